From an optimization exercise on the open Yosys and OpenROAD flow, aimed at small area, a short achievable clock period and few clock cycles per item; shortcuts taken in it are not production practice.
Where RTL was checked, it was by simulation tests only, not by an equivalence proof against the original.
Order is by start time. A run may have started before the one above it ended, and the first run may already hold edits.
Not every run is shown, and edits may drop behaviour that the tests do not exercise.
Function not checked in runs 3 to 6, 11, 12 and 14: the RTL went through the layout flow alone.

`flow/constraint.sdc`:
```
create_clock -name core_clock -period 6.0 [get_ports {clk_i}]
set_input_delay 1.2000 -clock core_clock [delete_from_list [all_inputs] [get_ports {clk_i}]]
set_output_delay 1.2000 -clock core_clock [all_outputs]
set_load 0.01 [all_outputs]
```
`flow/config.mk`:
```
export PLATFORM = sky130hd
export DESIGN_NAME = gcd
export DESIGN_NICKNAME = gcd
export VERILOG_FILES = /design/flow/design.v
export SDC_FILE = /design/flow/constraint.sdc
export NUM_CORES = 4
export LEC_CHECK = 0
export CAP_MARGIN = 20
export CORE_MARGIN = 2
export CORE_UTILIZATION = 40
export PLACE_DENSITY = 0.6
export SLEW_MARGIN = 20
```
`flow/run.sh`:
```
#!/bin/bash
# synth_recipe.tcl (not shown) runs the flow's synth.tcl, then flattens the netlist and writes it again
# the make line also repeats each setting of config.mk as NAME=value (left out here)
make -C /OpenROAD-flow-scripts/flow DESIGN_CONFIG=/design/flow/config.mk WORK_HOME=/design/flow/orfs CLKGATE_MAP_FILE= SYNTH_SCRIPT=/design/flow/synth_recipe.tcl finish
```
`flow/design.v`:
```
module gcd (
    input  logic        clk_i,
    input  logic        rst_i,
    input  logic        start_i,
    input  logic [31:0] a_i,
    input  logic [31:0] b_i,
    output logic        busy_o,
    output logic        valid_o,
    output logic [31:0] result_o
);
    logic [31:0] a, a_nxt;
    logic [31:0] b, b_nxt;
    logic [5:0]  k, k_nxt;           
    logic [31:0] result, result_nxt;
    typedef enum logic [3:0] {
        IDLE       = 4'b0000,
        LOAD       = 4'b0001,
        CHK_ZERO   = 4'b0010,
        FACTOR2    = 4'b0011,
        STRIP_A    = 4'b0100,
        STRIP_B    = 4'b0101,
        CMP        = 4'b0110,
        SUB        = 4'b0111,
        DONE       = 4'b1000
    } state_t;
    state_t state, state_nxt;
    logic a_is_zero, b_is_zero;
    logic both_even, a_even, b_even;
    logic a_gt_b;
    logic b_will_be_zero;           
    assign a_is_zero = (a == 0);
    assign b_is_zero = (b == 0);
    assign both_even = (a[0] == 0) && (b[0] == 0);
    assign a_even    = (a[0] == 0);
    assign b_even    = (b[0] == 0);
    assign a_gt_b    = (a > b);
    logic load_inputs, inc_k, shift_a, shift_b, swap, set_res;
    always_comb begin
        state_nxt   = state;
        load_inputs = 1'b0;
        inc_k       = 1'b0;
        shift_a     = 1'b0;
        shift_b     = 1'b0;
        swap        = 1'b0;
        set_res     = 1'b0;
        a_nxt      = a;
        b_nxt      = b;
        k_nxt      = k;
        result_nxt = result;
        b_will_be_zero = 1'b0;
        case (state)
            IDLE: begin
                if (start_i) begin
                    load_inputs = 1'b1;           
                    state_nxt   = LOAD;
                end
            end
            LOAD: begin
                a_nxt = a_i;                      
                b_nxt = b_i;
                k_nxt = 6'd0;                     
                state_nxt = CHK_ZERO;
            end
            CHK_ZERO: begin
                if (a_is_zero && b_is_zero) begin
                    set_res     = 1'b1;
                    result_nxt  = 32'd0;
                    state_nxt   = DONE;
                end else if (a_is_zero) begin
                    set_res     = 1'b1;
                    result_nxt  = b;
                    state_nxt   = DONE;
                end else if (b_is_zero) begin
                    set_res     = 1'b1;
                    result_nxt  = a;
                    state_nxt   = DONE;
                end else begin
                    state_nxt = FACTOR2;
                end
            end
            FACTOR2: begin
                if (both_even) begin
                    shift_a = 1'b1;
                    shift_b = 1'b1;
                    inc_k   = 1'b1;
                    a_nxt = a >> 1;
                    b_nxt = b >> 1;
                    k_nxt = k + 1'b1;
                    state_nxt = FACTOR2;           
                end else begin
                    state_nxt = STRIP_A;
                end
            end
            STRIP_A: begin
                if (a_even) begin
                    shift_a = 1'b1;
                    a_nxt   = a >> 1;
                    state_nxt = STRIP_A;
                end else begin
                    state_nxt = STRIP_B;
                end
            end
            STRIP_B: begin
                if (b_even) begin
                    shift_b = 1'b1;
                    b_nxt   = b >> 1;
                    state_nxt = STRIP_B;
                end else begin
                    state_nxt = CMP;
                end
            end
            CMP: begin
                if (a_gt_b) begin
                    swap  = 1'b1;
                    a_nxt = b;
                    b_nxt = a;
                end
                state_nxt = SUB;
            end
            SUB: begin
                b_nxt = b - a;                      
                b_will_be_zero = (b_nxt == 0);
                if (b_will_be_zero) begin
                    set_res     = 1'b1;
                    result_nxt  = a << k;         
                    state_nxt   = DONE;
                end else begin
                    state_nxt = STRIP_B;
                end
            end
            DONE: begin
                state_nxt = IDLE;                  
            end
            default: state_nxt = IDLE;            
        endcase
    end
    always_ff @(posedge clk_i or posedge rst_i) begin
        if (rst_i) begin
            a      <= 32'd0;
            b      <= 32'd0;
            k      <= 6'd0;
            result <= 32'd0;
        end else begin
            a      <= a_nxt;
            b      <= b_nxt;
            k      <= k_nxt;
            result <= result_nxt;
        end
    end
    always_ff @(posedge clk_i or posedge rst_i) begin
        if (rst_i)
            state <= IDLE;
        else
            state <= state_nxt;
    end
    always_ff @(posedge clk_i or posedge rst_i) begin
        if (rst_i) begin
            busy_o   <= 1'b0;
            valid_o  <= 1'b0;
            result_o <= 32'd0;
        end else begin
            busy_o   <= (state != IDLE) && (state != DONE);
            valid_o  <= set_res;                
            result_o <= result_nxt;
        end
    end
endmodule
```
==> summary.txt, run 1 <==
Setup path
  – Crit Path Category: reg -> reg
  – Category of the worst setup path capture point: flip-flop
  – Crit path arrival time: 5.17 ns
  – Worst Reg2Reg Path Length in Cells: 15
  – Worst flop-to-flop path startpoint: b[0]
  – Capturing element of the worst setup path: result[27]
  – Critical R2R Capture: result[27]
  – Worst setup SP type: flip-flop
  – Worst setup slack for register-to-register paths: 1.09 ns
  – Worst endpoint required time: 6.25 ns
  – Launch point of the critical path: b[0]
  – Worst Path Max Fanout: 34

Synth
  – Most common flop cell mapped by yosys: sky130_fd_sc_hd__dfrtp_1
  – Synthesis-stage register bit count: 108
  – Most instantiated library cell after synthesis: sky130_fd_sc_hd__nand2_1
  – Xor/xnor share of the synthesized area: 2.83%
  – Synthesized cell area: 9560 um^2
  – Yosys Warn Count: 1
  – Number of flops mapped to enable cells by yosys: 0
  – Synth top area cells: sky130_fd_sc_hd__dfrtp_1 28%, sky130_fd_sc_hd__o21ai_0 6.4%, sky130_fd_sc_hd__nand2_1 6.1%, sky130_fd_sc_hd__a21oi_1 5.5%, sky130_fd_sc_hd__ha_1 4.6%
  – Synth Area in Adders: 4.79%
  – Unique cell type count in the Yosys netlist: 75
  – Share of the synthesized area in compound gates (AO/OA/AOI/OAI): 27.9%
  – Leading cell types by count after synthesis: 156 x sky130_fd_sc_hd__nand2_1, 123 x sky130_fd_sc_hd__o21ai_0, 108 x sky130_fd_sc_hd__dfrtp_1
  – Async set or reset register ratio after synthesis: 100%
  – Register area share after synthesis: 28.3%
  – Combinational family with the most area after synthesis: compound AO/OA/AOI/OAI gates
  – Area share of the largest cell type after synthesis: 28.3%
  – Post-Syn Instances: 1181
  – Synthesized net count: 1284
  – Multiplexer share of the synthesized area: 12.7%
  – Average cell area after synthesis: 8.09 um^2
  – Simple-gate share of the synthesized area: 15.9%
  – Largest area contributor in the netlist: sky130_fd_sc_hd__dfrtp_1

Floorplanning
  – Area of the die: 25100 um^2
  – X dimension of the die: 159 um
  – Placeable core region: 23500 um^2
  – Standard-cell row count: 56
  – Die extent in y: 159 um
  – Initial Util: 40.7%
  – Top Ports: 101

STA
  – Number of slew-limit violations in the final report: 0
  – Actual transition at the worst max-transition pin: 1.07 ns
  – Unrepaired setup endpoints after global routing: no
  – Final-report setup violation count: 0
  – Max Freq: 0.204 GHz
  – Final setup skew: 0.00735 ns
  – Normalized max-slew margin: 29.0%
  – Aggregate negative setup slack: 0 ns
  – Min Tclk post-route: 4.91 ns
  – Final clock period utilization by the worst path: 81.9%
  – Final hold violation count: 0

Layout
  – Fraction of final layout cells with drive strength greater than 1: 9.61%
  – Number of filler cells placed in the layout: 2346
  – Net total in the final layout: 1305
  – Count of inserted antenna diode cells: 0
  – Area delta synth->final: 14.3%

Global routing
  – Initial antenna violation count: 0
  – GR Util All Layers: 27.4%
  – Global route overflow: 0
  – Met3 Resource Use GR: 2.56%
  – Maximum number of pins on one net before global-route repair: 65
  – Met2 track demand over resource: 41.8%
  – Vias in the first global route: 8935
  – Most Crowded Layer GR: met2
  – M1 GR Usage: 40.2%
  – Global-route wire length before repair: 52600 um

Route
  – Detailed-route via count: 9341
  – Post-DR wirelength/cell: 22.2 um
  – Via count normalized by instance count: 6.12
  – Number of iterations in the first detailed-routing pass: 5
  – Routed wire length: 33900 um
  – Number of DRC violations after detailed routing: 0
  – Residual antenna-violating net count after detailed routing: 0
  – Detailed router's first-iteration violation count: 977

Clocking
  – CTS clk-pin slew, worst paths: 0.08 ns
  – Insertion delay of the later-clocked pin in the worst-skew pair: 0.37 ns
  – Buffer count from post-CTS setup fixing: 0
  – Clock tree from TritonCTS: yes
  – Number of hold buffers added after cts: 0
  – Cts bufs inserted: 9
  – CTS sink cnt: 108
  – Clock tree root buffer cell: sky130_fd_sc_hd__clkbuf_16
  – Max Buffers Root-to-Sink: 2
  – CTS H-tree depth: 3
  – Post-cts resize count: 0

Outcome
  – Outcome: no timing/DRC/antenna violations

Placement
  – Half-perimeter wire length after detailed placement: 25200 um
  – Quantity of I/O buffers inserted on ports: 100
  – Gpl congestion: 0.969

Min path
  – Path category of the worst min-delay check: reg -> reg

Run
  – Max-cap violations: 0
## per-stage QoR
step,worst slack (ns),area (um^2),std cells,utilization [%],hold WS (ns)
after global routing,0.787,10900,1526,46.5,0.531
after floorplan,1.83,9560,1181,-,0.534
after CTS,1.11,10900,1526,46.5,0.517
after global placement,1.14,10600,1510,45.2,0.498
final,1.09,10900,1526,46.5,0.511
after detailed placement,1.14,10600,1510,45.2,0.496
## area by class of cell
class | instances | area (um^2) | area share, %
clock inverters | 3 | 46.3 | 0.424
clock buffers | 13 | 260 | 2.38
repair buffers | 121 | 1160 | 10.6
flip-flops and latches | 108 | 2700 | 24.8
inverters | 47 | 179 | 1.64
well taps | 319 | 399 | 3.65
multi-input cells | 915 | 6170 | 56.5
## kinds of logic after synthesis
group           after synthesis
buf+inv                     158
xor+xnor                     30
fa+ha+maj                    36
simple gates                343
flops                       108
mux                          85
compound gates              421
## critical path, stage by stage, from the launching register on
cell and delay, ns:
sky130_fd_sc_hd__dfrtp_1 0.46, sky130_fd_sc_hd__inv_1 0.14, sky130_fd_sc_hd__ha_1 0.16, sky130_fd_sc_hd__inv_1 0.05
sky130_fd_sc_hd__fa_1 0.40, sky130_fd_sc_hd__a211oi_1 0.40, sky130_fd_sc_hd__o21ai_1 0.20, sky130_fd_sc_hd__a21oi_1 0.30
sky130_fd_sc_hd__xor2_1 0.25, sky130_fd_sc_hd__o21ai_0 0.12, sky130_fd_sc_hd__or4_1 0.40, sky130_fd_sc_hd__nor4b_1 0.27
sky130_fd_sc_hd__nand4_1 0.15, sky130_fd_sc_hd__or4_4 0.48, sky130_fd_sc_hd__o32a_2 0.57, sky130_fd_sc_hd__mux2_4 0.43
## registers in the layout, summed over array words and instances, names as in the netlist
name,count
valid_o,1
a,32
b,32
k,6
result,32
state,4
busy_o,1
## how the worst min path moves through the flow
stage	cells after the start	to	from	slack, ns
2_1_floorplan	2	b[27]	b[27]	0.53
3_5_place_dp	1	result[15]	result[15]	0.50
6_report	1	result[1]	result[1]	0.51
5_1_grt	1	result[5]	result[5]	0.53
4_1_cts	1	result[24]	result[24]	0.52
3_3_place_gp	1	result[17]	result[17]	0.50
## per-layer routing
metal | wire, um | vias up | share of wire, %
met5 | 0 | - | 0
li1 | - | 4407 | -
met4 | 998 | 0 | 2.9
met1 | 15800 | 4471 | 47
met2 | 14800 | 409 | 44
met3 | 2220 | 54 | 6.6
## placed cells by master, fill, tap and decap left out, drive strengths merged, types with 9 or more instances in the layout
cell,instances
nand2,156
o21ai,126
dfrtp,108
a21oi,106
clkdlybuf4s50,100
nor2,90
inv,47
mux2,41
ha,35
a31oi,33
a22oi,33
mux2i,27
a221oi,21
buf,21
nor4,18
xor2,17
mux4,17
nor3,15
nand4,14
nand3,13
xnor2,13
clkbuf,13
o31ai,10
a221o,10
o22ai,10
o211ai,9
a211oi,9
Testbench counts, summed over its fixed seeds: cycles 237,910, items 2,400.
Power of run 1 is not shown: the default activity estimate is doubtful for this run.
==> run 2: changes to the inputs <==
==> flow/design.v (replaced) <==
module gcd #(
    parameter int M = 4
) (
    input  logic        clk_i,
    input  logic        rst_i,
    input  logic        start_i,
    input  logic [31:0] a_i,
    input  logic [31:0] b_i,
    output logic        busy_o,
    output logic        valid_o,
    output logic [31:0] result_o
);
    logic [31:0] a, b;
    logic [4:0]  k;
    logic        run;
    logic a_zero, k_zero;
    assign a_zero = (a == 32'd0);
    assign k_zero = (k == 5'd0);
    logic [32:0] t;
    logic        a_ge_b;
    logic [31:0] absd;
    assign t      = {1'b0, a} + {1'b0, ~b};
    assign a_ge_b = t[32];                  
    assign absd   = a_ge_b ? (t[31:0] + 32'd1) : ~t[31:0];
    logic [31:0] x;
    logic        both_even;
    assign both_even = ~a[0] & ~b[0];
    always_comb begin
        if (~a[0])      x = a;             
        else if (~b[0]) x = b;             
        else            x = absd;          
    end
    logic [31:0] xs;
    logic [M:0]  lowz;                     
    always_comb begin
        lowz[0] = 1'b1;
        for (int s = 1; s <= M; s++) lowz[s] = lowz[s-1] & ~x[s-1];
        xs = x >> 1;
        if (!both_even)
            for (int s = 2; s <= M; s++)
                if (lowz[s]) xs = x >> s;
    end
    always_ff @(posedge clk_i or posedge rst_i) begin
        if (rst_i) run <= 1'b0;
        else if (!run) run <= start_i;
        else if (a_zero && k_zero) run <= 1'b0;
    end
    always_ff @(posedge clk_i) begin
        if (!run) begin
            a <= a_i;
            b <= b_i;
            k <= 5'd0;
        end else if (a_zero) begin
            b <= b << 1;
            k <= k - 5'd1;
        end else begin
            a <= xs;
            if (both_even) begin
                b <= b >> 1;
                k <= k + 5'd1;
            end else if (a[0]) begin
                if (!b[0] || !a_ge_b) b <= a;    
            end
        end
    end
    assign busy_o   = run;
    assign valid_o  = run & a_zero & k_zero;
    assign result_o = b;
endmodule
==> run 2 against run 1 <==
Still clean on timing, DRC and antenna. Synthesized area shrank 12%. Routed wire length shrank 8.9%. First-iteration DRC count grew 5.0%. Via count shrank 4.5%. Final area shrank 8.5%. Clock-buffer cell count shrank 3. Register-to-register slack lost 0.49 ns. Core utilization grew 1.3 points. Die area shrank 11%. Final cell count shrank 8.3%. Sequential share of layout area shrank 4.3 points. Critical path type unchanged. Highest routed layer unchanged.
==> summary.txt, run 2 <==
STA
  – Normalized max-slew margin: 27.7% (-1.3 points)
  – Unrepaired setup endpoints after global routing: no
  – Final-report setup violation count: 0 (unchanged)
  – Number of slew-limit violations in the final report: 0 (unchanged)
  – Aggregate negative setup slack: 0 ns (unchanged)
  – Final clock period utilization by the worst path: 90.0% (+8.2 points)
  – Min Tclk post-route: 5.40 ns (+0.491 ns)
  – Max Freq: 0.185 GHz (-9.1%)
  – Final setup skew: 0.00949 ns (+0.00214 ns)
  – Final hold violation count: 0 (unchanged)
  – Actual transition at the worst max-transition pin: 1.08 ns (+0.0177 ns)

Synth
  – Average cell area after synthesis: 8.01 um^2 (-1.0%)
  – Yosys Warn Count: 1 (unchanged)
  – Most common flop cell mapped by yosys: sky130_fd_sc_hd__edfxtp_1
  – Synth top area cells: sky130_fd_sc_hd__edfxtp_1 23%, sky130_fd_sc_hd__ha_1 5.6%, sky130_fd_sc_hd__mux2i_1 5.0%, sky130_fd_sc_hd__nand2_1 4.8%, sky130_fd_sc_hd__o21ai_0 4.7%
  – Unique cell type count in the Yosys netlist: 95 (+27%)
  – Number of flops mapped to enable cells by yosys: 64 (+64)
  – Largest area contributor in the netlist: sky130_fd_sc_hd__edfxtp_1
  – Async set or reset register ratio after synthesis: 1.43% (-99 points)
  – Synthesized net count: 1160 (-9.7%)
  – Synthesis-stage register bit count: 70 (-35%)
  – Register area share after synthesis: 24.3% (-4.0 points)
  – Area share of the largest cell type after synthesis: 22.8% (-5.5 points)
  – Leading cell types by count after synthesis: 108 x sky130_fd_sc_hd__nand2_1, 94 x sky130_fd_sc_hd__nor2_1, 79 x sky130_fd_sc_hd__o21ai_0
  – Synthesized cell area: 8430 um^2 (-12%)
  – Post-Syn Instances: 1053 (-11%)
  – Most instantiated library cell after synthesis: sky130_fd_sc_hd__nand2_1

Clocking
  – Insertion delay of the later-clocked pin in the worst-skew pair: 0.36 ns (about the same)
  – Number of hold buffers added after cts: 0 (unchanged)
  – Cts bufs inserted: 9 (unchanged)
  – CTS sink cnt: 70 (-35%)
  – CTS H-tree depth: 3 (unchanged)
  – Buffer count from post-CTS setup fixing: 0 (unchanged)
  – Post-cts resize count: 0 (unchanged)
  – Clock tree root buffer cell: sky130_fd_sc_hd__clkbuf_16
  – CTS clk-pin slew, worst paths: 0.06 ns (-0.02 ns)
  – Max Buffers Root-to-Sink: 2 (unchanged)
  – Clock tree from TritonCTS: yes

Route
  – Detailed router's first-iteration violation count: 1026 (+5.0%)
  – Number of iterations in the first detailed-routing pass: 7 (+2)
  – Number of DRC violations after detailed routing: 0 (unchanged)
  – Residual antenna-violating net count after detailed routing: 0 (unchanged)
  – Post-DR wirelength/cell: 22.0 um (-0.67%)
  – Via count normalized by instance count: 6.37 (+4.1%)
  – Detailed-route via count: 8919 (-4.5%)
  – Routed wire length: 30800 um (-8.9%)

Layout
  – Post-route design area: 10000 um^2 (-8.5%)
  – Final core utilization: 47.9% (+1.3 points)
  – Number of filler cells placed in the layout: 2094 (-11%)
  – Count of inserted antenna diode cells: 0 (unchanged)
  – Most frequent cells in the layout: 108 x sky130_fd_sc_hd__nand2_1, 100 x sky130_fd_sc_hd__clkdlybuf4s50_1, 93 x sky130_fd_sc_hd__nor2_1
  – Fraction of final layout cells with drive strength greater than 1: 10.2% (+0.61 points)
  – Biggest regs: a x32, b x32, k x5
  – Net total in the final layout: 1227 (-6.0%)
  – Commonest non-fill, non-tap cell in the layout: sky130_fd_sc_hd__nand2_1
  – Area delta synth->final: 18.5%

Global routing
  – Maximum number of pins on one net before global-route repair: 75 (+15%)
  – Initial antenna violation count: 0 (unchanged)
  – Global route overflow: 0 (unchanged)
  – Global-route wire length before repair: 47900 um (-8.9%)
  – Vias in the first global route: 8350 (-6.5%)
  – GR Util All Layers: 27.7% (+0.29 points)

Setup path
  – Crit path buffers/inverters: 0 (-2)
  – Worst setup SP type: flip-flop
  – Cell family contributing the most delay on the critical path: compound AO/OA/AOI/OAI gates
  – List of cells traversed by the critical path: ha_1 > a21oi_4 > a21boi_2 > nor4_4 > a31oi_2 > a2111oi_0 > nor4bb_1 > a41oi_1 > xnor2_1 > a221oi_1 > o32a_1 > nor2_1 > a311o_1
  – Crit Path Category: reg -> reg
  – Largest stage delay on the critical path: 0.85 ns (+0.28 ns)
  – Worst Path Max Fanout: 10 (-71%)
  – CP max-delay cell: sky130_fd_sc_hd__a221oi_1
  – Category of the worst setup path capture point: flip-flop
  – Worst endpoint required time: 6.11 ns (-0.14 ns)
  – Crit path arrival time: 5.51 ns (+0.34 ns)

Floorplanning
  – Die extent in y: 149 um (-5.9%)
  – Top Ports: 101 (unchanged)
  – Standard-cell row count: 53 (-5.4%)
  – Initial Util: 40.4% (-0.33 points)
  – X dimension of the die: 149 um (-5.9%)
  – Area of the die: 22300 um^2 (-11%)
  – Placeable core region: 20900 um^2 (-11%)

Placement
  – Gpl congestion: 0.945 (-2.4%)
  – Cell area after placement: 9670 um^2 (-8.9%)
  – Quantity of I/O buffers inserted on ports: 100 (unchanged)
  – Half-perimeter wire length after detailed placement: 22800 um (-9.3%)

Min path
  – Path category of the worst min-delay check: reg -> reg

Outcome
  – Outcome: no timing/DRC/antenna violations

Run
  – Max-cap violations: 0 (unchanged)
[run 2: cell count changes after synthesis, moves of 15 or more]
cell | before | now
sky130_fd_sc_hd__o21ai_0 | 123 | 79
sky130_fd_sc_hd__a31oi_1 | 33 | 9
sky130_fd_sc_hd__mux2i_1 | 27 | 42
sky130_fd_sc_hd__mux2_4 | 27 | 0
sky130_fd_sc_hd__mux2_2 | 14 | 34
sky130_fd_sc_hd__nand3_1 | 13 | 30
sky130_fd_sc_hd__edfxtp_1 | 0 | 64
sky130_fd_sc_hd__a22oi_1 | 33 | 5
sky130_fd_sc_hd__dfrtp_1 | 108 | 1
sky130_fd_sc_hd__a21oi_1 | 105 | 75
sky130_fd_sc_hd__mux4_2 | 17 | 0
sky130_fd_sc_hd__clkbuf_1 | 89 | 45
sky130_fd_sc_hd__nand2_1 | 156 | 108
[run 2: worst paths after layout]
check,start,to,slack [ns],depth (start not counted)
setup / recovery,a[11],a[22],0.60,13
hold / removal,k[3],k[3],0.48,2
setup reg to reg,a[11],a[22],0.60,13
hold reg to reg,k[3],k[3],0.48,2
max in group asynchronous,rst_i,run,4.93,2
min in group asynchronous,rst_i,run,0.97,2
[run 2: through the flow]
stage | setup WS [ns] | cells | hold slack [ns]
2_1_floorplan | 1.15 | 1053 | 0.444
3_3_place_gp | 0.853 | 1384 | 0.465
3_5_place_dp | 0.812 | 1384 | 0.464
4_1_cts | 0.721 | 1400 | 0.477
5_1_grt | 0.337 | 1400 | 0.501
6_report | 0.597 | 1400 | 0.480
[run 2: logic make-up after synthesis]
logic type | after synthesis | share of synthesized area [%]
xor gates and xnor gates | 37 | 3.84
adders and majority gates | 40 | 6.11
AOI/OAI and AO/OA | 347 | 29.0
muxes | 76 | 9.52
DFF | 70 | 24.3
buffers and inverters | 114 | 5.53
and+or+nand+nor | 369 | 21.7
[run 2: tightest hold or removal path, stage by stage (launching register included)]
cell	delay, ns
sky130_fd_sc_hd__dfxtp_1	0.33
sky130_fd_sc_hd__nand2_1	0.06
sky130_fd_sc_hd__a21oi_1	0.05
[run 2: layer usage]
metal | routed length [um] | GRT usage, % | vias up
met3 | 2780 | 3.91 | 45
met4 | 652 | 8.52 | 0
met5 | 0 | 0 | -
met1 | 13600 | 39.6 | 4243
li1 | - | - | 4166
met2 | 13800 | 43.1 | 465
[run 2: layout make-up]
type | count | area [um^2] | area share [%]
clock buffer | 10 | 229 | 2.29
clock inverter | 6 | 95.1 | 0.951
inverter | 50 | 188 | 1.88
multi-input combinational | 869 | 5940 | 59.4
sequential | 70 | 2050 | 20.5
tap | 275 | 344 | 3.44
timing repair buffer | 120 | 1150 | 11.5
Testbench counts for the RTL of run 2, summed over its fixed seeds: cycles 59,861, items 2,400.
Power of run 2 is not shown: default switching activity piles up to over one toggle a cycle in this logic, so the estimate is an artifact.
==> run 3: changes to the inputs <==
==> flow/design.v (replaced) <==
module gcd (
    input  logic        clk_i,
    input  logic        rst_i,
    input  logic        start_i,
    input  logic [31:0] a_i,
    input  logic [31:0] b_i,
    output logic        busy_o,
    output logic        valid_o,
    output logic [31:0] result_o
);
    logic [31:0] a, b;
    logic [4:0]  k;
    logic        run;
    logic a_zero, k_zero;
    assign a_zero = ~|a;
    assign k_zero = ~|k;
    localparam int W = 31;
    logic [W-1:0] a1, b1, hp, hg, gg, pp, d;
    logic         cout;
    assign a1 = a[31:1];
    assign b1 = b[31:1];
    assign hg = a1 & ~b1;
    assign hp = ~(a1 ^ b1);             
    always_comb begin
        gg = hg;
        pp = hp;
        for (int l = 0; l < 5; l++)
            for (int i = 0; i < W; i++)
                if ((i >> l) & 1) begin
                    gg[i] = gg[i] | (pp[i] & gg[((i >> l) << l) - 1]);
                    pp[i] = pp[i] & pp[((i >> l) << l) - 1];
                end
    end
    assign cout = gg[W-1];              
    always_comb begin
        d[0] = ~hp[0];
        for (int i = 1; i < W; i++)
            d[i] = hp[i] ^ ~cout ^ (gg[i-1] | (cout & pp[i-1]));
    end
    logic both_odd, swap;
    assign both_odd = a[0] & b[0];
    assign swap     = a[0] & ~b[0];
    logic [31:0] y;
    logic [3:0]  ylow;                  
    always_comb begin
        if (both_odd) begin
            y    = {1'b0, d};
            ylow = a1[3:0] ^ b1[3:0];   
        end else if (swap) begin
            y    = b >> 1;
            ylow = b[4:1];
        end else begin
            y    = a >> 1;
            ylow = a[4:1];
        end
    end
    logic [1:0] s;
    always_comb begin
        if (~a[0] & ~b[0]) s = 2'd0;    
        else if (ylow[0])  s = 2'd0;
        else if (ylow[1])  s = 2'd1;
        else if (ylow[2])  s = 2'd2;
        else               s = 2'd3;
    end
    logic [31:0] ys;
    always_comb begin
        case (s)
            2'd0: ys = y;
            2'd1: ys = y >> 1;
            2'd2: ys = y >> 2;
            default: ys = y >> 3;
        endcase
    end
    always_ff @(posedge clk_i or posedge rst_i) begin
        if (rst_i) run <= 1'b0;
        else if (!run) run <= start_i;
        else if (a_zero && k_zero) run <= 1'b0;
    end
    always_ff @(posedge clk_i) begin
        if (!run) begin
            a <= a_i;
            b <= b_i;
            k <= 5'd0;
        end else if (a_zero) begin
            a <= ys;
            b <= b << 1;
            k <= k - 5'd1;
        end else begin
            a <= ys;
            if (~a[0] & ~b[0]) begin
                b <= b >> 1;
                k <= k + 5'd1;
            end else if (swap || (both_odd && !cout)) begin
                b <= a;
            end
        end
    end
    assign busy_o   = run;
    assign valid_o  = run & a_zero & k_zero;
    assign result_o = b;
endmodule
--- a/flow/config.mk
+++ b/flow/config.mk
@@ -9,4 +9,5 @@
 export CORE_MARGIN = 2
 export CORE_UTILIZATION = 40
 export PLACE_DENSITY = 0.6
+export SETUP_SLACK_MARGIN = 3.0
 export SLEW_MARGIN = 20
==> run 3 against run 2 <==
Still clean on timing, DRC and antenna. Routed wire length grew 4.7%. Clock-buffer cell count is the same. Worst setup slack better by 1.9 ns. Highest routed layer unchanged.
==> summary.txt, run 3 <==
Global routing
  – GR Util All Layers: 32.5% (+4.9 points)
  – Initial antenna violation count: 0 (unchanged)
  – Vias in the first global route: 7701 (-7.8%)
  – Global-route wire length before repair: 46000 um (-3.9%)
  – Global route overflow: 0 (unchanged)
  – Maximum number of pins on one net before global-route repair: 78 (+4.0%)

Placement
  – Pre-CTS setup slack: 1.84 ns (+1.03 ns)
  – Total instance count after detailed placement: 1213 (-12%)
  – Half-perimeter wire length after detailed placement: 20400 um (-11%)
  – Quantity of I/O buffers inserted on ports: 100 (unchanged)
  – Gpl congestion: 0.949 (+0.35%)

Synth
  – Average cell area after synthesis: 7.69 um^2 (-4.0%)
  – Synthesized net count: 1033 (-11%)
  – Register area share after synthesis: 24.1% (-0.14 points)
  – Most instantiated library cell after synthesis: sky130_fd_sc_hd__nand2_1
  – Yosys Warn Count: 1 (unchanged)
  – Synthesis-stage register bit count: 70 (unchanged)
  – Synthesized cell area: 7160 um^2 (-15%)
  – Unique cell type count in the Yosys netlist: 77 (-19%)
  – Synth top area cells: sky130_fd_sc_hd__edfxtp_1 13%, sky130_fd_sc_hd__dfxtp_1 10%, sky130_fd_sc_hd__o21ai_0 6.3%, sky130_fd_sc_hd__ha_1 5.9%, sky130_fd_sc_hd__mux2i_1 5.7%
  – Number of flops mapped to enable cells by yosys: 32 (-50%)
  – Area share of the largest cell type after synthesis: 13.4% (-9.4 points)
  – Most common flop cell mapped by yosys: sky130_fd_sc_hd__dfxtp_1
  – Async set or reset register ratio after synthesis: 1.43% (unchanged)
  – Post-Syn Instances: 931 (-12%)
  – Leading cell types by count after synthesis: 104 x sky130_fd_sc_hd__nand2_1, 90 x sky130_fd_sc_hd__o21ai_0, 73 x sky130_fd_sc_hd__nor2_1
  – Largest area contributor in the netlist: sky130_fd_sc_hd__edfxtp_1

Clocking
  – Cts bufs inserted: 9 (unchanged)
  – CTS clk-pin slew, worst paths: 0.06 ns (about the same)
  – CTS H-tree depth: 3 (unchanged)
  – Insertion delay of the later-clocked pin in the worst-skew pair: 0.36 ns (about the same)
  – Clock tree from TritonCTS: yes
  – Max Buffers Root-to-Sink: 2 (unchanged)
  – CTS sink cnt: 70 (unchanged)
  – Clock tree root buffer cell: sky130_fd_sc_hd__clkbuf_16

Floorplanning
  – Top Ports: 101 (unchanged)
  – Placeable core region: 17400 um^2 (-17%)
  – Standard-cell row count: 48 (-9.4%)
  – Initial Util: 41.1% (+0.71 points)
  – Area of the die: 19000 um^2 (-15%)
  – Die extent in y: 138 um (-7.7%)
  – X dimension of the die: 138 um (-7.7%)

Route
  – Post-DR wirelength/cell: 23.9 um (+8.3%)
  – Number of iterations in the first detailed-routing pass: 5 (-2)
  – Via count normalized by instance count: 6.35 (-0.30%)
  – Detailed-route via count: 8594 (-3.6%)
  – Number of DRC violations after detailed routing: 0 (unchanged)
  – Detailed router's first-iteration violation count: 1113 (+8.5%)
  – Residual antenna-violating net count after detailed routing: 0 (unchanged)
  – Routed wire length: 32300 um (+4.7%)

Layout
  – Net total in the final layout: 1225 (-0.16%)
  – Post-route non-filler standard cell count: 1353 (-3.4%)
  – Number of filler cells placed in the layout: 1499 (-28%)
  – Area used by multi-input combinational logic: 6260 um^2 (+5.4%)
  – Most frequent cells in the layout: 108 x sky130_fd_sc_hd__buf_4, 103 x sky130_fd_sc_hd__nand2_1, 99 x sky130_fd_sc_hd__clkdlybuf4s50_1
  – Count of inserted antenna diode cells: 0 (unchanged)
  – Commonest non-fill, non-tap cell in the layout: sky130_fd_sc_hd__buf_4
  – Area delta synth->final: 54.7%
  – Fraction of final layout cells with drive strength greater than 1: 33.4% (+23 points)
  – Footprint of the flip-flops and latches: 1750 um^2 (-15%)
  – Biggest regs: a x32, b x32, k x5

Setup path
  – Crit Path Category: reg -> reg
  – Worst Reg2Reg Path Length in Cells: 12 (-1)
  – Critical R2R Capture: a[21]
  – Crit path arrival time: 3.78 ns (-1.73 ns)
  – CP max-delay cell: sky130_fd_sc_hd__dfxtp_1
  – Worst endpoint required time: 6.24 ns (+0.13 ns)
  – Largest stage delay on the critical path: 0.49 ns (-0.36 ns)
  – Worst flop-to-flop path startpoint: a[30]
  – CP dominant cell by count: sky130_fd_sc_hd__a221o_1
  – Worst setup slack for register-to-register paths: 2.46 ns (+1.87 ns)
  – List of cells traversed by the critical path: ha_4 > a21o_1 > a221o_1 > or2_4 > nor4_4 > nor2_4 > buf_12 > o2111a_1 > a221o_1 > a21o_1 > a221o_1 > a32o_1
  – Worst Path Max Fanout: 5 (-5)
  – Worst setup SP type: flip-flop
  – Category of the worst setup path capture point: flip-flop

STA
  – Actual transition at the worst max-transition pin: 1.01 ns (-0.0742 ns)
  – Aggregate negative setup slack: 0 ns (unchanged)
  – PnR worst setup slack: 2.46 ns (+1.87 ns)
  – Normalized max-slew margin: 32.7% (+5.0 points)
  – Number of slew-limit violations in the final report: 0 (unchanged)
  – Final setup skew: 0.0102 ns (+0.000682 ns)
  – Final clock period utilization by the worst path: 58.9% (-31 points)
  – Unrepaired setup endpoints after global routing: yes
  – Final hold violation count: 0 (unchanged)
  – Min Tclk post-route: 3.54 ns (-1.87 ns)
  – Final-report setup violation count: 0 (unchanged)
  – Max Freq: 0.283 GHz (+53%)

Min path
  – Hold path cells: 2 (unchanged)
  – Start point of the worst hold path: k[1]
  – Path category of the worst min-delay check: reg -> reg
  – Capture endpoint of the worst hold path: k[1]

Run
  – Max-cap violations: 0 (unchanged)

Outcome
  – Outcome: no timing/DRC/antenna violations
-- run 3: how the worst max path moves through the flow --
stage,from,to,slack [ns],depth (start not counted)
6_report,a[30],a[21],2.46,12
5_1_grt,b[30],a[21],2.42,13
4_1_cts,b[31],a[21],2.54,13
3_5_place_dp,b[14],b[1],1.84,10
3_3_place_gp,b[14],b[1],1.85,10
2_1_floorplan,b[30],b[0],2.62,10
-- run 3: final cells by class --
| cell class | instances | share of cell area (%) |
|---|---|---|
| multi-input combinational | 760 | 56.6 |
| timing repair buffer | 239 | 20.9 |
| sequential | 70 | 15.8 |
| tap | 225 | 2.54 |
| clock buffer | 10 | 2.26 |
| inverter | 43 | 1.48 |
| clock inverter | 6 | 0.396 |
-- run 3: metal layers --
layer / share of wire [%] / up-vias / global-route usage (%) / wire, um
met3: 12 / 74 / 10.6 / 3810
met1: 43 / 4077 / 47.3 / 14000
li1: - / 3910 / - / -
met2: 42 / 533 / 44.7 / 13400
met5: 0 / - / 0 / 0
met4: 3.2 / 0 / 11.1 / 1030
-- run 3: per-stage QoR --
stage	cell area (um^2)	util [%]	hold WS, ns
floorplan	7350	-	0.479
global placement	8510	48.9	0.501
detailed placement	8510	48.9	0.519
finish	11100	63.6	0.537
CTS	9990	57.3	0.542
global route	11100	63.6	0.562
-- run 3: logic make-up after synthesis --
family                   after synthesis  synth area share (%)
XOR/XNOR                              26                  3.18
adder cells (fa/ha/maj)               35                  6.22
flip-flops                            70                  24.1
AO/OA/AOI/OAI                        338                  31.1
multiplexers                          74                  11.0
buffers and inverters                101                  5.63
AND/OR/NAND/NOR                      287                  18.8
-- run 3: critical path, delay by kind of cell, from the launching register on --
family / cells / cell delay (ns)
simple gates: 3 / 0.78
compound gates: 7 / 1.73
flops: 1 / 0.49
fa+ha+maj: 1 / 0.28
buf+inv: 1 / 0.15
-- run 3: timing repair --
action,in CTS,in global routing
hold buffers,0,0
setup buffers,59,61
hold endpoints to repair,0,0
cloned,4,0
resized for setup,138,120
endpoints found under the setup margin,67,66
pin swaps,68,77
Power of run 3 is left out for the same reason.
==> run 4: changes to the inputs <==
--- a/flow/config.mk
+++ b/flow/config.mk
@@ -9,5 +9,5 @@
 export CORE_MARGIN = 2
 export CORE_UTILIZATION = 40
 export PLACE_DENSITY = 0.6
-export SETUP_SLACK_MARGIN = 3.0
+export SETUP_SLACK_MARGIN = 3.8
 export SLEW_MARGIN = 20
==> run 4 against run 3 <==
Synthesized cell count did not move. Global-route usage grew 4.9 points. Worst setup slack worse by 0.033 ns. Highest routed layer unchanged.
==> summary.txt, run 4 <==
Route
  – Via count normalized by instance count: 6.65 (+4.7%)
  – Number of iterations in the first detailed-routing pass: 8 (+3)
  – Detailed router's first-iteration violation count: 1415 (+27%)
  – Residual antenna-violating net count after detailed routing: 0 (unchanged)
  – Detailed-route via count: 9461 (+10%)
  – Number of DRC violations after detailed routing: 0 (unchanged)
  – Post-DR wirelength/cell: 25.9 um (+8.7%)
  – Routed wire length: 36900 um (+14%)

Clocking
  – CTS sink cnt: 70 (unchanged)
  – Number of hold buffers added after cts: 0 (unchanged)
  – Cts bufs inserted: 9 (unchanged)
  – Insertion delay of the later-clocked pin in the worst-skew pair: 0.35 ns (about the same)
  – CTS clk-pin slew, worst paths: 0.06 ns (about the same)
  – CTS H-tree depth: 3 (unchanged)
  – Clock tree from TritonCTS: yes
  – Clock tree root buffer cell: sky130_fd_sc_hd__clkbuf_16
  – Max Buffers Root-to-Sink: 2 (unchanged)

Layout
  – Fraction of final layout cells with drive strength greater than 1: 40.5% (+7.1 points)
  – Number of filler cells placed in the layout: 1321 (-12%)
  – Area delta synth->final: 67.4%
  – Commonest non-fill, non-tap cell in the layout: sky130_fd_sc_hd__buf_4
  – Most frequent cells in the layout: 118 x sky130_fd_sc_hd__buf_4, 101 x sky130_fd_sc_hd__nand2_1, 93 x sky130_fd_sc_hd__buf_6
  – Post-route non-filler standard cell count: 1423 (+5.2%)
  – Count of inserted antenna diode cells: 0 (unchanged)
  – Biggest regs: a x32, b x32, k x5
  – Post-route design area: 12000 um^2 (+8.2%)
  – Net total in the final layout: 1295 (+5.7%)

Floorplanning
  – Area of the die: 19000 um^2 (unchanged)
  – Initial Util: 41.1% (unchanged)
  – Standard-cell row count: 48 (unchanged)
  – X dimension of the die: 138 um (unchanged)
  – Die extent in y: 138 um (unchanged)
  – Placeable core region: 17400 um^2 (unchanged)
  – Top Ports: 101 (unchanged)

Synth
  – Simple-gate share of the synthesized area: 18.8% (unchanged)
  – Area share of the largest cell type after synthesis: 13.4% (unchanged)
  – Average cell area after synthesis: 7.69 um^2 (unchanged)
  – Synthesis-stage register bit count: 70 (unchanged)
  – Yosys Warn Count: 1 (unchanged)
  – Post-Syn Instances: 931 (unchanged)
  – Unique cell type count in the Yosys netlist: 77 (unchanged)
  – Synth top area cells: sky130_fd_sc_hd__edfxtp_1 13%, sky130_fd_sc_hd__dfxtp_1 10%, sky130_fd_sc_hd__o21ai_0 6.3%, sky130_fd_sc_hd__ha_1 5.9%, sky130_fd_sc_hd__mux2i_1 5.7%
  – Async set or reset register ratio after synthesis: 1.43% (unchanged)
  – Synth Area in Adders: 6.22% (unchanged)
  – Leading cell types by count after synthesis: 104 x sky130_fd_sc_hd__nand2_1, 90 x sky130_fd_sc_hd__o21ai_0, 73 x sky130_fd_sc_hd__nor2_1
  – Number of flops mapped to enable cells by yosys: 32 (unchanged)
  – Synthesized net count: 1033 (unchanged)
  – Most common flop cell mapped by yosys: sky130_fd_sc_hd__dfxtp_1
  – Largest area contributor in the netlist: sky130_fd_sc_hd__edfxtp_1
  – Register area share after synthesis: 24.1% (unchanged)
  – Share of the synthesized area in compound gates (AO/OA/AOI/OAI): 31.1% (unchanged)
  – Multiplexer share of the synthesized area: 11.0% (unchanged)
  – Xor/xnor share of the synthesized area: 3.18% (unchanged)
  – Combinational family with the most area after synthesis: compound AO/OA/AOI/OAI gates
  – Most instantiated library cell after synthesis: sky130_fd_sc_hd__nand2_1
  – Synthesized cell area: 7160 um^2 (unchanged)

Global routing
  – Vias in the first global route: 8507 (+10%)
  – GR Util All Layers: 37.4% (+4.9 points)
  – Maximum number of pins on one net before global-route repair: 40 (-49%)
  – Initial antenna violation count: 0 (unchanged)
  – Global-route wire length before repair: 52100 um (+13%)
  – Global route overflow: 0 (unchanged)

Placement
  – Total instance count after detailed placement: 1216 (+0.25%)
  – Pre-CTS setup slack: 1.94 ns (+0.101 ns)
  – Cell area after placement: 8570 um^2 (+0.69%)
  – Half-perimeter wire length after detailed placement: 20700 um (+1.8%)
  – Quantity of I/O buffers inserted on ports: 100 (unchanged)
  – Gpl congestion: 0.930 (-1.9%)

STA
  – Final setup skew: 0.00694 ns (-0.00323 ns)
  – Final-report setup violation count: 0 (unchanged)
  – Final clock period utilization by the worst path: 59.5% (+0.55 points)
  – Max Freq: 0.280 GHz (-0.92%)
  – Final hold violation count: 0 (unchanged)
  – Unrepaired setup endpoints after global routing: yes
  – Min Tclk post-route: 3.57 ns (+0.0327 ns)
  – Actual transition at the worst max-transition pin: 1.15 ns (+0.145 ns)
  – Normalized max-slew margin: 22.8% (-9.9 points)
  – Number of slew-limit violations in the final report: 0 (unchanged)
  – PnR worst setup slack: 2.43 ns (-0.0327 ns)
  – Aggregate negative setup slack: 0 ns (unchanged)

Setup path
  – List of cells traversed by the critical path: inv_2 > ha_4 > a21o_1 > a221o_1 > or2_4 > nor4_4 > nor2_4 > buf_12 > o2111a_1 > a221o_1 > a21o_1 > a221o_1 > a32o_1
  – Crit path buffers/inverters: 2 (+1)
  – Largest stage delay on the critical path: 0.45 ns (-0.04 ns)
  – Crit path arrival time: 3.81 ns (+0.03 ns)
  – Launch point of the critical path: b[30]
  – Worst setup SP type: flip-flop
  – Worst endpoint required time: 6.24 ns (about the same)
  – Worst Path Max Fanout: 5 (unchanged)
  – CP dominant cell by count: sky130_fd_sc_hd__a221o_1
  – Cell family contributing the most delay on the critical path: compound AO/OA/AOI/OAI gates
  – Worst flop-to-flop path startpoint: b[30]
  – Category of the worst setup path capture point: flip-flop
  – Crit Path Category: reg -> reg
  – CP max-delay cell: sky130_fd_sc_hd__edfxtp_1

Run
  – Max-cap violations: 0 (unchanged)

Min path
  – Start point of the worst hold path: k[1]
  – Path category of the worst min-delay check: reg -> reg

Outcome
  – Outcome: no timing/DRC/antenna violations
[run 4: cell counts after synthesis]
No cell type changed its count.
[run 4: worst reg2reg max path: cells and delay by family, from the launching register on]
| kind | cells | cell delay [ns] |
|---|---|---|
| flip-flops | 1 | 0.45 |
| AND/OR/NAND/NOR | 3 | 0.75 |
| AO/OA/AOI/OAI | 7 | 1.77 |
| buffers and inverters | 2 | 0.28 |
| adder cells (fa/ha/maj) | 1 | 0.21 |
[run 4: what timing repair did]
| item | CTS | global route |
|---|---|---|
| pin swaps | 65 | 43 |
| gates cloned | 11 | 1 |
| setup buffers | 143 | 36 |
| setup endpoints to repair | 133 | 132 |
| gates resized for setup | 374 | 110 |
[run 4: final timing paths]
check	end	slack [ns]	depth (start not counted)
setup / recovery	a[21]	2.43	13
hold / removal	k[1]	0.55	2
setup reg to reg	a[21]	2.43	13
hold reg to reg	k[1]	0.55	2
max in group asynchronous	run	4.91	2
min in group asynchronous	run	0.99	2
[run 4: cell families (layout without fill, tap and decap cells)]
kind of cell               Yosys count  in the layout
AOI/OAI and AO/OA                  338            338
xor gates and xnor gates            26             26
adders and majority gates           35             35
buffers and inverters              101            368
DFF                                 70             70
muxes                               74             74
and+or+nand+nor                    287            287
[run 4: final cells by class]
cell class,count,area (um^2),share of cell area (%)
clock buffer,11,264,2.20
clock inverter,5,31.3,0.261
inverter,43,164,1.37
multi-input combinational,760,6220,51.9
sequential,70,1750,14.6
tap,225,282,2.35
timing repair buffer,309,3270,27.3
[run 4: stage by stage]
| step | hold WS (ns) | utilization, % |
|---|---|---|
| 4_1_cts | 0.539 | 64.3 |
| 2_1_floorplan | 0.484 | - |
| 5_1_grt | 0.563 | 68.8 |
| 3_5_place_dp | 0.529 | 49.2 |
| 6_report | 0.547 | 68.8 |
| 3_3_place_gp | 0.525 | 49.2 |
[run 4: routing by layer]
layer	track usage [%]	part of all wire (%)	wire length [um]	vias to the layer above
li1	-	-	-	4047
met1	51.6	38	14200	4425
met2	53.2	42	15400	825
met3	11.3	14	5340	164
met4	17.2	5.3	1970	0
met5	0	0	0	-
Power of run 4 is left out for the same reason.
==> run 5: changes to the inputs <==
==> flow/design.v (replaced) <==
module gcd (
    input  logic        clk_i,
    input  logic        rst_i,
    input  logic        start_i,
    input  logic [31:0] a_i,
    input  logic [31:0] b_i,
    output logic        busy_o,
    output logic        valid_o,
    output logic [31:0] result_o
);
    logic [31:0] a, b;
    logic [4:0]  k;
    logic        run;
    logic both_odd, both_even, swap;
    assign both_odd  = a[0] & b[0];
    assign both_even = ~a[0] & ~b[0];
    assign swap      = a[0] & ~b[0];
    localparam int W = 31;
    logic [W-1:0] x1, x2, hp, hg, gg, pp, d;
    logic         cout;
    assign x1 = a[31:1] & {W{~swap}};
    assign x2 = b[31:1] & {W{a[0]}};
    assign hg = x1 & ~x2;
    assign hp = ~(x1 ^ x2);             
    always_comb begin
        gg = hg;
        pp = hp;
        for (int l = 0; l < 5; l++)
            for (int i = 0; i < W; i++)
                if ((i >> l) & 1) begin
                    gg[i] = gg[i] | (pp[i] & gg[((i >> l) << l) - 1]);
                    pp[i] = pp[i] & pp[((i >> l) << l) - 1];
                end
    end
    assign cout = gg[W-1];              
    always_comb begin
        d[0] = ~hp[0];
        for (int i = 1; i < W; i++)
            d[i] = hp[i] ^ ~cout ^ (gg[i-1] | (cout & pp[i-1]));
    end
    logic eq, a_zero, k_zero, fin;
    assign eq     = both_odd & (&hp);
    assign a_zero = ~|a;
    assign k_zero = ~|k;
    assign fin    = a_zero | eq;
    logic [3:0] dlow;
    assign dlow = ~hp[3:0];
    logic [1:0] s;
    always_comb begin
        if (both_even)    s = 2'd0;
        else if (dlow[0]) s = 2'd0;
        else if (dlow[1]) s = 2'd1;
        else if (dlow[2]) s = 2'd2;
        else              s = 2'd3;
    end
    logic [31:0] ds;
    always_comb begin
        case (s)
            2'd0: ds = {1'b0, d};
            2'd1: ds = {2'b0, d[W-1:1]};
            2'd2: ds = {3'b0, d[W-1:2]};
            default: ds = {4'b0, d[W-1:3]};
        endcase
    end
    always_ff @(posedge clk_i or posedge rst_i) begin
        if (rst_i) run <= 1'b0;
        else if (!run) run <= start_i;
        else if (fin && k_zero) run <= 1'b0;
    end
    always_ff @(posedge clk_i) begin
        if (!run) begin
            a <= a_i;
            b <= b_i;
            k <= 5'd0;
        end else begin
            a <= ds;
            if (fin) begin
                b <= b << 1;
                k <= k - 5'd1;
            end else if (both_even) begin
                b <= b >> 1;
                k <= k + 5'd1;
            end else if (swap || (both_odd && !cout)) begin
                b <= a;
            end
        end
    end
    assign busy_o   = run;
    assign valid_o  = run & fin & k_zero;
    assign result_o = b;
endmodule
--- a/flow/config.mk
+++ b/flow/config.mk
@@ -9,5 +9,5 @@
 export CORE_MARGIN = 2
 export CORE_UTILIZATION = 40
 export PLACE_DENSITY = 0.6
-export SETUP_SLACK_MARGIN = 3.8
+export SETUP_SLACK_MARGIN = 3.5
 export SLEW_MARGIN = 20
==> run 5 against run 4 <==
Still clean on timing, DRC and antenna. Final area decreased by 8.7%. Synthesized area decreased by 5.8%. Synthesized cell count decreased by 4.0%. Hold slack got worse by 0.014 ns. Routed wire length decreased by 16%. Critical path depth decreased by 4. Core utilization decreased by 2.6 points. Worst setup slack got worse by 0.53 ns. Critical path type is now reg -> out. Largest cell class unchanged.
==> summary.txt, run 5 <==
Outcome
  – Outcome: no timing/DRC/antenna violations

Setup path
  – Crit path buffers/inverters: 1 (-1)
  – Worst flop-to-flop path startpoint: b[0]
  – Crit path arrival time: 2.90 ns (-0.91 ns)
  – Worst setup slack for register-to-register paths: 2.00 ns (-0.43 ns)
  – Crit Path Category: reg -> out
  – CP max-delay cell: sky130_fd_sc_hd__edfxtp_1
  – Category of the worst setup path capture point: output pin
  – Worst endpoint required time: 4.80 ns (-1.44 ns)
  – Largest stage delay on the critical path: 0.53 ns (+0.08 ns)
  – Critical R2R Capture: k[4]
  – Worst Reg2Reg Path Length in Cells: 16 (+3)
  – List of cells traversed by the critical path: nand2b_4 > and2_4 > ha_4 > nand4_1 > or2_4 > nor3_4 > a41oi_4 > nor4_4 > buf_2
  – Worst Path Max Fanout: 8 (+3)
  – Cell family contributing the most delay on the critical path: simple AND/OR/NAND/NOR gates
  – Worst setup SP type: flip-flop

Global routing
  – Met3 Resource Use GR: 5.71% (-5.6 points)
  – Global route overflow: 0 (unchanged)
  – M1 GR Usage: 38.7% (-13 points)
  – Met2 track demand over resource: 51.9% (-1.4 points)
  – Initial antenna violation count: 0 (unchanged)
  – Global-route wire length before repair: 43500 um (-17%)
  – Vias in the first global route: 7584 (-11%)
  – Most Crowded Layer GR: met2
  – Maximum number of pins on one net before global-route repair: 66 (+65%)
  – GR Util All Layers: 31.3% (-6.1 points)

Synth
  – Largest area contributor in the netlist: sky130_fd_sc_hd__edfxtp_1
  – Synthesis-stage register bit count: 70 (unchanged)
  – Post-Syn Instances: 894 (-4.0%)
  – Register area share after synthesis: 25.6% (+1.5 points)
  – Area share of the largest cell type after synthesis: 14.2% (+0.82 points)
  – Leading cell types by count after synthesis: 125 x sky130_fd_sc_hd__nand2_1, 74 x sky130_fd_sc_hd__a21oi_1, 60 x sky130_fd_sc_hd__o21ai_0
  – Unique cell type count in the Yosys netlist: 74 (-3.9%)
  – Number of flops mapped to enable cells by yosys: 32 (unchanged)
  – Yosys Warn Count: 1 (unchanged)
  – Synthesized cell area: 6750 um^2 (-5.8%)
  – Synth top area cells: sky130_fd_sc_hd__edfxtp_1 14%, sky130_fd_sc_hd__dfxtp_1 11%, sky130_fd_sc_hd__nand2_1 7.0%, sky130_fd_sc_hd__ha_1 6.3%, sky130_fd_sc_hd__a21oi_1 5.5%
  – Most instantiated library cell after synthesis: sky130_fd_sc_hd__nand2_1
  – Async set or reset register ratio after synthesis: 1.43% (unchanged)
  – Synthesized net count: 996 (-3.6%)
  – Average cell area after synthesis: 7.54 um^2 (-1.9%)
  – Most common flop cell mapped by yosys: sky130_fd_sc_hd__dfxtp_1

Clocking
  – Max Buffers Root-to-Sink: 2 (unchanged)
  – Number of hold buffers added after cts: 0 (unchanged)
  – Clock tree root buffer cell: sky130_fd_sc_hd__clkbuf_16
  – Cts bufs inserted: 9 (unchanged)
  – CTS clk-pin slew, worst paths: 0.06 ns (about the same)
  – Clock tree from TritonCTS: yes
  – Insertion delay of the later-clocked pin in the worst-skew pair: 0.36 ns (about the same)
  – CTS H-tree depth: 3 (unchanged)
  – CTS sink cnt: 70 (unchanged)

Layout
  – Fraction of final layout cells with drive strength greater than 1: 32.1% (-8.4 points)
  – Most frequent cells in the layout: 120 x sky130_fd_sc_hd__nand2_1, 113 x sky130_fd_sc_hd__buf_4, 66 x sky130_fd_sc_hd__clkdlybuf4s50_1
  – Area delta synth->final: 62.1%
  – Net total in the final layout: 1206 (-6.9%)
  – Count of inserted antenna diode cells: 0 (unchanged)
  – Biggest regs: a x32, b x32, k x5
  – Final core utilization: 66.2% (-2.6 points)
  – Number of filler cells placed in the layout: 1328 (+0.53%)
  – Commonest non-fill, non-tap cell in the layout: sky130_fd_sc_hd__nand2_1
  – Post-route non-filler standard cell count: 1329 (-6.6%)

Route
  – Number of iterations in the first detailed-routing pass: 8 (unchanged)
  – Number of DRC violations after detailed routing: 0 (unchanged)
  – Post-DR wirelength/cell: 23.3 um (-10%)
  – Detailed-route via count: 8513 (-10%)
  – Via count normalized by instance count: 6.41 (-3.7%)
  – Residual antenna-violating net count after detailed routing: 0 (unchanged)
  – Routed wire length: 31000 um (-16%)
  – Detailed router's first-iteration violation count: 1025 (-28%)

Floorplanning
  – X dimension of the die: 134 um (-2.8%)
  – Standard-cell row count: 47 (-2.1%)
  – Area of the die: 17900 um^2 (-5.6%)
  – Initial Util: 40.8% (-0.27 points)
  – Placeable core region: 16500 um^2 (-5.1%)
  – Top Ports: 101 (unchanged)
  – Die extent in y: 134 um (-2.8%)

STA
  – Normalized max-slew margin: 23.4% (+0.66 points)
  – Aggregate negative setup slack: 0 ns (unchanged)
  – Number of slew-limit violations in the final report: 0 (unchanged)
  – Final-report setup violation count: 0 (unchanged)
  – Final setup skew: 0.00987 ns (+0.00293 ns)
  – Actual transition at the worst max-transition pin: 1.14 ns (-0.00984 ns)
  – Final hold violation count: 0 (unchanged)
  – Min Tclk post-route: 4.10 ns (+0.529 ns)
  – Final clock period utilization by the worst path: 68.3% (+8.8 points)
  – PnR worst setup slack: 1.90 ns (-0.529 ns)
  – Max Freq: 0.244 GHz (-13%)
  – Unrepaired setup endpoints after global routing: yes

Min path
  – Capture endpoint of the worst hold path: k[3]
  – Start point of the worst hold path: k[3]
  – Hold path cells: 2 (unchanged)
  – Path category of the worst min-delay check: reg -> reg

Placement
  – Total instance count after detailed placement: 1160 (-4.6%)
  – Pre-CTS setup slack: 1.30 ns (-0.641 ns)
  – Quantity of I/O buffers inserted on ports: 100 (unchanged)
  – Gpl congestion: 0.923 (-0.80%)
  – Half-perimeter wire length after detailed placement: 18000 um (-13%)

Run
  – Max-cap violations: 0 (unchanged)
-- run 5: how the worst max path moves through the flow --
stage | startpoint | to | slack, ns | cells past startpoint
after CTS | b[0] | valid_o | 2.00 | 9
after global routing | b[0] | valid_o | 1.85 | 9
final | b[0] | valid_o | 1.90 | 9
after global placement | a[0] | valid_o | 1.38 | 10
after floorplan | b[0] | b[0] | 1.84 | 15
after detailed placement | a[0] | valid_o | 1.30 | 10
-- run 5: worst register-to-register path: stages, from the launching register on --
cell and delay [ns]:
sky130_fd_sc_hd__edfxtp_1 0.53, sky130_fd_sc_hd__nand2b_4 0.29, sky130_fd_sc_hd__and2_4 0.21, sky130_fd_sc_hd__ha_4 0.24, sky130_fd_sc_hd__nand4_1 0.17, sky130_fd_sc_hd__or2_4 0.18
sky130_fd_sc_hd__nor3_4 0.05, sky130_fd_sc_hd__a41oi_4 0.26, sky130_fd_sc_hd__buf_4 0.58, sky130_fd_sc_hd__inv_2 0.21, sky130_fd_sc_hd__ha_1 0.37, sky130_fd_sc_hd__nor2b_1 0.15
sky130_fd_sc_hd__o21a_1 0.18, sky130_fd_sc_hd__o211ai_1 0.16, sky130_fd_sc_hd__o31ai_1 0.11, sky130_fd_sc_hd__xnor2_1 0.16, sky130_fd_sc_hd__nor2_1 0.05
-- run 5: layer usage --
metal / vias to the layer above / wire, um
li1: 3770 / -
met1: 4040 / 11700
met2: 549 / 14500
met3: 154 / 2700
met4: 0 / 2150
met5: - / 0
-- run 5: cells by family (layout without fill, tap and decap cells) --
family / after synthesis / in the layout / synth area share (%)
buffers and inverters: 108 / 320 / 6.57
AO/OA/AOI/OAI: 332 / 332 / 33.3
flip-flops: 70 / 70 / 25.6
multiplexers: 18 / 18 / 2.73
adder cells (fa/ha/maj): 35 / 35 / 6.60
XOR/XNOR: 30 / 30 / 4.12
AND/OR/NAND/NOR: 301 / 304 / 21.1
-- run 5: area by class of cell --
| type | instances | area, um^2 | share of cell area (%) |
|---|---|---|---|
| multi-input cells | 719 | 5830 | 53.3 |
| repair buffers | 265 | 2660 | 24.3 |
| flip-flops and latches | 70 | 1730 | 15.8 |
| well taps | 220 | 275 | 2.52 |
| clock buffers | 9 | 225 | 2.06 |
| inverters | 39 | 146 | 1.34 |
| clock inverters | 7 | 72.6 | 0.664 |
-- run 5: stage by stage --
step / instance area (um^2) / hold slack, ns
detailed placement: 7990 / 0.526
global route: 10900 / 0.594
finish: 10900 / 0.533
global placement: 7990 / 0.522
floorplan: 6950 / 0.481
CTS: 9780 / 0.536
-- run 5: repair_timing --
item / CTS / global route
pin swaps: 40 / 73
setup endpoints to repair: 135 / 104
cloned: 9 / 2
resized for setup: 167 / 122
setup buffers: 83 / 59
Power of run 5 is left out for the same reason.
==> run 6: changes to the inputs <==
==> flow/flow/run.sh (new file) <==
#!/bin/bash
# Standard layout, with the smallest buffer on each port.
export BUFFER_PORTS_ARGS="-buffer_cell sky130_fd_sc_hd__buf_1"
bash standard.sh > standard.log 2>&1
==> flow/standard.sh (new file) <==
#!/bin/bash
# synth_recipe.tcl (not shown) runs the flow's synth.tcl, then flattens the netlist and writes it again
# the make line also repeats each setting of config.mk as NAME=value (left out here)
make -C /OpenROAD-flow-scripts/flow DESIGN_CONFIG=/design/flow/config.mk WORK_HOME=/design/flow/orfs CLKGATE_MAP_FILE= SYNTH_SCRIPT=/design/flow/synth_recipe.tcl "${@:-finish}"
removed: flow/run.sh
==> run 6 against run 5 <==
Still clean. Non-clock buffer count down 58. Core utilization is 9.0 points lower. Routed wire length is 11% lower. Synthesized cell count stayed put. Via count down 4.5%. Hold slack improved by 0.021 ns. Highest routed layer unchanged. Fmax decreased by 0.76%. Clock skew grew 0.0030 ns.
==> summary.txt, run 6 <==
Outcome
  – Outcome: no timing/DRC/antenna violations

Clocking
  – Clock tree from TritonCTS: yes
  – Cts bufs inserted: 9 (unchanged)
  – Max Buffers Root-to-Sink: 2 (unchanged)
  – Insertion delay of the later-clocked pin in the worst-skew pair: 0.36 ns (about the same)
  – CTS H-tree depth: 3 (unchanged)
  – CTS sink cnt: 70 (unchanged)
  – Clock tree root buffer cell: sky130_fd_sc_hd__clkbuf_16
  – CTS clk-pin slew, worst paths: 0.06 ns (about the same)

Layout
  – Area delta synth->final: 40.0%
  – Count of inserted antenna diode cells: 0 (unchanged)
  – Fraction of final layout cells with drive strength greater than 1: 22.7% (-9.4 points)
  – Most frequent cells in the layout: 121 x sky130_fd_sc_hd__nand2_1, 99 x sky130_fd_sc_hd__buf_1, 70 x sky130_fd_sc_hd__buf_4
  – Post-route non-filler standard cell count: 1272 (-4.3%)
  – Net total in the final layout: 1149 (-4.7%)
  – Commonest non-fill, non-tap cell in the layout: sky130_fd_sc_hd__nand2_1
  – Biggest regs: a x32, b x32, k x5

Synth
  – Synth top area cells: sky130_fd_sc_hd__edfxtp_1 14%, sky130_fd_sc_hd__dfxtp_1 11%, sky130_fd_sc_hd__nand2_1 7.0%, sky130_fd_sc_hd__ha_1 6.3%, sky130_fd_sc_hd__a21oi_1 5.5%
  – Synthesized cell area: 6750 um^2 (unchanged)
  – Area share of the largest cell type after synthesis: 14.2% (unchanged)
  – Largest area contributor in the netlist: sky130_fd_sc_hd__edfxtp_1
  – Async set or reset register ratio after synthesis: 1.43% (unchanged)
  – Unique cell type count in the Yosys netlist: 74 (unchanged)
  – Post-Syn Instances: 894 (unchanged)
  – Synthesized net count: 996 (unchanged)
  – Leading cell types by count after synthesis: 125 x sky130_fd_sc_hd__nand2_1, 74 x sky130_fd_sc_hd__a21oi_1, 60 x sky130_fd_sc_hd__o21ai_0
  – Most common flop cell mapped by yosys: sky130_fd_sc_hd__dfxtp_1
  – Most instantiated library cell after synthesis: sky130_fd_sc_hd__nand2_1
  – Synthesis-stage register bit count: 70 (unchanged)
  – Number of flops mapped to enable cells by yosys: 32 (unchanged)
  – Register area share after synthesis: 25.6% (unchanged)
  – Average cell area after synthesis: 7.54 um^2 (unchanged)
  – Yosys Warn Count: 1 (unchanged)

Placement
  – Gpl congestion: 0.918 (-0.56%)
  – Half-perimeter wire length after detailed placement: 17000 um (-5.4%)
  – Quantity of I/O buffers inserted on ports: 100 (unchanged)
  – Total instance count after detailed placement: 1159 (-0.086%)

Min path
  – Start point of the worst hold path: k[3]
  – Hold path cells: 2 (unchanged)
  – Path category of the worst min-delay check: reg -> reg
  – Capture endpoint of the worst hold path: k[3]

Setup path
  – Category of the worst setup path capture point: output pin
  – List of cells traversed by the critical path: buf_6 > nand2b_4 > and2_1 > ha_4 > nand3_2 > nor3_4 > a41oi_4 > buf_12 > nor4_4 > buf_2
  – Largest stage delay on the critical path: 0.50 ns (-0.03 ns)
  – Worst setup slack for register-to-register paths: 1.96 ns (-0.04 ns)
  – CP max-delay cell: sky130_fd_sc_hd__edfxtp_1
  – Crit path arrival time: 2.93 ns (+0.03 ns)
  – Crit path buffers/inverters: 3 (+2)
  – Worst flop-to-flop path startpoint: b[0]
  – Worst setup SP type: flip-flop
  – Crit Path Category: reg -> out
  – Worst Reg2Reg Path Length in Cells: 17 (+1)
  – Cell family contributing the most delay on the critical path: simple AND/OR/NAND/NOR gates
  – Worst endpoint required time: 4.80 ns (about the same)
  – Critical R2R Capture: a[28]
  – Worst Path Max Fanout: 9 (+1)

Global routing
  – Global-route wire length before repair: 42800 um (-1.6%)
  – Initial antenna violation count: 0 (unchanged)
  – GR Util All Layers: 30.5% (-0.85 points)
  – Vias in the first global route: 7780 (+2.6%)
  – Global route overflow: 0 (unchanged)
  – Maximum number of pins on one net before global-route repair: 61 (-7.6%)

Route
  – Residual antenna-violating net count after detailed routing: 0 (unchanged)
  – Detailed router's first-iteration violation count: 821 (-20%)
  – Number of iterations in the first detailed-routing pass: 5 (-3)
  – Number of DRC violations after detailed routing: 0 (unchanged)
  – Post-DR wirelength/cell: 21.6 um (-7.2%)
  – Routed wire length: 27500 um (-11%)
  – Via count normalized by instance count: 6.39 (-0.24%)
  – Detailed-route via count: 8128 (-4.5%)

STA
  – Actual transition at the worst max-transition pin: 0.951 ns (-0.193 ns)
  – Min Tclk post-route: 4.13 ns (+0.0315 ns)
  – Number of slew-limit violations in the final report: 0 (unchanged)
  – Aggregate negative setup slack: 0 ns (unchanged)
  – Final setup skew: 0.0129 ns (+0.00300 ns)
  – Final-report setup violation count: 0 (unchanged)
  – Max Freq: 0.242 GHz (-0.76%)
  – Normalized max-slew margin: 36.4% (+13 points)
  – Final clock period utilization by the worst path: 68.8% (+0.52 points)
  – Unrepaired setup endpoints after global routing: yes
  – Final hold violation count: 0 (unchanged)

Floorplanning
  – X dimension of the die: 134 um (unchanged)
  – Die extent in y: 134 um (unchanged)
  – Initial Util: 40.8% (unchanged)
  – Placeable core region: 16500 um^2 (unchanged)
  – Area of the die: 17900 um^2 (unchanged)
  – Standard-cell row count: 47 (unchanged)
  – Top Ports: 101 (unchanged)

Run
  – Max-cap violations: 0 (unchanged)
-- run 6: changes by cell type in the layout (fill, tap and decap cells not counted), sizes merged, moves of 2 or more --
cell / change
dlygate4sd2: -32
clkdlybuf4s50: -66
inv: -2
clkinv: -2
buf: +41
-- run 6: cell type report --
cell class                      count  area, um^2
Tap cell                          220         275
Clock buffer                       12         246
Clock inverter                      4        71.3
Sequential cell                    70        1730
Inverter                           39         159
Fill cell                        1473        7080
Timing Repair Buffer              207        1550
Multi-Input combinational cell    720        5410
-- run 6: how the worst max path moves through the flow --
stage / cells after the start / slack, ns / from / to
after floorplan: 15 / 1.84 / b[0] / b[0]
after global placement: 10 / 1.43 / b[0] / valid_o
after detailed placement: 10 / 1.37 / b[0] / valid_o
after CTS: 11 / 1.94 / b[0] / valid_o
after global routing: 11 / 1.78 / b[0] / valid_o
final: 10 / 1.87 / b[0] / valid_o
-- run 6: logic make-up (layout without fill, tap and decap cells) --
| family | count (synthesis) | after routing | synth area share [%] |
|---|---|---|---|
| compound gates | 332 | 332 | 33.3 |
| simple gates | 301 | 305 | 21.1 |
| buf+inv | 108 | 262 | 6.57 |
| flops | 70 | 70 | 25.6 |
| fa+ha+maj | 35 | 35 | 6.60 |
| xor+xnor | 30 | 30 | 4.12 |
| mux | 18 | 18 | 2.73 |
-- run 6: repair_timing --
item / CTS / global route
setup buffers: 75 / 9
pin swaps: 53 / 17
cloned: 13 / 0
hold buffers: 0 / 0
endpoints found under the setup margin: 103 / 103
gates resized for setup: 158 / 33
-- run 6: metrics by stage --
step                setup WS, ns  cell area, um^2  hold WS [ns]  utilization, %
CTS                         1.94             9290         0.550            56.2
global placement            1.43             7360         0.517            44.5
global route                1.78             9440         0.581            57.1
finish                      1.87             9440         0.554            57.1
detailed placement          1.37             7360         0.518            44.5
floorplan                   1.84             6950         0.481               -
-- run 6: per-layer routing --
metal  GRT usage [%]  share of wire [%]
met1            39.0                 41
met2            46.9                 45
met3            6.76                8.3
met4            18.4                6.0
met5               0                  0
-- run 6: worst register-to-register path: cells and delay by family, from the launching register on --
family	cells	cell delay, ns
AOI/OAI and AO/OA	6	1.39
buffers and inverters	5	0.64
and+or+nand+nor	3	0.63
DFF	1	0.50
muxes	1	0.34
adders and majority gates	1	0.22
xor gates and xnor gates	1	0.16
Power of run 6 is left out for the same reason.
==> run 7: changes to the inputs <==
--- a/flow/design.v
+++ b/flow/design.v
@@ -18,8 +18,8 @@
     localparam int W = 31;
     logic [W-1:0] x1, x2, hp, hg, gg, pp, d;
     logic         cout;
-    assign x1 = a[31:1] & {W{~swap}};
-    assign x2 = b[31:1] & {W{a[0]}};
+    assign x1 = a[31:1];
+    assign x2 = b[31:1];
     assign hg = x1 & ~x2;
     assign hp = ~(x1 ^ x2);             
     always_comb begin
@@ -43,23 +43,26 @@
     assign a_zero = ~|a;
     assign k_zero = ~|k;
     assign fin    = a_zero | eq;
-    logic [3:0] dlow;
-    assign dlow = ~hp[3:0];
+    logic [31:0] ye, y;
+    logic [3:0]  ylow;
+    assign ye = swap ? (b >> 1) : (a >> 1);
+    assign y  = both_odd ? {1'b0, d} : ye;
+    assign ylow = both_odd ? ~hp[3:0] : ye[3:0];
     logic [1:0] s;
     always_comb begin
         if (both_even)    s = 2'd0;
-        else if (dlow[0]) s = 2'd0;
-        else if (dlow[1]) s = 2'd1;
-        else if (dlow[2]) s = 2'd2;
+        else if (ylow[0]) s = 2'd0;
+        else if (ylow[1]) s = 2'd1;
+        else if (ylow[2]) s = 2'd2;
         else              s = 2'd3;
     end
     logic [31:0] ds;
     always_comb begin
         case (s)
-            2'd0: ds = {1'b0, d};
-            2'd1: ds = {2'b0, d[W-1:1]};
-            2'd2: ds = {3'b0, d[W-1:2]};
-            default: ds = {4'b0, d[W-1:3]};
+            2'd0: ds = y;
+            2'd1: ds = y >> 1;
+            2'd2: ds = y >> 2;
+            default: ds = y >> 3;
         endcase
     end
     always_ff @(posedge clk_i or posedge rst_i) begin
==> flow/run.sh (new file) <==
#!/bin/bash
# synth_recipe.tcl (not shown) runs the flow's synth.tcl, then flattens the netlist and writes it again
# the make line also repeats each setting of config.mk as NAME=value (left out here)
make -C /OpenROAD-flow-scripts/flow DESIGN_CONFIG=/design/flow/config.mk WORK_HOME=/design/flow/orfs CLKGATE_MAP_FILE= SYNTH_SCRIPT=/design/flow/synth_recipe.tcl finish
--- a/flow/config.mk
+++ b/flow/config.mk
@@ -9,5 +9,5 @@
 export CORE_MARGIN = 2
 export CORE_UTILIZATION = 40
 export PLACE_DENSITY = 0.6
-export SETUP_SLACK_MARGIN = 3.5
+export SETUP_SLACK_MARGIN = 3.0
 export SLEW_MARGIN = 20
removed: flow/flow/run.sh
removed: flow/standard.sh
==> run 7 against run 6 <==
First-iteration DRC count grew 29%. Final area grew 15%. Still clean. Clock-buffer cell count shrank 2. Non-clock buffer count grew 34. Register-to-register slack gained 0.51 ns. Sequential cell count is the same. Die area grew 3.3%. Highest routed layer is now met5. Critical path depth grew 3.
==> summary.txt, run 7 <==
Outcome
  – Outcome: no timing/DRC/antenna violations

Clocking
  – CTS clk-pin slew, worst paths: 0.06 ns (about the same)
  – Clock tree from TritonCTS: yes
  – Clock tree root buffer cell: sky130_fd_sc_hd__clkbuf_16
  – CTS sink cnt: 70 (unchanged)
  – Insertion delay of the later-clocked pin in the worst-skew pair: 0.36 ns (about the same)
  – Max Buffers Root-to-Sink: 2 (unchanged)
  – CTS H-tree depth: 3 (unchanged)
  – Cts bufs inserted: 9 (unchanged)
  – Number of hold buffers added after cts: 0 (unchanged)

Global routing
  – Global-route wire length before repair: 48300 um (+13%)
  – Global route overflow: 0 (unchanged)
  – GR Util All Layers: 34.4% (+4.0 points)
  – Initial antenna violation count: 1 (+1)
  – Vias in the first global route: 8233 (+5.8%)
  – Maximum number of pins on one net before global-route repair: 74 (+21%)

STA
  – Number of slew-limit violations in the final report: 0 (unchanged)
  – Unrepaired setup endpoints after global routing: yes
  – Final-report setup violation count: 0 (unchanged)
  – Normalized max-slew margin: 24.4% (-12 points)
  – Final setup skew: 0.0113 ns (-0.00153 ns)
  – Actual transition at the worst max-transition pin: 1.13 ns (+0.183 ns)
  – Final hold violation count: 0 (unchanged)
  – Aggregate negative setup slack: 0 ns (unchanged)
  – Min Tclk post-route: 3.53 ns (-0.595 ns)
  – Smallest hold slack: 0.559 ns (+0.00516 ns)
  – Max Freq: 0.283 GHz (+17%)
  – Final clock period utilization by the worst path: 58.9% (-9.9 points)

Synth
  – Synthesis-stage register bit count: 70 (unchanged)
  – Most common flop cell mapped by yosys: sky130_fd_sc_hd__dfxtp_1
  – Average cell area after synthesis: 7.88 um^2 (+4.5%)
  – Area share of the largest cell type after synthesis: 13.8% (-0.47 points)
  – Register area share after synthesis: 24.7% (-0.85 points)
  – Synthesized net count: 987 (-0.90%)
  – Post-Syn Instances: 885 (-1.0%)
  – Most instantiated library cell after synthesis: sky130_fd_sc_hd__nor2_1
  – Unique cell type count in the Yosys netlist: 86 (+16%)
  – Synthesized cell area: 6980 um^2 (+3.4%)
  – Async set or reset register ratio after synthesis: 1.43% (unchanged)
  – Synth top area cells: sky130_fd_sc_hd__edfxtp_1 14%, sky130_fd_sc_hd__dfxtp_1 11%, sky130_fd_sc_hd__ha_1 6.1%, sky130_fd_sc_hd__a21oi_1 4.9%, sky130_fd_sc_hd__nor2_1 4.8%
  – Number of flops mapped to enable cells by yosys: 32 (unchanged)
  – Largest area contributor in the netlist: sky130_fd_sc_hd__edfxtp_1
  – Yosys Warn Count: 1 (unchanged)
  – Leading cell types by count after synthesis: 89 x sky130_fd_sc_hd__nor2_1, 69 x sky130_fd_sc_hd__a21oi_1, 56 x sky130_fd_sc_hd__nand2_1

Setup path
  – Worst setup SP type: flip-flop
  – Worst setup slack for register-to-register paths: 2.47 ns (+0.51 ns)
  – Capturing element of the worst setup path: a[15]
  – Crit path arrival time: 3.77 ns (+0.84 ns)
  – Launch point of the critical path: b[2]
  – Critical R2R Capture: a[15]
  – Worst flop-to-flop path startpoint: b[2]
  – Worst Reg2Reg Path Length in Cells: 13 (-4)
  – Category of the worst setup path capture point: flip-flop
  – Worst Path Max Fanout: 6 (-3)
  – Crit Path Category: reg -> reg
  – Worst endpoint required time: 6.24 ns (+1.44 ns)

Route
  – Residual antenna-violating net count after detailed routing: 0 (unchanged)
  – Routed wire length: 33400 um (+21%)
  – Detailed router's first-iteration violation count: 1056 (+29%)
  – Number of iterations in the first detailed-routing pass: 6 (+1)
  – Detailed-route via count: 8807 (+8.4%)
  – Number of DRC violations after detailed routing: 0 (unchanged)
  – Post-DR wirelength/cell: 25.6 um (+18%)
  – Via count normalized by instance count: 6.73 (+5.4%)

Layout
  – Biggest regs: a x32, b x32, k x5
  – Net total in the final layout: 1180 (+2.7%)
  – Final core utilization: 63.2% (+6.0 points)
  – Most frequent cells in the layout: 107 x sky130_fd_sc_hd__buf_4, 99 x sky130_fd_sc_hd__clkdlybuf4s50_1, 85 x sky130_fd_sc_hd__nor2_1
  – Post-route design area: 10800 um^2 (+15%)
  – Fraction of final layout cells with drive strength greater than 1: 31.9% (+9.2 points)
  – Commonest non-fill, non-tap cell in the layout: sky130_fd_sc_hd__buf_4
  – Area delta synth->final: 55.5%
  – Count of inserted antenna diode cells: 0 (unchanged)

Placement
  – Cell area after placement: 8360 um^2 (+14%)
  – Gpl congestion: 0.943 (+2.7%)
  – Quantity of I/O buffers inserted on ports: 100 (unchanged)
  – Half-perimeter wire length after detailed placement: 20400 um (+20%)

Floorplanning
  – Area of the die: 18500 um^2 (+3.3%)
  – Placeable core region: 17200 um^2 (+3.9%)
  – X dimension of the die: 136 um (+1.7%)
  – Die extent in y: 136 um (+1.7%)
  – Standard-cell row count: 48 (+2.1%)
  – Initial Util: 40.6% (-0.20 points)
  – Top Ports: 101 (unchanged)

Run
  – Max-cap violations: 0 (unchanged)

Min path
  – Path category of the worst min-delay check: reg -> reg
-- run 7: changes by cell type in the layout (fill, tap and decap cells not counted), sizes merged, moves of 10 or more --
cell / delta
o221ai: +33
and2: -28
inv: +11
nand3: -24
o22ai: -12
nor2: +50
buf: -66
o2bb2ai: +28
clkdlybuf4s50: +99
nand2b: +11
o211ai: -24
nand2: -67
xor2: -15
a211oi: -10
-- run 7: metrics by stage --
stage / std cells / setup WS, ns
final: 1308 / 2.47
after global routing: 1308 / 2.43
after CTS: 1272 / 2.53
after detailed placement: 1165 / 1.78
after global placement: 1165 / 1.81
after floorplan: 885 / 2.65
-- run 7: worst min-delay path by stage --
stage | from | to | slack, ns | cells after the start
floorplan | k[3] | k[3] | 0.48 | 2
global placement | k[3] | k[3] | 0.51 | 2
detailed placement | k[3] | k[3] | 0.51 | 2
CTS | k[3] | k[3] | 0.53 | 2
global route | k[0] | k[0] | 0.61 | 2
finish | k[4] | k[4] | 0.56 | 2
-- run 7: area by class of cell --
class                      instances  area, um^2
clock inverter                     6        86.3
inverter                          50         191
tap                              225         282
clock buffer                      10         229
multi-input combinational        706        6000
fill                            1495        6330
sequential                        70        1740
timing repair buffer             241        2320
-- run 7: logic make-up after synthesis --
logic type | synth area share (%)
XOR/XNOR | 2.46
flip-flops | 24.7
AND/OR/NAND/NOR | 18.9
AO/OA/AOI/OAI | 39.0
multiplexers | 2.03
buffers and inverters | 6.46
adder cells (fa/ha/maj) | 6.38
-- run 7: critical path: stages (launching register included) --
cell	delay (ns)
sky130_fd_sc_hd__edfxtp_1	0.43
sky130_fd_sc_hd__inv_2	0.10
sky130_fd_sc_hd__ha_4	0.21
sky130_fd_sc_hd__a211o_1	0.31
sky130_fd_sc_hd__a21o_4	0.24
sky130_fd_sc_hd__a221o_1	0.36
sky130_fd_sc_hd__or3_4	0.41
sky130_fd_sc_hd__a221o_1	0.34
sky130_fd_sc_hd__o21ai_2	0.08
sky130_fd_sc_hd__nor3_2	0.07
sky130_fd_sc_hd__a2111oi_4	0.29
sky130_fd_sc_hd__buf_4	0.20
sky130_fd_sc_hd__a221oi_2	0.06
sky130_fd_sc_hd__a221o_1	0.31
-- run 7: what timing repair did --
item | in CTS | in global routing
endpoints found under the setup margin | 101 | 69
pin swaps | 64 | 54
resized for setup | 136 | 83
setup buffers | 89 | 33
gates cloned | 2 | 3
-- run 7: routing by layer --
| layer | global-route usage (%) | wire [um] | up-vias |
|---|---|---|---|
| met4 | 13.4 | 1420 | 2 |
| li1 | - | - | 3842 |
| met5 | 0 | 13 | - |
| met2 | 52.4 | 14600 | 613 |
| met3 | 7.12 | 3690 | 119 |
| met1 | 47.7 | 13700 | 4231 |
Testbench counts for the RTL of run 7, summed over its fixed seeds: cycles 57,461, items 2,400.
Power of run 7 is left out for the same reason.
==> run 8: changes to the inputs <==
==> flow/flow/run.sh (new file) <==
#!/bin/bash
# The standard layout (standard.sh, unchanged synthesis), except that
# the buffer put on each input and output port is the smallest buffer cell.
set -euo pipefail
export BUFFER_PORTS_ARGS="-buffer_cell sky130_fd_sc_hd__buf_1"
bash standard.sh > standard.log 2>&1
==> flow/standard.sh (new file) <==
#!/bin/bash
# synth_recipe.tcl (not shown) runs the flow's synth.tcl, then flattens the netlist and writes it again
# the make line also repeats each setting of config.mk as NAME=value (left out here)
make -C /OpenROAD-flow-scripts/flow DESIGN_CONFIG=/design/flow/config.mk WORK_HOME=/design/flow/orfs CLKGATE_MAP_FILE= SYNTH_SCRIPT=/design/flow/synth_recipe.tcl "${@:-finish}"
removed: flow/run.sh
==> run 8 against run 7 <==
Highest routed layer is now met4. Register-to-register slack about the same. Still clean on timing, DRC and antenna. Sequential cell count unchanged. Sequential share of layout area up 1.9 points. Final cell count shrank 1.8%. Worst setup slack got worse by 0.14 ns. Routed wire length fell by 6.2%. Clock skew shrank 0.0049 ns. Global-route usage down 0.69 points. Via count is 3.7% lower. Fmax is 3.8% lower. Clock-buffer cell count rose by 1.
==> summary.txt, run 8 <==
Setup path
  – Crit path arrival time: 2.47 ns (-1.30 ns)
  – Worst Path Max Fanout: 40 (+34)
  – Worst endpoint required time: 4.80 ns (-1.44 ns)
  – Launch point of the critical path: a[0]
  – Category of the worst setup path capture point: output pin
  – List of cells traversed by the critical path: buf_4 > nor4_1 > nand4_1 > nor2_2 > a31oi_4 > nor4_4 > buf_2
  – Worst setup SP type: flip-flop
  – Largest stage delay on the critical path: 0.46 ns (+0.03 ns)
  – Crit Path Category: reg -> out
  – Worst flop-to-flop path startpoint: a[3]
  – Cell family contributing the most delay on the critical path: simple AND/OR/NAND/NOR gates
  – Crit path buffers/inverters: 2 (unchanged)
  – CP max-delay cell: sky130_fd_sc_hd__nor4_1

Clocking
  – Clock tree root buffer cell: sky130_fd_sc_hd__clkbuf_16
  – Insertion delay of the later-clocked pin in the worst-skew pair: 0.36 ns (about the same)
  – CTS sink cnt: 70 (unchanged)
  – CTS H-tree depth: 3 (unchanged)
  – Clock tree from TritonCTS: yes
  – Cts bufs inserted: 9 (unchanged)
  – Max Buffers Root-to-Sink: 2 (unchanged)
  – CTS clk-pin slew, worst paths: 0.06 ns (about the same)
  – Number of hold buffers added after cts: 0 (unchanged)

Global routing
  – Global-route wire length before repair: 47700 um (-1.1%)
  – GR Util All Layers: 33.7% (-0.69 points)
  – Vias in the first global route: 8287 (+0.66%)
  – Initial antenna violation count: 0 (-1)
  – Maximum number of pins on one net before global-route repair: 75 (+1.4%)
  – Global route overflow: 0 (unchanged)

Min path
  – Path category of the worst min-delay check: reg -> reg
  – Start point of the worst hold path: k[3]

STA
  – Aggregate negative setup slack: 0 ns (unchanged)
  – Final hold violation count: 0 (unchanged)
  – Max Freq: 0.272 GHz (-3.8%)
  – Final clock period utilization by the worst path: 61.2% (+2.3 points)
  – Min Tclk post-route: 3.67 ns (+0.139 ns)
  – Final-report setup violation count: 0 (unchanged)
  – Unrepaired setup endpoints after global routing: yes
  – Final setup skew: 0.00641 ns (-0.00493 ns)
  – Smallest hold slack: 0.529 ns (-0.0299 ns)
  – Normalized max-slew margin: 39.4% (+15 points)
  – Actual transition at the worst max-transition pin: 0.908 ns (-0.226 ns)
  – Number of slew-limit violations in the final report: 0 (unchanged)

Synth
  – Combinational family with the most area after synthesis: compound AO/OA/AOI/OAI gates
  – Unique cell type count in the Yosys netlist: 86 (unchanged)
  – Share of the synthesized area in compound gates (AO/OA/AOI/OAI): 39.0% (unchanged)
  – Post-Syn Instances: 885 (unchanged)
  – Simple-gate share of the synthesized area: 18.9% (unchanged)
  – Register area share after synthesis: 24.7% (unchanged)
  – Largest area contributor in the netlist: sky130_fd_sc_hd__edfxtp_1
  – Yosys Warn Count: 1 (unchanged)
  – Synthesized net count: 987 (unchanged)
  – Most common flop cell mapped by yosys: sky130_fd_sc_hd__dfxtp_1
  – Synth top area cells: sky130_fd_sc_hd__edfxtp_1 14%, sky130_fd_sc_hd__dfxtp_1 11%, sky130_fd_sc_hd__ha_1 6.1%, sky130_fd_sc_hd__a21oi_1 4.9%, sky130_fd_sc_hd__nor2_1 4.8%
  – Leading cell types by count after synthesis: 89 x sky130_fd_sc_hd__nor2_1, 69 x sky130_fd_sc_hd__a21oi_1, 56 x sky130_fd_sc_hd__nand2_1
  – Synth Area in Adders: 6.38% (unchanged)
  – Synthesized cell area: 6980 um^2 (unchanged)
  – Async set or reset register ratio after synthesis: 1.43% (unchanged)
  – Synthesis-stage register bit count: 70 (unchanged)
  – Average cell area after synthesis: 7.88 um^2 (unchanged)
  – Most instantiated library cell after synthesis: sky130_fd_sc_hd__nor2_1
  – Area share of the largest cell type after synthesis: 13.8% (unchanged)
  – Number of flops mapped to enable cells by yosys: 32 (unchanged)
  – Xor/xnor share of the synthesized area: 2.46% (unchanged)
  – Multiplexer share of the synthesized area: 2.03% (unchanged)

Layout
  – Net total in the final layout: 1157 (-1.9%)
  – Area delta synth->final: 38.9%
  – Most frequent cells in the layout: 99 x sky130_fd_sc_hd__buf_1, 99 x sky130_fd_sc_hd__buf_4, 82 x sky130_fd_sc_hd__nor2_1
  – Count of inserted antenna diode cells: 0 (unchanged)
  – Biggest regs: a x32, b x32, k x5
  – Fraction of final layout cells with drive strength greater than 1: 27.7% (-4.2 points)
  – Number of filler cells placed in the layout: 1618 (+8.2%)

Floorplanning
  – Area of the die: 18500 um^2 (unchanged)
  – Top Ports: 101 (unchanged)
  – Initial Util: 40.6% (unchanged)
  – Placeable core region: 17200 um^2 (unchanged)
  – Standard-cell row count: 48 (unchanged)
  – Die extent in y: 136 um (unchanged)
  – X dimension of the die: 136 um (unchanged)

Route
  – WL met2: 13500 um (-7.7%)
  – Detailed router's first-iteration violation count: 1197 (+13%)
  – Post-DR wirelength/cell: 24.4 um (-4.5%)
  – Residual antenna-violating net count after detailed routing: 0 (unchanged)
  – Uppermost signal routing layer after detailed routing: met4
  – Detailed-route via count: 8481 (-3.7%)
  – Wl on met1: 13100 um (-4.2%)
  – Number of iterations in the first detailed-routing pass: 6 (unchanged)
  – Number of DRC violations after detailed routing: 0 (unchanged)
  – Routed wire length: 31400 um (-6.2%)
  – Via count normalized by instance count: 6.60 (-2.0%)
  – Amount of wire on met3 after detailed routing: 3120 um (-15%)

Placement
  – Quantity of I/O buffers inserted on ports: 100 (unchanged)
  – Gpl congestion: 0.987 (+4.7%)
  – Half-perimeter wire length after detailed placement: 20000 um (-2.1%)

Run
  – Max-cap violations: 0 (unchanged)

Outcome
  – Outcome: no timing/DRC/antenna violations
## run 8: worst paths after layout
check	to	slack, ns	cells after the start
max	valid_o	2.33	7
min	k[3]	0.53	2
max reg2reg	a[18]	2.46	13
min reg2reg	k[3]	0.53	2
max in group asynchronous	run	5.26	2
min in group asynchronous	run	0.65	2
## run 8: through the flow
stage | utilization (%) | setup slack [ns] | cell area, um^2 | instances
after floorplan | - | 2.65 | 7260 | 885
after global placement | 45.1 | 1.77 | 7740 | 1164
after detailed placement | 45.1 | 1.60 | 7740 | 1164
after CTS | 53.5 | 2.54 | 9190 | 1261
after global routing | 56.4 | 2.27 | 9690 | 1285
final | 56.4 | 2.33 | 9690 | 1285
## run 8: per-layer routing
layer / vias up / track usage [%]
li1: 3796 / -
met4: 0 / 16.3
met5: - / 0
met1: 4001 / 45.8
met3: 135 / 6.97
met2: 549 / 50.9
## run 8: what timing repair did
action	4_1_cts	5_1_grt
endpoints found under the setup margin	100	98
pin swaps	52	35
gates resized for setup	92	64
cloned	1	0
setup buffers	80	23
## run 8: logic make-up after synthesis
kind of cell | after synthesis
AO/OA/AOI/OAI | 370
AND/OR/NAND/NOR | 268
buffers and inverters | 110
flip-flops | 70
adder cells (fa/ha/maj) | 35
XOR/XNOR | 18
multiplexers | 14
## run 8: cell type report
type | count | area, um^2 | area share, %
Clock buffer | 11 | 253 | 2.61
Clock inverter | 5 | 104 | 1.07
Inverter | 50 | 188 | 1.94
Multi-Input combinational cell | 706 | 5740 | 59.3
Sequential cell | 70 | 1730 | 17.9
Tap cell | 225 | 282 | 2.91
Timing Repair Buffer | 218 | 1390 | 14.3
## run 8: worst register-to-register path: stages, from the launching register on
cell and delay (ns):
sky130_fd_sc_hd__dfxtp_1 0.49, sky130_fd_sc_hd__ha_4 0.27, sky130_fd_sc_hd__o21a_1 0.26, sky130_fd_sc_hd__a21o_4 0.28
sky130_fd_sc_hd__a221oi_4 0.32, sky130_fd_sc_hd__buf_4 0.18, sky130_fd_sc_hd__nand2_4 0.06, sky130_fd_sc_hd__or4_4 0.52
sky130_fd_sc_hd__nand2_4 0.08, sky130_fd_sc_hd__xnor2_2 0.07, sky130_fd_sc_hd__a222oi_1 0.27, sky130_fd_sc_hd__buf_4 0.21
sky130_fd_sc_hd__a21oi_1 0.07, sky130_fd_sc_hd__a221o_1 0.33
Power of run 8 is left out for the same reason.
==> run 9: changes to the inputs <==
--- a/flow/config.mk
+++ b/flow/config.mk
@@ -9,5 +9,5 @@
 export CORE_MARGIN = 2
 export CORE_UTILIZATION = 40
 export PLACE_DENSITY = 0.6
-export SETUP_SLACK_MARGIN = 3.0
+export SETUP_SLACK_MARGIN = 1.0
 export SLEW_MARGIN = 20
==> run 9 against run 8 <==
Still clean. Worst setup slack worse by 0.77 ns. Fmax down 17%. Synthesized area stayed put. Non-clock buffer count shrank 104. Hold slack worse by 0.0077 ns. Die area stayed put. Synthesized cell count stayed put. Global-route usage decreased by 3.9 points. Sequential cell count unchanged. Routed wire length is 13% lower. Via count shrank 9.0%. Final area is 19% lower. Critical path type is now reg -> reg.
==> summary.txt, run 9 <==
Global routing
  – Initial antenna violation count: 0 (unchanged)
  – Global route overflow: 0 (unchanged)
  – Maximum number of pins on one net before global-route repair: 74 (-1.3%)
  – Vias in the first global route: 7154 (-14%)
  – GR Util All Layers: 29.8% (-3.9 points)
  – Global-route wire length before repair: 42300 um (-11%)

Route
  – Routed wire length: 27400 um (-13%)
  – Via count normalized by instance count: 6.54 (-0.87%)
  – Detailed-route via count: 7720 (-9.0%)
  – Residual antenna-violating net count after detailed routing: 0 (unchanged)
  – Detailed router's first-iteration violation count: 885 (-26%)
  – Post-DR wirelength/cell: 23.2 um (-5.0%)
  – Number of DRC violations after detailed routing: 0 (unchanged)
  – Number of iterations in the first detailed-routing pass: 5 (-1)

Synth
  – Synthesis-stage register bit count: 70 (unchanged)
  – Average cell area after synthesis: 7.88 um^2 (unchanged)
  – Area share of the largest cell type after synthesis: 13.8% (unchanged)
  – Synthesized cell area: 6980 um^2 (unchanged)
  – Leading cell types by count after synthesis: 89 x sky130_fd_sc_hd__nor2_1, 69 x sky130_fd_sc_hd__a21oi_1, 56 x sky130_fd_sc_hd__nand2_1
  – Post-Syn Instances: 885 (unchanged)
  – Synth top area cells: sky130_fd_sc_hd__edfxtp_1 14%, sky130_fd_sc_hd__dfxtp_1 11%, sky130_fd_sc_hd__ha_1 6.1%, sky130_fd_sc_hd__a21oi_1 4.9%, sky130_fd_sc_hd__nor2_1 4.8%
  – Most instantiated library cell after synthesis: sky130_fd_sc_hd__nor2_1
  – Yosys Warn Count: 1 (unchanged)
  – Largest area contributor in the netlist: sky130_fd_sc_hd__edfxtp_1
  – Synthesized net count: 987 (unchanged)
  – Unique cell type count in the Yosys netlist: 86 (unchanged)
  – Register area share after synthesis: 24.7% (unchanged)
  – Async set or reset register ratio after synthesis: 1.43% (unchanged)
  – Most common flop cell mapped by yosys: sky130_fd_sc_hd__dfxtp_1
  – Number of flops mapped to enable cells by yosys: 32 (unchanged)

Clocking
  – Clock tree root buffer cell: sky130_fd_sc_hd__clkbuf_16
  – Insertion delay of the later-clocked pin in the worst-skew pair: 0.36 ns (about the same)
  – Max Buffers Root-to-Sink: 2 (unchanged)
  – CTS sink cnt: 70 (unchanged)
  – CTS H-tree depth: 3 (unchanged)
  – Post-cts resize count: 0 (-100%)
  – Clock tree from TritonCTS: yes
  – Number of hold buffers added after cts: 0 (unchanged)
  – Cts bufs inserted: 9 (unchanged)
  – CTS clk-pin slew, worst paths: 0.06 ns (about the same)
  – Buffer count from post-CTS setup fixing: 0 (-100%)

Setup path
  – Crit Path Category: reg -> reg
  – Launch point of the critical path: b[2]
  – CP max-delay cell: sky130_fd_sc_hd__o21ai_2
  – Cell family contributing the most delay on the critical path: compound AO/OA/AOI/OAI gates
  – Category of the worst setup path capture point: flip-flop
  – Worst endpoint required time: 6.25 ns (+1.45 ns)
  – List of cells traversed by the critical path: inv_1 > ha_1 > a211o_1 > a21o_1 > a221o_1 > o21ai_2 > nand2_2 > xnor2_1 > xnor2_1 > a222oi_1 > a21oi_1 > a221o_1
  – Critical R2R Capture: a[18]
  – Largest stage delay on the critical path: 0.62 ns (+0.16 ns)
  – Crit path buffers/inverters: 1 (-1)
  – Worst setup SP type: flip-flop
  – Worst flop-to-flop path startpoint: b[2]
  – Worst Path Max Fanout: 14 (-65%)
  – Worst setup slack for register-to-register paths: 1.56 ns (-0.90 ns)
  – Capturing element of the worst setup path: a[18]
  – Critical path depth: 12 (+5)
  – Worst Reg2Reg Path Length in Cells: 12 (-1)
  – Crit path arrival time: 4.69 ns (+2.22 ns)

STA
  – Aggregate negative setup slack: 0 ns (unchanged)
  – Normalized max-slew margin: 27.8% (-12 points)
  – Final-report setup violation count: 0 (unchanged)
  – Max Freq: 0.225 GHz (-17%)
  – Final hold violation count: 0 (unchanged)
  – Final clock period utilization by the worst path: 74.0% (+13 points)
  – Number of slew-limit violations in the final report: 0 (unchanged)
  – Actual transition at the worst max-transition pin: 1.08 ns (+0.171 ns)
  – Min Tclk post-route: 4.44 ns (+0.770 ns)
  – Unrepaired setup endpoints after global routing: no
  – Final setup skew: 0.00737 ns (+0.000961 ns)
  – Smallest hold slack: 0.521 ns (-0.00773 ns)

Run
  – Max-cap violations: 0 (unchanged)

Min path
  – Start point of the worst hold path: k[4]
  – Path category of the worst min-delay check: reg -> reg

Floorplanning
  – Initial Util: 40.6% (unchanged)
  – Die extent in y: 136 um (unchanged)
  – X dimension of the die: 136 um (unchanged)
  – Placeable core region: 17200 um^2 (unchanged)
  – Top Ports: 101 (unchanged)
  – Standard-cell row count: 48 (unchanged)
  – Area of the die: 18500 um^2 (unchanged)

Layout
  – Count of inserted antenna diode cells: 0 (unchanged)
  – Biggest regs: a x32, b x32, k x5
  – Commonest non-fill, non-tap cell in the layout: sky130_fd_sc_hd__buf_1
  – Most frequent cells in the layout: 100 x sky130_fd_sc_hd__buf_1, 88 x sky130_fd_sc_hd__nor2_1, 69 x sky130_fd_sc_hd__a21oi_1
  – Fraction of final layout cells with drive strength greater than 1: 7.12% (-21 points)
  – Number of filler cells placed in the layout: 1734 (+7.2%)
  – Net total in the final layout: 1052 (-9.1%)
  – Area delta synth->final: 12.5%

Placement
  – Quantity of I/O buffers inserted on ports: 100 (unchanged)
  – Half-perimeter wire length after detailed placement: 19400 um (-3.0%)
  – Gpl congestion: 1.01 (+2.4%)

Outcome
  – Outcome: no timing/DRC/antenna violations
-- run 9: cell counts after synthesis --
Identical to the previous run, type by type.
-- run 9: tightest hold or removal path: stages (launching register included) --
cell	delay [ns]
sky130_fd_sc_hd__dfxtp_1	0.34
sky130_fd_sc_hd__xnor2_1	0.08
sky130_fd_sc_hd__nor2_1	0.07
-- run 9: logic make-up (layout without fill, tap and decap cells) --
| kind of cell | count (synthesis) | count (layout) | synth area share [%] |
|---|---|---|---|
| simple gates | 268 | 268 | 18.9 |
| flops | 70 | 70 | 24.7 |
| fa+ha+maj | 35 | 35 | 6.38 |
| mux | 14 | 14 | 2.03 |
| xor+xnor | 18 | 18 | 2.46 |
| compound gates | 370 | 370 | 39.0 |
| buf+inv | 110 | 180 | 6.46 |
-- run 9: area by class of cell --
cell class / count / area [um^2] / share of cell area, %
Multi-Input combinational cell: 705 / 4840 / 61.7
Sequential cell: 70 / 1730 / 22.0
Timing Repair Buffer: 114 / 480 / 6.12
Tap cell: 225 / 282 / 3.59
Clock buffer: 10 / 239 / 3.04
Inverter: 50 / 188 / 2.39
Clock inverter: 6 / 88.8 / 1.13
-- run 9: worst min path at each step --
| stage | cells after the start | slack (ns) | end |
|---|---|---|---|
| floorplan | 2 | 0.48 | k[3] |
| global placement | 2 | 0.51 | k[2] |
| detailed placement | 2 | 0.51 | k[4] |
| CTS | 2 | 0.53 | k[4] |
| global route | 2 | 0.58 | k[4] |
| finish | 2 | 0.52 | k[4] |
-- run 9: stage by stage --
step                      utilization, %  instances  setup slack (ns)  area (um^2)
after floorplan                        -        885              1.67         6980
after global placement              43.7       1164              1.67         7510
after detailed placement            43.8       1164              1.76         7520
after CTS                           45.7       1180              1.49         7840
after global routing                45.7       1180              1.32         7850
final                               45.7       1180              1.56         7850
-- run 9: layer usage --
| metal | share of wire, % | global-route usage (%) | wire [um] |
|---|---|---|---|
| met5 | 0 | 0 | 0 |
| met4 | 3.3 | 12.2 | 901 |
| met3 | 8.4 | 3.88 | 2310 |
| met2 | 44 | 46.3 | 12100 |
| met1 | 44 | 41.6 | 12100 |
Power of run 9 is left out for the same reason.
==> run 10: changes to the inputs <==
--- a/flow/config.mk
+++ b/flow/config.mk
@@ -9,5 +9,5 @@
 export CORE_MARGIN = 2
 export CORE_UTILIZATION = 40
 export PLACE_DENSITY = 0.6
-export SETUP_SLACK_MARGIN = 1.0
+export SETUP_SLACK_MARGIN = 2.0
 export SLEW_MARGIN = 20
==> run 10 against run 9 <==
Core utilization rose by 0.60 points. Global-route usage about the same. Worst setup slack improved by 0.59 ns. Via count grew 3.2%. Synthesized cell count unchanged. Final cell count rose by 1.1%. Fmax up 15%. Sequential share of layout area is 0.28 points lower. Critical endpoint is now valid_o. Non-clock buffer count grew 13. First-iteration DRC count rose by 14%. Synthesized area unchanged.
==> summary.txt, run 10 <==
STA
  – Final hold violation count: 0 (unchanged)
  – Normalized max-slew margin: 33.6% (+5.8 points)
  – Aggregate negative setup slack: 0 ns (unchanged)
  – Max Freq: 0.260 GHz (+15%)
  – Min Tclk post-route: 3.85 ns (-0.592 ns)
  – Unrepaired setup endpoints after global routing: yes
  – Number of slew-limit violations in the final report: 0 (unchanged)
  – Final clock period utilization by the worst path: 64.2% (-9.9 points)
  – Actual transition at the worst max-transition pin: 0.995 ns (-0.0842 ns)
  – Final-report setup violation count: 0 (unchanged)
  – Final setup skew: 0.00811 ns (+0.000741 ns)

Run
  – Max-cap violations: 0 (unchanged)

Route
  – Detailed router's first-iteration violation count: 1005 (+14%)
  – Post-DR wirelength/cell: 23.2 um (about the same)
  – Residual antenna-violating net count after detailed routing: 0 (unchanged)
  – Number of DRC violations after detailed routing: 0 (unchanged)
  – Routed wire length: 27700 um (+1.2%)
  – Number of iterations in the first detailed-routing pass: 5 (unchanged)
  – Detailed-route via count: 7968 (+3.2%)
  – Via count normalized by instance count: 6.68 (+2.1%)

Setup path
  – Worst setup SP type: flip-flop
  – List of cells traversed by the critical path: inv_1 > ha_1 > nand4_1 > nor4_4 > buf_4 > a31oi_4 > nor4_2 > buf_1
  – Largest stage delay on the critical path: 0.45 ns (-0.17 ns)
  – Crit path buffers/inverters: 3 (+2)
  – CP max-delay cell: sky130_fd_sc_hd__edfxtp_1
  – Worst endpoint required time: 4.80 ns (-1.45 ns)
  – Worst Path Max Fanout: 6 (-8)
  – Cell family contributing the most delay on the critical path: simple AND/OR/NAND/NOR gates
  – Crit Path Category: reg -> out
  – Crit path arrival time: 2.65 ns (-2.04 ns)
  – Category of the worst setup path capture point: output pin

Clocking
  – Clock tree root buffer cell: sky130_fd_sc_hd__clkbuf_16
  – Clock tree from TritonCTS: yes
  – Max Buffers Root-to-Sink: 2 (unchanged)
  – Number of hold buffers added after cts: 0 (unchanged)
  – Insertion delay of the later-clocked pin in the worst-skew pair: 0.35 ns (about the same)
  – Cts bufs inserted: 9 (unchanged)
  – CTS sink cnt: 70 (unchanged)
  – CTS clk-pin slew, worst paths: 0.06 ns (about the same)
  – CTS H-tree depth: 3 (unchanged)

Synth
  – Synthesized net count: 987 (unchanged)
  – Register area share after synthesis: 24.7% (unchanged)
  – Synthesis-stage register bit count: 70 (unchanged)
  – Area share of the largest cell type after synthesis: 13.8% (unchanged)
  – Post-Syn Instances: 885 (unchanged)
  – Most instantiated library cell after synthesis: sky130_fd_sc_hd__nor2_1
  – Async set or reset register ratio after synthesis: 1.43% (unchanged)
  – Average cell area after synthesis: 7.88 um^2 (unchanged)
  – Leading cell types by count after synthesis: 89 x sky130_fd_sc_hd__nor2_1, 69 x sky130_fd_sc_hd__a21oi_1, 56 x sky130_fd_sc_hd__nand2_1
  – Unique cell type count in the Yosys netlist: 86 (unchanged)
  – Synth top area cells: sky130_fd_sc_hd__edfxtp_1 14%, sky130_fd_sc_hd__dfxtp_1 11%, sky130_fd_sc_hd__ha_1 6.1%, sky130_fd_sc_hd__a21oi_1 4.9%, sky130_fd_sc_hd__nor2_1 4.8%
  – Number of flops mapped to enable cells by yosys: 32 (unchanged)
  – Largest area contributor in the netlist: sky130_fd_sc_hd__edfxtp_1
  – Synthesized cell area: 6980 um^2 (unchanged)
  – Yosys Warn Count: 1 (unchanged)
  – Most common flop cell mapped by yosys: sky130_fd_sc_hd__dfxtp_1

Floorplanning
  – Placeable core region: 17200 um^2 (unchanged)
  – Area of the die: 18500 um^2 (unchanged)
  – X dimension of the die: 136 um (unchanged)
  – Standard-cell row count: 48 (unchanged)
  – Top Ports: 101 (unchanged)
  – Die extent in y: 136 um (unchanged)
  – Initial Util: 40.6% (unchanged)

Layout
  – Biggest regs: a x32, b x32, k x5
  – Fraction of final layout cells with drive strength greater than 1: 9.09% (+2.0 points)
  – Count of inserted antenna diode cells: 0 (unchanged)
  – Most frequent cells in the layout: 100 x sky130_fd_sc_hd__buf_1, 89 x sky130_fd_sc_hd__nor2_1, 68 x sky130_fd_sc_hd__a21oi_1
  – Number of filler cells placed in the layout: 1733 (-0.058%)
  – Post-route design area: 7950 um^2 (+1.3%)
  – Net total in the final layout: 1065 (+1.2%)
  – Commonest non-fill, non-tap cell in the layout: sky130_fd_sc_hd__buf_1
  – Area delta synth->final: 14.0%

Placement
  – Half-perimeter wire length after detailed placement: 19300 um (-0.45%)
  – Quantity of I/O buffers inserted on ports: 100 (unchanged)
  – Cell area after placement: 7510 um^2 (about the same)
  – Gpl congestion: 1.02 (+1.4%)

Global routing
  – GR Util All Layers: 29.8% (about the same)
  – Global-route wire length before repair: 42700 um (+1.0%)
  – Global route overflow: 0 (unchanged)
  – Maximum number of pins on one net before global-route repair: 74 (unchanged)
  – Vias in the first global route: 7428 (+3.8%)
  – Initial antenna violation count: 0 (unchanged)

Outcome
  – Outcome: no timing/DRC/antenna violations

Min path
  – Path category of the worst min-delay check: reg -> reg
run 10: cell count changes in the layout (fill, tap and decap cells not counted), sizes merged:
cell / previous run / this run
inv: 53 / 50
clkbuf: 10 / 11
clkinvlp: 0 / 4
buf: 114 / 127
bufinv: 2 / 0
run 10: tightest hold or removal path: cells and delay by family (launching register included):
kind,cells,cell delay [ns]
mux,1,0.07
simple gates,1,0.08
flops,1,0.35
run 10: final cells by class:
| class | instances | area [um^2] | area share [%] |
|---|---|---|---|
| Multi-Input combinational cell | 705 | 4900 | 61.6 |
| Sequential cell | 70 | 1730 | 21.7 |
| Timing Repair Buffer | 127 | 578 | 7.27 |
| Tap cell | 225 | 282 | 3.54 |
| Clock buffer | 11 | 243 | 3.05 |
| Inverter | 50 | 188 | 2.36 |
| Clock inverter | 5 | 35.0 | 0.441 |
run 10: path summary, 6_finish.rpt:
path / from / to / slack (ns) / cells after the start
worst max-delay path: b[13] / valid_o / 2.15 / 8
worst min-delay path: k[2] / k[2] / 0.54 / 2
worst max register to register: b[2] / a[18] / 2.16 / 13
worst min register to register: k[2] / k[2] / 0.54 / 2
max in group asynchronous: rst_i / run / 5.25 / 2
min in group asynchronous: rst_i / run / 0.65 / 2
run 10: metrics by stage:
stage	hold WS, ns	setup slack, ns	utilization [%]	std cells
finish	0.538	2.15	46.3	1193
global route	0.564	1.93	46.3	1193
CTS	0.534	1.76	45.7	1185
detailed placement	0.515	1.68	43.7	1164
global placement	0.508	1.76	43.7	1164
floorplan	0.481	2.37	-	885
run 10: cells by family (layout without fill, tap and decap cells):
| logic type | Yosys count | after routing | share of synthesized area [%] |
|---|---|---|---|
| AO/OA/AOI/OAI | 370 | 370 | 39.0 |
| AND/OR/NAND/NOR | 268 | 268 | 18.9 |
| buffers and inverters | 110 | 193 | 6.46 |
| XOR/XNOR | 18 | 18 | 2.46 |
| flip-flops | 70 | 70 | 24.7 |
| multiplexers | 14 | 14 | 2.03 |
| adder cells (fa/ha/maj) | 35 | 35 | 6.38 |
run 10: timing repair:
item / in CTS / in global routing
endpoints found under the hold margin: 0 / 0
gates cloned: 0 / 0
pin swaps: 2 / 4
endpoints found under the setup margin: 42 / 19
setup buffers: 5 / 8
resized for setup: 4 / 10
run 10: per-layer routing:
layer  global-route usage [%]  share of wire [%]  up-vias
met5                        0                  0        -
met2                     46.1                 45      488
li1                         -                  -     3609
met4                     9.55                2.3        0
met3                     6.08                9.3       58
met1                     41.4                 44     3813
Power of run 10 is left out for the same reason.
==> run 11: changes to the inputs <==
--- a/flow/design.v
+++ b/flow/design.v
@@ -43,46 +43,59 @@
     assign a_zero = ~|a;
     assign k_zero = ~|k;
     assign fin    = a_zero | eq;
-    logic [31:0] ye, y;
-    logic [3:0]  ylow;
+    logic [3:0] dlow, sd;               
+    assign dlow = ~hp[3:0];
+    always_comb begin
+        if (dlow[0])      sd = 4'b0001;
+        else if (dlow[1]) sd = 4'b0010;
+        else if (dlow[2]) sd = 4'b0100;
+        else              sd = 4'b1000;
+    end
+    logic [31:0] ye, yes, e;
     assign ye = swap ? (b >> 1) : (a >> 1);
-    assign y  = both_odd ? {1'b0, d} : ye;
-    assign ylow = both_odd ? ~hp[3:0] : ye[3:0];
-    logic [1:0] s;
     always_comb begin
-        if (both_even)    s = 2'd0;
-        else if (ylow[0]) s = 2'd0;
-        else if (ylow[1]) s = 2'd1;
-        else if (ylow[2]) s = 2'd2;
-        else              s = 2'd3;
+        if (both_even || ye[0]) yes = ye;
+        else if (ye[1])         yes = ye >> 1;
+        else if (ye[2])         yes = ye >> 2;
+        else                    yes = ye >> 3;
     end
-    logic [31:0] ds;
+    assign e = run ? (yes & {32{~both_odd}}) : a_i;
+    logic [3:0] sel;
+    assign sel = sd & {4{run & both_odd}};
+    logic [31:0] ds, d0;
+    assign d0 = {1'b0, d};
     always_comb begin
-        case (s)
-            2'd0: ds = y;
-            2'd1: ds = y >> 1;
-            2'd2: ds = y >> 2;
-            default: ds = y >> 3;
-        endcase
+        for (int i = 0; i < 32; i++) begin
+            ds[i] = e[i] | (sel[0] & d0[i]);
+            if (i + 1 < 32) ds[i] = ds[i] | (sel[1] & d0[i+1]);
+            if (i + 2 < 32) ds[i] = ds[i] | (sel[2] & d0[i+2]);
+            if (i + 3 < 32) ds[i] = ds[i] | (sel[3] & d0[i+3]);
+        end
     end
     always_ff @(posedge clk_i or posedge rst_i) begin
         if (rst_i) run <= 1'b0;
         else if (!run) run <= start_i;
         else if (fin && k_zero) run <= 1'b0;
     end
+    logic [4:0] k_dec, k_inc;
+    always_comb begin
+        for (int i = 0; i < 5; i++) begin
+            k_dec[i] = k[i] ^ ~|(k & ((5'd1 << i) - 5'd1));
+            k_inc[i] = k[i] ^ &(k | ~((5'd1 << i) - 5'd1));
+        end
+    end
     always_ff @(posedge clk_i) begin
+        a <= ds;
         if (!run) begin
-            a <= a_i;
             b <= b_i;
             k <= 5'd0;
         end else begin
-            a <= ds;
             if (fin) begin
                 b <= b << 1;
-                k <= k - 5'd1;
+                k <= k_dec;
             end else if (both_even) begin
                 b <= b >> 1;
-                k <= k + 5'd1;
+                k <= k_inc;
             end else if (swap || (both_odd && !cout)) begin
                 b <= a;
             end
==> run 11 against run 10 <==
First-iteration DRC count shrank 12%. Still clean on timing, DRC and antenna. Global-route usage shrank 1.5 points. Critical path type unchanged. Clock-buffer cell count did not move. Sequential share of layout area is 2.9 points lower. Clock skew rose by 0.0011 ns. Via count is 2.1% lower.
==> summary.txt, run 11 <==
Route
  – Residual antenna-violating net count after detailed routing: 0 (unchanged)
  – Detailed-route via count: 7797 (-2.1%)
  – Via count normalized by instance count: 6.15 (-7.9%)
  – Routed wire length: 28500 um (+3.1%)
  – Detailed router's first-iteration violation count: 888 (-12%)
  – Post-DR wirelength/cell: 22.5 um (-3.0%)
  – Number of DRC violations after detailed routing: 0 (unchanged)
  – Number of iterations in the first detailed-routing pass: 6 (+1)

STA
  – Final hold violation count: 0 (unchanged)
  – Number of slew-limit violations in the final report: 0 (unchanged)
  – Unrepaired setup endpoints after global routing: yes
  – Normalized max-slew margin: 13.3% (-20 points)
  – Max Freq: 0.254 GHz (-2.3%)
  – Aggregate negative setup slack: 0 ns (unchanged)
  – Final setup skew: 0.00926 ns (+0.00115 ns)
  – Final-report setup violation count: 0 (unchanged)
  – Min Tclk post-route: 3.94 ns (+0.0916 ns)
  – Final clock period utilization by the worst path: 65.7% (+1.5 points)
  – PnR worst setup slack: 2.06 ns (-0.0916 ns)
  – Actual transition at the worst max-transition pin: 1.30 ns (+0.301 ns)

Layout
  – Most frequent cells in the layout: 99 x sky130_fd_sc_hd__buf_1, 95 x sky130_fd_sc_hd__a21oi_1, 94 x sky130_fd_sc_hd__mux2i_1
  – Commonest non-fill, non-tap cell in the layout: sky130_fd_sc_hd__buf_1
  – Area delta synth->final: 23.2%
  – Net total in the final layout: 1131 (+6.2%)
  – Biggest regs: a x32, b x32, k x5
  – Fraction of final layout cells with drive strength greater than 1: 19.5% (+10 points)
  – Post-route non-filler standard cell count: 1268 (+6.3%)

Synth
  – Leading cell types by count after synthesis: 97 x sky130_fd_sc_hd__a21oi_1, 97 x sky130_fd_sc_hd__mux2i_1, 81 x sky130_fd_sc_hd__nor2_1
  – Simple-gate share of the synthesized area: 14.4% (-4.5 points)
  – Share of the synthesized area in compound gates (AO/OA/AOI/OAI): 27.9% (-11 points)
  – Synthesis-stage register bit count: 70 (unchanged)
  – Area share of the largest cell type after synthesis: 13.1% (-0.71 points)
  – Yosys Warn Count: 1 (unchanged)
  – Combinational family with the most area after synthesis: compound AO/OA/AOI/OAI gates
  – Number of flops mapped to enable cells by yosys: 32 (unchanged)
  – Most common flop cell mapped by yosys: sky130_fd_sc_hd__dfxtp_1
  – Xor/xnor share of the synthesized area: 5.07% (+2.6 points)
  – Post-Syn Instances: 914 (+3.3%)
  – Multiplexer share of the synthesized area: 17.6% (+16 points)
  – Register area share after synthesis: 23.2% (-1.5 points)
  – Unique cell type count in the Yosys netlist: 75 (-13%)
  – Largest area contributor in the netlist: sky130_fd_sc_hd__mux2i_1
  – Synthesized cell area: 7430 um^2 (+6.5%)
  – Synthesized net count: 1012 (+2.5%)
  – Average cell area after synthesis: 8.13 um^2 (+3.2%)
  – Synth Area in Adders: 5.22% (-1.2 points)
  – Synth top area cells: sky130_fd_sc_hd__mux2i_1 13%, sky130_fd_sc_hd__edfxtp_1 13%, sky130_fd_sc_hd__dfxtp_1 10%, sky130_fd_sc_hd__a21oi_1 6.5%, sky130_fd_sc_hd__ha_1 5.2%
  – Async set or reset register ratio after synthesis: 1.43% (unchanged)

Clocking
  – CTS H-tree depth: 3 (unchanged)
  – Insertion delay of the later-clocked pin in the worst-skew pair: 0.36 ns (about the same)
  – Number of hold buffers added after cts: 0 (unchanged)
  – Clock tree root buffer cell: sky130_fd_sc_hd__clkbuf_16
  – CTS clk-pin slew, worst paths: 0.06 ns (about the same)
  – Clock tree from TritonCTS: yes
  – CTS sink cnt: 70 (unchanged)
  – Max Buffers Root-to-Sink: 2 (unchanged)
  – Cts bufs inserted: 9 (unchanged)

Min path
  – Path category of the worst min-delay check: reg -> reg
  – Hold path cells: 2 (unchanged)

Floorplanning
  – Area of the die: 19700 um^2 (+6.4%)
  – Standard-cell row count: 49 (+2.1%)
  – X dimension of the die: 140 um (+3.1%)
  – Die extent in y: 140 um (+3.1%)
  – Top Ports: 101 (unchanged)
  – Initial Util: 41.1% (+0.48 points)
  – Placeable core region: 18100 um^2 (+5.3%)

Global routing
  – Global route overflow: 0 (unchanged)
  – Initial antenna violation count: 0 (unchanged)
  – Global-route wire length before repair: 43400 um (+1.6%)
  – GR Util All Layers: 28.3% (-1.5 points)
  – Vias in the first global route: 7509 (+1.1%)
  – Maximum number of pins on one net before global-route repair: 66 (-11%)

Outcome
  – Outcome: no timing/DRC/antenna violations

Setup path
  – List of cells traversed by the critical path: inv_1 > ha_2 > nand4_4 > nor4_4 > nand4_4 > o21ba_4 > nor3_4 > nand2b_1 > nor4_4 > buf_2
  – Largest stage delay on the critical path: 0.40 ns (-0.05 ns)
  – Worst endpoint required time: 4.80 ns (about the same)
  – Worst Path Max Fanout: 5 (-1)
  – Worst setup SP type: flip-flop
  – CP max-delay cell: sky130_fd_sc_hd__ha_2
  – Worst Reg2Reg Path Length in Cells: 24 (+11)
  – Category of the worst setup path capture point: output pin
  – Crit Path Category: reg -> out
  – Crit path arrival time: 2.74 ns (+0.09 ns)

Placement
  – Pre-CTS setup slack: 1.61 ns (-0.0655 ns)
  – Half-perimeter wire length after detailed placement: 19000 um (-1.7%)
  – Gpl congestion: 0.919 (-10%)
  – Quantity of I/O buffers inserted on ports: 100 (unchanged)
  – Total instance count after detailed placement: 1191 (+2.3%)

Run
  – Max-cap violations: 0 (unchanged)
[run 11: repair_timing]
item / 4_1_cts / 5_1_grt
pin swaps: 15 / 23
gates cloned: 0 / 1
setup buffers: 52 / 7
resized for setup: 44 / 42
setup endpoints to repair: 1 / 51
[run 11: worst max-delay path: cells and delay by family, from the launching register on]
kind	cells	cell delay [ns]
compound gates	1	0.25
flops	1	0.37
buf+inv	2	0.24
simple gates	6	1.12
fa+ha+maj	1	0.40
[run 11: cells by family (layout without fill, tap and decap cells)]
kind of cell / Yosys count / in the layout
AOI/OAI and AO/OA: 306 / 306
and+or+nand+nor: 229 / 229
muxes: 127 / 128
buffers and inverters: 108 / 231
DFF: 70 / 70
xor gates and xnor gates: 43 / 43
adders and majority gates: 31 / 31
other: 0 / 1
[run 11: layer usage]
| layer | track usage [%] | wire length [um] | vias to the layer above |
|---|---|---|---|
| met2 | 47.4 | 13300 | 369 |
| met4 | 10.2 | 875 | 0 |
| met1 | 35.7 | 12200 | 3677 |
| met5 | 0 | 0 | - |
| li1 | - | - | 3678 |
| met3 | 6.63 | 2230 | 73 |
[run 11: worst paths after layout]
check / startpoint / slack, ns / endpoint
max: b[27] / 2.06 / valid_o
min: k[2] / 0.54 / k[2]
max reg2reg: b[20] / 2.16 / a[25]
min reg2reg: k[2] / 0.54 / k[2]
max in group asynchronous: rst_i / 5.27 / run
min in group asynchronous: rst_i / 0.64 / run
[run 11: layout make-up]
| class | count | area [um^2] |
|---|---|---|
| clock inverters | 5 | 26.3 |
| repair buffers | 172 | 928 |
| diodes | 1 | 2.50 |
| multi-input cells | 737 | 5790 |
| clock buffers | 11 | 233 |
| fillers | 1738 | 8930 |
| flip-flops and latches | 70 | 1730 |
| well taps | 229 | 287 |
| inverters | 43 | 161 |
[run 11: through the flow]
stage	area, um^2	hold slack (ns)	utilization [%]
after global routing	9160	0.590	50.6
after floorplan	7430	0.485	-
after global placement	7940	0.514	43.9
final	9160	0.539	50.6
after CTS	8860	0.537	49.0
after detailed placement	7940	0.525	43.9
Power of run 11 is left out for the same reason.
==> run 12: changes to the inputs <==
--- a/flow/design.v
+++ b/flow/design.v
@@ -77,13 +77,6 @@
         else if (!run) run <= start_i;
         else if (fin && k_zero) run <= 1'b0;
     end
-    logic [4:0] k_dec, k_inc;
-    always_comb begin
-        for (int i = 0; i < 5; i++) begin
-            k_dec[i] = k[i] ^ ~|(k & ((5'd1 << i) - 5'd1));
-            k_inc[i] = k[i] ^ &(k | ~((5'd1 << i) - 5'd1));
-        end
-    end
     always_ff @(posedge clk_i) begin
         a <= ds;
         if (!run) begin
@@ -92,10 +85,10 @@
         end else begin
             if (fin) begin
                 b <= b << 1;
-                k <= k_dec;
+                k <= k - 5'd1;
             end else if (both_even) begin
                 b <= b >> 1;
-                k <= k_inc;
+                k <= k + 5'd1;
             end else if (swap || (both_odd && !cout)) begin
                 b <= a;
             end
==> run 12 against run 11 <==
Die area fell by 0.19%. Final area decreased by 7.1%. Synthesized area is 0.20% lower. Still clean. Critical path depth down 2. Largest cell class unchanged. Hold slack got worse by 0.029 ns. Worst setup slack better by 0.068 ns.
==> summary.txt, run 12 <==
Setup path
  – Worst Path Max Fanout: 5 (unchanged)
  – Critical path depth: 8 (-2)
  – Worst setup SP type: flip-flop
  – Crit Path Category: reg -> out
  – CP max-delay cell: sky130_fd_sc_hd__or4_4
  – Worst setup slack for register-to-register paths: 2.21 ns (+0.05 ns)
  – Largest stage delay on the critical path: 0.59 ns (+0.19 ns)
  – Category of the worst setup path capture point: output pin
  – Worst endpoint required time: 4.80 ns (about the same)
  – Cell family contributing the most delay on the critical path: simple AND/OR/NAND/NOR gates
  – Worst flop-to-flop path startpoint: a[0]
  – Critical R2R Capture: a[4]
  – Crit path arrival time: 2.67 ns (-0.07 ns)
  – Crit path buffers/inverters: 2 (unchanged)
  – List of cells traversed by the critical path: inv_1 > ha_1 > nand4_1 > or4_4 > nor2_2 > a21oi_4 > nor4_4 > clkbuf_2
  – Worst Reg2Reg Path Length in Cells: 9 (-63%)

STA
  – Max Freq: 0.258 GHz (+1.8%)
  – Normalized max-slew margin: 30.0% (+17 points)
  – Smallest hold slack: 0.510 ns (-0.0292 ns)
  – Final setup skew: 0.0115 ns (+0.00228 ns)
  – PnR worst setup slack: 2.13 ns (+0.0683 ns)
  – Min Tclk post-route: 3.87 ns (-0.0683 ns)
  – Unrepaired setup endpoints after global routing: no
  – Final clock period utilization by the worst path: 64.6% (-1.1 points)
  – Actual transition at the worst max-transition pin: 1.05 ns (-0.245 ns)
  – Aggregate negative setup slack: 0 ns (unchanged)
  – Final hold violation count: 0 (unchanged)
  – Final-report setup violation count: 0 (unchanged)
  – Number of slew-limit violations in the final report: 0 (unchanged)

Floorplanning
  – Area of the die: 19700 um^2 (-0.19%)
  – Top Ports: 101 (unchanged)
  – Die extent in y: 140 um (about the same)
  – Initial Util: 41.0% (-0.083 points)
  – Placeable core region: 18100 um^2 (unchanged)
  – X dimension of the die: 140 um (about the same)
  – Standard-cell row count: 49 (unchanged)

Global routing
  – Global-route wire length before repair: 38800 um (-10%)
  – Vias in the first global route: 7228 (-3.7%)
  – GR Util All Layers: 24.6% (-3.7 points)
  – Maximum number of pins on one net before global-route repair: 64 (-3.0%)
  – Global route overflow: 0 (unchanged)
  – Initial antenna violation count: 0 (unchanged)

Clocking
  – Clock tree root buffer cell: sky130_fd_sc_hd__clkbuf_16
  – Max Buffers Root-to-Sink: 2 (unchanged)
  – CTS clk-pin slew, worst paths: 0.06 ns (about the same)
  – Cts bufs inserted: 9 (unchanged)
  – CTS H-tree depth: 3 (unchanged)
  – Insertion delay of the later-clocked pin in the worst-skew pair: 0.36 ns (about the same)
  – CTS sink cnt: 70 (unchanged)
  – Clock tree from TritonCTS: yes

Layout
  – Area delta synth->final: 14.7%
  – Net total in the final layout: 1108 (-2.0%)
  – Post-route non-filler standard cell count: 1240 (-2.2%)
  – Most frequent cells in the layout: 101 x sky130_fd_sc_hd__mux2i_1, 99 x sky130_fd_sc_hd__buf_1, 95 x sky130_fd_sc_hd__a21oi_1
  – Fraction of final layout cells with drive strength greater than 1: 10.8% (-8.7 points)
  – Commonest non-fill, non-tap cell in the layout: sky130_fd_sc_hd__mux2i_1
  – Biggest regs: a x32, b x32, k x5
  – Number of filler cells placed in the layout: 1858 (+6.9%)
  – Count of inserted antenna diode cells: 0 (-1)

Route
  – Detailed router's first-iteration violation count: 562 (-37%)
  – Via count normalized by instance count: 6.07 (-1.3%)
  – Residual antenna-violating net count after detailed routing: 0 (unchanged)
  – Routed wire length: 24600 um (-14%)
  – Post-DR wirelength/cell: 19.8 um (-12%)
  – Number of DRC violations after detailed routing: 0 (unchanged)
  – Detailed-route via count: 7529 (-3.4%)
  – Number of iterations in the first detailed-routing pass: 6 (unchanged)

Synth
  – Unique cell type count in the Yosys netlist: 66 (-12%)
  – Synthesized cell area: 7420 um^2 (-0.20%)
  – Most instantiated library cell after synthesis: sky130_fd_sc_hd__mux2i_1
  – Register area share after synthesis: 23.3% (+0.047 points)
  – Synthesized net count: 1028 (+1.6%)
  – Leading cell types by count after synthesis: 103 x sky130_fd_sc_hd__mux2i_1, 96 x sky130_fd_sc_hd__a21oi_1, 85 x sky130_fd_sc_hd__nor2_1
  – Area share of the largest cell type after synthesis: 13.9% (+0.84 points)
  – Synthesis-stage register bit count: 70 (unchanged)
  – Most common flop cell mapped by yosys: sky130_fd_sc_hd__dfxtp_1
  – Yosys Warn Count: 1 (unchanged)
  – Largest area contributor in the netlist: sky130_fd_sc_hd__mux2i_1
  – Average cell area after synthesis: 8.01 um^2 (-1.5%)
  – Async set or reset register ratio after synthesis: 1.43% (unchanged)
  – Number of flops mapped to enable cells by yosys: 32 (unchanged)
  – Synth top area cells: sky130_fd_sc_hd__mux2i_1 14%, sky130_fd_sc_hd__edfxtp_1 13%, sky130_fd_sc_hd__dfxtp_1 10%, sky130_fd_sc_hd__a21oi_1 6.5%, sky130_fd_sc_hd__ha_1 5.7%
  – Post-Syn Instances: 926 (+1.3%)

Min path
  – Hold path cells: 2 (unchanged)
  – Capture endpoint of the worst hold path: k[1]
  – Path category of the worst min-delay check: reg -> reg
  – Start point of the worst hold path: k[1]

Placement
  – Pre-CTS setup slack: 1.89 ns (+0.276 ns)
  – Half-perimeter wire length after detailed placement: 17700 um (-6.7%)
  – Gpl congestion: 0.918 (-0.13%)
  – Quantity of I/O buffers inserted on ports: 100 (unchanged)
  – Total instance count after detailed placement: 1210 (+1.6%)

Outcome
  – Outcome: no timing/DRC/antenna violations

Run
  – Max-cap violations: 0 (unchanged)
-- run 12: final cells by class --
class / count / area, um^2 / area share (%)
Clock buffer: 12 / 246 / 2.90
Clock inverter: 4 / 46.3 / 0.544
Inverter: 46 / 176 / 2.07
Multi-Input combinational cell: 750 / 5410 / 63.6
Sequential cell: 70 / 1730 / 20.3
Tap cell: 229 / 287 / 3.37
Timing Repair Buffer: 129 / 614 / 7.22
-- run 12: logic make-up (layout without fill, tap and decap cells) --
logic type | Yosys count | after routing | share of synthesized area (%)
DFF | 70 | 70 | 23.3
AOI/OAI and AO/OA | 302 | 302 | 27.2
xor gates and xnor gates | 40 | 40 | 4.72
buffers and inverters | 106 | 191 | 5.77
and+or+nand+nor | 237 | 237 | 14.2
adders and majority gates | 35 | 35 | 6.00
muxes | 136 | 136 | 18.9
-- run 12: what timing repair did --
item,in CTS,in global routing
gates resized for setup,7,14
endpoints found under the setup margin,3,32
pin swaps,1,4
buffers inserted,2,12
hold buffers,0,0
-- run 12: tightest hold or removal path: stages, from the launching register on --
cell	delay, ns
sky130_fd_sc_hd__dfxtp_1	0.34
sky130_fd_sc_hd__nand2_1	0.07
sky130_fd_sc_hd__a21oi_1	0.05
-- run 12: routing by layer --
metal / vias up / global-route usage (%) / routed length, um
li1: 3639 / - / -
met1: 3613 / 33.1 / 11200
met2: 243 / 41.0 / 11500
met3: 34 / 3.69 / 1260
met4: 0 / 7.28 / 564
met5: - / 0 / 0
-- run 12: how the worst max path moves through the flow --
stage | slack [ns] | startpoint | end
after floorplan | 2.12 | b[3] | valid_o
after global placement | 2.01 | b[3] | k[4]
after detailed placement | 1.89 | b[3] | k[4]
after CTS | 2.01 | b[3] | valid_o
after global routing | 2.00 | b[19] | k[4]
final | 2.13 | b[5] | valid_o
-- run 12: per-stage QoR --
stage          utilization, %  instance area (um^2)
3_3_place_gp             44.4                  8020
5_1_grt                  47.0                  8510
2_1_floorplan               -                  7420
6_report                 47.0                  8510
4_1_cts                  46.2                  8350
3_5_place_dp             44.4                  8020
Power of run 12 is left out for the same reason.
==> run 13: changes to the inputs <==
--- a/flow/design.v
+++ b/flow/design.v
@@ -43,34 +43,27 @@
     assign a_zero = ~|a;
     assign k_zero = ~|k;
     assign fin    = a_zero | eq;
-    logic [3:0] dlow, sd;               
-    assign dlow = ~hp[3:0];
+    logic [31:0] ye, y;
+    logic [3:0]  ylow;
+    assign ye = swap ? (b >> 1) : (a >> 1);
+    assign y  = both_odd ? {1'b0, d} : ye;
+    assign ylow = both_odd ? ~hp[3:0] : ye[3:0];
+    logic [1:0] s;
     always_comb begin
-        if (dlow[0])      sd = 4'b0001;
-        else if (dlow[1]) sd = 4'b0010;
-        else if (dlow[2]) sd = 4'b0100;
-        else              sd = 4'b1000;
+        if (both_even)    s = 2'd0;
+        else if (ylow[0]) s = 2'd0;
+        else if (ylow[1]) s = 2'd1;
+        else if (ylow[2]) s = 2'd2;
+        else              s = 2'd3;
     end
-    logic [31:0] ye, yes, e;
-    assign ye = swap ? (b >> 1) : (a >> 1);
+    logic [31:0] ds;
     always_comb begin
-        if (both_even || ye[0]) yes = ye;
-        else if (ye[1])         yes = ye >> 1;
-        else if (ye[2])         yes = ye >> 2;
-        else                    yes = ye >> 3;
-    end
-    assign e = run ? (yes & {32{~both_odd}}) : a_i;
-    logic [3:0] sel;
-    assign sel = sd & {4{run & both_odd}};
-    logic [31:0] ds, d0;
-    assign d0 = {1'b0, d};
-    always_comb begin
-        for (int i = 0; i < 32; i++) begin
-            ds[i] = e[i] | (sel[0] & d0[i]);
-            if (i + 1 < 32) ds[i] = ds[i] | (sel[1] & d0[i+1]);
-            if (i + 2 < 32) ds[i] = ds[i] | (sel[2] & d0[i+2]);
-            if (i + 3 < 32) ds[i] = ds[i] | (sel[3] & d0[i+3]);
-        end
+        case (s)
+            2'd0: ds = y;
+            2'd1: ds = y >> 1;
+            2'd2: ds = y >> 2;
+            default: ds = y >> 3;
+        endcase
     end
     always_ff @(posedge clk_i or posedge rst_i) begin
         if (rst_i) run <= 1'b0;
@@ -78,11 +71,12 @@
         else if (fin && k_zero) run <= 1'b0;
     end
     always_ff @(posedge clk_i) begin
-        a <= ds;
         if (!run) begin
+            a <= a_i;
             b <= b_i;
             k <= 5'd0;
         end else begin
+            a <= ds;
             if (fin) begin
                 b <= b << 1;
                 k <= k - 5'd1;
--- a/flow/config.mk
+++ b/flow/config.mk
@@ -9,5 +9,5 @@
 export CORE_MARGIN = 2
 export CORE_UTILIZATION = 40
 export PLACE_DENSITY = 0.6
-export SETUP_SLACK_MARGIN = 2.0
+export SETUP_SLACK_MARGIN = 2.5
 export SLEW_MARGIN = 20
==> run 13 against run 12 <==
Clock skew decreased by 0.0034 ns. Die area decreased by 5.8%. Via count increased by 7.7%. Register-to-register slack improved by 0.22 ns. Largest cell class unchanged.
==> summary.txt, run 13 <==
Setup path
  – Largest stage delay on the critical path: 0.40 ns (-0.19 ns)
  – Worst setup slack for register-to-register paths: 2.43 ns (+0.22 ns)
  – Worst Path Max Fanout: 7 (+2)
  – Crit Path Category: reg -> out
  – Category of the worst setup path capture point: output pin
  – Worst endpoint required time: 4.80 ns (about the same)
  – CP max-delay cell: sky130_fd_sc_hd__edfxtp_1
  – Crit path buffers/inverters: 2 (unchanged)
  – List of cells traversed by the critical path: inv_1 > ha_4 > and4_4 > nand3_4 > nor3_4 > a31oi_4 > nor4_4 > buf_2
  – Worst setup SP type: flip-flop
  – Crit path arrival time: 2.48 ns (-0.19 ns)
  – Cell family contributing the most delay on the critical path: simple AND/OR/NAND/NOR gates

Clocking
  – Clock tree from TritonCTS: yes
  – CTS clk-pin slew, worst paths: 0.07 ns (about the same)
  – CTS H-tree depth: 3 (unchanged)
  – Insertion delay of the later-clocked pin in the worst-skew pair: 0.36 ns (about the same)
  – Clock tree root buffer cell: sky130_fd_sc_hd__clkbuf_16
  – Max Buffers Root-to-Sink: 2 (unchanged)
  – Cts bufs inserted: 9 (unchanged)
  – CTS sink cnt: 70 (unchanged)

Global routing
  – Vias in the first global route: 7257 (+0.40%)
  – Maximum number of pins on one net before global-route repair: 74 (+16%)
  – Initial antenna violation count: 0 (unchanged)
  – GR Util All Layers: 29.7% (+5.1 points)
  – Global route overflow: 0 (unchanged)
  – Global-route wire length before repair: 42100 um (+8.5%)

Floorplanning
  – Initial Util: 40.6% (-0.40 points)
  – Placeable core region: 17200 um^2 (-5.0%)
  – Top Ports: 101 (unchanged)
  – X dimension of the die: 136 um (-2.9%)
  – Standard-cell row count: 48 (-2.0%)
  – Die extent in y: 136 um (-2.9%)
  – Area of the die: 18500 um^2 (-5.8%)

STA
  – Aggregate negative setup slack: 0 ns (unchanged)
  – Smallest hold slack: 0.541 ns (+0.0310 ns)
  – Number of slew-limit violations in the final report: 0 (unchanged)
  – Final clock period utilization by the worst path: 61.3% (-3.3 points)
  – Min Tclk post-route: 3.68 ns (-0.195 ns)
  – Final-report setup violation count: 0 (unchanged)
  – Unrepaired setup endpoints after global routing: yes
  – Actual transition at the worst max-transition pin: 0.879 ns (-0.171 ns)
  – Max Freq: 0.272 GHz (+5.3%)
  – Final setup skew: 0.00810 ns (-0.00344 ns)
  – Final hold violation count: 0 (unchanged)
  – Normalized max-slew margin: 41.2% (+11 points)

Route
  – Post-DR wirelength/cell: 22.5 um (+14%)
  – Number of DRC violations after detailed routing: 0 (unchanged)
  – Via count normalized by instance count: 6.42 (+5.7%)
  – Residual antenna-violating net count after detailed routing: 0 (unchanged)
  – Detailed router's first-iteration violation count: 895 (+59%)
  – Routed wire length: 28400 um (+16%)
  – Number of iterations in the first detailed-routing pass: 8 (+2)
  – Detailed-route via count: 8109 (+7.7%)

Outcome
  – Outcome: no timing/DRC/antenna violations

Layout
  – Most frequent cells in the layout: 99 x sky130_fd_sc_hd__buf_1, 90 x sky130_fd_sc_hd__buf_4, 86 x sky130_fd_sc_hd__nor2_1
  – Number of filler cells placed in the layout: 1690 (-9.0%)
  – Fraction of final layout cells with drive strength greater than 1: 20.4% (+9.6 points)
  – Count of inserted antenna diode cells: 0 (unchanged)
  – Biggest regs: a x32, b x32, k x5
  – Commonest non-fill, non-tap cell in the layout: sky130_fd_sc_hd__buf_1
  – Final core utilization: 52.3% (+5.3 points)
  – Net total in the final layout: 1135 (+2.4%)
  – Area delta synth->final: 28.8%

Synth
  – Synthesized cell area: 6980 um^2 (-6.0%)
  – Leading cell types by count after synthesis: 89 x sky130_fd_sc_hd__nor2_1, 69 x sky130_fd_sc_hd__a21oi_1, 56 x sky130_fd_sc_hd__nand2_1
  – Register area share after synthesis: 24.7% (+1.5 points)
  – Yosys Warn Count: 1 (unchanged)
  – Async set or reset register ratio after synthesis: 1.43% (unchanged)
  – Post-Syn Instances: 885 (-4.4%)
  – Largest area contributor in the netlist: sky130_fd_sc_hd__edfxtp_1
  – Average cell area after synthesis: 7.88 um^2 (-1.6%)
  – Area share of the largest cell type after synthesis: 13.8% (-0.12 points)
  – Most instantiated library cell after synthesis: sky130_fd_sc_hd__nor2_1
  – Synthesis-stage register bit count: 70 (unchanged)
  – Synthesized net count: 987 (-4.0%)
  – Number of flops mapped to enable cells by yosys: 32 (unchanged)
  – Synth top area cells: sky130_fd_sc_hd__edfxtp_1 14%, sky130_fd_sc_hd__dfxtp_1 11%, sky130_fd_sc_hd__ha_1 6.1%, sky130_fd_sc_hd__a21oi_1 4.9%, sky130_fd_sc_hd__nor2_1 4.8%
  – Unique cell type count in the Yosys netlist: 86 (+30%)
  – Most common flop cell mapped by yosys: sky130_fd_sc_hd__dfxtp_1

Placement
  – Half-perimeter wire length after detailed placement: 19100 um (+7.6%)
  – Gpl congestion: 1.01 (+10%)
  – Quantity of I/O buffers inserted on ports: 100 (unchanged)

Run
  – Max-cap violations: 0 (unchanged)

Min path
  – Path category of the worst min-delay check: reg -> reg
## run 13: worst register-to-register path: cells and delay by family, from the launching register on
family | cells | cell delay [ns]
buffers and inverters | 2 | 0.30
XOR/XNOR | 1 | 0.07
AND/OR/NAND/NOR | 3 | 0.79
AO/OA/AOI/OAI | 6 | 1.67
adder cells (fa/ha/maj) | 1 | 0.21
flip-flops | 1 | 0.42
## run 13: metal layers
metal	global-route usage, %	vias up	share of wire [%]
met2	45.8	418	45
li1	-	3749	-
met1	42.1	3893	44
met3	3.95	49	8.0
met4	11.4	0	3.0
met5	0	-	0
## run 13: worst paths after layout
kind                       startpoint      end  cells after the start
setup / recovery                b[17]  valid_o                      8
hold / removal                   k[3]     k[3]                      2
setup reg to reg                 b[2]    a[18]                     13
hold reg to reg                  k[3]     k[3]                      2
max in group asynchronous       rst_i      run                      2
min in group asynchronous       rst_i      run                      2
## run 13: final cells by class
cell class | instances | area (um^2) | area share, %
Sequential cell | 70 | 1730 | 19.3
Timing Repair Buffer | 197 | 1160 | 12.9
Tap cell | 225 | 282 | 3.13
Clock inverter | 7 | 97.6 | 1.09
Clock buffer | 9 | 225 | 2.51
Inverter | 50 | 188 | 2.09
Multi-Input combinational cell | 705 | 5310 | 59.0
## run 13: cell families after synthesis
family                   after synthesis  synth area share [%]
AO/OA/AOI/OAI                        370                  39.0
AND/OR/NAND/NOR                      268                  18.9
buffers and inverters                110                  6.46
flip-flops                            70                  24.7
multiplexers                          14                  2.03
adder cells (fa/ha/maj)               35                  6.38
XOR/XNOR                              18                  2.46
## run 13: timing repair
item                                    CTS  global route
hold buffers                              0             0
pin swaps                                24            24
endpoints found under the setup margin   57            33
setup buffers                            29            51
gates resized for setup                  35            65
## run 13: per-stage QoR
step           cells  setup slack (ns)  area [um^2]
2_1_floorplan    885              2.56         7010
3_3_place_gp    1167              2.02         7550
3_5_place_dp    1167              1.96         7550
4_1_cts         1212              2.23         8270
5_1_grt         1263              2.24         8990
6_report        1263              2.32         8990
Testbench counts for the RTL of run 13, summed over its fixed seeds: cycles 57,461, items 2,400.
Power of run 13 is left out for the same reason.
==> run 14: changes to the inputs <==
--- a/flow/design.v
+++ b/flow/design.v
@@ -43,27 +43,34 @@
     assign a_zero = ~|a;
     assign k_zero = ~|k;
     assign fin    = a_zero | eq;
-    logic [31:0] ye, y;
-    logic [3:0]  ylow;
+    logic [3:0] dlow, sd;               
+    assign dlow = ~hp[3:0];
+    always_comb begin
+        if (dlow[0])      sd = 4'b0001;
+        else if (dlow[1]) sd = 4'b0010;
+        else if (dlow[2]) sd = 4'b0100;
+        else              sd = 4'b1000;
+    end
+    logic [31:0] ye, yes, e;
     assign ye = swap ? (b >> 1) : (a >> 1);
-    assign y  = both_odd ? {1'b0, d} : ye;
-    assign ylow = both_odd ? ~hp[3:0] : ye[3:0];
-    logic [1:0] s;
     always_comb begin
-        if (both_even)    s = 2'd0;
-        else if (ylow[0]) s = 2'd0;
-        else if (ylow[1]) s = 2'd1;
-        else if (ylow[2]) s = 2'd2;
-        else              s = 2'd3;
+        if (both_even || ye[0]) yes = ye;
+        else if (ye[1])         yes = ye >> 1;
+        else if (ye[2])         yes = ye >> 2;
+        else                    yes = ye >> 3;
     end
-    logic [31:0] ds;
+    assign e = run ? (yes & {32{~both_odd}}) : a_i;
+    logic [3:0] sel;
+    assign sel = sd & {4{run & both_odd}};
+    logic [31:0] ds, d0;
+    assign d0 = {1'b0, d};
     always_comb begin
-        case (s)
-            2'd0: ds = y;
-            2'd1: ds = y >> 1;
-            2'd2: ds = y >> 2;
-            default: ds = y >> 3;
-        endcase
+        for (int i = 0; i < 32; i++) begin
+            ds[i] = e[i] | (sel[0] & d0[i]);
+            if (i + 1 < 32) ds[i] = ds[i] | (sel[1] & d0[i+1]);
+            if (i + 2 < 32) ds[i] = ds[i] | (sel[2] & d0[i+2]);
+            if (i + 3 < 32) ds[i] = ds[i] | (sel[3] & d0[i+3]);
+        end
     end
     always_ff @(posedge clk_i or posedge rst_i) begin
         if (rst_i) run <= 1'b0;
@@ -71,12 +78,11 @@
         else if (fin && k_zero) run <= 1'b0;
     end
     always_ff @(posedge clk_i) begin
+        a <= ds;
         if (!run) begin
-            a <= a_i;
             b <= b_i;
             k <= 5'd0;
         end else begin
-            a <= ds;
             if (fin) begin
                 b <= b << 1;
                 k <= k - 5'd1;
--- a/flow/config.mk
+++ b/flow/config.mk
@@ -9,5 +9,5 @@
 export CORE_MARGIN = 2
 export CORE_UTILIZATION = 40
 export PLACE_DENSITY = 0.6
-export SETUP_SLACK_MARGIN = 2.5
+export SETUP_SLACK_MARGIN = 3.0
 export SLEW_MARGIN = 20
==> run 14 against run 13 <==
Clock skew about the same. Sequential cell count stayed put. Via count grew 2.4%. Final cell count up 4.7%. Synthesized cell count increased by 4.6%. Highest routed layer unchanged.
==> summary.txt, run 14 <==
Route
  – Residual antenna-violating net count after detailed routing: 0 (unchanged)
  – Amount of wire on met3 after detailed routing: 1950 um (-14%)
  – WL met2: 13800 um (+8.3%)
  – Number of iterations in the first detailed-routing pass: 7 (-1)
  – Wl on met1: 12500 um (-0.75%)
  – Via count normalized by instance count: 6.28 (-2.2%)
  – Post-DR wirelength/cell: 22.2 um (-1.6%)
  – Uppermost signal routing layer after detailed routing: met4
  – Detailed-route via count: 8304 (+2.4%)
  – Routed wire length: 29300 um (+3.0%)
  – Number of DRC violations after detailed routing: 0 (unchanged)
  – Detailed router's first-iteration violation count: 833 (-6.9%)

Synth
  – Async set or reset register ratio after synthesis: 1.43% (unchanged)
  – Most instantiated library cell after synthesis: sky130_fd_sc_hd__mux2i_1
  – Leading cell types by count after synthesis: 103 x sky130_fd_sc_hd__mux2i_1, 96 x sky130_fd_sc_hd__a21oi_1, 85 x sky130_fd_sc_hd__nor2_1
  – Most common flop cell mapped by yosys: sky130_fd_sc_hd__dfxtp_1
  – Synth top area cells: sky130_fd_sc_hd__mux2i_1 14%, sky130_fd_sc_hd__edfxtp_1 13%, sky130_fd_sc_hd__dfxtp_1 10%, sky130_fd_sc_hd__a21oi_1 6.5%, sky130_fd_sc_hd__ha_1 5.7%
  – Synthesis-stage register bit count: 70 (unchanged)
  – Largest area contributor in the netlist: sky130_fd_sc_hd__mux2i_1
  – Number of flops mapped to enable cells by yosys: 32 (unchanged)
  – Register area share after synthesis: 23.3% (-1.5 points)
  – Post-Syn Instances: 926 (+4.6%)
  – Synthesized cell area: 7420 um^2 (+6.3%)
  – Unique cell type count in the Yosys netlist: 66 (-23%)
  – Average cell area after synthesis: 8.01 um^2 (+1.6%)
  – Synthesized net count: 1028 (+4.2%)
  – Yosys Warn Count: 1 (unchanged)
  – Area share of the largest cell type after synthesis: 13.9% (+0.12 points)

Floorplanning
  – Initial Util: 41.0% (+0.40 points)
  – Standard-cell row count: 49 (+2.1%)
  – Placeable core region: 18100 um^2 (+5.3%)
  – Top Ports: 101 (unchanged)
  – X dimension of the die: 140 um (+3.0%)
  – Die extent in y: 140 um (+3.0%)
  – Area of the die: 19700 um^2 (+6.1%)

Layout
  – Count of inserted antenna diode cells: 0 (unchanged)
  – Biggest regs: a x32, b x32, k x5
  – Commonest non-fill, non-tap cell in the layout: sky130_fd_sc_hd__buf_1
  – Area delta synth->final: 40.0%
  – Area used by multi-input combinational logic: 6480 um^2 (+22%)
  – Final core utilization: 57.4% (+5.1 points)
  – Most frequent cells in the layout: 99 x sky130_fd_sc_hd__buf_1, 91 x sky130_fd_sc_hd__mux2i_1, 88 x sky130_fd_sc_hd__buf_4
  – Net total in the final layout: 1190 (+4.8%)
  – Fraction of final layout cells with drive strength greater than 1: 31.0% (+11 points)
  – Footprint of the flip-flops and latches: 1740 um^2 (+0.29%)
  – Post-route design area: 10400 um^2 (+16%)
  – Number of filler cells placed in the layout: 1595 (-5.6%)

Clocking
  – CTS clk-pin slew, worst paths: 0.06 ns (about the same)
  – CTS H-tree depth: 3 (unchanged)
  – Clock tree from TritonCTS: yes
  – Max Buffers Root-to-Sink: 2 (unchanged)
  – CTS sink cnt: 70 (unchanged)
  – Clock tree root buffer cell: sky130_fd_sc_hd__clkbuf_16
  – Cts bufs inserted: 9 (unchanged)
  – Insertion delay of the later-clocked pin in the worst-skew pair: 0.36 ns (about the same)

STA
  – Final setup skew: 0.00782 ns (-0.000277 ns)
  – Final hold violation count: 0 (unchanged)
  – Aggregate negative setup slack: 0 ns (unchanged)
  – Actual transition at the worst max-transition pin: 1.12 ns (+0.240 ns)
  – PnR worst setup slack: 2.33 ns (+0.00736 ns)
  – Normalized max-slew margin: 25.4% (-16 points)
  – Min Tclk post-route: 3.67 ns (-0.00736 ns)
  – Number of slew-limit violations in the final report: 0 (unchanged)
  – Max Freq: 0.272 GHz (+0.20%)
  – Unrepaired setup endpoints after global routing: yes
  – Final clock period utilization by the worst path: 61.2% (-0.12 points)
  – Final-report setup violation count: 0 (unchanged)

Setup path
  – Category of the worst setup path capture point: output pin
  – Crit path arrival time: 2.47 ns (about the same)
  – Largest stage delay on the critical path: 0.57 ns (+0.17 ns)
  – CP max-delay cell: sky130_fd_sc_hd__or4_4
  – Worst Path Max Fanout: 4 (-3)
  – Worst setup SP type: flip-flop
  – Worst endpoint required time: 4.80 ns (about the same)
  – List of cells traversed by the critical path: inv_1 > ha_4 > nand4_1 > or4_4 > nor2_4 > a21oi_4 > nor4_4 > buf_2
  – Crit Path Category: reg -> out

Min path
  – Path category of the worst min-delay check: reg -> reg

Global routing
  – GR Util All Layers: 27.2% (-2.5 points)
  – Vias in the first global route: 7749 (+6.8%)
  – Global-route wire length before repair: 42300 um (+0.46%)
  – Initial antenna violation count: 0 (unchanged)
  – Global route overflow: 0 (unchanged)
  – Maximum number of pins on one net before global-route repair: 59 (-20%)

Placement
  – Gpl congestion: 0.913 (-10%)
  – Pre-CTS setup slack: 2.09 ns (+0.129 ns)
  – Quantity of I/O buffers inserted on ports: 100 (unchanged)
  – Cell area after placement: 8190 um^2 (+8.5%)
  – Half-perimeter wire length after detailed placement: 17800 um (-6.7%)

Run
  – Max-cap violations: 0 (unchanged)

Outcome
  – Outcome: no timing/DRC/antenna violations
-- run 14: cell types whose count changed after synthesis, moves of 10 or more --
cell | before | now
sky130_fd_sc_hd__a21oi_1 | 69 | 96
sky130_fd_sc_hd__nand2_1 | 56 | 84
sky130_fd_sc_hd__a31oi_1 | 20 | 8
sky130_fd_sc_hd__xnor2_1 | 14 | 28
sky130_fd_sc_hd__nand2b_1 | 16 | 4
sky130_fd_sc_hd__nand3_1 | 21 | 11
sky130_fd_sc_hd__a221oi_1 | 9 | 22
sky130_fd_sc_hd__mux2_2 | 0 | 33
sky130_fd_sc_hd__mux2i_1 | 13 | 103
sky130_fd_sc_hd__o2bb2ai_1 | 31 | 18
sky130_fd_sc_hd__o221ai_1 | 36 | 6
-- run 14: logic make-up (layout without fill, tap and decap cells) --
kind of cell	Yosys count	count (layout)	share of synthesized area, %
DFF	70	70	23.3
muxes	136	137	18.9
and+or+nand+nor	237	238	14.2
AOI/OAI and AO/OA	302	304	27.2
buffers and inverters	106	269	5.77
xor gates and xnor gates	40	40	4.72
adders and majority gates	35	35	6.00
-- run 14: area by class of cell --
type	instances	share of cell area, %
Clock buffer	10	2.30
Clock inverter	6	0.807
Inverter	46	1.73
Multi-Input combinational cell	754	62.4
Sequential cell	70	16.7
Tap cell	229	2.76
Timing Repair Buffer	207	13.2
-- run 14: stage by stage --
step | std cells | hold slack [ns]
6_report | 1322 | 0.534
5_1_grt | 1322 | 0.547
4_1_cts | 1275 | 0.494
3_5_place_dp | 1210 | 0.481
3_3_place_gp | 1210 | 0.479
2_1_floorplan | 926 | 0.457
-- run 14: worst paths after layout --
path                            endpoint  start  slack, ns  cells after the start
worst min-delay path                k[1]   k[1]       0.53                      2
max in group asynchronous            run  rst_i       5.26                      2
worst max-delay path             valid_o   b[4]       2.33                      8
worst max register to register      k[4]   b[4]       2.66                     17
worst min register to register      k[1]   k[1]       0.53                      2
min in group asynchronous            run  rst_i       0.64                      2
-- run 14: per-layer routing --
layer | track usage (%) | up-vias
met3 | 3.83 | 76
met5 | 0 | -
met4 | 13.1 | 0
li1 | - | 3813
met1 | 35.2 | 4027
met2 | 44.8 | 388
-- run 14: timing repair --
action | CTS | global route
buffers inserted | 44 | 41
setup endpoints to repair | 89 | 97
pin swaps | 15 | 29
gates resized for setup | 61 | 150
gates cloned | 5 | 6
hold buffers | 0 | 0
-- run 14: critical path: cells and delay by family, from the launching register on --
family	cells	cell delay, ns
and+or+nand+nor	4	1.05
DFF	1	0.40
AOI/OAI and AO/OA	1	0.09
buffers and inverters	2	0.26
adders and majority gates	1	0.31
Power of run 14 is left out for the same reason.
==> run 15: changes to the inputs <==
--- a/flow/design.v
+++ b/flow/design.v
@@ -43,34 +43,27 @@
     assign a_zero = ~|a;
     assign k_zero = ~|k;
     assign fin    = a_zero | eq;
-    logic [3:0] dlow, sd;               
-    assign dlow = ~hp[3:0];
+    logic [31:0] ye, y;
+    logic [3:0]  ylow;
+    assign ye = swap ? (b >> 1) : (a >> 1);
+    assign y  = both_odd ? {1'b0, d} : ye;
+    assign ylow = both_odd ? ~hp[3:0] : ye[3:0];
+    logic [1:0] s;
     always_comb begin
-        if (dlow[0])      sd = 4'b0001;
-        else if (dlow[1]) sd = 4'b0010;
-        else if (dlow[2]) sd = 4'b0100;
-        else              sd = 4'b1000;
+        if (both_even)    s = 2'd0;
+        else if (ylow[0]) s = 2'd0;
+        else if (ylow[1]) s = 2'd1;
+        else if (ylow[2]) s = 2'd2;
+        else              s = 2'd3;
     end
-    logic [31:0] ye, yes, e;
-    assign ye = swap ? (b >> 1) : (a >> 1);
+    logic [31:0] ds;
     always_comb begin
-        if (both_even || ye[0]) yes = ye;
-        else if (ye[1])         yes = ye >> 1;
-        else if (ye[2])         yes = ye >> 2;
-        else                    yes = ye >> 3;
-    end
-    assign e = run ? (yes & {32{~both_odd}}) : a_i;
-    logic [3:0] sel;
-    assign sel = sd & {4{run & both_odd}};
-    logic [31:0] ds, d0;
-    assign d0 = {1'b0, d};
-    always_comb begin
-        for (int i = 0; i < 32; i++) begin
-            ds[i] = e[i] | (sel[0] & d0[i]);
-            if (i + 1 < 32) ds[i] = ds[i] | (sel[1] & d0[i+1]);
-            if (i + 2 < 32) ds[i] = ds[i] | (sel[2] & d0[i+2]);
-            if (i + 3 < 32) ds[i] = ds[i] | (sel[3] & d0[i+3]);
-        end
+        case (s)
+            2'd0: ds = y;
+            2'd1: ds = y >> 1;
+            2'd2: ds = y >> 2;
+            default: ds = y >> 3;
+        endcase
     end
     always_ff @(posedge clk_i or posedge rst_i) begin
         if (rst_i) run <= 1'b0;
@@ -78,11 +71,12 @@
         else if (fin && k_zero) run <= 1'b0;
     end
     always_ff @(posedge clk_i) begin
-        a <= ds;
         if (!run) begin
+            a <= a_i;
             b <= b_i;
             k <= 5'd0;
         end else begin
+            a <= ds;
             if (fin) begin
                 b <= b << 1;
                 k <= k - 5'd1;
--- a/flow/config.mk
+++ b/flow/config.mk
@@ -8,6 +8,7 @@
 export CAP_MARGIN = 20
 export CORE_MARGIN = 2
 export CORE_UTILIZATION = 40
+export CTS_BUF_LIST = sky130_fd_sc_hd__clkbuf_4 sky130_fd_sc_hd__clkbuf_8
 export PLACE_DENSITY = 0.6
-export SETUP_SLACK_MARGIN = 3.0
+export SETUP_SLACK_MARGIN = 2.0
 export SLEW_MARGIN = 20
==> run 15 against run 14 <==
Still clean on timing, DRC and antenna. Final cell count is 9.6% lower. Routed wire length shrank 6.1%. Clock skew increased by 0.0030 ns. Critical endpoint unchanged.
==> summary.txt, run 15 <==
Setup path
  – Worst setup slack for register-to-register paths: 2.18 ns (-0.48 ns)
  – Category of the worst setup path capture point: output pin
  – Crit Path Category: reg -> out
  – Worst Path Max Fanout: 7 (+3)
  – Crit path arrival time: 2.69 ns (+0.22 ns)
  – Worst flop-to-flop path startpoint: b[2]
  – Worst Reg2Reg Path Length in Cells: 12 (-5)
  – Worst endpoint required time: 4.80 ns (about the same)
  – Critical R2R Capture: a[15]
  – Worst setup SP type: flip-flop

STA
  – Final hold violation count: 0 (unchanged)
  – Aggregate negative setup slack: 0 ns (unchanged)
  – Actual transition at the worst max-transition pin: 1.02 ns (-0.0964 ns)
  – Max Freq: 0.257 GHz (-5.6%)
  – Final-report setup violation count: 0 (unchanged)
  – Min Tclk post-route: 3.89 ns (+0.218 ns)
  – Final clock period utilization by the worst path: 64.8% (+3.6 points)
  – Final setup skew: 0.0108 ns (+0.00297 ns)
  – Unrepaired setup endpoints after global routing: yes
  – Number of slew-limit violations in the final report: 0 (unchanged)
  – Normalized max-slew margin: 31.6% (+6.2 points)

Synth
  – Average cell area after synthesis: 7.88 um^2 (-1.6%)
  – Synthesized cell area: 6980 um^2 (-6.0%)
  – Async set or reset register ratio after synthesis: 1.43% (unchanged)
  – Most common flop cell mapped by yosys: sky130_fd_sc_hd__dfxtp_1
  – Most instantiated library cell after synthesis: sky130_fd_sc_hd__nor2_1
  – Synth top area cells: sky130_fd_sc_hd__edfxtp_1 14%, sky130_fd_sc_hd__dfxtp_1 11%, sky130_fd_sc_hd__ha_1 6.1%, sky130_fd_sc_hd__a21oi_1 4.9%, sky130_fd_sc_hd__nor2_1 4.8%
  – Post-Syn Instances: 885 (-4.4%)
  – Yosys Warn Count: 1 (unchanged)
  – Area share of the largest cell type after synthesis: 13.8% (-0.12 points)
  – Synthesis-stage register bit count: 70 (unchanged)
  – Register area share after synthesis: 24.7% (+1.5 points)
  – Leading cell types by count after synthesis: 89 x sky130_fd_sc_hd__nor2_1, 69 x sky130_fd_sc_hd__a21oi_1, 56 x sky130_fd_sc_hd__nand2_1
  – Synthesized net count: 987 (-4.0%)
  – Largest area contributor in the netlist: sky130_fd_sc_hd__edfxtp_1
  – Unique cell type count in the Yosys netlist: 86 (+30%)
  – Number of flops mapped to enable cells by yosys: 32 (unchanged)

Clocking
  – Number of hold buffers added after cts: 0 (unchanged)
  – CTS H-tree depth: 3 (unchanged)
  – Insertion delay of the later-clocked pin in the worst-skew pair: 0.39 ns (+0.03 ns)
  – Cts bufs inserted: 9 (unchanged)
  – Clock tree from TritonCTS: yes
  – CTS clk-pin slew, worst paths: 0.08 ns (+0.02 ns)
  – CTS sink cnt: 70 (unchanged)
  – Clock tree root buffer cell: sky130_fd_sc_hd__clkbuf_8
  – Max Buffers Root-to-Sink: 2 (unchanged)

Placement
  – Total instance count after detailed placement: 1164 (-3.8%)
  – Quantity of I/O buffers inserted on ports: 100 (unchanged)
  – Gpl congestion: 1.02 (+12%)
  – Half-perimeter wire length after detailed placement: 19300 um (+8.7%)

Min path
  – Start point of the worst hold path: k[2]
  – Capture endpoint of the worst hold path: k[2]
  – Path category of the worst min-delay check: reg -> reg
  – Hold path cells: 2 (unchanged)

Global routing
  – Vias in the first global route: 7389 (-4.6%)
  – Maximum number of pins on one net before global-route repair: 74 (+25%)
  – Global-route wire length before repair: 42500 um (+0.51%)
  – GR Util All Layers: 29.8% (+2.5 points)
  – Global route overflow: 0 (unchanged)
  – Initial antenna violation count: 0 (unchanged)

Route
  – Routed wire length: 27500 um (-6.1%)
  – Number of iterations in the first detailed-routing pass: 8 (+1)
  – Residual antenna-violating net count after detailed routing: 0 (unchanged)
  – Number of DRC violations after detailed routing: 0 (unchanged)
  – Via count normalized by instance count: 6.62 (+5.4%)
  – Detailed-route via count: 7914 (-4.7%)
  – Detailed router's first-iteration violation count: 1065 (+28%)
  – Post-DR wirelength/cell: 23.0 um (+3.8%)

Floorplanning
  – X dimension of the die: 136 um (-2.9%)
  – Top Ports: 101 (unchanged)
  – Die extent in y: 136 um (-2.9%)
  – Standard-cell row count: 48 (-2.0%)
  – Area of the die: 18500 um^2 (-5.8%)
  – Initial Util: 40.6% (-0.40 points)
  – Placeable core region: 17200 um^2 (-5.0%)

Run
  – Max-cap violations: 0 (unchanged)

Layout
  – Most frequent cells in the layout: 100 x sky130_fd_sc_hd__buf_1, 89 x sky130_fd_sc_hd__nor2_1, 68 x sky130_fd_sc_hd__a21oi_1
  – Commonest non-fill, non-tap cell in the layout: sky130_fd_sc_hd__buf_1
  – Post-route non-filler standard cell count: 1195 (-9.6%)
  – Biggest regs: a x32, b x32, k x5
  – Net total in the final layout: 1067 (-10%)
  – Fraction of final layout cells with drive strength greater than 1: 9.38% (-22 points)
  – Area delta synth->final: 12.8%
  – Count of inserted antenna diode cells: 0 (unchanged)

Outcome
  – Outcome: no timing/DRC/antenna violations
## run 15: routing by layer
metal / GRT usage (%) / vias to the layer above / share of wire [%]
met2: 46.1 / 439 / 45
met4: 8.56 / 0 / 2.6
met3: 6.49 / 69 / 9.8
met1: 41.5 / 3803 / 43
met5: 0 / - / 0
li1: - / 3603 / -
## run 15: critical path, cell delays in order (launching register included)
cell and delay (ns):
sky130_fd_sc_hd__edfxtp_1 0.45, sky130_fd_sc_hd__inv_1 0.07, sky130_fd_sc_hd__ha_1 0.39, sky130_fd_sc_hd__and4_2 0.35, sky130_fd_sc_hd__nand3_1 0.19, sky130_fd_sc_hd__nor3_4 0.23
sky130_fd_sc_hd__a31oi_4 0.14, sky130_fd_sc_hd__nor4_2 0.30, sky130_fd_sc_hd__buf_1 0.18
## run 15: stage by stage
stage / setup WS, ns / cell area [um^2] / utilization, % / hold slack, ns
6_report: 2.11 / 7870 / 45.8 / 0.540
5_1_grt: 1.95 / 7870 / 45.8 / 0.568
4_1_cts: 1.71 / 7750 / 45.1 / 0.539
3_5_place_dp: 1.68 / 7510 / 43.7 / 0.515
3_3_place_gp: 1.76 / 7510 / 43.7 / 0.508
2_1_floorplan: 2.37 / 6980 / - / 0.481
## run 15: kinds of logic (layout without fill, tap and decap cells)
kind of cell	count (synthesis)	in the layout	share of synthesized area (%)
AO/OA/AOI/OAI	370	370	39.0
multiplexers	14	14	2.03
flip-flops	70	70	24.7
adder cells (fa/ha/maj)	35	35	6.38
buffers and inverters	110	195	6.46
XOR/XNOR	18	18	2.46
AND/OR/NAND/NOR	268	268	18.9
## run 15: worst max path at each step
stage / end / start / cells after the start
CTS: valid_o / b[17] / 8
floorplan: valid_o / b[13] / 6
global route: valid_o / b[15] / 8
finish: valid_o / b[17] / 8
detailed placement: b[15] / b[2] / 9
global placement: a[29] / b[13] / 12
## run 15: final cells by class
cell class / count / area [um^2]
fillers: 1752 / 9310
repair buffers: 129 / 593
clock buffers: 11 / 145
multi-input cells: 705 / 4900
well taps: 225 / 282
inverters: 50 / 188
clock inverters: 5 / 35.0
flip-flops and latches: 70 / 1730
## run 15: repair_timing
item	CTS	global route
endpoints found under the setup margin	43	19
resized for setup	4	10
setup buffers	5	10
pin swaps	2	4
Testbench counts for the RTL of run 15, summed over its fixed seeds: cycles 57,461, items 2,400.
Power of run 15 is left out for the same reason.
==> run 16: changes to the inputs <==
==> flow/config.mk (replaced) <==
export PLATFORM = sky130hd
export DESIGN_NAME = gcd
export DESIGN_NICKNAME = gcd
export VERILOG_FILES = /design/flow/design.v
export SDC_FILE = /design/flow/constraint.sdc
export NUM_CORES = 4
export LEC_CHECK = 0
export CAP_MARGIN = 20
export CORE_MARGIN = 2
export CORE_UTILIZATION = 60
export PLACE_DENSITY = 0.75
export SETUP_SLACK_MARGIN = 2.0
export SLEW_MARGIN = 20
==> run 16 against run 15 <==
Highest routed layer unchanged. First-iteration DRC count increased by 16%. Critical path depth up 5. Final cell count shrank 7.0%. Clock skew decreased by 0.0017 ns. Fmax down 0.95%. Hold slack improved by 0.0076 ns. Register-to-register slack worse by 0.11 ns. Sequential share of layout area about the same. Synthesized area is the same. Routed wire length decreased by 0.25%.
==> summary.txt, run 16 <==
Outcome
  – Outcome: no timing/DRC/antenna violations

Route
  – Routed wire length: 27400 um (-0.25%)
  – Number of iterations in the first detailed-routing pass: 8 (unchanged)
  – Via count normalized by instance count: 7.43 (+12%)
  – Detailed router's first-iteration violation count: 1237 (+16%)
  – Residual antenna-violating net count after detailed routing: 0 (unchanged)
  – Detailed-route via count: 8255 (+4.3%)
  – Post-DR wirelength/cell: 24.7 um (+7.3%)
  – Number of DRC violations after detailed routing: 0 (unchanged)

Setup path
  – Category of the worst setup path capture point: flip-flop
  – Crit path arrival time: 4.16 ns (+1.47 ns)
  – Worst setup slack for register-to-register paths: 2.07 ns (-0.11 ns)
  – CP dominant cell by count: sky130_fd_sc_hd__a221o_1
  – Crit Path Category: reg -> reg
  – Largest stage delay on the critical path: 0.43 ns (-0.02 ns)
  – Worst setup SP type: flip-flop
  – Critical R2R Capture: a[18]
  – Worst Reg2Reg Path Length in Cells: 13 (+1)
  – List of cells traversed by the critical path: inv_1 > ha_1 > a211o_1 > a21o_1 > a221oi_4 > a21oi_2 > buf_4 > nor2_8 > xnor3_1 > a221o_1 > o21ai_1 > a21oi_1 > a221o_1
  – Crit path buffers/inverters: 2 (unchanged)
  – CP max-delay cell: sky130_fd_sc_hd__edfxtp_1
  – Worst flop-to-flop path startpoint: b[2]
  – Worst endpoint required time: 6.24 ns (+1.44 ns)
  – Worst Path Max Fanout: 10 (+3)
  – Cell family contributing the most delay on the critical path: compound AO/OA/AOI/OAI gates

Global routing
  – GR Util All Layers: 43.2% (+13 points)
  – Global-route wire length before repair: 42400 um (-0.28%)
  – Global route overflow: 0 (unchanged)
  – Vias in the first global route: 7740 (+4.8%)
  – Initial antenna violation count: 0 (unchanged)
  – Maximum number of pins on one net before global-route repair: 74 (unchanged)

Clocking
  – CTS clk-pin slew, worst paths: 0.06 ns (-0.02 ns)
  – Max Buffers Root-to-Sink: 2 (unchanged)
  – Insertion delay of the later-clocked pin in the worst-skew pair: 0.35 ns (-0.04 ns)
  – CTS H-tree depth: 3 (unchanged)
  – CTS sink cnt: 70 (unchanged)
  – Cts bufs inserted: 9 (unchanged)
  – Number of hold buffers added after cts: 0 (unchanged)
  – Clock tree root buffer cell: sky130_fd_sc_hd__clkbuf_16
  – Clock tree from TritonCTS: yes

Layout
  – Fraction of final layout cells with drive strength greater than 1: 8.78% (-0.60 points)
  – Commonest non-fill, non-tap cell in the layout: sky130_fd_sc_hd__buf_1
  – Area delta synth->final: 12.9% (about the same)
  – Most frequent cells in the layout: 100 x sky130_fd_sc_hd__buf_1, 88 x sky130_fd_sc_hd__nor2_1, 67 x sky130_fd_sc_hd__a21oi_1
  – Count of inserted antenna diode cells: 0 (unchanged)
  – Net total in the final layout: 1065 (-0.19%)
  – Biggest regs: a x32, b x32, k x5

STA
  – Normalized max-slew margin: 29.4% (-2.2 points)
  – Actual transition at the worst max-transition pin: 1.06 ns (+0.0327 ns)
  – Final hold violation count: 0 (unchanged)
  – Aggregate negative setup slack: 0 ns (unchanged)
  – Max Freq: 0.255 GHz (-0.95%)
  – Final clock period utilization by the worst path: 65.4% (+0.62 points)
  – Final-report setup violation count: 0 (unchanged)
  – Number of slew-limit violations in the final report: 0 (unchanged)
  – Final setup skew: 0.00905 ns (-0.00175 ns)
  – Min Tclk post-route: 3.93 ns (+0.0372 ns)
  – Unrepaired setup endpoints after global routing: yes

Synth
  – Leading cell types by count after synthesis: 89 x sky130_fd_sc_hd__nor2_1, 69 x sky130_fd_sc_hd__a21oi_1, 56 x sky130_fd_sc_hd__nand2_1
  – Synthesized cell area: 6980 um^2 (unchanged)
  – Synthesized net count: 987 (unchanged)
  – Register area share after synthesis: 24.7% (unchanged)
  – Async set or reset register ratio after synthesis: 1.43% (unchanged)
  – Yosys Warn Count: 1 (unchanged)
  – Unique cell type count in the Yosys netlist: 86 (unchanged)
  – Synth top area cells: sky130_fd_sc_hd__edfxtp_1 14%, sky130_fd_sc_hd__dfxtp_1 11%, sky130_fd_sc_hd__ha_1 6.1%, sky130_fd_sc_hd__a21oi_1 4.9%, sky130_fd_sc_hd__nor2_1 4.8%
  – Post-Syn Instances: 885 (unchanged)
  – Largest area contributor in the netlist: sky130_fd_sc_hd__edfxtp_1
  – Most common flop cell mapped by yosys: sky130_fd_sc_hd__dfxtp_1
  – Number of flops mapped to enable cells by yosys: 32 (unchanged)
  – Area share of the largest cell type after synthesis: 13.8% (unchanged)
  – Average cell area after synthesis: 7.88 um^2 (unchanged)
  – Synthesis-stage register bit count: 70 (unchanged)
  – Most instantiated library cell after synthesis: sky130_fd_sc_hd__nor2_1

Floorplanning
  – Area of the die: 12500 um^2 (-32%)
  – X dimension of the die: 112 um (-18%)
  – Top Ports: 101 (unchanged)
  – Placeable core region: 11400 um^2 (-34%)
  – Initial Util: 61.4% (+21 points)
  – Die extent in y: 112 um (-18%)
  – Standard-cell row count: 39 (-19%)

Min path
  – Hold path cells: 2 (unchanged)
  – Capture endpoint of the worst hold path: k[3]
  – Start point of the worst hold path: k[3]
  – Path category of the worst min-delay check: reg -> reg

Placement
  – Half-perimeter wire length after detailed placement: 19200 um (-0.60%)
  – Gpl congestion: 1.04 (+1.1%)
  – Quantity of I/O buffers inserted on ports: 100 (unchanged)

Run
  – Max-cap violations: 0 (unchanged)
## run 16: changes by cell type in the layout (fill, tap and decap cells not counted), moves of 2 or more
cell                         before  now
sky130_fd_sc_hd__buf_4           29   27
sky130_fd_sc_hd__clkbuf_1         0    5
sky130_fd_sc_hd__clkbuf_16        0   10
sky130_fd_sc_hd__clkbuf_8        10    1
sky130_fd_sc_hd__clkinvlp_4       4    0
sky130_fd_sc_hd__o21ai_1         10   12
## run 16: kinds of logic (layout without fill, tap and decap cells)
kind of cell / after synthesis / in the layout / synth area share [%]
simple gates: 268 / 268 / 18.9
flops: 70 / 70 / 24.7
xor+xnor: 18 / 18 / 2.46
mux: 14 / 14 / 2.03
buf+inv: 110 / 193 / 6.46
compound gates: 370 / 370 / 39.0
fa+ha+maj: 35 / 35 / 6.38
## run 16: worst register-to-register path, stage by stage (launching register included)
cell and delay [ns]:
sky130_fd_sc_hd__edfxtp_1 0.43, sky130_fd_sc_hd__inv_1 0.12, sky130_fd_sc_hd__ha_1 0.31, sky130_fd_sc_hd__a211o_1 0.35, sky130_fd_sc_hd__a21o_1 0.26, sky130_fd_sc_hd__a221oi_4 0.36, sky130_fd_sc_hd__a21oi_2 0.15, sky130_fd_sc_hd__buf_4 0.23
sky130_fd_sc_hd__nor2_8 0.24, sky130_fd_sc_hd__xnor3_1 0.38, sky130_fd_sc_hd__a221o_1 0.40, sky130_fd_sc_hd__o21ai_1 0.18, sky130_fd_sc_hd__a21oi_1 0.06, sky130_fd_sc_hd__a221o_1 0.33
## run 16: layout make-up
cell class	count	area [um^2]
fill	964	3500
tap	143	179
multi-input combinational	705	4920
inverter	50	188
clock buffer	16	283
sequential	70	1730
timing repair buffer	127	578
## run 16: how the worst max path moves through the flow
stage	from	slack (ns)	endpoint	cells after the start
2_1_floorplan	b[13]	2.37	valid_o	6
3_3_place_gp	b[17]	1.98	a[15]	13
5_1_grt	b[18]	1.94	a[18]	12
6_report	b[2]	2.07	a[18]	13
3_5_place_dp	b[10]	1.84	b[24]	9
4_1_cts	b[18]	1.97	valid_o	8
## run 16: through the flow
stage                     cell area [um^2]  instances  setup WS [ns]  hold WS, ns  util, %
after floorplan                       6980        885           2.37        0.481        -
after global routing                  7870       1111           1.94        0.577     69.3
after CTS                             7730       1100           1.97        0.551     68.0
final                                 7870       1111           2.07        0.548     69.3
after global placement                7420       1083           1.98        0.499     65.2
after detailed placement              7420       1083           1.84        0.522     65.2
## run 16: layer usage
metal  wire, um  global-route usage (%)  vias to the layer above  share of wire [%]
met5          0                       0                        -                  0
met4       1610                    23.7                        0                5.9
met3       3470                    9.74                      140                 13
met2      11800                    65.1                      664                 43
met1      10600                    57.5                     3847                 38
li1           -                       -                     3604                  -
## run 16: what timing repair did
action,in CTS,in global routing
endpoints found under the setup margin,31,41
gates cloned,0,0
pin swaps,2,6
buffers inserted,1,11
resized for setup,5,13
Power of run 16 is left out for the same reason.

separate check: timing with driven ports:
Ports are ideal in the flow. The routed layouts listed here were re-timed in OpenROAD.
Step 1 (the two cells are an assumption about what drives the block):
set clk [get_ports {clk_i}]
set_driving_cell -lib_cell sky130_fd_sc_hd__clkbuf_16 $clk
set_driving_cell -lib_cell sky130_fd_sc_hd__buf_2 [delete_from_list [all_inputs] $clk]
Step 2, shift: input delay + t, output delay - t, t = (earliest + latest rising clock arrival at the registers) / 2. This alone moves slack from input paths to output paths.
Slacks: no drivers / after step 1 / after step 2; pairs: no drivers / after step 1.
run | t, ns | setup slack, ns | worst hold slack (ns) | latest minus earliest clock arrival (ns) | slew at the worst register clock pin (ns)
run 1 | 0.411 | 1.088 / 1.088 / 1.088 | 0.511 / 0.511 / 0.511 | 0.007 / 0.007 | 0.08 / 0.08
run 2 | 0.406 | 0.597 / 0.597 / 0.597 | 0.480 / 0.480 / 0.480 | 0.009 / 0.009 | 0.07 / 0.07
run 3 | 0.396 | 2.465 / 2.465 / 2.465 | 0.537 / 0.537 / 0.537 | 0.011 / 0.011 | 0.07 / 0.07
run 4 | 0.394 | 2.432 / 2.432 / 2.432 | 0.547 / 0.547 / 0.547 | 0.007 / 0.007 | 0.06 / 0.06
run 5 | 0.408 | 1.903 / 1.852 / 2.000 | 0.533 / 0.533 / 0.533 | 0.010 / 0.010 | 0.07 / 0.07
run 6 | 0.396 | 1.871 / 1.826 / 1.962 | 0.554 / 0.554 / 0.554 | 0.013 / 0.013 | 0.06 / 0.06
run 7 | 0.401 | 2.466 / 2.426 / 2.466 | 0.559 / 0.559 / 0.559 | 0.011 / 0.012 | 0.07 / 0.07
run 8 | 0.399 | 2.327 / 2.283 / 2.456 | 0.529 / 0.529 / 0.529 | 0.006 / 0.007 | 0.06 / 0.06
run 9 | 0.403 | 1.557 / 1.557 / 1.557 | 0.521 / 0.521 / 0.521 | 0.007 / 0.007 | 0.07 / 0.07
run 10 | 0.388 | 2.149 / 2.107 / 2.163 | 0.538 / 0.538 / 0.538 | 0.008 / 0.008 | 0.06 / 0.06
run 11 | 0.401 | 2.058 / 2.012 / 2.158 | 0.539 / 0.539 / 0.539 | 0.009 / 0.009 | 0.06 / 0.06
run 12 | 0.395 | 2.126 / 2.082 / 2.209 | 0.510 / 0.510 / 0.510 | 0.011 / 0.011 | 0.06 / 0.06
run 13 | 0.404 | 2.321 / 2.276 / 2.428 | 0.541 / 0.541 / 0.541 | 0.008 / 0.008 | 0.07 / 0.07
run 14 | 0.398 | 2.329 / 2.287 / 2.659 | 0.534 / 0.534 / 0.534 | 0.008 / 0.008 | 0.06 / 0.06
run 15 | 0.420 | 2.111 / 2.073 / 2.176 | 0.540 / 0.540 / 0.540 | 0.011 / 0.011 | 0.09 / 0.09
run 16 | 0.390 | 2.074 / 2.072 / 2.074 | 0.548 / 0.548 / 0.548 | 0.009 / 0.009 | 0.06 / 0.06
After both steps every run listed still meets setup and hold.
